This design comes from an exercise in tuning for small area, a short achievable clock period and few clock cycles per item on the open sky130 flow, not from production work.
In this exercise RTL edits were held to simulation tests only and were not proved equivalent to the original.
The runs stand in the order in which they began. Some may have run side by side, so a run need not build on the results above it, and the first need not be the original design.
The series may have gaps, and a smaller design here may also do less where the tests do not look.
Power figures rest on the tool's default switching activity, not on a simulated workload.

`flow/run.sh`:
```
#!/bin/bash
# synth_recipe.tcl (not shown) runs the flow's synth.tcl, then flattens the netlist and writes it again
# the make line also repeats each setting of config.mk as NAME=value (left out here)
make -C /OpenROAD-flow-scripts/flow DESIGN_CONFIG=/design/flow/config.mk WORK_HOME=/design/flow/orfs CLKGATE_MAP_FILE= SYNTH_SCRIPT=/design/flow/synth_recipe.tcl finish
```
`flow/config.mk`:
```
export PLATFORM = sky130hd
export DESIGN_NAME = SHA256_core
export DESIGN_NICKNAME = SHA256_core
export VERILOG_FILES = /design/flow/design.v
export SDC_FILE = /design/flow/constraint.sdc
export NUM_CORES = 4
export LEC_CHECK = 0
export CAP_MARGIN = 20
export CORE_MARGIN = 2
export CORE_UTILIZATION = 40
export SLEW_MARGIN = 20
```
`flow/constraint.sdc`:
```
create_clock -name core_clock -period 15.0 [get_ports {CLK}]
set_input_delay 3.0000 -clock core_clock [delete_from_list [all_inputs] [get_ports {CLK}]]
set_output_delay 3.0000 -clock core_clock [all_outputs]
set_load 0.01 [all_outputs]
```
`flow/design.v`:
```
`timescale 1ns / 1ps
module SHA256_FSM(
    input clk,
    input rst,
    input next,
    input [5:0] t,
    output logic digest_we,
    output logic ah_update,
    output logic cnt_en,
    output logic cntr_reset,
    output logic w_reset,
    output logic core_ready
    );
    typedef enum {IDLE, ROUNDS, LAST_ROUND, BDONE} state;
    state PS, NS;
    always_ff @(posedge clk) begin
        if (rst) begin
            PS <= IDLE;
        end
        else begin
            PS <= NS;
        end
    end
    always_comb begin
        digest_we = 0;
        cntr_reset = 0;
        w_reset = 0;
        ah_update = 0;
        cnt_en = 0;
        core_ready = 0;
        case (PS)
            IDLE: begin
                core_ready = 1;
                if (next) begin
                    cnt_en = 1;
                    w_reset = 1;
                    NS = ROUNDS;  
                end
                else begin
                    cntr_reset = 1;  
                    w_reset = 1;
                    NS = IDLE;
                end
            end
            ROUNDS: begin
                cnt_en = 1;
                ah_update = 1;
                if (t == 63) NS = LAST_ROUND;
                else NS = ROUNDS;
            end
            LAST_ROUND: begin
                cnt_en = 1;
                ah_update = 1;
                NS = BDONE;
            end
            BDONE: begin
                digest_we = 1;
                cntr_reset = 1;  
                NS = IDLE;
            end
            default: begin
                NS = IDLE;
            end
        endcase
    end
endmodule
`timescale 1ns / 1ps
module CNTR(
    input clk,
    input reset,
    input cnt_en,
    output logic [5:0] cnt
    );
    always_ff @(posedge clk) begin
        if (reset) begin
            cnt <= 0;
        end
        else if (cnt_en) begin
            cnt <= cnt + 1;
        end
    end
endmodule
`timescale 1ns / 1ps
module DIGEST_REG(
    input clk,
    input WE,
    input RST,
    input [31:0] a,
    input [31:0] b,
    input [31:0] c,
    input [31:0] d,
    input [31:0] e,
    input [31:0] f,
    input [31:0] g,
    input [31:0] h,
    output [255:0] digest
    );
    localparam SHA256_H0_0 = 32'h6a09e667;
    localparam SHA256_H0_1 = 32'hbb67ae85;
    localparam SHA256_H0_2 = 32'h3c6ef372;
    localparam SHA256_H0_3 = 32'ha54ff53a;
    localparam SHA256_H0_4 = 32'h510e527f;
    localparam SHA256_H0_5 = 32'h9b05688c;
    localparam SHA256_H0_6 = 32'h1f83d9ab;
    localparam SHA256_H0_7 = 32'h5be0cd19;
    logic [255:0] digest_reg;
    always_ff @(posedge clk) begin
        if (RST) begin
            digest_reg <= {SHA256_H0_0, SHA256_H0_1, SHA256_H0_2, SHA256_H0_3, SHA256_H0_4, SHA256_H0_5, SHA256_H0_6, SHA256_H0_7};
        end
        else if (WE) begin
            digest_reg <= {(digest[255:224] + a), (digest[223:192] + b), (digest[191:160] + c), (digest[159:128] + d), (digest[127:96] + e), (digest[95:64] + f), (digest[63:32] + g), (digest[31:0] + h)};
        end
    end
    assign digest = digest_reg;
endmodule
`timescale 1ns / 1ps
module T1(
    input [31:0] e,
    input [31:0] f,
    input [31:0] g,
    input [31:0] h,
    input [31:0] k_t,
    input [31:0] w_t,
    output [31:0] T1
    );
    logic [31:0] sum1;
    logic [31:0] ch;
    assign sum1 = ({e[5:0], e[31:6]} ^ {e[10:0], e[31:11]} ^ {e[24:0], e[31:25]});
    assign ch = (e & f) ^ (~e & g);
    assign T1 = h + sum1 + ch + k_t + w_t;
endmodule
`timescale 1ns / 1ps
module T2(
    input [31:0] a,
    input [31:0] b,
    input [31:0] c,
    output [31:0] T2
    );
    logic [31:0] sum0;
    logic [31:0] maj;
    assign sum0 = ({a[1:0], a[31:2]} ^ {a[12:0], a[31:13]} ^ {a[21:0], a[31:22]});
    assign maj = (a & b) ^ (a & c) ^ (b & c);
    assign T2 = sum0 + maj;
endmodule
`timescale 1ns / 1ps
module ah_reg(
    input reset,
    input clk,
    input ah_update,
    input [255:0] digest,
    input [31:0] t1,
    input [31:0] t2,
    output logic [31:0] a,
    output logic [31:0] b,
    output logic [31:0] c,
    output logic [31:0] d,
    output logic [31:0] e,
    output logic [31:0] f,
    output logic [31:0] g,
    output logic [31:0] h
);
    localparam SHA256_H0_0 = 32'h6a09e667;
    localparam SHA256_H0_1 = 32'hbb67ae85;
    localparam SHA256_H0_2 = 32'h3c6ef372;
    localparam SHA256_H0_3 = 32'ha54ff53a;
    localparam SHA256_H0_4 = 32'h510e527f;
    localparam SHA256_H0_5 = 32'h9b05688c;
    localparam SHA256_H0_6 = 32'h1f83d9ab;
    localparam SHA256_H0_7 = 32'h5be0cd19;
    always_ff @(posedge clk) begin
        if (reset) begin
            a <= digest[255:224];
            b <= digest[223:192];
            c <= digest[191:160];
            d <= digest[159:128];
            e <= digest[127:96];
            f <= digest[95:64];
            g <= digest[63:32];
            h <= digest[31:0];
        end
        else if (ah_update) begin
            a <= t1 + t2;
            b <= a;
            c <= b;
            d <= c;
            e <= d + t1;
            f <= e;
            g <= f;
            h <= g;
        end
    end
endmodule
`timescale 1ns / 1ps
module k_constant_rom(
    input clk,
    input [5:0] t,
    output logic [31:0] k_out
    );
    logic [31:0] k_rom;
    always_comb begin
        case (t)
            6'd0: k_rom = 32'h428a2f98;
            6'd1: k_rom = 32'h71374491;
            6'd2: k_rom = 32'hb5c0fbcf;
            6'd3: k_rom = 32'he9b5dba5;
            6'd4: k_rom = 32'h3956c25b;
            6'd5: k_rom = 32'h59f111f1;
            6'd6: k_rom = 32'h923f82a4;
            6'd7: k_rom = 32'hab1c5ed5;
            6'd8: k_rom = 32'hd807aa98;
            6'd9: k_rom = 32'h12835b01;
            6'd10: k_rom = 32'h243185be;
            6'd11: k_rom = 32'h550c7dc3;
            6'd12: k_rom = 32'h72be5d74;
            6'd13: k_rom = 32'h80deb1fe;
            6'd14: k_rom = 32'h9bdc06a7;
            6'd15: k_rom = 32'hc19bf174;
            6'd16: k_rom = 32'he49b69c1;
            6'd17: k_rom = 32'hefbe4786;
            6'd18: k_rom = 32'h0fc19dc6;
            6'd19: k_rom = 32'h240ca1cc;
            6'd20: k_rom = 32'h2de92c6f;
            6'd21: k_rom = 32'h4a7484aa;
            6'd22: k_rom = 32'h5cb0a9dc;
            6'd23: k_rom = 32'h76f988da;
            6'd24: k_rom = 32'h983e5152;
            6'd25: k_rom = 32'ha831c66d;
            6'd26: k_rom = 32'hb00327c8;
            6'd27: k_rom = 32'hbf597fc7;
            6'd28: k_rom = 32'hc6e00bf3;
            6'd29: k_rom = 32'hd5a79147;
            6'd30: k_rom = 32'h06ca6351;
            6'd31: k_rom = 32'h14292967;
            6'd32: k_rom = 32'h27b70a85;
            6'd33: k_rom = 32'h2e1b2138;
            6'd34: k_rom = 32'h4d2c6dfc;
            6'd35: k_rom = 32'h53380d13;
            6'd36: k_rom = 32'h650a7354;
            6'd37: k_rom = 32'h766a0abb;
            6'd38: k_rom = 32'h81c2c92e;
            6'd39: k_rom = 32'h92722c85;
            6'd40: k_rom = 32'ha2bfe8a1;
            6'd41: k_rom = 32'ha81a664b;
            6'd42: k_rom = 32'hc24b8b70;
            6'd43: k_rom = 32'hc76c51a3;
            6'd44: k_rom = 32'hd192e819;
            6'd45: k_rom = 32'hd6990624;
            6'd46: k_rom = 32'hf40e3585;
            6'd47: k_rom = 32'h106aa070;
            6'd48: k_rom = 32'h19a4c116;
            6'd49: k_rom = 32'h1e376c08;
            6'd50: k_rom = 32'h2748774c;
            6'd51: k_rom = 32'h34b0bcb5;
            6'd52: k_rom = 32'h391c0cb3;
            6'd53: k_rom = 32'h4ed8aa4a;
            6'd54: k_rom = 32'h5b9cca4f;
            6'd55: k_rom = 32'h682e6ff3;
            6'd56: k_rom = 32'h748f82ee;
            6'd57: k_rom = 32'h78a5636f;
            6'd58: k_rom = 32'h84c87814;
            6'd59: k_rom = 32'h8cc70208;
            6'd60: k_rom = 32'h90befffa;
            6'd61: k_rom = 32'ha4506ceb;
            6'd62: k_rom = 32'hbef9a3f7;
            6'd63: k_rom = 32'hc67178f2;
            default: k_rom = 32'h0;
        endcase
    end
    always_ff @(posedge clk) begin
        k_out <= k_rom;
    end
endmodule
`timescale 1ns / 1ps
module w_reg(
    input clk,
    input reset,
    input [511:0] block,
    output [31:0] w_t
    );
    logic [31:0] w_reg [0:15];
    always_ff @(posedge clk) begin
        if (reset) begin
            w_reg[0] <= block[511 : 480];
            w_reg[1] <= block[479 : 448];
            w_reg[2] <= block[447 : 416];
            w_reg[3] <= block[415 : 384];
            w_reg[4] <= block[383 : 352];
            w_reg[5] <= block[351 : 320];
            w_reg[6] <= block[319 : 288];
            w_reg[7] <= block[287 : 256];
            w_reg[8] <= block[255 : 224];
            w_reg[9] <= block[223 : 192];
            w_reg[10] <= block[191 : 160];
            w_reg[11] <= block[159 : 128];
            w_reg[12] <= block[127 : 96];
            w_reg[13] <= block[95 : 64];
            w_reg[14] <= block[63 : 32];
            w_reg[15] <= block[31 : 0];     
        end
        else begin
            w_reg[0] <= w_reg[1];
            w_reg[1] <= w_reg[2];
            w_reg[2] <= w_reg[3];
            w_reg[3] <= w_reg[4];
            w_reg[4] <= w_reg[5];
            w_reg[5] <= w_reg[6];
            w_reg[6] <= w_reg[7];
            w_reg[7] <= w_reg[8];
            w_reg[8] <= w_reg[9];
            w_reg[9] <= w_reg[10];
            w_reg[10] <= w_reg[11];
            w_reg[11] <= w_reg[12];
            w_reg[12] <= w_reg[13];
            w_reg[13] <= w_reg[14];
            w_reg[14] <= w_reg[15];
            w_reg[15] <= ({w_reg[14][16:0], w_reg[14][31:17]} ^ {w_reg[14][18:0], w_reg[14][31:19]} ^ {10'b0, w_reg[14][31:10]}) + w_reg[9] + ({w_reg[1][6:0], w_reg[1][31:7]} ^ {w_reg[1][17:0], w_reg[1][31:18]} ^ {3'b0, w_reg[1][31:3]}) + w_reg[0];
        end
    end
    assign w_t = w_reg[0];
endmodule
`timescale 1ns / 1ps
module SHA256_core(
    input RST,
    input CLK,
    input next_b,
    input [511:0] block,
    output [255:0] digest,
    output core_ready
    );
    logic [31:0] a_bus;
    logic [31:0] b_bus;
    logic [31:0] c_bus;
    logic [31:0] d_bus;
    logic [31:0] e_bus;
    logic [31:0] f_bus;
    logic [31:0] g_bus;
    logic [31:0] h_bus;
    logic [255:0] digest_bus;
    logic [31:0] w_t;
    logic [31:0] k_t;
    logic [31:0] t1;
    logic [31:0] t2;
    logic digest_we;
    logic ah_update;
    logic cntr_reset;
    logic w_reset;
    logic cnt_en;
    logic [5:0] rounds_cntr;
    ah_reg AH0 (.clk(CLK), .reset(w_reset), .ah_update(ah_update), .digest(digest_bus), .t1(t1), .t2(t2), .a(a_bus), .b(b_bus), .c(c_bus), .d(d_bus), .e(e_bus), .f(f_bus), .g(g_bus), .h(h_bus));
    w_reg W0 (.clk(CLK), .reset(w_reset), .block(block), .w_t(w_t));
    SHA256_FSM CORE_FSM (.clk(CLK), .rst(RST), .next(next_b), .t(rounds_cntr), .digest_we(digest_we), .ah_update(ah_update), .cntr_reset(cntr_reset), .w_reset(w_reset), .cnt_en(cnt_en), .core_ready(core_ready));
    DIGEST_REG D_REG (.clk(CLK), .WE(digest_we), .RST(RST), .a(a_bus), .b(b_bus), .c(c_bus), .d(d_bus), .e(e_bus), .f(f_bus), .g(g_bus), .h(h_bus), .digest(digest_bus));
    k_constant_rom K_ROM (.clk(CLK), .t(rounds_cntr), .k_out(k_t));
    CNTR R_CNTR (.clk(CLK), .cnt_en(cnt_en), .reset(cntr_reset | RST), .cnt(rounds_cntr));
    T1 T1_L (.e(e_bus), .f(f_bus), .g(g_bus), .h(h_bus), .k_t(k_t), .w_t(w_t), .T1(t1));
    T2 T2_L (.a(a_bus), .b(b_bus), .c(c_bus), .T2(t2)); 
    assign digest = digest_bus;
endmodule  
```
==> results of run 1 <==
[stage by stage]
stage                     instance area, um^2  hold slack [ps]    util
after floorplan                         64300            434.0       -
after global placement                  73940            437.2  0.4621
final                                   78280            438.2  0.4892
after global routing                    78260            450.5  0.4891
after CTS                               78240            439.9  0.4889
after detailed placement                73940            439.8  0.4621
[kinds of logic after synthesis]
logic type	count (synthesis)
XOR/XNOR	549
AND/OR/NAND/NOR	1215
buffers and inverters	670
flip-flops	1064
adder cells (fa/ha/maj)	592
multiplexers	793
AO/OA/AOI/OAI	1551
[worst register-to-register path: cells and delay by family, from the launching register on]
family                   cells  cell delay (ps)
adder cells (fa/ha/maj)      6             2490
XOR/XNOR                     2              230
AND/OR/NAND/NOR              6              790
AO/OA/AOI/OAI               13             3400
buffers and inverters        2              180
flip-flops                   1              390
[Yosys cell counts (13+ instances only)]
cell                        count  area, um^2
sky130_fd_sc_hd__nor2_1       381        1430
sky130_fd_sc_hd__a2111oi_0     13       113.9
sky130_fd_sc_hd__nand2b_1      51       319.1
sky130_fd_sc_hd__inv_1        362        1359
sky130_fd_sc_hd__a21o_1       189        1419
sky130_fd_sc_hd__a211oi_1      78       585.6
sky130_fd_sc_hd__o21ai_1       27       135.1
sky130_fd_sc_hd__nand3_1       86       430.4
sky130_fd_sc_hd__fa_1         195        3904
sky130_fd_sc_hd__xnor2_1      386        3381
sky130_fd_sc_hd__o21a_1        58       435.4
sky130_fd_sc_hd__o211ai_1      27       202.7
sky130_fd_sc_hd__edfxtp_1     256        7687
sky130_fd_sc_hd__a311oi_1      14       122.6
sky130_fd_sc_hd__and2_1        17       106.4
sky130_fd_sc_hd__dfxtp_1      808       16180
sky130_fd_sc_hd__buf_1         23       86.33
sky130_fd_sc_hd__o31ai_1       46       345.3
sky130_fd_sc_hd__and3_1        42       262.8
sky130_fd_sc_hd__xor2_1       163        1428
sky130_fd_sc_hd__o22ai_1       13       81.33
sky130_fd_sc_hd__mux2i_1       82       820.8
sky130_fd_sc_hd__ha_1         394        4930
sky130_fd_sc_hd__a211o_1       31       271.5
sky130_fd_sc_hd__mux2_2       703        7916
sky130_fd_sc_hd__a31oi_1       46       287.8
sky130_fd_sc_hd__nor2b_1       52       325.3
sky130_fd_sc_hd__a21oi_1      403        2017
sky130_fd_sc_hd__o21bai_1      45       337.8
sky130_fd_sc_hd__a31o_2        13       113.9
sky130_fd_sc_hd__o21ai_0      405        2027
sky130_fd_sc_hd__clkbuf_1     279        1047
sky130_fd_sc_hd__nand4_1       19       118.9
sky130_fd_sc_hd__or3_1         22       137.6
sky130_fd_sc_hd__nand2_1      420        1577
sky130_fd_sc_hd__nor3_1        82       410.4
[routing by layer]
metal,track usage,share of wire,vias up
met5,0,0.00063,-
met1,0.4258,0.45,25546
met2,0.4365,0.43,2111
met4,0.06036,0.019,24
met3,0.08720,0.097,258
li1,-,-,24198
[layout make-up]
type | instances | area, um^2
fill | 14857 | 81730
multi-input combinational | 4700 | 37960
sequential | 1064 | 23870
timing repair buffer | 823 | 8134
clock buffer | 196 | 3752
tap | 2086 | 2610
inverter | 365 | 1383
clock inverter | 41 | 548.0
antenna | 10 | 25.02
[worst paths after layout]
path,end,slack [ps],depth (start not counted)
setup / recovery,AH0.e[30],7210,29
hold / removal,W0.w_reg[11][9],440,1
setup reg to reg,AH0.e[30],7210,29
hold reg to reg,W0.w_reg[11][9],440,1
==> reports/summary.log, run 1 <==
qor: run_status.run_status finished clean
qor: setup_path.worst-path-max-fanout 6
qor: clock_network.clk_path_buf_depth 3
qor: worst_hold_path.timing.hold.worst.start W0.w_reg[12][9]
qor: setup_path.path_delay_family compound AO/OA/AOI/OAI gates
qor: clock_network.cts-htree-levels 4
qor: yosys.post_synth_and_or_nand_nor_area_fraction 0.08451
qor: clock_network.clk-insertion-delay-late 810 ps
qor: grt.grt_remaining_overflow 0
qor: sta.final.setup_skew 54.13 ps
qor: place.buffers_on_ports 771
qor: clock_network.ctsResizeCount 0
qor: setup_path.worst_ep_arrival 8270 ps
qor: sta.rsz0062_at_grt no
qor: cells_and_area.area_growth_syn_to_layout 21.75%
qor: sta.final.min_clock_period 7785 ps
qor: setup_path.critical_path.endpoint_type flip-flop
qor: clock_network.worst_setup_hold_path_clk_slew 60 ps
qor: yosys.synth_enable_flop_cells 256
qor: cells_and_area.largest_reg_flops 512
qor: setup_path.type_of_the_worst_setup_path reg2reg
qor: yosys.asyncSetResetFlopFracSynth 0
qor: route.wl_per_cell 27.09 um
qor: route.first_iter_violations 5,244
qor: die.design.core.area 0.1600 mm^2
qor: yosys.ys.flop_type sky130_fd_sc_hd__dfxtp_1
qor: grt.number_of_global_route_vias_before_repair 48.94k
qor: sta.max_slew_margin 0.1556
qor: sta.slew_violations 0
qor: yosys.synth.avg_cell_area 9.994 um^2
qor: clock_network.cts_tree yes
qor: yosys.ys.warnings.count 7
qor: yosys.synthCells 6,434
qor: grt.track_usage 0.2960
qor: place.place_ws 7448 ps
qor: yosys.yosys.area_share.xor_xnor 0.07478
qor: place.placed_cells_incl_taps 9,037
qor: die.rows 147
qor: flow_run.timing.max_cap.violations 0
qor: clock_network.clock_sinks 1,064
qor: clock_network.clk_root_buffer_cell sky130_fd_sc_hd__clkbuf_16
qor: clock_network.cts-hold-fix-buffers 0
qor: setup_path.cpMaxStageDelayCell sky130_fd_sc_hd__a2111oi_0
qor: route.ant_nets 0
qor: route.route.vias.total 52.14k
qor: sta.finalHoldViolations 0
qor: die.fp.dieH 404.9 um
qor: yosys.synth_cell_types 91
qor: yosys.synthesized_area_fraction_occupied_by_adder_cells 0.1378
qor: clock_network.cts_buffers 130
qor: route.first_pass_iters 6
qor: place.hpwl 199,700 um
qor: cells_and_area.drive_above_1_share 0.1409
qor: clock_network.cts_setup_buffers 0
qor: setup_path.timing.critical_path.from_type flip-flop
qor: setup_path.critical-path-max-stage-delay 960 ps
qor: setup_path.buffering_stage_count_on_the_worst_path_with_inverters_included 2
qor: sta.postLayoutSetupSlackWorst 7215 ps
qor: sta.setup-tns-final 0 ps
qor: cells_and_area.num-nets-final 8,188
qor: setup_path.setup.worst_path.start AH0.h[1]
qor: yosys.muxShareOfSynthArea 0.1387
qor: sta.finalSetupViolCount 0
qor: setup_path.data_required_time_at_the_worst_endpoint 15,490 ps
qor: die.area_enclosed_by_the_die_boundary 0.1640 mm^2
qor: sta.tightest_slew 1262 ps
qor: yosys.synth.net_count 7,538
qor: worst_hold_path.hold_path.class reg2reg
qor: sta.max_freq 0.1284 GHz
qor: setup_path.crit-reg2reg-launch AH0.h[1]
qor: grt.wire_length_of_the_first_global_routing_pass 352,700 um
qor: sta.layout_worst_path_cycle_share 0.5190
qor: route.detailed_route_wl 251,500 um
qor: grt.grt_max_degree 163
qor: route.route.detailed.drc 0
qor: cells_and_area.most_frequent_standard_cell_in_the_layout_excluding_fill_and_tap_cells sky130_fd_sc_hd__dfxtp_1
qor: yosys.main_combinational_cell_family_by_area_after_synthesis compound AO/OA/AOI/OAI gates
qor: die.io-pin-count 772
qor: yosys.synth_compound_area_frac 0.1539
qor: yosys.yosysSeqAreaShare 0.3711
qor: die.initial_utilization 0.4018
qor: route.vias_per_cell 5.615
qor: yosys.post_synth_instance_area 0.06430 mm^2
qor: die.die_w 404.9 um
qor: cells_and_area.layout_common_cells 805 x sky130_fd_sc_hd__dfxtp_1, 770 x sky130_fd_sc_hd__clkdlybuf4s50_1, 703 x sky130_fd_sc_hd__mux2_2
qor: place.routability_congestion 0.9487
qor: cells_and_area.final-instance-count-excl-fill 9,285
qor: yosys.yosys_register_bits 1,064
qor: grt.grt_antenna_before_repair 34
Testbench counts, summed over its fixed seeds: cycles 8,456, blocks 128.
Power of run 1 is left out: the tool's default activity adds up to more than one toggle a clock period on the data nets, which glitch-free logic cannot reach.
==> inputs of run 2 (changes only) <==
==> flow/design.v (replaced) <==
module k_constant_rom(
    input [5:0] t,
    output [31:0] k
    );
    localparam logic [2047:0] KTAB = {
        32'hc67178f2, 32'hbef9a3f7, 32'ha4506ceb, 32'h90befffa, 32'h8cc70208, 32'h84c87814, 32'h78a5636f, 32'h748f82ee,
        32'h682e6ff3, 32'h5b9cca4f, 32'h4ed8aa4a, 32'h391c0cb3, 32'h34b0bcb5, 32'h2748774c, 32'h1e376c08, 32'h19a4c116,
        32'h106aa070, 32'hf40e3585, 32'hd6990624, 32'hd192e819, 32'hc76c51a3, 32'hc24b8b70, 32'ha81a664b, 32'ha2bfe8a1,
        32'h92722c85, 32'h81c2c92e, 32'h766a0abb, 32'h650a7354, 32'h53380d13, 32'h4d2c6dfc, 32'h2e1b2138, 32'h27b70a85,
        32'h14292967, 32'h06ca6351, 32'hd5a79147, 32'hc6e00bf3, 32'hbf597fc7, 32'hb00327c8, 32'ha831c66d, 32'h983e5152,
        32'h76f988da, 32'h5cb0a9dc, 32'h4a7484aa, 32'h2de92c6f, 32'h240ca1cc, 32'h0fc19dc6, 32'hefbe4786, 32'he49b69c1,
        32'hc19bf174, 32'h9bdc06a7, 32'h80deb1fe, 32'h72be5d74, 32'h550c7dc3, 32'h243185be, 32'h12835b01, 32'hd807aa98,
        32'hab1c5ed5, 32'h923f82a4, 32'h59f111f1, 32'h3956c25b, 32'he9b5dba5, 32'hb5c0fbcf, 32'h71374491, 32'h428a2f98
    };
    assign k = KTAB[{t, 5'd0} +: 32];
endmodule
module SHA256_core(
    input RST,
    input CLK,
    input next_b,
    input [511:0] block,
    output [255:0] digest,
    output core_ready
    );
    localparam logic [255:0] H_INIT = {32'h6a09e667, 32'hbb67ae85, 32'h3c6ef372, 32'ha54ff53a,
                                       32'h510e527f, 32'h9b05688c, 32'h1f83d9ab, 32'h5be0cd19};
    function automatic logic [31:0] ror(input logic [31:0] x, input int n);
        ror = (x >> n) | (x << (32 - n));
    endfunction
    logic rst_q;            
    logic rdy;              
    logic busy;             
    logic [6:0] cnt;        
    logic fin;              
    logic [31:0] ha [0:3];  
    logic [31:0] he [0:3];  
    logic [31:0] a, b, c, d, e, f, g, h;
    logic [31:0] w [0:15];
    logic [31:0] hk;        
    logic [31:0] k_t, kq;   
    k_constant_rom K_ROM (.t(cnt[5:0] + 6'd1), .k(k_t));
    logic [31:0] s1, ch, s0, mj;
    assign s1 = ror(e, 6) ^ ror(e, 11) ^ ror(e, 25);
    assign ch = (e & f) ^ (~e & g);
    assign s0 = ror(a, 2) ^ ror(a, 13) ^ ror(a, 22);
    assign mj = (a & b) ^ (a & c) ^ (b & c);
    logic [31:0] p1s, p1c, p2s, p2c, p3s, p3c, p4s, p4c, q2s, q2c, q3s, q3c;
    always_comb begin
        p1s = s1 ^ ch ^ hk;
        p1c = {((s1 & ch) | (s1 & hk) | (ch & hk)), 1'b0};
        p2s = s0 ^ mj ^ w[0];
        p2c = {((s0 & mj) | (s0 & w[0]) | (mj & w[0])), 1'b0};
        p3s = p1s ^ p1c ^ p2s;
        p3c = {((p1s & p1c) | (p1s & p2s) | (p1c & p2s)), 1'b0};
        p4s = p3s ^ p3c ^ p2c;
        p4c = {((p3s & p3c) | (p3s & p2c) | (p3c & p2c)), 1'b0};
        q2s = p1s ^ p1c ^ d;
        q2c = {((p1s & p1c) | (p1s & d) | (p1c & d)), 1'b0};
        q3s = q2s ^ q2c ^ w[0];
        q3c = {((q2s & q2c) | (q2s & w[0]) | (q2c & w[0])), 1'b0};
    end
    logic [31:0] a_new, e_new;
    assign a_new = p4s + p4c;
    assign e_new = q3s + q3c;
    logic [31:0] sg0, sg1, w_new;
    assign sg0 = ror(w[1], 7) ^ ror(w[1], 18) ^ (w[1] >> 3);
    assign sg1 = ror(w[14], 17) ^ ror(w[14], 19) ^ (w[14] >> 10);
    assign w_new = sg1 + w[9] + sg0 + w[0];
    logic [31:0] sum_a, sum_e;
    assign sum_a = ha[3] + a;
    assign sum_e = he[3] + e;
    always_ff @(posedge CLK) begin
        rst_q <= RST;
        if (RST) begin
            rdy <= 1'b0;
            busy <= 1'b0;
            cnt <= 7'd0;
            fin <= 1'b0;
        end else if (rst_q) begin
            rdy <= 1'b1;
            busy <= 1'b0;
            cnt <= 7'd0;
            fin <= 1'b0;
        end else if (busy) begin
            if (cnt == 7'd65) begin
                busy <= 1'b0;
                rdy <= 1'b1;
                cnt <= 7'd0;
            end else begin
                cnt <= cnt + 7'd1;
            end
            fin <= (cnt >= 7'd61) && (cnt != 7'd65);
        end else if (rdy) begin
            if (next_b) begin
                rdy <= 1'b0;
                busy <= 1'b1;
                cnt <= 7'd1;
            end
            fin <= 1'b0;
        end else begin
            rdy <= 1'b1;
            cnt <= 7'd0;
            fin <= 1'b0;
        end
    end
    always_ff @(posedge CLK) begin
        if (rst_q) begin
            {ha[0], ha[1], ha[2], ha[3], he[0], he[1], he[2], he[3]} <= H_INIT;
        end else if (fin) begin
            ha[0] <= sum_a;
            ha[1] <= ha[0];
            ha[2] <= ha[1];
            ha[3] <= ha[2];
            he[0] <= sum_e;
            he[1] <= he[0];
            he[2] <= he[1];
            he[3] <= he[2];
        end
    end
    always_ff @(posedge CLK) begin
        if (busy) begin
            a <= a_new;
            b <= a;
            c <= b;
            d <= c;
            e <= e_new;
            f <= e;
            g <= f;
            h <= g;
            for (int i = 0; i < 15; i++) w[i] <= w[i + 1];
            w[15] <= w_new;
        end else begin
            a <= ha[0];
            b <= ha[1];
            c <= ha[2];
            d <= ha[3];
            e <= he[0];
            f <= he[1];
            g <= he[2];
            h <= he[3];
            for (int i = 0; i < 16; i++) w[i] <= block[511 - 32*i -: 32];
        end
        kq <= k_t;
        hk <= (busy ? g : he[3]) + (busy ? kq : 32'h428a2f98);
    end
    assign digest = {ha[0], ha[1], ha[2], ha[3], he[0], he[1], he[2], he[3]};
    assign core_ready = rdy;
endmodule
==> run 2 against run 1 <==
Against the previous run:
- final cell count shrank 15%
- worst hold slack got worse by 6.6 ps
- clock skew up 12 ps
- routed wire length decreased by 16%
- highest routed layer unchanged
- non-clock buffer count decreased by 4
- largest cell class unchanged
- still clean
- via count is 19% lower
- first-iteration DRC count is 36% lower
- register-to-register slack improved by 1800 ps
==> reports/summary.log, run 2 <==
qor: run_status.run_status finished clean
qor: setup_path.path_delay_family compound AO/OA/AOI/OAI gates
qor: worst_hold_path.hold_path.class reg2reg
qor: clock_network.cts_tree yes
qor: setup_path.timing.critical_path.from_type flip-flop
qor: pwr.ir_worst_vdd 346.7 uV
qor: clock_network.cts-hold-fix-buffers 0 [unchanged]
qor: pwr.report.power.total 17.21 mW
qor: sta.max_slew_margin 0.2721 [+0.1165]
qor: die.die_w 375.2 um [-7.3%]
qor: clock_network.worst_setup_hold_path_clk_slew 60 ps [about the same]
qor: yosys.yosysSeqAreaShare 0.3875 [+0.01637]
qor: clock_network.cts-htree-levels 3 [-1]
qor: grt.wire_length_of_the_first_global_routing_pass 300,500 um [-15%]
qor: grt.grt_remaining_overflow 0 [unchanged]
qor: cells_and_area.multi_input_comb_area 0.03178 mm^2 [-16%]
qor: setup_path.buffering_stage_count_on_the_worst_path_with_inverters_included 0 [-2]
qor: yosys.ys.warnings.count 4 [-3]
qor: pwr.pwr-share-seq 0.189
qor: setup_path.critical-path-max-stage-delay 590 ps [-370 ps]
qor: setup_path.rrSetupSlack 8980 ps [+1760 ps]
qor: grt.grt_antenna_before_repair 46 [+35%]
qor: setup_path.worst_r2r_path_depth 18 [-38%]
qor: sta.layout_worst_path_cycle_share 0.4015 [-0.1175]
qor: setup_path.critical_path.endpoint_type flip-flop
qor: clock_network.cts_buffers 117 [-10%]
qor: yosys.synth_enable_flop_cells 0 [-100%]
qor: cells_and_area.num-nets-final 6,887 [-16%]
qor: cells_and_area.fillers 12.54k [-16%]
qor: die.fp.dieH 375.2 um [-7.3%]
qor: sta.finalSetupViolCount 0 [unchanged]
qor: pwr.swShare 0.4558
qor: setup_path.type_of_the_worst_setup_path reg2reg
qor: worst_hold_path.worstHoldPathCells 1 [unchanged]
qor: cells_and_area.most_frequent_standard_cell_in_the_layout_excluding_fill_and_tap_cells sky130_fd_sc_hd__dfxtp_1
qor: yosys.asyncSetResetFlopFracSynth 0 [unchanged]
qor: clock_network.clock_sinks 1,067 [+0.28%]
qor: place.place_ws 9120 ps [+1673 ps]
qor: setup_path.worst_ep_arrival 6670 ps [-1600 ps]
qor: yosys.synth_top_area_cell sky130_fd_sc_hd__dfxtp_1
qor: grt.track_usage 0.2930 [-0.003006]
qor: setup_path.data_required_time_at_the_worst_endpoint 15,640 ps [+150 ps]
qor: sta.rsz0062_at_grt no
qor: yosys.synth_cell_types 85 [-6.6%]
qor: yosys.ys.flop_type sky130_fd_sc_hd__dfxtp_1
qor: die.area_enclosed_by_the_die_boundary 0.1408 mm^2 [-14%]
qor: yosys.synth.cells.most_frequent 1,067 x sky130_fd_sc_hd__dfxtp_1, 750 x sky130_fd_sc_hd__mux2_2, 332 x sky130_fd_sc_hd__nand2_1
qor: pwr.internal_power 9.368 mW
qor: flow_run.timing.max_cap.violations 0 [unchanged]
qor: setup_path.crit-reg2reg-launch e[27]
qor: die.io-pin-count 772 [unchanged]
qor: route.vias_per_cell 5.379 [-4.2%]
qor: place.buffers_on_ports 771 [unchanged]
qor: worst_hold_path.timing.hold.worst.start w[15][7]
qor: pwr.power_frac_comb 0.626
qor: yosys.synth.avg_cell_area 10.42 um^2 [+4.3%]
qor: setup_path.rr_endpoint a[30]
qor: route.first_pass_iters 6 [unchanged]
qor: setup_path.cp_cell_sequence xor2_1 > xnor2_1 > fa_1 > xnor2_1 > xor2_1 > fa_1 > ha_1 > fa_1 > a21oi_1 > o21ai_1 > a31oi_1 > o211ai_1 > a221oi_2 > a211oi_1 > o31ai_1 > o21ai_1 > xor2_1 > mux2_2
qor: cells_and_area.layout_common_cells 1,064 x sky130_fd_sc_hd__dfxtp_1, 771 x sky130_fd_sc_hd__clkdlybuf4s50_1, 750 x sky130_fd_sc_hd__mux2_2
qor: place.hpwl 170,300 um [-15%]
qor: pwr.leakagePower 26.69 nW
qor: cells_and_area.seqCellArea 0.02137 mm^2 [-10%]
qor: cells_and_area.postLayoutCoreUtil 0.5017 [+0.01243]
qor: worst_hold_path.whs_endpoint w[14][7]
qor: yosys.yosysMostFrequentCell sky130_fd_sc_hd__dfxtp_1
qor: die.design.core.area 0.1372 mm^2 [-14%]
qor: yosys.synth.net_count 6,231 [-17%]
qor: place.routability_congestion 0.9667 [+1.9%]
qor: route.wl_per_cell 26.92 um [-0.62%]
qor: route.route.detailed.drc 0 [unchanged]
qor: sta.max_freq 0.1660 GHz [+29%]
qor: sta.setup-tns-final 0 ps [unchanged]
qor: sta.tightest_slew 1092 ps [-170.5 ps]
qor: grt.grt_max_degree 112 [-31%]
qor: clock_network.clk_root_buffer_cell sky130_fd_sc_hd__clkbuf_16
qor: route.route.vias.total 42.28k [-19%]
qor: route.detailed_route_wl 211,600 um [-16%]
qor: die.initial_utilization 0.4019 [about the same]
qor: setup_path.worst-path-max-fanout 6 [unchanged]
qor: yosys.yosys_register_bits 1,067 [+0.28%]
qor: yosys.post_synth_instance_area 0.05513 mm^2 [-14%]
qor: clock_network.cts_setup_buffers 0 [unchanged]
qor: sta.final.min_clock_period 6023 ps [-1763 ps]
qor: sta.slew_violations 0 [unchanged]
qor: route.first_iter_violations 3,374 [-36%]
qor: cells_and_area.area_growth_syn_to_layout 24.81%
qor: sta.final.setup_skew 66.45 ps [+12.32 ps]
qor: cells_and_area.drive_above_1_share 0.1721 [+0.03118]
qor: setup_path.cpMaxStageDelayCell sky130_fd_sc_hd__dfxtp_1
qor: sta.finalHoldViolations 0 [unchanged]
qor: pwr.p_sw 7.844 mW
qor: sta.postLayoutSetupSlackWorst 8977 ps [+1763 ps]
qor: pwr.power_density 250.2 mW/mm^2
qor: yosys.synthTopCellsByArea sky130_fd_sc_hd__dfxtp_1 39%, sky130_fd_sc_hd__mux2_2 15%, sky130_fd_sc_hd__fa_1 8.0%
qor: pwr.clkPwrFrac 0.185
qor: grt.number_of_global_route_vias_before_repair 41.88k [-14%]
qor: cells_and_area.largest_reg_flops 512 [unchanged]
qor: die.rows 136 [-7.5%]
qor: clock_network.clk_path_buf_depth 3 [unchanged]
qor: sta.whs 431.7 ps [-6.590 ps]
qor: yosys.synthCells 5,291 [-18%]
qor: yosys.netlist.area_leader.share 0.3875 [+0.1359]
qor: clock_network.ctsResizeCount 0 [unchanged]
qor: route.ant_nets 0 [unchanged]
qor: clock_network.clk-insertion-delay-late 790 ps [-20 ps]
==> run 2: changes by cell type in the layout (fill, tap and decap cells not counted), sizes merged, moves of 40 or more <==
cell,previous run,this run
dfxtp,808,1067
edfxtp,256,0
o21ai,432,207
ha,394,204
a21oi,403,238
mux2i,82,234
inv,375,263
a21o,190,102
nand2,420,332
xnor2,386,325
nor2,381,322
mux2,703,750
nand3,86,46
==> run 2: how the worst max path moves through the flow <==
stage          startpoint    end  slack [ps]  cells after the start
2_1_floorplan       e[13]  a[26]       10040                     19
3_3_place_gp        e[27]  a[26]        9080                     18
3_5_place_dp        e[27]  a[30]        9120                     18
4_1_cts             e[27]  a[30]        9060                     18
5_1_grt             e[27]  a[28]        8710                     18
6_report            e[27]  a[30]        8980                     18
==> run 2: power by group through the flow <==
stage / Clock, mW / Sequential, mW / Combinational [mW]
4_1_cts: 3.23 / 3.25 / 10.7
5_1_grt: 3.34 / 3.27 / 11.6
6_report: 3.19 / 3.25 / 10.8
3_3_place_gp: 0 / 3.31 / 10.6
3_5_place_dp: 0 / 3.31 / 10.6
2_1_floorplan: 0 / 3.15 / 7.56
==> run 2: stage by stage <==
step           cells  instance area, um^2
3_3_place_gp    7622                64470
2_1_floorplan   5291                55130
3_5_place_dp    7622                64470
6_report        7860                68800
4_1_cts         7843                68760
5_1_grt         7853                68790
==> run 2: per-layer routing <==
metal / GRT usage / wire length (um) / up-vias
met4: 0.08305 / 6060 / 28
met5: 0 / 184 / -
li1: - / - / 19619
met1: 0.3877 / 92440 / 20838
met2: 0.4811 / 98780 / 1500
met3: 0.06217 / 14120 / 293
==> run 2: worst reg2reg max path, stage by stage (launching register included) <==
cell and delay, ps:
sky130_fd_sc_hd__dfxtp_1 590, sky130_fd_sc_hd__xor2_1 270, sky130_fd_sc_hd__xnor2_1 190, sky130_fd_sc_hd__fa_1 530, sky130_fd_sc_hd__xnor2_1 300, sky130_fd_sc_hd__xor2_1 220, sky130_fd_sc_hd__fa_1 440, sky130_fd_sc_hd__ha_1 250
sky130_fd_sc_hd__fa_1 460, sky130_fd_sc_hd__a21oi_1 250, sky130_fd_sc_hd__o21ai_1 150, sky130_fd_sc_hd__a31oi_1 330, sky130_fd_sc_hd__o211ai_1 150, sky130_fd_sc_hd__a221oi_2 550, sky130_fd_sc_hd__a211oi_1 270, sky130_fd_sc_hd__o31ai_1 390
sky130_fd_sc_hd__o21ai_1 130, sky130_fd_sc_hd__xor2_1 150, sky130_fd_sc_hd__mux2_2 260
==> run 2: area by class of cell <==
type | instances | area share
multi-input combinational | 3680 | 0.4619
timing repair buffer | 819 | 0.1176
tap | 1794 | 0.03262
antenna | 17 | 0.0006183
clock inverter | 61 | 0.01406
inverter | 262 | 0.01433
clock buffer | 160 | 0.04826
sequential | 1067 | 0.3106
==> run 2: logic make-up after synthesis <==
family | synth area share
AO/OA/AOI/OAI | 0.1033
XOR/XNOR | 0.07134
adder cells (fa/ha/maj) | 0.1315
buffers and inverters | 0.03706
flip-flops | 0.3875
multiplexers | 0.1961
AND/OR/NAND/NOR | 0.07320
Testbench counts for the RTL of run 2, summed over its fixed seeds: cycles 8,456, blocks 128.
==> inputs of run 3 (changes only) <==
--- a/flow/design.v
+++ b/flow/design.v
@@ -65,7 +65,14 @@
     logic [31:0] sg0, sg1, w_new;
     assign sg0 = ror(w[1], 7) ^ ror(w[1], 18) ^ (w[1] >> 3);
     assign sg1 = ror(w[14], 17) ^ ror(w[14], 19) ^ (w[14] >> 10);
-    assign w_new = sg1 + w[9] + sg0 + w[0];
+    logic [31:0] ws1s, ws1c, ws2s, ws2c;
+    always_comb begin
+        ws1s = sg1 ^ w[9] ^ w[0];
+        ws1c = {((sg1 & w[9]) | (sg1 & w[0]) | (w[9] & w[0])), 1'b0};
+        ws2s = ws1s ^ ws1c ^ sg0;
+        ws2c = {((ws1s & ws1c) | (ws1s & sg0) | (ws1c & sg0)), 1'b0};
+    end
+    assign w_new = ws2s + ws2c;
     logic [31:0] sum_a, sum_e;
     assign sum_a = ha[3] + a;
     assign sum_e = he[3] + e;
==> flow/flow/run.sh (new file) <==
#!/bin/bash
# Layout flow: the standard synthesis and layout (standard.sh), with
#  - port buffers of the smallest buffer cell (buf_1) instead of the default choice,
#  - timing repair run with an extra setup margin so that the achieved period is pushed
#    well below the (loose) 15 ns clock; the SDC itself is unchanged.
# Each make step's output goes to its own log file here; ORFS keeps per-tool logs under orfs/logs.
set -eo pipefail
MARGIN=$(cat flow/margin.txt)
bash standard.sh synth > log_synth.txt 2>&1
bash standard.sh BUFFER_PORTS_ARGS="-buffer_cell sky130_fd_sc_hd__buf_1" \
    SETUP_SLACK_MARGIN=$MARGIN finish > log_layout.txt 2>&1
==> flow/flow/margin.txt (new file) <==
11.2
==> flow/standard.sh (new file) <==
#!/bin/bash
# synth_recipe.tcl (not shown) runs the flow's synth.tcl, then flattens the netlist and writes it again
# the make line also repeats each setting of config.mk as NAME=value (left out here)
make -C /OpenROAD-flow-scripts/flow DESIGN_CONFIG=/design/flow/config.mk WORK_HOME=/design/flow/orfs CLKGATE_MAP_FILE= SYNTH_SCRIPT=/design/flow/synth_recipe.tcl "${@:-finish}"
--- a/flow/config.mk
+++ b/flow/config.mk
@@ -5,7 +5,9 @@
 export SDC_FILE = /design/flow/constraint.sdc
 export NUM_CORES = 4
 export LEC_CHECK = 0
+export ABC_AREA = 1
 export CAP_MARGIN = 20
 export CORE_MARGIN = 2
-export CORE_UTILIZATION = 40
+export CORE_UTILIZATION = 55
+export PLACE_DENSITY = 0.65
 export SLEW_MARGIN = 20
removed: flow/run.sh
==> run 3 against run 2 <==
Against the previous run:
- the flow now stops in global routing
- synthesized cell count grew 56%
- area after synthesis grew 5.8%
==> reports/summary.log, run 3 <==
qor: clock_network.cts_buffers 107 [-8.5%]
qor: place.buffers_on_ports 771 [unchanged]
qor: die.initial_utilization 0.5541 [+0.1522]
qor: yosys.synth.net_count 9,184 [+47%]
qor: grt.grt_remaining_overflow 5
qor: place.placement.cell_area 0.06178 mm^2 [-4.2%]
qor: yosys.synth.avg_cell_area 7.077 um^2 [-32%]
qor: die.die_w 329.7 um [-12%]
qor: clock_network.clk_root_buffer_cell sky130_fd_sc_hd__clkbuf_16
qor: place.hpwl 196,100 um [+15%]
qor: yosys.synth.cells.most_frequent 3,249 x sky130_fd_sc_hd__nand2_1, 1,067 x sky130_fd_sc_hd__dfxtp_1, 745 x sky130_fd_sc_hd__inv_1
qor: place.placed_cells_incl_taps 10.08k [+32%]
qor: yosys.ys.flop_type sky130_fd_sc_hd__dfxtp_1
qor: yosys.ys.warnings.count 4 [unchanged]
qor: yosys.yosysSeqAreaShare 0.3662 [-0.02127]
qor: die.rows 119 [-13%]
qor: run_status.stop_stage global routing
qor: clock_network.cts-htree-levels 3 [unchanged]
qor: yosys.synth_enable_flop_cells 0 [unchanged]
qor: yosys.synthTopCellsByArea sky130_fd_sc_hd__dfxtp_1 37%, sky130_fd_sc_hd__nand2_1 21%, sky130_fd_sc_hd__fa_1 7.6%
qor: sta.worst-endpoint-pin-kind top-level output
qor: place.routability_congestion 1.047 [+8.3%]
qor: yosys.yosysMostFrequentCell sky130_fd_sc_hd__nand2_1
qor: yosys.netlist.area_leader.share 0.3662 [-0.02127]
qor: sta.grt_repair_worst_endpoint digest[216]
qor: yosys.asyncSetResetFlopFracSynth 0 [unchanged]
qor: clock_network.clk_path_buf_depth 3 [unchanged]
qor: grt.grt_max_degree 195
qor: yosys.yosys_register_bits 1,067 [unchanged]
qor: run_status.flow.first_error [ERROR GRT-0232] Routing congestion too high. Check the congestion heatmap in the GUI.
qor: die.io-pin-count 772 [unchanged]
qor: yosys.synth_cell_types 53 [-38%]
qor: run_status.run_status did not finish
qor: yosys.synth_top_area_cell sky130_fd_sc_hd__dfxtp_1
qor: grt.track_usage 0.5780
qor: clock_network.clock_sinks 1,067 [unchanged]
qor: yosys.post_synth_instance_area 0.05833 mm^2 [+5.8%]
qor: clock_network.cts-hold-fix-buffers 0 [unchanged]
qor: yosys.synthCells 8,242 [+56%]
qor: die.fp.dieH 329.7 um [-12%]
run 3: timing repair:
item	4_1_cts
setup endpoints to repair	597
pin swaps	216
buffers inserted	381
resized for setup	1762
run 3: worst min-delay path by stage:
stage / end / slack, ps / cells after the start
2_1_floorplan: w[10][0] / 400 / 2
3_3_place_gp: w[11][3] / 410 / 2
4_1_cts: w[14][10] / 400 / 2
3_5_place_dp: w[6][3] / 410 / 2
run 3: routing by layer:
metal | GRT overflow | global-route usage
met3 | 1 | 0.3108
met2 | 1 | 0.7637
met5 | 0 | 0.1135
met1 | 0 | 0.6731
met4 | 3 | 0.4773
run 3: stage by stage:
| stage | setup WS (ps) | hold slack [ps] |
|---|---|---|
| after floorplan | 11220 | 403.0 |
| after global placement | 9779 | 406.2 |
| after detailed placement | 9825 | 407.3 |
| after CTS | 10750 | 398.4 |
run 3: kinds of logic after synthesis:
group | count (synthesis) | share of synthesized area
AOI/OAI and AO/OA | 961 | 0.09029
xor gates and xnor gates | 347 | 0.05243
adders and majority gates | 438 | 0.1219
buffers and inverters | 1110 | 0.07332
DFF | 1067 | 0.3662
muxes | 17 | 0.002917
and+or+nand+nor | 4302 | 0.2929
Testbench counts for the RTL of run 3, summed over its fixed seeds: cycles 8,456, blocks 128.
==> inputs of run 4 (changes only) <==
==> flow/flow/margin.txt (replaced) <==
10.5
==> run 4 against run 3 <==
Against the previous run:
- the run now finishes clean
- area after synthesis did not move
- synthesized cell count unchanged
==> reports/summary.log, run 4 <==
qor: yosys.yosys_register_bits 1,067 [unchanged]
qor: pwr.power_density 246.2 mW/mm^2
qor: die.fp.dieH 329.7 um [unchanged]
qor: yosys.synthTopCellsByArea sky130_fd_sc_hd__dfxtp_1 37%, sky130_fd_sc_hd__nand2_1 21%, sky130_fd_sc_hd__fa_1 7.6%
qor: route.detailed_route_wl 246,000 um
qor: cells_and_area.fin_area 0.06641 mm^2
qor: cells_and_area.drive_above_1_share 0.05304
qor: route.route.detailed.drc 0
qor: die.initial_utilization 0.5541 [unchanged]
qor: die.design.core.area 0.1053 mm^2
qor: die.die_w 329.7 um [unchanged]
qor: yosys.post_synth_instance_area 0.05833 mm^2 [unchanged]
qor: yosys.asyncSetResetFlopFracSynth 0 [unchanged]
qor: yosys.yosysSeqAreaShare 0.3662 [unchanged]
qor: yosys.yosysMostFrequentCell sky130_fd_sc_hd__nand2_1
qor: die.area_enclosed_by_the_die_boundary 0.1087 mm^2
qor: place.buffers_on_ports 771 [unchanged]
qor: route.route.vias.total 58.65k
qor: clock_network.cts-htree-levels 3 [unchanged]
qor: yosys.netlist.area_leader.share 0.3662 [unchanged]
qor: sta.finalSetupViolCount 0
qor: sta.final.setup_skew 75.42 ps
qor: yosys.synth.cells.most_frequent 3,249 x sky130_fd_sc_hd__nand2_1, 1,067 x sky130_fd_sc_hd__dfxtp_1, 745 x sky130_fd_sc_hd__inv_1
qor: grt.grt_max_degree 261
qor: grt.number_of_global_route_vias_before_repair 54.31k
qor: yosys.synth.net_count 9,184 [unchanged]
qor: grt.grt_remaining_overflow 0
qor: cells_and_area.postLayoutCoreUtil 0.6308
qor: setup_path.timing.critical_path.from_type flip-flop
qor: setup_path.worst-path-max-fanout 4
qor: yosys.ys.flop_type sky130_fd_sc_hd__dfxtp_1
qor: run_status.run_status finished clean
qor: yosys.ys.warnings.count 4 [unchanged]
qor: setup_path.type_of_the_worst_setup_path reg2out
qor: clock_network.clock_sinks 1,067 [unchanged]
qor: cells_and_area.area_growth_syn_to_layout 13.85%
qor: sta.rsz0062_at_grt yes
qor: setup_path.cpMaxStageDelayCell sky130_fd_sc_hd__dfxtp_1
qor: sta.slew_violations 0
qor: route.first_iter_violations 7,647
qor: sta.setup-tns-final 0 ps
qor: cells_and_area.layout_common_cells 3,237 x sky130_fd_sc_hd__nand2_1, 993 x sky130_fd_sc_hd__dfxtp_1, 769 x sky130_fd_sc_hd__buf_1
qor: clock_network.worst_setup_hold_path_clk_slew 60 ps
qor: setup_path.critical-path-max-stage-delay 530 ps
qor: sta.whs 362.9 ps
qor: setup_path.data_required_time_at_the_worst_endpoint 12,000 ps
qor: clock_network.clk_path_buf_depth 3 [unchanged]
qor: yosys.synth_top_area_cell sky130_fd_sc_hd__dfxtp_1
qor: route.wl_per_cell 23.85 um
qor: setup_path.worst_ep_arrival 1490 ps
qor: clock_network.cts_tree yes
qor: setup_path.path_delay_family flip-flops
qor: place.hpwl 194,600 um [-0.77%]
qor: route.ant_nets 0
qor: setup_path.rrSetupSlack 10,510 ps
qor: clock_network.cts_buffers 110 [+2.8%]
qor: route.first_pass_iters 8
qor: pwr.report.power.total 16.35 mW
qor: yosys.synth.avg_cell_area 7.077 um^2 [unchanged]
qor: setup_path.cp_cell_sequence buf_1
qor: pwr.leakagePower 32.47 nW
qor: clock_network.clk-insertion-delay-late 760 ps
qor: place.routability_congestion 1.061 [+1.3%]
qor: grt.wire_length_of_the_first_global_routing_pass 349,900 um
qor: place.placement.cell_area 0.06179 mm^2 [about the same]
qor: pwr.ir_worst_vdd 245.1 uV
qor: sta.layout_worst_path_cycle_share 0.2997
qor: die.io-pin-count 772 [unchanged]
qor: sta.max_slew_margin 0.2331
qor: setup_path.critical_path.endpoint_type primary output
qor: clock_network.cts-hold-fix-buffers 0 [unchanged]
qor: yosys.synth_cell_types 53 [unchanged]
qor: yosys.synthCells 8,242 [unchanged]
qor: sta.final.min_clock_period 4495 ps
qor: sta.max_freq 0.2225 GHz
qor: sta.finalHoldViolations 0
qor: sta.tightest_slew 1150 ps
qor: cells_and_area.largest_reg_flops 512
qor: grt.grt_antenna_before_repair 31
qor: clock_network.clk_root_buffer_cell sky130_fd_sc_hd__clkbuf_16
qor: cells_and_area.num-nets-final 9,746
qor: grt.track_usage 0.4374
qor: yosys.synth_enable_flop_cells 0 [unchanged]
qor: setup_path.buffering_stage_count_on_the_worst_path_with_inverters_included 1
qor: die.rows 119 [unchanged]
qor: worst_hold_path.hold_path.class reg2reg
qor: route.vias_per_cell 5.686
qor: flow_run.timing.max_cap.violations 0
qor: cells_and_area.most_frequent_standard_cell_in_the_layout_excluding_fill_and_tap_cells sky130_fd_sc_hd__nand2_1
run 4: cell counts after synthesis:
Identical to the previous run, type by type.
run 4: path summary, 6_finish.rpt:
path / from / to / depth (start not counted)
setup / recovery: he[0][12] / digest[108] / 1
hold reg to reg: w[13][25] / w[12][25] / 2
setup reg to reg: e[19] / e[28] / 14
hold / removal: w[13][25] / w[12][25] / 2
run 4: logic make-up after synthesis:
group           count (synthesis)  share of synthesized area
fa+ha+maj                     438                     0.1219
simple gates                 4302                     0.2929
compound gates                961                    0.09029
flops                        1067                     0.3662
buf+inv                      1110                    0.07332
mux                            17                   0.002917
xor+xnor                      347                    0.05243
run 4: area by class of cell:
class / instances / area [um^2]
Inverter: 752 / 2840
Multi-Input combinational cell: 6065 / 33150
Timing Repair Buffer: 808 / 3268
Tap cell: 1391 / 1740
Sequential cell: 1067 / 21510
Clock inverter: 51 / 619.3
Antenna cell: 25 / 62.56
Clock buffer: 156 / 3216
Fill cell: 9514 / 38860
run 4: metrics by stage:
stage,cells,setup WS [ps]
after global routing,10310,10400
after detailed placement,10074,9824
final,10315,10510
after global placement,10074,9952
after floorplan,8242,11050
after CTS,10281,10450
run 4: per-layer routing:
metal	share of wire	global-route usage	vias to the layer above	wire (um)
met3	0.11	0.08714	719	26910
met5	0.00060	0	-	147
met1	0.39	0.5745	27375	95740
met4	0.068	0.2595	20	16770
li1	-	-	26916	-
met2	0.43	0.6688	3618	106400
run 4: report_power, final:
part	switching (mW)	internal (mW)	total, mW
clock network	1.24	1.62	2.86
logic	6.79	3.47	10.3
registers	0.213	3.01	3.22
total	8.25	8.10	16.3
run 4: timing repair:
action	CTS	global route
setup endpoints to repair	70	131
setup buffers	0	8
pin swaps	0	5
resized for setup	87	138
cloned	0	0
==> inputs of run 5 (changes only) <==
--- a/flow/design.v
+++ b/flow/design.v
@@ -22,12 +22,11 @@
     output [255:0] digest,
     output core_ready
     );
-    localparam logic [255:0] H_INIT = {32'h6a09e667, 32'hbb67ae85, 32'h3c6ef372, 32'ha54ff53a,
-                                       32'h510e527f, 32'h9b05688c, 32'h1f83d9ab, 32'h5be0cd19};
     function automatic logic [31:0] ror(input logic [31:0] x, input int n);
         ror = (x >> n) | (x << (32 - n));
     endfunction
-    logic rst_q;            
+    logic rsh;              
+    logic [1:0] rk;         
     logic rdy;              
     logic busy;             
     logic [6:0] cnt;        
@@ -37,8 +36,8 @@
     logic [31:0] a, b, c, d, e, f, g, h;
     logic [31:0] w [0:15];
     logic [31:0] hk;        
-    logic [31:0] k_t, kq;   
-    k_constant_rom K_ROM (.t(cnt[5:0] + 6'd1), .k(k_t));
+    logic [31:0] k_t;
+    k_constant_rom K_ROM (.t(cnt[5:0]), .k(k_t));
     logic [31:0] s1, ch, s0, mj;
     assign s1 = ror(e, 6) ^ ror(e, 11) ^ ror(e, 25);
     assign ch = (e & f) ^ (~e & g);
@@ -72,22 +71,33 @@
         ws2s = ws1s ^ ws1c ^ sg0;
         ws2c = {((ws1s & ws1c) | (ws1s & sg0) | (ws1c & sg0)), 1'b0};
     end
-    assign w_new = ws2s + ws2c;
+    add32_bk W_ADD (.x(ws2s), .y(ws2c), .s(w_new));
     logic [31:0] sum_a, sum_e;
-    assign sum_a = ha[3] + a;
-    assign sum_e = he[3] + e;
+    add32_bk A_ADD (.x(ha[3]), .y(a), .s(sum_a));
+    add32_bk E_ADD (.x(he[3]), .y(e), .s(sum_e));
+    logic [31:0] h0a, h0e;
+    always_comb begin
+        case (rk)
+            2'd0: begin h0a = 32'ha54ff53a; h0e = 32'h5be0cd19; end
+            2'd1: begin h0a = 32'h3c6ef372; h0e = 32'h1f83d9ab; end
+            2'd2: begin h0a = 32'hbb67ae85; h0e = 32'h9b05688c; end
+            default: begin h0a = 32'h6a09e667; h0e = 32'h510e527f; end
+        endcase
+    end
     always_ff @(posedge CLK) begin
-        rst_q <= RST;
         if (RST) begin
             rdy <= 1'b0;
             busy <= 1'b0;
             cnt <= 7'd0;
             fin <= 1'b0;
-        end else if (rst_q) begin
-            rdy <= 1'b1;
-            busy <= 1'b0;
-            cnt <= 7'd0;
-            fin <= 1'b0;
+            rsh <= 1'b1;
+            rk <= 2'd0;
+        end else if (rsh) begin
+            rk <= rk + 2'd1;
+            if (rk == 2'd3) begin
+                rsh <= 1'b0;
+                rdy <= 1'b1;
+            end
         end else if (busy) begin
             if (cnt == 7'd65) begin
                 busy <= 1'b0;
@@ -103,27 +113,25 @@
                 busy <= 1'b1;
                 cnt <= 7'd1;
             end
-            fin <= 1'b0;
         end else begin
-            rdy <= 1'b1;
-            cnt <= 7'd0;
-            fin <= 1'b0;
+            rsh <= 1'b1;
+            rk <= 2'd0;
         end
     end
     always_ff @(posedge CLK) begin
-        if (rst_q) begin
-            {ha[0], ha[1], ha[2], ha[3], he[0], he[1], he[2], he[3]} <= H_INIT;
-        end else if (fin) begin
-            ha[0] <= sum_a;
+        if (fin || rsh) begin
+            ha[0] <= rsh ? h0a : sum_a;
             ha[1] <= ha[0];
             ha[2] <= ha[1];
             ha[3] <= ha[2];
-            he[0] <= sum_e;
+            he[0] <= rsh ? h0e : sum_e;
             he[1] <= he[0];
             he[2] <= he[1];
             he[3] <= he[2];
         end
     end
+    logic [31:0] hk_new;
+    add32_bk H_ADD (.x(busy ? g : he[3]), .y(k_t), .s(hk_new));
     always_ff @(posedge CLK) begin
         if (busy) begin
             a <= a_new;
@@ -147,9 +155,43 @@
             h <= he[3];
             for (int i = 0; i < 16; i++) w[i] <= block[511 - 32*i -: 32];
         end
-        kq <= k_t;
-        hk <= (busy ? g : he[3]) + (busy ? kq : 32'h428a2f98);
+        hk <= hk_new;
     end
     assign digest = {ha[0], ha[1], ha[2], ha[3], he[0], he[1], he[2], he[3]};
     assign core_ready = rdy;
 endmodule
+module add32_bk(
+    input [31:0] x,
+    input [31:0] y,
+    output [31:0] s
+    );
+    logic [31:0] g [0:9];
+    logic [31:0] p [0:9];
+    assign g[0] = x & y;
+    assign p[0] = x ^ y;
+    genvar l, i;
+    for (l = 1; l <= 5; l++) begin : up
+        for (i = 0; i < 32; i++) begin : b
+            if ((i % (1 << l)) == ((1 << l) - 1)) begin : n
+                assign g[l][i] = g[l-1][i] | (p[l-1][i] & g[l-1][i - (1 << (l-1))]);
+                assign p[l][i] = p[l-1][i] & p[l-1][i - (1 << (l-1))];
+            end else begin : t
+                assign g[l][i] = g[l-1][i];
+                assign p[l][i] = p[l-1][i];
+            end
+        end
+    end
+    for (l = 6; l <= 9; l++) begin : dn
+        localparam int D = 1 << (9 - l);
+        for (i = 0; i < 32; i++) begin : b
+            if (i >= 3*D - 1 && ((i - (3*D - 1)) % (2*D)) == 0) begin : n
+                assign g[l][i] = g[l-1][i] | (p[l-1][i] & g[l-1][i - D]);
+                assign p[l][i] = p[l-1][i] & p[l-1][i - D];
+            end else begin : t
+                assign g[l][i] = g[l-1][i];
+                assign p[l][i] = p[l-1][i];
+            end
+        end
+    end
+    assign s = p[0] ^ {g[9][30:0], 1'b0};
+endmodule
==> run 5 against run 4 <==
Against the previous run:
- clock-buffer cell count is 8 lower
- sequential share of layout area rose by 5.2 points
- routed wire length down 10%
- register-to-register slack got worse by 20 ps
- worst setup slack got worse by 29 ps
- clock skew fell by 41 ps
- maximum frequency shrank 0.65%
- flip-flop and latch count decreased by 30
- non-clock buffer count grew 45
==> reports/summary.log, run 5 <==
qor: yosys.synthTopCellsByArea sky130_fd_sc_hd__dfxtp_1 29%, sky130_fd_sc_hd__nand2_1 18%, sky130_fd_sc_hd__edfxtp_1 14%
qor: cells_and_area.area_growth_syn_to_layout 16.24%
qor: cells_and_area.num-nets-final 8,089 [-17%]
qor: setup_path.cp_cell_sequence buf_1
qor: yosys.ys.flop_type sky130_fd_sc_hd__dfxtp_1
qor: flow_run.timing.max_cap.violations 0 [unchanged]
qor: cells_and_area.layout_common_cells 2,585 x sky130_fd_sc_hd__nand2_1, 770 x sky130_fd_sc_hd__buf_1, 690 x sky130_fd_sc_hd__dfxtp_1
qor: sta.final.setup_skew 34.69 ps [-40.73 ps]
qor: sta.max_freq 0.2210 GHz [-0.65%]
qor: cells_and_area.drive_above_1_share 0.07739 [+0.02435]
qor: yosys.synthCells 6,365 [-23%]
qor: yosys.synth_enable_flop_cells 256 [+256]
qor: clock_network.cts-htree-levels 3 [unchanged]
qor: route.vias_per_cell 5.718 [+0.56%]
qor: yosys.yosysMostFrequentCell sky130_fd_sc_hd__nand2_1
qor: setup_path.type_of_the_worst_setup_path reg2out
qor: cells_and_area.fillers 7,971 [-16%]
qor: die.io-pin-count 772 [unchanged]
qor: clock_network.cts_buffers 103 [-6.4%]
qor: setup_path.critical-path-max-stage-delay 600 ps [+70 ps]
qor: sta.rsz0062_at_grt yes
qor: die.initial_utilization 0.5556 [+0.001529]
qor: place.place_ws 9641 ps [-182.7 ps]
qor: worst_hold_path.hold_path.class reg2reg
qor: grt.grt_remaining_overflow 0 [unchanged]
qor: setup_path.cpMaxStageDelayCell sky130_fd_sc_hd__edfxtp_1
qor: setup_path.critical_path_depth 1 [unchanged]
qor: yosys.post_synth_instance_area 0.05381 mm^2 [-7.7%]
qor: sta.tightest_slew 1173 ps [+22.37 ps]
qor: sta.max_slew_margin 0.2129 [-0.02016]
qor: setup_path.rrSetupSlack 10,490 ps [-20 ps]
qor: place.routability_congestion 1.108 [+4.4%]
qor: yosys.asyncSetResetFlopFracSynth 0 [unchanged]
qor: clock_network.clk-insertion-delay-late 730 ps [-30 ps]
qor: clock_network.cts_tree yes
qor: setup_path.buffering_stage_count_on_the_worst_path_with_inverters_included 1 [unchanged]
qor: yosys.ys.warnings.count 10 [+6]
qor: setup_path.data_required_time_at_the_worst_endpoint 12,000 ps [about the same]
qor: setup_path.timing.critical_path.from_type flip-flop
qor: setup_path.worst-path-max-fanout 3 [-1]
qor: route.wl_per_cell 26.23 um [+10%]
qor: yosys.synth.net_count 7,396 [-19%]
qor: die.rows 114 [-4.2%]
qor: setup_path.worst_r2r_path_depth 16 [+2]
qor: clock_network.clk_path_buf_depth 3 [unchanged]
qor: clock_network.worst_setup_hold_path_clk_slew 70 ps [about the same]
qor: clock_network.clk_root_buffer_cell sky130_fd_sc_hd__clkbuf_16
qor: die.design.core.area 0.09685 mm^2 [-8.0%]
qor: clock_network.cts-hold-fix-buffers 0 [unchanged]
qor: cells_and_area.most_frequent_standard_cell_in_the_layout_excluding_fill_and_tap_cells sky130_fd_sc_hd__nand2_1
qor: yosys.synth.avg_cell_area 8.454 um^2 [+19%]
qor: sta.layout_worst_path_cycle_share 0.3016 [+0.001953]
qor: yosys.synth_cell_types 65 [+23%]
qor: die.area_enclosed_by_the_die_boundary 0.1004 mm^2 [-7.6%]
qor: die.die_w 316.8 um [-3.9%]
qor: place.hpwl 174,900 um [-10%]
qor: place.buffers_on_ports 771 [unchanged]
qor: sta.setup-tns-final 0 ps [unchanged]
qor: yosys.synth.cells.most_frequent 2,611 x sky130_fd_sc_hd__nand2_1, 781 x sky130_fd_sc_hd__dfxtp_1, 523 x sky130_fd_sc_hd__inv_1
qor: clock_network.clock_sinks 1,037 [-2.8%]
qor: sta.finalHoldViolations 0 [unchanged]
qor: setup_path.worst_ep_arrival 1520 ps [+30 ps]
qor: grt.grt_antenna_before_repair 18 [-42%]
qor: sta.finalSetupViolCount 0 [unchanged]
qor: grt.number_of_global_route_vias_before_repair 44.75k [-18%]
qor: route.route.vias.total 48.23k [-18%]
qor: route.detailed_route_wl 221,200 um [-10%]
qor: route.first_pass_iters 6 [-2]
qor: route.first_iter_violations 6,594 [-14%]
qor: yosys.yosys_register_bits 1,037 [-2.8%]
qor: sta.slew_violations 0 [unchanged]
qor: setup_path.path_delay_family flip-flops
qor: yosys.yosysSeqAreaShare 0.4334 [+0.06719]
qor: yosys.netlist.area_leader.share 0.2906 [-0.07567]
qor: setup_path.critical_path.endpoint_type primary output
qor: yosys.synth_top_area_cell sky130_fd_sc_hd__dfxtp_1
qor: worst_hold_path.worstHoldPathCells 2 [unchanged]
qor: grt.grt_max_degree 218 [-16%]
qor: route.route.detailed.drc 0 [unchanged]
qor: run_status.run_status finished clean
qor: grt.track_usage 0.4261 [-0.01133]
qor: route.ant_nets 0 [unchanged]
qor: sta.final.min_clock_period 4524 ps [+29.30 ps]
qor: grt.wire_length_of_the_first_global_routing_pass 305,400 um [-13%]
qor: die.fp.dieH 316.8 um [-3.9%]
qor: sta.postLayoutSetupSlackWorst 10,480 ps [-29.30 ps]
qor: cells_and_area.largest_reg_flops 512 [unchanged]
## run 5: changes by cell type in the layout (fill, tap and decap cells not counted), moves of 87 or more
cell                       delta
sky130_fd_sc_hd__o21ai_0    -194
sky130_fd_sc_hd__nand2_1    -652
sky130_fd_sc_hd__a21oi_1    -169
sky130_fd_sc_hd__inv_1      -227
sky130_fd_sc_hd__edfxtp_1   +256
sky130_fd_sc_hd__fa_1        +87
sky130_fd_sc_hd__dfxtp_1    -303
sky130_fd_sc_hd__nand3_1    -232
sky130_fd_sc_hd__nor2_1     -290
## run 5: metrics by stage
step / instance area, um^2 / instances / hold slack [ps] / utilization
2_1_floorplan: 53810 / 6365 / 403.0 / -
3_3_place_gp: 57370 / 8175 / 405.0 / 0.5923
3_5_place_dp: 57370 / 8175 / 407.9 / 0.5923
4_1_cts: 61380 / 8381 / 422.0 / 0.6338
5_1_grt: 62550 / 8433 / 434.6 / 0.6458
6_report: 62550 / 8435 / 419.3 / 0.6459
## run 5: repair_timing
item,4_1_cts,5_1_grt
setup endpoints to repair,176,69
pin swaps,7,44
buffers inserted,12,39
cloned,1,2
resized for setup,107,228
## run 5: per-layer routing
metal  GRT usage  vias up  share of wire
met2      0.6092     3376           0.42
met4      0.2213        8          0.061
li1            -    21327              -
met1      0.5879    22852           0.39
met3      0.1214      665           0.13
met5           0        -        0.00041
## run 5: worst register-to-register path: stages, from the launching register on
cell	delay [ps]
sky130_fd_sc_hd__dfxtp_4	460
sky130_fd_sc_hd__mux2i_1	590
sky130_fd_sc_hd__fa_1	450
sky130_fd_sc_hd__inv_1	100
sky130_fd_sc_hd__fa_1	500
sky130_fd_sc_hd__inv_1	50
sky130_fd_sc_hd__fa_1	470
sky130_fd_sc_hd__inv_1	40
sky130_fd_sc_hd__ha_1	450
sky130_fd_sc_hd__a21oi_1	450
sky130_fd_sc_hd__nand2_1	180
sky130_fd_sc_hd__a21oi_1	230
sky130_fd_sc_hd__nand2_1	80
sky130_fd_sc_hd__a21oi_1	130
sky130_fd_sc_hd__nand2_1	60
sky130_fd_sc_hd__nand3_1	70
sky130_fd_sc_hd__nand2_1	60
## run 5: path summary, 6_finish.rpt
kind,endpoint,from
setup / recovery,digest[100],he[0][4]
hold / removal,w[5][4],w[6][4]
setup reg to reg,e[31],e[29]
hold reg to reg,w[5][4],w[6][4]
## run 5: cells by family (layout without fill, tap and decap cells)
logic type | after synthesis | in the layout | synth area share
flops | 1037 | 1037 | 0.4334
mux | 19 | 19 | 0.003581
other cells | 0 | 13 | 0
fa+ha+maj | 533 | 533 | 0.1661
simple gates | 3071 | 3071 | 0.2234
xor+xnor | 324 | 324 | 0.05273
compound gates | 569 | 569 | 0.06083
buf+inv | 812 | 1593 | 0.05999
## run 5: layout make-up
cell class / instances / area (um^2) / share of cell area
multi-input combinational: 4516 / 27980 / 0.4474
sequential: 1037 / 23520 / 0.3760
timing repair buffer: 853 / 3690 / 0.05899
clock buffer: 148 / 3020 / 0.04829
inverter: 547 / 2100 / 0.03356
tap: 1276 / 1597 / 0.02552
clock inverter: 45 / 610.6 / 0.009761
antenna: 13 / 32.53 / 0.0005201
Testbench counts for the RTL of run 5, summed over its fixed seeds: cycles 8,456, blocks 128.
Power of run 5 is not shown: the default activity estimate is doubtful for this run.
==> inputs of run 6 (changes only) <==
--- a/flow/design.v
+++ b/flow/design.v
@@ -36,8 +36,8 @@
     logic [31:0] a, b, c, d, e, f, g, h;
     logic [31:0] w [0:15];
     logic [31:0] hk;        
-    logic [31:0] k_t;
-    k_constant_rom K_ROM (.t(cnt[5:0]), .k(k_t));
+    logic [31:0] k_t, kq;   
+    k_constant_rom K_ROM (.t(cnt[5:0] + 6'd1), .k(k_t));
     logic [31:0] s1, ch, s0, mj;
     assign s1 = ror(e, 6) ^ ror(e, 11) ^ ror(e, 25);
     assign ch = (e & f) ^ (~e & g);
@@ -131,7 +131,7 @@
         end
     end
     logic [31:0] hk_new;
-    add32_bk H_ADD (.x(busy ? g : he[3]), .y(k_t), .s(hk_new));
+    add32_bk H_ADD (.x(busy ? g : he[3]), .y(busy ? kq : 32'h428a2f98), .s(hk_new));
     always_ff @(posedge CLK) begin
         if (busy) begin
             a <= a_new;
@@ -155,6 +155,7 @@
             h <= he[3];
             for (int i = 0; i < 16; i++) w[i] <= block[511 - 32*i -: 32];
         end
+        kq <= k_t;
         hk <= hk_new;
     end
     assign digest = {ha[0], ha[1], ha[2], ha[3], he[0], he[1], he[2], he[3]};
==> flow/flow/margin.txt (replaced) <==
10.6
==> run 6 against run 5 <==
Against the previous run:
- final cell count up 2.5%
- sequential share of layout area up 0.19 points
- clock skew up 24 ps
- global-route usage down 2.6 points
- via count down 1.4%
- synthesized cell count up 2.0%
- register-to-register slack better by 130 ps
- area after synthesis up 1.4%
- die area up 1.4%
- critical path depth unchanged
- flip-flop and latch count up 32
- critical path type unchanged
- critical endpoint is now digest[97]
==> reports/summary.log, run 6 <==
qor: run_status.run_status finished clean
qor: route.route.vias.total 47.57k [-1.4%]
qor: yosys.post_synth_instance_area 0.05455 mm^2 [+1.4%]
qor: place.buffers_on_ports 771 [unchanged]
qor: clock_network.clk-insertion-delay-late 740 ps [about the same]
qor: clock_network.cts-hold-fix-buffers 0 [unchanged]
qor: setup_path.type_of_the_worst_setup_path reg2out
qor: clock_network.clock_sinks 1,069 [+3.1%]
qor: route.ant_nets 0 [unchanged]
qor: route.first_pass_iters 8 [+2]
qor: setup_path.cpMaxStageDelayCell sky130_fd_sc_hd__edfxtp_1
qor: setup_path.worst_ep_arrival 1460 ps [-60 ps]
qor: sta.setup-tns-final 0 ps [unchanged]
qor: route.first_iter_violations 5,854 [-11%]
qor: yosys.synth.net_count 7,519 [+1.7%]
qor: sta.final.min_clock_period 4457 ps [-66.90 ps]
qor: setup_path.critical_path.endpoint_type primary output
qor: place.routability_congestion 1.046 [-5.6%]
qor: sta.max_freq 0.2243 GHz [+1.5%]
qor: sta.finalHoldViolations 0 [unchanged]
qor: cells_and_area.drive_above_1_share 0.08337 [+0.005981]
qor: flow_run.timing.max_cap.violations 0 [unchanged]
qor: yosys.yosysSeqAreaShare 0.4393 [+0.005858]
qor: route.route.detailed.drc 0 [unchanged]
qor: yosys.synthTopCellsByArea sky130_fd_sc_hd__dfxtp_1 30%, sky130_fd_sc_hd__nand2_1 18%, sky130_fd_sc_hd__edfxtp_1 14%
qor: yosys.synth_top_area_cell sky130_fd_sc_hd__dfxtp_1
qor: clock_network.cts_buffers 106 [+2.9%]
qor: die.initial_utilization 0.5543 [-0.001332]
qor: grt.grt_antenna_before_repair 25 [+7]
qor: cells_and_area.layout_common_cells 2,619 x sky130_fd_sc_hd__nand2_1, 753 x sky130_fd_sc_hd__buf_1, 721 x sky130_fd_sc_hd__dfxtp_1
qor: die.io-pin-count 772 [unchanged]
qor: yosys.netlist.area_leader.share 0.2983 [+0.007798]
qor: sta.finalSetupViolCount 0 [unchanged]
qor: grt.wire_length_of_the_first_global_routing_pass 297,600 um [-2.6%]
qor: die.area_enclosed_by_the_die_boundary 0.1017 mm^2 [+1.4%]
qor: setup_path.path_delay_family flip-flops
qor: setup_path.timing.critical_path.from_type flip-flop
qor: cells_and_area.largest_reg_flops 512 [unchanged]
qor: yosys.yosys_register_bits 1,069 [+3.1%]
qor: die.rows 115 [+0.88%]
qor: clock_network.worst_setup_hold_path_clk_slew 60 ps [about the same]
qor: clock_network.cts_tree yes
qor: setup_path.critical-path-max-stage-delay 540 ps [-60 ps]
qor: route.detailed_route_wl 208,400 um [-5.8%]
qor: setup_path.worst-path-max-fanout 2 [-1]
qor: yosys.synth.avg_cell_area 8.403 um^2 [-0.61%]
qor: yosys.asyncSetResetFlopFracSynth 0 [unchanged]
qor: yosys.ys.warnings.count 10 [unchanged]
qor: worst_hold_path.hold_path.class reg2reg
qor: grt.grt_remaining_overflow 0 [unchanged]
qor: grt.track_usage 0.3999 [-0.02617]
qor: die.design.core.area 0.09842 mm^2 [+1.6%]
qor: clock_network.cts-htree-levels 3 [unchanged]
qor: sta.final.setup_skew 59.18 ps [+24.49 ps]
qor: route.wl_per_cell 24.11 um [-8.1%]
qor: die.fp.dieH 318.9 um [+0.68%]
qor: setup_path.cp_cell_sequence clkbuf_2
qor: setup_path.data_required_time_at_the_worst_endpoint 12,000 ps [about the same]
qor: cells_and_area.area_growth_syn_to_layout 17.35%
qor: yosys.ys.flop_type sky130_fd_sc_hd__dfxtp_1
qor: grt.grt_max_degree 260 [+19%]
qor: clock_network.clk_root_buffer_cell sky130_fd_sc_hd__clkbuf_16
qor: cells_and_area.num-nets-final 8,275 [+2.3%]
qor: yosys.synth_enable_flop_cells 256 [unchanged]
qor: setup_path.buffering_stage_count_on_the_worst_path_with_inverters_included 1 [unchanged]
qor: grt.number_of_global_route_vias_before_repair 45.06k [+0.68%]
qor: yosys.synth.cells.most_frequent 2,641 x sky130_fd_sc_hd__nand2_1, 813 x sky130_fd_sc_hd__dfxtp_1, 548 x sky130_fd_sc_hd__inv_1
qor: yosys.yosysMostFrequentCell sky130_fd_sc_hd__nand2_1
qor: cells_and_area.most_frequent_standard_cell_in_the_layout_excluding_fill_and_tap_cells sky130_fd_sc_hd__nand2_1
qor: yosys.synth_cell_types 48 [-26%]
qor: clock_network.clk_path_buf_depth 3 [unchanged]
qor: route.vias_per_cell 5.503 [-3.8%]
qor: die.die_w 318.9 um [+0.68%]
qor: sta.tightest_slew 1168 ps [-5.201 ps]
qor: yosys.synthCells 6,492 [+2.0%]
qor: sta.max_slew_margin 0.2216 [+0.008713]
qor: sta.layout_worst_path_cycle_share 0.2972 [-0.004460]
qor: sta.slew_violations 0 [unchanged]
qor: place.hpwl 160,900 um [-8.0%]
qor: sta.rsz0062_at_grt yes
## run 6: area by class of cell
class	count	area, um^2
diodes	16	40.04
clock buffers	148	2985
clock inverters	53	531.8
fillers	8550	34400
inverters	552	2102
multi-input cells	4594	28360
flip-flops and latches	1069	24190
well taps	1287	1610
repair buffers	924	4179
repair inverters	1	11.26
## run 6: worst paths after layout
check,from,slack [ps],to,cells past startpoint
setup reg to reg,e[16],10620,a[31],15
setup / recovery,he[0][1],10540,digest[97],1
hold / removal,w[13][26],420,w[12][26],2
hold reg to reg,w[13][26],420,w[12][26],2
## run 6: worst min-delay path, delay by kind of cell (launching register included)
family | cells | cell delay (ps)
AND/OR/NAND/NOR | 2 | 100
flip-flops | 1 | 310
## run 6: metrics by stage
| stage | setup WS, ps | util | cell area, um^2 | hold WS (ps) | instances |
|---|---|---|---|---|---|
| finish | 10540 | 0.6505 | 64020 | 422.3 | 8644 |
| global route | 10450 | 0.6504 | 64010 | 438.1 | 8640 |
| CTS | 10560 | 0.6390 | 62890 | 421.3 | 8592 |
| detailed placement | 9777 | 0.5920 | 58270 | 407.4 | 8299 |
| global placement | 9846 | 0.5920 | 58270 | 406.9 | 8299 |
| floorplan | 10610 | - | 54550 | 403.0 | 6492 |
## run 6: logic make-up after synthesis
family                     synth area share
muxes                              0.002936
DFF                                  0.4393
buffers and inverters               0.05752
adders and majority gates            0.1629
and+or+nand+nor                      0.2238
AOI/OAI and AO/OA                   0.06034
xor gates and xnor gates            0.05323
## run 6: per-layer routing
layer / global-route usage / vias up / wire length (um)
li1: - / 21828 / -
met1: 0.5645 / 22613 / 86840
met2: 0.5961 / 2695 / 88920
met3: 0.09494 / 418 / 23480
met4: 0.1538 / 12 / 9086
met5: 0 / - / 69
## run 6: repair_timing
| action | CTS | global route |
|---|---|---|
| hold endpoints to repair | 0 | 0 |
| buffers inserted | 91 | 35 |
| pin swaps | 25 | 64 |
| gates cloned | 1 | 1 |
| resized for setup | 128 | 207 |
| endpoints found under the setup margin | 136 | 67 |
Testbench counts for the RTL of run 6, summed over its fixed seeds: cycles 8,456, blocks 128.
Power of run 6 is not shown: the default activity estimate is doubtful for this run.
==> inputs of run 7 (changes only) <==
--- a/flow/config.mk
+++ b/flow/config.mk
@@ -8,6 +8,8 @@
 export ABC_AREA = 1
 export CAP_MARGIN = 20
 export CORE_MARGIN = 2
-export CORE_UTILIZATION = 55
-export PLACE_DENSITY = 0.65
+export CORE_UTILIZATION = 62
+export CTS_CLUSTER_DIAMETER = 80
+export CTS_CLUSTER_SIZE = 30
+export PLACE_DENSITY = 0.7
 export SLEW_MARGIN = 20
==> run 7 against run 6 <==
Against the previous run:
- critical endpoint unchanged
- flip-flop and latch count unchanged
- still clean on timing, DRC and antenna
- global-route usage up 4.7 points
- register-to-register slack about the same
==> reports/summary.log, run 7 <==
qor: cells_and_area.postLayoutCoreUtil 0.7086 [+0.05812]
qor: yosys.post_synth_instance_area 0.05455 mm^2 [unchanged]
qor: grt.met2_usage 0.6484 [+0.05227]
qor: die.area_enclosed_by_the_die_boundary 0.09038 mm^2 [-11%]
qor: route.route.detailed.drc 0 [unchanged]
qor: sta.slew_violations 0 [unchanged]
qor: setup_path.critical-path-max-stage-delay 570 ps [+30 ps]
qor: cells_and_area.seqCellArea 0.02416 mm^2 [-0.14%]
qor: cells_and_area.largest_reg_flops 512 [unchanged]
qor: die.io-pin-count 772 [unchanged]
qor: die.initial_utilization 0.6269 [+0.07258]
qor: sta.postLayoutSetupSlackWorst 10,540 ps [+0.7000 ps]
qor: clock_network.clock_sinks 1,069 [unchanged]
qor: yosys.synthCells 6,492 [unchanged]
qor: yosys.netlist.area_leader.share 0.2983 [unchanged]
qor: cells_and_area.drive_above_1_share 0.06530 [-0.01807]
qor: yosys.yosys_register_bits 1,069 [unchanged]
qor: grt.track_usage 0.4472 [+0.04732]
qor: sta.layout_worst_path_cycle_share 0.2971 [about the same]
qor: run_status.run_status finished clean
qor: sta.finalSetupViolCount 0 [unchanged]
qor: setup_path.type_of_the_worst_setup_path reg2out
qor: setup_path.cp_cell_sequence buf_6
qor: grt.grt.busiest_layer met2
qor: sta.final.min_clock_period 4457 ps [-0.7000 ps]
qor: route.first_pass_iters 8 [unchanged]
qor: grt.wire_length_of_the_first_global_routing_pass 294,900 um [-0.92%]
qor: place.place_ws 9708 ps [-68.77 ps]
qor: cells_and_area.fillers 6,893 [-19%]
qor: setup_path.critical_path.endpoint_type primary output
qor: cells_and_area.num-nets-final 8,178 [-1.2%]
qor: place.hpwl 160,300 um [-0.37%]
qor: grt.grt_antenna_before_repair 25 [unchanged]
qor: yosys.ys.flop_type sky130_fd_sc_hd__dfxtp_1
qor: sta.tightest_slew 1271 ps [+103.3 ps]
qor: clock_network.cts_buffers 49 [-54%]
qor: yosys.synth.avg_cell_area 8.403 um^2 [unchanged]
qor: yosys.ys.warnings.count 10 [unchanged]
qor: sta.setup-tns-final 0 ps [unchanged]
qor: setup_path.timing.critical_path.from_type flip-flop
qor: place.buffers_on_ports 771 [unchanged]
qor: sta.finalHoldViolations 0 [unchanged]
qor: grt.grt_use_met3 0.1234 [+0.02851]
qor: worst_hold_path.hold_path.class reg2reg
qor: clock_network.cts-htree-levels 2 [-1]
qor: yosys.yosysSeqAreaShare 0.4393 [unchanged]
qor: route.route.vias.total 48.19k [+1.3%]
qor: grt.number_of_global_route_vias_before_repair 46.16k [+2.5%]
qor: sta.max_slew_margin 0.1528 [-0.06884]
qor: clock_network.clk-insertion-delay-late 680 ps [-60 ps]
qor: yosys.synth_cell_types 48 [unchanged]
qor: setup_path.path_delay_family flip-flops
qor: cells_and_area.multi_input_comb_area 0.02835 mm^2 [about the same]
qor: clock_network.clk_path_buf_depth 3 [unchanged]
qor: setup_path.data_required_time_at_the_worst_endpoint 12,000 ps [about the same]
qor: cells_and_area.layout_common_cells 2,621 x sky130_fd_sc_hd__nand2_1, 749 x sky130_fd_sc_hd__buf_1, 731 x sky130_fd_sc_hd__dfxtp_1
qor: grt.grt_use_met1 0.6007 [+0.03621]
qor: route.wl_per_cell 24.69 um [+2.4%]
qor: yosys.synth.cells.most_frequent 2,641 x sky130_fd_sc_hd__nand2_1, 813 x sky130_fd_sc_hd__dfxtp_1, 548 x sky130_fd_sc_hd__inv_1
qor: cells_and_area.most_frequent_standard_cell_in_the_layout_excluding_fill_and_tap_cells sky130_fd_sc_hd__nand2_1
qor: route.vias_per_cell 5.765 [+4.8%]
qor: sta.max_freq 0.2244 GHz [about the same]
qor: yosys.synth.net_count 7,519 [unchanged]
qor: clock_network.worst_setup_hold_path_clk_slew 120 ps [+60 ps]
qor: die.rows 108 [-6.1%]
qor: clock_network.cts_tree yes
qor: die.die_w 300.6 um [-5.7%]
qor: sta.rsz0062_at_grt yes
qor: yosys.asyncSetResetFlopFracSynth 0 [unchanged]
qor: clock_network.clk_root_buffer_cell sky130_fd_sc_hd__clkbuf_16
qor: flow_run.timing.max_cap.violations 0 [unchanged]
qor: die.design.core.area 0.08702 mm^2 [-12%]
qor: sta.final.setup_skew 49.67 ps [-9.509 ps]
qor: yosys.synth_top_area_cell sky130_fd_sc_hd__dfxtp_1
qor: die.fp.dieH 300.6 um [-5.7%]
qor: route.ant_nets 0 [unchanged]
qor: place.routability_congestion 1.075 [+2.7%]
qor: yosys.yosysMostFrequentCell sky130_fd_sc_hd__nand2_1
qor: cells_and_area.area_growth_syn_to_layout 13.03%
qor: setup_path.worst_ep_arrival 1460 ps [about the same]
qor: setup_path.cpMaxStageDelayCell sky130_fd_sc_hd__edfxtp_1
qor: grt.grt_max_degree 252 [-3.1%]
qor: route.first_iter_violations 6,557 [+12%]
qor: setup_path.buffering_stage_count_on_the_worst_path_with_inverters_included 1 [unchanged]
qor: yosys.synth_enable_flop_cells 256 [unchanged]
qor: route.detailed_route_wl 206,300 um [-0.98%]
qor: yosys.synthTopCellsByArea sky130_fd_sc_hd__dfxtp_1 30%, sky130_fd_sc_hd__nand2_1 18%, sky130_fd_sc_hd__edfxtp_1 14%
qor: grt.grt_remaining_overflow 0 [unchanged]
qor: setup_path.worst-path-max-fanout 2 [unchanged]
-- run 7: cell counts after synthesis --
No cell type changed its count.
-- run 7: per-stage QoR --
| stage | hold WS, ps | instance area (um^2) | cells |
|---|---|---|---|
| 2_1_floorplan | 403.0 | 54550 | 6492 |
| 3_3_place_gp | 406.5 | 58130 | 8169 |
| 3_5_place_dp | 408.0 | 58130 | 8169 |
| 4_1_cts | 423.6 | 60550 | 8294 |
| 5_1_grt | 446.4 | 61640 | 8350 |
| 6_report | 421.4 | 61660 | 8359 |
-- run 7: final cells by class --
type,instances,share of cell area
Sequential cell,1069,0.3918
Antenna cell,22,0.0008928
Multi-Input combinational cell,4594,0.4597
Tap cell,1155,0.02344
Clock buffer,60,0.02090
Timing Repair Buffer,885,0.06306
Inverter,552,0.03387
Clock inverter,22,0.006351
-- run 7: final timing paths --
path	startpoint	to	slack, ps	cells after the start
max reg2reg	w[14][17]	w[15][31]	10630	23
max	he[0][1]	digest[97]	10540	1
min	w[3][1]	w[2][1]	420	2
min reg2reg	w[3][1]	w[2][1]	420	2
-- run 7: cell families (layout without fill, tap and decap cells) --
| family | after synthesis | after routing | synth area share |
|---|---|---|---|
| other cells | 0 | 22 | 0 |
| xor+xnor | 329 | 329 | 0.05323 |
| mux | 16 | 16 | 0.002936 |
| fa+ha+maj | 529 | 529 | 0.1629 |
| simple gates | 3130 | 3130 | 0.2238 |
| compound gates | 590 | 590 | 0.06034 |
| flops | 1069 | 1069 | 0.4393 |
| buf+inv | 829 | 1519 | 0.05752 |
-- run 7: metal layers --
metal  wire [um]  up-vias
met1       77710    22598
met5          69        -
met4       14460       10
li1            -    21551
met2       86530     3388
met3       27580      646
-- run 7: worst reg2reg max path, stage by stage (launching register included) --
cell and delay, ps:
sky130_fd_sc_hd__dfxtp_1 470, sky130_fd_sc_hd__xnor2_1 190, sky130_fd_sc_hd__xor2_1 240, sky130_fd_sc_hd__fa_1 460, sky130_fd_sc_hd__fa_1 490, sky130_fd_sc_hd__inv_1 40, sky130_fd_sc_hd__ha_1 320, sky130_fd_sc_hd__a21oi_1 140
sky130_fd_sc_hd__o21a_1 140, sky130_fd_sc_hd__nand2_2 70, sky130_fd_sc_hd__nand2_2 80, sky130_fd_sc_hd__nand2_4 60, sky130_fd_sc_hd__nand2_2 60, sky130_fd_sc_hd__nand2_2 60, sky130_fd_sc_hd__nand2_2 60, sky130_fd_sc_hd__nand2_2 60
sky130_fd_sc_hd__nand2_2 70, sky130_fd_sc_hd__nand2_2 50, sky130_fd_sc_hd__fa_2 370, sky130_fd_sc_hd__xnor2_2 150, sky130_fd_sc_hd__xnor2_1 170, sky130_fd_sc_hd__xor2_1 200, sky130_fd_sc_hd__xor2_1 170, sky130_fd_sc_hd__o21ai_1 70
-- run 7: what timing repair did --
item,4_1_cts,5_1_grt
gates cloned,0,1
hold buffers,0,0
setup buffers,43,42
pin swaps,31,47
setup endpoints to repair,83,86
resized for setup,143,189
Power of run 7 is not shown: the default activity estimate is doubtful for this run.
==> inputs of run 8 (changes only) <==
==> flow/flow/margin.txt (replaced) <==
10.75
--- a/flow/config.mk
+++ b/flow/config.mk
@@ -9,7 +9,7 @@
 export CAP_MARGIN = 20
 export CORE_MARGIN = 2
 export CORE_UTILIZATION = 62
-export CTS_CLUSTER_DIAMETER = 80
+export CTS_CLUSTER_DIAMETER = 70
 export CTS_CLUSTER_SIZE = 30
 export PLACE_DENSITY = 0.7
 export SLEW_MARGIN = 20
==> run 8 against run 7 <==
Against the previous run:
- still clean on timing, DRC and antenna
- utilization increased by 4.1 points
- sequential share of layout area fell by 2.1 points
- worst setup slack got worse by 200 ps
==> reports/summary.log, run 8 <==
qor: run_status.run_status finished clean
qor: yosys.synthTopCellsByArea sky130_fd_sc_hd__dfxtp_1 30%, sky130_fd_sc_hd__nand2_1 18%, sky130_fd_sc_hd__edfxtp_1 14%
qor: sta.max_freq 0.2148 GHz [-4.3%]
qor: setup_path.worst_ep_arrival 1650 ps [+190 ps]
qor: sta.finalSetupViolCount 0 [unchanged]
qor: setup_path.type_of_the_worst_setup_path reg2out
qor: sta.layout_worst_path_cycle_share 0.3103 [+0.01319]
qor: die.design.core.area 0.08702 mm^2 [unchanged]
qor: flow_run.timing.max_cap.violations 0 [unchanged]
qor: place.buffers_on_ports 771 [unchanged]
qor: cells_and_area.fillers 6,231 [-9.6%]
qor: cells_and_area.multi_input_comb_area 0.02898 mm^2 [+2.2%]
qor: clock_network.clock_sinks 1,069 [unchanged]
qor: sta.slew_violations 0 [unchanged]
qor: cells_and_area.area_growth_syn_to_layout 19.62%
qor: cells_and_area.seqCellArea 0.02422 mm^2 [+0.25%]
qor: yosys.asyncSetResetFlopFracSynth 0 [unchanged]
qor: place.place_ws 10,060 ps [+348.6 ps]
qor: route.ant_nets 0 [unchanged]
qor: clock_network.clk_path_buf_depth 3 [unchanged]
qor: sta.setup-tns-final 0 ps [unchanged]
qor: grt.wire_length_of_the_first_global_routing_pass 297,400 um [+0.85%]
qor: route.wl_per_cell 25.10 um [+1.7%]
qor: route.first_iter_violations 7,600 [+16%]
qor: grt.grt_antenna_before_repair 28 [+12%]
qor: grt.track_usage 0.4510 [+0.003766]
qor: yosys.netlist.area_leader.share 0.2983 [unchanged]
qor: route.vias_per_cell 5.836 [+1.2%]
qor: die.fp.dieH 300.6 um [unchanged]
qor: die.rows 108 [unchanged]
qor: yosys.synth_enable_flop_cells 256 [unchanged]
qor: sta.tightest_slew 1342 ps [+71.03 ps]
qor: yosys.synthCells 6,492 [unchanged]
qor: sta.max_slew_margin 0.1054 [-0.04735]
qor: yosys.synth.avg_cell_area 8.403 um^2 [unchanged]
qor: yosys.synth_cell_types 48 [unchanged]
qor: place.routability_congestion 1.067 [-0.66%]
qor: route.route.vias.total 50.49k [+4.8%]
qor: clock_network.worst_setup_hold_path_clk_slew 120 ps [about the same]
qor: yosys.synth_top_area_cell sky130_fd_sc_hd__dfxtp_1
qor: setup_path.cp_cell_sequence buf_1
qor: clock_network.cts-hold-fix-buffers 0 [unchanged]
qor: route.route.detailed.drc 0 [unchanged]
qor: place.hpwl 155,800 um [-2.8%]
qor: sta.final.setup_skew 44.17 ps [-5.496 ps]
qor: grt.grt_max_degree 275 [+9.1%]
qor: route.first_pass_iters 9 [+1]
qor: grt.met2_usage 0.6556 [+0.007187]
qor: grt.grt_use_met3 0.1209 [-0.002525]
qor: sta.postLayoutSetupSlackWorst 10,350 ps [-197.9 ps]
qor: die.die_w 300.6 um [unchanged]
qor: setup_path.cpMaxStageDelayCell sky130_fd_sc_hd__edfxtp_1
qor: setup_path.data_required_time_at_the_worst_endpoint 12,000 ps [about the same]
qor: cells_and_area.largest_reg_flops 512 [unchanged]
qor: grt.number_of_global_route_vias_before_repair 46.62k [+0.99%]
qor: grt.grt_use_met1 0.6124 [+0.01170]
qor: setup_path.path_delay_family flip-flops
qor: die.initial_utilization 0.6269 [unchanged]
qor: die.area_enclosed_by_the_die_boundary 0.09038 mm^2 [unchanged]
qor: grt.grt_remaining_overflow 0 [unchanged]
qor: yosys.synth.cells.most_frequent 2,641 x sky130_fd_sc_hd__nand2_1, 813 x sky130_fd_sc_hd__dfxtp_1, 548 x sky130_fd_sc_hd__inv_1
qor: cells_and_area.num-nets-final 8,459 [+3.4%]
qor: route.detailed_route_wl 217,100 um [+5.2%]
qor: worst_hold_path.hold_path.class reg2reg
qor: cells_and_area.drive_above_1_share 0.1401 [+0.07478]
qor: yosys.yosys_register_bits 1,069 [unchanged]
qor: yosys.post_synth_instance_area 0.05455 mm^2 [unchanged]
qor: grt.grt.busiest_layer met2
qor: yosys.synth.net_count 7,519 [unchanged]
qor: setup_path.critical_path.endpoint_type primary output
qor: clock_network.cts_buffers 54 [+10%]
qor: setup_path.buffering_stage_count_on_the_worst_path_with_inverters_included 1 [unchanged]
qor: clock_network.cts-htree-levels 2 [unchanged]
qor: setup_path.worst-path-max-fanout 2 [unchanged]
qor: sta.final.min_clock_period 4655 ps [+197.9 ps]
qor: yosys.yosysMostFrequentCell sky130_fd_sc_hd__nand2_1
qor: yosys.ys.flop_type sky130_fd_sc_hd__dfxtp_1
qor: yosys.ys.warnings.count 10 [unchanged]
qor: yosys.yosysSeqAreaShare 0.4393 [unchanged]
qor: clock_network.clk_root_buffer_cell sky130_fd_sc_hd__clkbuf_16
qor: cells_and_area.layout_common_cells 2,609 x sky130_fd_sc_hd__nand2_1, 718 x sky130_fd_sc_hd__dfxtp_1, 574 x sky130_fd_sc_hd__buf_1
qor: clock_network.cts_tree yes
qor: sta.rsz0062_at_grt yes
qor: setup_path.timing.critical_path.from_type flip-flop
qor: setup_path.critical-path-max-stage-delay 740 ps [+170 ps]
qor: die.io-pin-count 772 [unchanged]
qor: cells_and_area.most_frequent_standard_cell_in_the_layout_excluding_fill_and_tap_cells sky130_fd_sc_hd__nand2_1
qor: clock_network.clk-insertion-delay-late 710 ps [+30 ps]
qor: sta.finalHoldViolations 0 [unchanged]
## run 8: final cells by class
class / instances / area share
Antenna cell: 22 / 0.0008436
Clock buffer: 68 / 0.02247
Clock inverter: 30 / 0.008628
Inverter: 552 / 0.03198
Multi-Input combinational cell: 4594 / 0.4441
Sequential cell: 1069 / 0.3711
Tap cell: 1155 / 0.02215
Timing Repair Buffer: 1161 / 0.09865
## run 8: logic make-up (layout without fill, tap and decap cells)
group                    after synthesis  in the layout  synth area share
adder cells (fa/ha/maj)              529            529            0.1629
multiplexers                          16             16          0.002936
buffers and inverters                829           1811           0.05752
other                                  0             22                 0
AND/OR/NAND/NOR                     3130           3130            0.2238
AO/OA/AOI/OAI                        590            590           0.06034
XOR/XNOR                             329            329           0.05323
flip-flops                          1069           1069            0.4393
## run 8: final timing paths
check / startpoint / endpoint / slack (ps) / cells after the start
hold / removal: w[11][27] / w[10][27] / 420 / 2
setup / recovery: ha[3][31] / digest[159] / 10350 / 1
hold reg to reg: w[11][27] / w[10][27] / 420 / 2
setup reg to reg: w[1][14] / w[15][31] / 10620 / 22
## run 8: repair_timing
action | CTS | global route
pin swaps | 49 | 61
endpoints found under the setup margin | 400 | 332
gates resized for setup | 305 | 425
buffers inserted | 270 | 91
cloned | 1 | 1
## run 8: worst reg2reg max path: cells and delay by family (launching register included)
family / cells / cell delay, ps
adders and majority gates: 3 / 1170
DFF: 1 / 500
AOI/OAI and AO/OA: 3 / 420
xor gates and xnor gates: 6 / 1500
and+or+nand+nor: 9 / 570
buffers and inverters: 1 / 80
## run 8: routing by layer
layer,wire length [um],up-vias
met5,175,-
met4,16330,20
met3,31250,898
met2,90620,3973
met1,78770,23445
li1,-,22155
## run 8: stage by stage
stage	instances	utilization	hold WS [ps]	instance area, um^2
after floorplan	6492	-	402.9	54570
after global placement	8168	0.6678	407.1	58110
after detailed placement	8168	0.6678	408.1	58110
after CTS	8537	0.7261	421.5	63190
after global routing	8642	0.7496	420.7	65240
final	8651	0.7499	417.2	65260
Power of run 8 is not shown: the default activity estimate is doubtful for this run.
==> inputs of run 9 (changes only) <==
==> flow/flow/margin.txt (replaced) <==
10.6
--- a/flow/config.mk
+++ b/flow/config.mk
@@ -8,8 +8,8 @@
 export ABC_AREA = 1
 export CAP_MARGIN = 20
 export CORE_MARGIN = 2
-export CORE_UTILIZATION = 62
+export CORE_UTILIZATION = 70
 export CTS_CLUSTER_DIAMETER = 70
 export CTS_CLUSTER_SIZE = 30
-export PLACE_DENSITY = 0.7
+export PLACE_DENSITY = 0.78
 export SLEW_MARGIN = 20
==> run 9 against run 8 <==
Against the previous run:
- area after synthesis did not move
- register-to-register slack lost 250 ps
- utilization grew 5.3 points
- non-clock buffer count is 247 lower
- critical endpoint is now e[21]
==> reports/summary.log, run 9 <==
qor: run_status.run_status finished clean
qor: worst_hold_path.hold_path.class reg2reg
qor: clock_network.cts-hold-fix-buffers 0 [unchanged]
qor: route.ant_nets 0 [unchanged]
qor: grt.grt_remaining_overflow 0 [unchanged]
qor: place.hpwl 161,400 um [+3.6%]
qor: clock_network.cts_tree yes
qor: yosys.yosysSeqAreaShare 0.4393 [unchanged]
qor: clock_network.clock_sinks 1,069 [unchanged]
qor: yosys.synth_cell_types 48 [unchanged]
qor: cells_and_area.most_frequent_standard_cell_in_the_layout_excluding_fill_and_tap_cells sky130_fd_sc_hd__nand2_1
qor: clock_network.clk_path_buf_depth 3 [unchanged]
qor: setup_path.type_of_the_worst_setup_path reg2reg
qor: place.routability_congestion 1.123 [+5.2%]
qor: cells_and_area.num-nets-final 8,209 [-3.0%]
qor: clock_network.cts_buffers 50 [-7.4%]
qor: setup_path.cpMaxStageDelayCell sky130_fd_sc_hd__fa_2
qor: yosys.synthCells 6,492 [unchanged]
qor: cells_and_area.fillers 4,695 [-25%]
qor: sta.final.min_clock_period 4629 ps [-26.10 ps]
qor: sta.tightest_slew 1168 ps [-173.4 ps]
qor: clock_network.worst_setup_hold_path_clk_slew 120 ps [about the same]
qor: route.route.vias.total 52.59k [+4.1%]
qor: yosys.synth_enable_flop_cells 256 [unchanged]
qor: route.vias_per_cell 6.342 [+8.7%]
qor: yosys.yosys_register_bits 1,069 [unchanged]
qor: place.buffers_on_ports 771 [unchanged]
qor: route.first_pass_iters 13 [+4]
qor: yosys.ys.warnings.count 10 [unchanged]
qor: setup_path.worst-path-max-fanout 3 [+1]
qor: yosys.synth.avg_cell_area 8.403 um^2 [unchanged]
qor: setup_path.worst_ep_arrival 5210 ps [+3560 ps]
qor: setup_path.critical-path-max-stage-delay 600 ps [-140 ps]
qor: grt.grt_max_degree 167 [-39%]
qor: clock_network.clk-insertion-delay-late 720 ps [about the same]
qor: sta.layout_worst_path_cycle_share 0.3086 [-0.001740]
qor: die.design.core.area 0.07734 mm^2 [-11%]
qor: sta.final.setup_skew 38.27 ps [-5.907 ps]
qor: yosys.synth.cells.most_frequent 2,641 x sky130_fd_sc_hd__nand2_1, 813 x sky130_fd_sc_hd__dfxtp_1, 548 x sky130_fd_sc_hd__inv_1
qor: yosys.netlist.area_leader.share 0.2983 [unchanged]
qor: clock_network.cts-htree-levels 2 [unchanged]
qor: sta.max_slew_margin 0.2210 [+0.1156]
qor: route.wl_per_cell 26.98 um [+7.5%]
qor: cells_and_area.area_growth_syn_to_layout 13.80%
qor: sta.finalHoldViolations 0 [unchanged]
qor: setup_path.timing.critical_path.from_type flip-flop
qor: cells_and_area.seqCellArea 0.02416 mm^2 [-0.25%]
qor: grt.track_usage 0.5231 [+0.07210]
qor: yosys.asyncSetResetFlopFracSynth 0 [unchanged]
qor: flow_run.timing.max_cap.violations 0 [unchanged]
qor: yosys.synth.net_count 7,519 [unchanged]
qor: cells_and_area.multi_input_comb_area 0.02853 mm^2 [-1.6%]
qor: yosys.synth_top_area_cell sky130_fd_sc_hd__dfxtp_1
qor: sta.max_freq 0.2161 GHz [+0.57%]
qor: grt.wire_length_of_the_first_global_routing_pass 309,200 um [+4.0%]
qor: die.initial_utilization 0.7054 [+0.07850]
qor: clock_network.clk_root_buffer_cell sky130_fd_sc_hd__clkbuf_16
qor: route.first_iter_violations 9,722 [+28%]
qor: cells_and_area.largest_reg_flops 512 [unchanged]
qor: grt.number_of_global_route_vias_before_repair 48.90k [+4.9%]
qor: setup_path.data_required_time_at_the_worst_endpoint 15,580 ps [+3580 ps]
qor: route.route.detailed.drc 0 [unchanged]
qor: setup_path.cp_cell_sequence xnor2_2 > xor2_1 > inv_1 > fa_2 > buf_4 > fa_1 > fa_1 > inv_1 > fa_2 > inv_2 > nand2_2 > o21ai_4 > buf_4 > buf_4 > nand3_1 > nand3_1 > nand2_1 > nand3_1 > nand2_1
qor: place.placement.cell_area 0.05797 mm^2 [-0.24%]
qor: cells_and_area.drive_above_1_share 0.07346 [-0.06663]
qor: die.area_enclosed_by_the_die_boundary 0.08018 mm^2 [-11%]
qor: sta.finalSetupViolCount 0 [unchanged]
qor: sta.setup-tns-final 0 ps [unchanged]
qor: cells_and_area.layout_common_cells 2,620 x sky130_fd_sc_hd__nand2_1, 745 x sky130_fd_sc_hd__buf_1, 725 x sky130_fd_sc_hd__dfxtp_1
qor: yosys.post_synth_instance_area 0.05455 mm^2 [unchanged]
qor: sta.slew_violations 0 [unchanged]
qor: sta.rsz0062_at_grt yes
qor: die.io-pin-count 772 [unchanged]
qor: die.rows 102 [-5.6%]
qor: die.die_w 283.2 um [-5.8%]
qor: cells_and_area.fin_area 0.06208 mm^2 [-4.9%]
qor: route.detailed_route_wl 223,700 um [+3.0%]
qor: yosys.ys.flop_type sky130_fd_sc_hd__dfxtp_1
qor: die.fp.dieH 283.2 um [-5.8%]
qor: yosys.yosysMostFrequentCell sky130_fd_sc_hd__nand2_1
qor: yosys.synthTopCellsByArea sky130_fd_sc_hd__dfxtp_1 30%, sky130_fd_sc_hd__nand2_1 18%, sky130_fd_sc_hd__edfxtp_1 14%
qor: setup_path.critical_path.endpoint_type flip-flop
qor: grt.grt_antenna_before_repair 34 [+21%]
run 9: cell counts after synthesis:
No cell type changed its count.
run 9: per-stage QoR:
step	cells	utilization	setup WS [ps]	hold WS, ps
after floorplan	6492	-	10610	403.0
after global placement	8054	0.7496	9904	405.3
after detailed placement	8054	0.7496	9757	408.6
after CTS	8183	0.7835	10560	425.3
after global routing	8269	0.8019	10300	447.1
final	8292	0.8027	10370	428.3
run 9: cell families (layout without fill, tap and decap cells):
group	count (synthesis)	in the layout	share of synthesized area
buffers and inverters	829	1552	0.05752
muxes	16	16	0.002936
AOI/OAI and AO/OA	590	590	0.06034
adders and majority gates	529	529	0.1629
and+or+nand+nor	3130	3130	0.2238
DFF	1069	1069	0.4393
other	0	37	0
xor gates and xnor gates	329	329	0.05323
run 9: final cells by class:
class                      instances  area share
antenna                           37    0.001491
clock buffer                      61     0.02132
clock inverter                    24    0.006853
inverter                         552     0.03380
multi-input combinational       4594      0.4596
sequential                      1069      0.3892
tap                             1040     0.02096
timing repair buffer             914     0.06663
timing repair inverter             1   0.0001814
run 9: worst paths after layout:
check / depth (start not counted) / startpoint / end / slack, ps
worst max-delay path: 19 / e[27] / e[21] / 10370
worst min-delay path: 2 / w[12][12] / w[11][12] / 430
worst max register to register: 19 / e[27] / e[21] / 10370
worst min register to register: 2 / w[12][12] / w[11][12] / 430
run 9: critical path: cells and delay by family, from the launching register on:
kind,cells,cell delay [ps]
buf+inv,6,630
xor+xnor,2,430
fa+ha+maj,4,1990
flops,1,410
compound gates,1,200
simple gates,6,850
run 9: timing repair:
| item | in CTS | in global routing |
|---|---|---|
| endpoints found under the setup margin | 90 | 120 |
| resized for setup | 155 | 215 |
| pin swaps | 36 | 52 |
| setup buffers | 43 | 70 |
| cloned | 1 | 2 |
run 9: layer usage:
metal	share of wire	wire length, um	track usage
met5	0.00091	204	0
met4	0.10	22760	0.3782
met3	0.17	38460	0.2060
met2	0.40	89840	0.7407
met1	0.32	72420	0.6513
Power of run 9 is not shown: the default activity estimate is doubtful for this run.
==> inputs of run 10 (changes only) <==
--- a/flow/design.v
+++ b/flow/design.v
@@ -35,28 +35,29 @@
     logic [31:0] he [0:3];  
     logic [31:0] a, b, c, d, e, f, g, h;
     logic [31:0] w [0:15];
-    logic [31:0] hk;        
     logic [31:0] k_t, kq;   
-    k_constant_rom K_ROM (.t(cnt[5:0] + 6'd1), .k(k_t));
+    k_constant_rom K_ROM (.t(cnt[5:0]), .k(k_t));
     logic [31:0] s1, ch, s0, mj;
     assign s1 = ror(e, 6) ^ ror(e, 11) ^ ror(e, 25);
     assign ch = (e & f) ^ (~e & g);
     assign s0 = ror(a, 2) ^ ror(a, 13) ^ ror(a, 22);
     assign mj = (a & b) ^ (a & c) ^ (b & c);
-    logic [31:0] p1s, p1c, p2s, p2c, p3s, p3c, p4s, p4c, q2s, q2c, q3s, q3c;
+    logic [31:0] ks, kc, p1s, p1c, p2s, p2c, p3s, p3c, p4s, p4c, q2s, q2c, q3s, q3c;
     always_comb begin
-        p1s = s1 ^ ch ^ hk;
-        p1c = {((s1 & ch) | (s1 & hk) | (ch & hk)), 1'b0};
-        p2s = s0 ^ mj ^ w[0];
-        p2c = {((s0 & mj) | (s0 & w[0]) | (mj & w[0])), 1'b0};
+        ks = h ^ kq ^ w[0];
+        kc = {((h & kq) | (h & w[0]) | (kq & w[0])), 1'b0};
+        p1s = s1 ^ ch ^ ks;
+        p1c = {((s1 & ch) | (s1 & ks) | (ch & ks)), 1'b0};
+        p2s = s0 ^ mj ^ kc;
+        p2c = {((s0 & mj) | (s0 & kc) | (mj & kc)), 1'b0};
         p3s = p1s ^ p1c ^ p2s;
         p3c = {((p1s & p1c) | (p1s & p2s) | (p1c & p2s)), 1'b0};
         p4s = p3s ^ p3c ^ p2c;
         p4c = {((p3s & p3c) | (p3s & p2c) | (p3c & p2c)), 1'b0};
-        q2s = p1s ^ p1c ^ d;
-        q2c = {((p1s & p1c) | (p1s & d) | (p1c & d)), 1'b0};
-        q3s = q2s ^ q2c ^ w[0];
-        q3c = {((q2s & q2c) | (q2s & w[0]) | (q2c & w[0])), 1'b0};
+        q2s = p1s ^ p1c ^ kc;
+        q2c = {((p1s & p1c) | (p1s & kc) | (p1c & kc)), 1'b0};
+        q3s = q2s ^ q2c ^ d;
+        q3c = {((q2s & q2c) | (q2s & d) | (q2c & d)), 1'b0};
     end
     logic [31:0] a_new, e_new;
     assign a_new = p4s + p4c;
@@ -130,8 +131,6 @@
             he[3] <= he[2];
         end
     end
-    logic [31:0] hk_new;
-    add32_bk H_ADD (.x(busy ? g : he[3]), .y(busy ? kq : 32'h428a2f98), .s(hk_new));
     always_ff @(posedge CLK) begin
         if (busy) begin
             a <= a_new;
@@ -156,7 +155,6 @@
             for (int i = 0; i < 16; i++) w[i] <= block[511 - 32*i -: 32];
         end
         kq <= k_t;
-        hk <= hk_new;
     end
     assign digest = {ha[0], ha[1], ha[2], ha[3], he[0], he[1], he[2], he[3]};
     assign core_ready = rdy;
--- a/flow/config.mk
+++ b/flow/config.mk
@@ -8,8 +8,8 @@
 export ABC_AREA = 1
 export CAP_MARGIN = 20
 export CORE_MARGIN = 2
-export CORE_UTILIZATION = 70
-export CTS_CLUSTER_DIAMETER = 70
+export CORE_UTILIZATION = 62
+export CTS_CLUSTER_DIAMETER = 80
 export CTS_CLUSTER_SIZE = 30
-export PLACE_DENSITY = 0.78
+export PLACE_DENSITY = 0.7
 export SLEW_MARGIN = 20
==> run 10 against run 9 <==
Against the previous run:
- cell area fell by 1.1%
- critical path depth fell by 5
- clock-buffer cell count rose by 4
- clock skew rose by 7.7 ps
- maximum frequency rose by 1.6%
- final cell count fell by 0.90%
- via count fell by 8.4%
- die area rose by 12%
- sequential share of layout area rose by 0.51 points
==> reports/summary.log, run 10 <==
qor: run_status.run_status finished clean
qor: clock_network.cts-hold-fix-buffers 0 [unchanged]
qor: place.hpwl 167,200 um [+3.6%]
qor: place.buffers_on_ports 771 [unchanged]
qor: cells_and_area.layout_common_cells 2,558 x sky130_fd_sc_hd__nand2_1, 766 x sky130_fd_sc_hd__buf_1, 692 x sky130_fd_sc_hd__dfxtp_1
qor: yosys.synth_enable_flop_cells 256 [unchanged]
qor: sta.tightest_slew 1122 ps [-46.11 ps]
qor: die.die_w 299.3 um [+5.7%]
qor: sta.rsz0062_at_grt yes
qor: sta.final.setup_skew 45.92 ps [+7.657 ps]
qor: sta.finalHoldViolations 0 [unchanged]
qor: yosys.synth.cells.most_frequent 2,578 x sky130_fd_sc_hd__nand2_1, 813 x sky130_fd_sc_hd__dfxtp_1, 587 x sky130_fd_sc_hd__inv_1
qor: sta.finalSetupViolCount 0 [unchanged]
qor: setup_path.critical_path.endpoint_type flip-flop
qor: cells_and_area.multi_input_comb_area 0.02812 mm^2 [-1.4%]
qor: clock_network.cts_tree yes
qor: worst_hold_path.hold_path.class reg2reg
qor: sta.setup-tns-final 0 ps [unchanged]
qor: yosys.synthCells 6,365 [-2.0%]
qor: yosys.synth.avg_cell_area 8.494 um^2 [+1.1%]
qor: cells_and_area.most_frequent_standard_cell_in_the_layout_excluding_fill_and_tap_cells sky130_fd_sc_hd__nand2_1
qor: clock_network.clk-insertion-delay-late 690 ps [-30 ps]
qor: route.route.vias.total 48.19k [-8.4%]
qor: grt.track_usage 0.4556 [-0.06749]
qor: die.initial_utilization 0.6242 [-0.08118]
qor: setup_path.worst_ep_arrival 5180 ps [-30 ps]
qor: route.route.detailed.drc 0 [unchanged]
qor: yosys.yosys_register_bits 1,069 [unchanged]
qor: route.first_pass_iters 10 [-3]
qor: yosys.yosysSeqAreaShare 0.4432 [+0.003954]
qor: cells_and_area.largest_reg_flops 512 [unchanged]
qor: route.wl_per_cell 25.84 um [-4.2%]
qor: sta.layout_worst_path_cycle_share 0.3037 [-0.004907]
qor: clock_network.cts-htree-levels 2 [unchanged]
qor: yosys.synth_cell_types 60 [+25%]
qor: clock_network.cts_buffers 50 [unchanged]
qor: die.area_enclosed_by_the_die_boundary 0.08958 mm^2 [+12%]
qor: sta.final.min_clock_period 4555 ps [-73.60 ps]
qor: die.fp.dieH 299.3 um [+5.7%]
qor: setup_path.cp_cell_sequence a21oi_1 > o21bai_1 > fa_1 > inv_1 > fa_1 > fa_1 > ha_1 > a21oi_1 > o21ai_0 > a211oi_1 > nand3_1 > nand2_1 > nand3_1 > nand2_1
qor: flow_run.timing.max_cap.violations 0 [unchanged]
qor: route.detailed_route_wl 212,300 um [-5.1%]
qor: grt.grt_antenna_before_repair 17 [-50%]
qor: yosys.synth_top_area_cell sky130_fd_sc_hd__dfxtp_1
qor: clock_network.clk_path_buf_depth 3 [unchanged]
qor: yosys.netlist.area_leader.share 0.3010 [+0.002686]
qor: setup_path.buffering_stage_count_on_the_worst_path_with_inverters_included 1 [-5]
qor: setup_path.critical-path-max-stage-delay 650 ps [+50 ps]
qor: yosys.synthTopCellsByArea sky130_fd_sc_hd__dfxtp_1 30%, sky130_fd_sc_hd__nand2_1 18%, sky130_fd_sc_hd__edfxtp_1 14%
qor: yosys.ys.warnings.count 10 [unchanged]
qor: setup_path.data_required_time_at_the_worst_endpoint 15,630 ps [+50 ps]
qor: setup_path.timing.critical_path.from_type flip-flop
qor: yosys.yosysMostFrequentCell sky130_fd_sc_hd__nand2_1
qor: cells_and_area.seqCellArea 0.02421 mm^2 [+0.23%]
qor: yosys.post_synth_instance_area 0.05407 mm^2 [-0.89%]
qor: sta.max_slew_margin 0.2518 [+0.03074]
qor: grt.grt_remaining_overflow 0 [unchanged]
qor: route.vias_per_cell 5.865 [-7.5%]
qor: sta.slew_violations 0 [unchanged]
qor: grt.grt_max_degree 249 [+49%]
qor: die.design.core.area 0.08662 mm^2 [+12%]
qor: cells_and_area.fillers 6,534 [+39%]
qor: grt.wire_length_of_the_first_global_routing_pass 294,900 um [-4.6%]
qor: clock_network.worst_setup_hold_path_clk_slew 110 ps [about the same]
qor: cells_and_area.drive_above_1_share 0.07734 [+0.003880]
qor: yosys.ys.flop_type sky130_fd_sc_hd__dfxtp_1
qor: setup_path.cpMaxStageDelayCell sky130_fd_sc_hd__dfxtp_1
qor: setup_path.cp_common_cell sky130_fd_sc_hd__fa_1
qor: clock_network.clock_sinks 1,069 [unchanged]
qor: cells_and_area.num-nets-final 8,032 [-2.2%]
qor: place.routability_congestion 1.112 [-1.0%]
qor: clock_network.clk_root_buffer_cell sky130_fd_sc_hd__clkbuf_16
qor: setup_path.worst-path-max-fanout 7 [+4]
qor: cells_and_area.area_growth_syn_to_layout 13.61%
qor: grt.number_of_global_route_vias_before_repair 43.86k [-10%]
qor: die.io-pin-count 772 [unchanged]
qor: setup_path.path_delay_family adder cells
qor: route.ant_nets 0 [unchanged]
qor: sta.max_freq 0.2195 GHz [+1.6%]
qor: yosys.asyncSetResetFlopFracSynth 0 [unchanged]
qor: die.rows 108 [+5.9%]
qor: route.first_iter_violations 7,619 [-22%]
qor: setup_path.type_of_the_worst_setup_path reg2reg
qor: yosys.synth.net_count 7,381 [-1.8%]
run 10: cell families (layout without fill, tap and decap cells):
kind of cell / count (synthesis) / count (layout) / synth area share
xor+xnor: 315 / 315 / 0.05103
fa+ha+maj: 502 / 502 / 0.1607
mux: 8 / 8 / 0.001481
flops: 1069 / 1069 / 0.4432
compound gates: 618 / 618 / 0.06528
simple gates: 3001 / 3001 / 0.2163
other cells: 0 / 15 / 0
buf+inv: 852 / 1534 / 0.06202
run 10: metrics by stage:
stage / cell area [um^2] / hold slack [ps] / utilization / setup WS (ps) / std cells
finish: 61430 / 430.3 / 0.7091 / 10450 / 8217
global route: 61410 / 444.0 / 0.7089 / 10300 / 8209
CTS: 60110 / 432.2 / 0.6939 / 10450 / 8172
detailed placement: 57530 / 408.6 / 0.6641 / 9826 / 8059
global placement: 57530 / 405.2 / 0.6641 / 9879 / 8059
floorplan: 54070 / 403.0 / - / 10750 / 6365
run 10: worst reg2reg max path, delay by kind of cell (launching register included):
family                     cells  cell delay (ps)
and+or+nand+nor                4              370
buffers and inverters          1               60
DFF                            1              650
AOI/OAI and AO/OA              5             1410
adders and majority gates      4             2020
run 10: final cells by class:
type                            instances  share of cell area
Sequential cell                      1069              0.3942
Timing Repair Buffer                  859             0.05942
Inverter                              592             0.03640
Antenna cell                           15           0.0006111
Multi-Input combinational cell       4444              0.4578
Tap cell                             1155             0.02353
Clock inverter                         18            0.006070
Clock buffer                           65             0.02196
run 10: routing by layer:
metal | share of wire | global-route usage
met5 | 0.00017 | 0
met4 | 0.052 | 0.1765
met3 | 0.15 | 0.1534
met2 | 0.41 | 0.6418
met1 | 0.38 | 0.6494
run 10: final timing paths:
path | from | end | slack [ps] | cells after the start
setup / recovery | a[23] | a[28] | 10450 | 14
hold / removal | w[3][4] | w[2][4] | 430 | 2
setup reg to reg | a[23] | a[28] | 10450 | 14
hold reg to reg | w[3][4] | w[2][4] | 430 | 2
run 10: what timing repair did:
action | CTS | global route
gates resized for setup | 200 | 248
pin swaps | 36 | 53
setup endpoints to repair | 70 | 61
endpoints found under the hold margin | 0 | 0
cloned | 0 | 0
buffers inserted | 30 | 29
Testbench counts for the RTL of run 10, summed over its fixed seeds: cycles 8,456, blocks 128.
Power of run 10 is not shown: the default activity estimate is doubtful for this run.
==> inputs of run 11 (changes only) <==
--- a/flow/design.v
+++ b/flow/design.v
@@ -72,7 +72,7 @@
         ws2s = ws1s ^ ws1c ^ sg0;
         ws2c = {((ws1s & ws1c) | (ws1s & sg0) | (ws1c & sg0)), 1'b0};
     end
-    add32_bk W_ADD (.x(ws2s), .y(ws2c), .s(w_new));
+    assign w_new = ws2s + ws2c;
     logic [31:0] sum_a, sum_e;
     add32_bk A_ADD (.x(ha[3]), .y(a), .s(sum_a));
     add32_bk E_ADD (.x(he[3]), .y(e), .s(sum_e));
==> run 11 against run 10 <==
Against the previous run:
- area after synthesis grew 2.1%
- worst hold slack lost 4.6 ps
- register-to-register slack gained 140 ps
- cell area grew 0.35%
- first-iteration DRC count shrank 3.0%
- worst setup slack gained 110 ps
- via count grew 4.0%
- die area grew 2.1%
- maximum frequency grew 2.5%
- critical path type is now reg2out
- largest cell class unchanged
==> reports/summary.log, run 11 <==
qor: die.design.core.area 0.08837 mm^2 [+2.0%]
qor: clock_network.clk_path_buf_depth 3 [unchanged]
qor: die.io-pin-count 772 [unchanged]
qor: setup_path.data_required_time_at_the_worst_endpoint 12,000 ps [-3630 ps]
qor: clock_network.clk_root_buffer_cell sky130_fd_sc_hd__clkbuf_16
qor: clock_network.worst_setup_hold_path_clk_slew 120 ps [about the same]
qor: grt.grt_antenna_before_repair 17 [unchanged]
qor: grt.grt_max_degree 277 [+11%]
qor: yosys.asyncSetResetFlopFracSynth 0 [unchanged]
qor: grt.grt_remaining_overflow 0 [unchanged]
qor: grt.wire_length_of_the_first_global_routing_pass 296,900 um [+0.67%]
qor: die.fp.dieH 302.5 um [+1.1%]
qor: route.ant_nets 0 [unchanged]
qor: setup_path.cp_cell_sequence clkbuf_2
qor: sta.final.min_clock_period 4444 ps [-111.1 ps]
qor: yosys.post_synth_instance_area 0.05523 mm^2 [+2.1%]
qor: grt.number_of_global_route_vias_before_repair 45.93k [+4.7%]
qor: route.first_iter_violations 7,393 [-3.0%]
qor: setup_path.cpMaxStageDelayCell sky130_fd_sc_hd__edfxtp_1
qor: sta.max_slew_margin 0.2161 [-0.03567]
qor: route.first_pass_iters 18 [+8]
qor: yosys.ys.warnings.count 10 [unchanged]
qor: place.routability_congestion 1.093 [-1.6%]
qor: flow_run.timing.max_cap.violations 0 [unchanged]
qor: yosys.synth_cell_types 63 [+5.0%]
qor: yosys.synthTopCellsByArea sky130_fd_sc_hd__dfxtp_1 29%, sky130_fd_sc_hd__nand2_1 19%, sky130_fd_sc_hd__edfxtp_1 14%
qor: setup_path.critical_path.endpoint_type primary output
qor: die.die_w 302.5 um [+1.1%]
qor: place.place_ws 10,140 ps [+318.2 ps]
qor: sta.layout_worst_path_cycle_share 0.2963 [-0.007407]
qor: cells_and_area.largest_reg_flops 512 [unchanged]
qor: clock_network.cts_buffers 50 [unchanged]
qor: yosys.synthCells 6,764 [+6.3%]
qor: sta.postLayoutSetupSlackWorst 10,560 ps [+111.1 ps]
qor: sta.slew_violations 0 [unchanged]
qor: clock_network.cts_tree yes
qor: die.area_enclosed_by_the_die_boundary 0.09148 mm^2 [+2.1%]
qor: clock_network.cts-htree-levels 2 [unchanged]
qor: sta.final.setup_skew 79.64 ps [+33.72 ps]
qor: yosys.ys.flop_type sky130_fd_sc_hd__dfxtp_1
qor: route.vias_per_cell 5.802 [-1.1%]
qor: route.detailed_route_wl 213,500 um [+0.57%]
qor: cells_and_area.layout_common_cells 2,724 x sky130_fd_sc_hd__nand2_1, 766 x sky130_fd_sc_hd__buf_1, 738 x sky130_fd_sc_hd__dfxtp_1
qor: clock_network.clock_sinks 1,069 [unchanged]
qor: yosys.synth.net_count 7,737 [+4.8%]
qor: sta.tightest_slew 1176 ps [+53.50 ps]
qor: setup_path.critical-path-max-stage-delay 520 ps [-130 ps]
qor: grt.track_usage 0.4474 [-0.008197]
qor: sta.finalHoldViolations 0 [unchanged]
qor: die.rows 109 [+0.93%]
qor: place.hpwl 166,100 um [-0.69%]
qor: worst_hold_path.hold_path.class reg2reg
qor: yosys.synth.avg_cell_area 8.165 um^2 [-3.9%]
qor: setup_path.worst-path-max-fanout 2 [-5]
qor: route.route.vias.total 50.10k [+4.0%]
qor: yosys.yosysSeqAreaShare 0.4339 [-0.009309]
qor: sta.max_freq 0.2250 GHz [+2.5%]
qor: setup_path.path_delay_family flip-flops
qor: yosys.synth_top_area_cell sky130_fd_sc_hd__dfxtp_1
qor: yosys.yosysMostFrequentCell sky130_fd_sc_hd__nand2_1
qor: yosys.yosys_register_bits 1,069 [unchanged]
qor: route.route.detailed.drc 0 [unchanged]
qor: cells_and_area.postLayoutCoreUtil 0.6975 [-0.01166]
qor: sta.setup-tns-final 0 ps [unchanged]
qor: setup_path.buffering_stage_count_on_the_worst_path_with_inverters_included 1 [unchanged]
qor: cells_and_area.num-nets-final 8,400 [+4.6%]
qor: yosys.synth_enable_flop_cells 256 [unchanged]
qor: route.wl_per_cell 24.73 um [-4.3%]
qor: place.buffers_on_ports 771 [unchanged]
qor: setup_path.timing.critical_path.from_type flip-flop
qor: clock_network.cts-hold-fix-buffers 0 [unchanged]
qor: run_status.run_status finished clean
qor: sta.finalSetupViolCount 0 [unchanged]
qor: cells_and_area.area_growth_syn_to_layout 11.62%
qor: setup_path.worst_ep_arrival 1440 ps [-3740 ps]
qor: die.initial_utilization 0.6249 [+0.0007171]
qor: yosys.synth.cells.most_frequent 2,734 x sky130_fd_sc_hd__nand2_1, 813 x sky130_fd_sc_hd__dfxtp_1, 667 x sky130_fd_sc_hd__inv_1
qor: sta.rsz0062_at_grt yes
qor: clock_network.clk-insertion-delay-late 750 ps [+60 ps]
qor: yosys.netlist.area_leader.share 0.2947 [-0.006322]
qor: cells_and_area.drive_above_1_share 0.06102 [-0.01632]
qor: cells_and_area.most_frequent_standard_cell_in_the_layout_excluding_fill_and_tap_cells sky130_fd_sc_hd__nand2_1
qor: setup_path.type_of_the_worst_setup_path reg2out
## run 11: cell count changes in the layout (fill, tap and decap cells not counted), sizes merged, moves of 7 or more
cell / previous run / this run
o21ai: 295 / 254
a21oi: 168 / 217
nand3: 135 / 187
xor2: 137 / 152
nand4: 33 / 43
fa: 321 / 277
mux2i: 8 / 22
a21boi: 15 / 8
inv: 600 / 693
nor2: 181 / 262
buf: 859 / 877
nand2: 2581 / 2751
nor3: 31 / 24
## run 11: what timing repair did
| action | CTS | global route |
|---|---|---|
| gates cloned | 0 | 0 |
| endpoints found under the setup margin | 95 | 84 |
| buffers inserted | 54 | 21 |
| pin swaps | 2 | 16 |
| gates resized for setup | 41 | 183 |
## run 11: layout make-up
type / count / area (um^2)
Multi-Input combinational cell: 4744 / 28080
Fill cell: 6881 / 26730
Sequential cell: 1069 / 24070
Timing Repair Buffer: 878 / 3732
Inverter: 684 / 2582
Tap cell: 1165 / 1458
Clock buffer: 63 / 1310
Clock inverter: 19 / 377.9
Antenna cell: 12 / 30.03
## run 11: kinds of logic (layout without fill, tap and decap cells)
family,after synthesis,after routing,synth area share
AND/OR/NAND/NOR,3309,3309,0.2356
flip-flops,1069,1069,0.4339
buffers and inverters,951,1644,0.06747
AO/OA/AOI/OAI,623,623,0.06491
adder cells (fa/ha/maj),459,459,0.1416
XOR/XNOR,331,331,0.05249
multiplexers,22,22,0.003987
other,0,12,0
## run 11: metrics by stage
step	area, um^2	hold slack [ps]	std cells
6_report	61640	425.7	8634
4_1_cts	60900	430.7	8601
3_5_place_dp	58710	407.3	8465
3_3_place_gp	58710	405.2	8465
2_1_floorplan	55230	403.0	6764
5_1_grt	61620	445.8	8627
## run 11: per-layer routing
layer / GRT usage / up-vias / share of wire / wire length, um
li1: - / 22306 / - / -
met3: 0.1500 / 662 / 0.15 / 31880
met5: 0 / - / 0.00040 / 86
met4: 0.2046 / 12 / 0.055 / 11700
met2: 0.6351 / 3697 / 0.42 / 88920
met1: 0.6199 / 23418 / 0.38 / 80940
## run 11: worst paths after layout
path	from	endpoint	slack (ps)	cells after the start
setup / recovery	he[0][21]	digest[117]	10560	1
hold / removal	w[7][13]	w[6][13]	430	2
setup reg to reg	w[0][12]	e[31]	10590	23
hold reg to reg	w[7][13]	w[6][13]	430	2
Testbench counts for the RTL of run 11, summed over its fixed seeds: cycles 8,456, blocks 128.
Power of run 11 is not shown: the default activity estimate is doubtful for this run.
==> inputs of run 12 (changes only) <==
--- a/flow/config.mk
+++ b/flow/config.mk
@@ -9,7 +9,7 @@
 export CAP_MARGIN = 20
 export CORE_MARGIN = 2
 export CORE_UTILIZATION = 62
-export CTS_CLUSTER_DIAMETER = 80
+export CTS_CLUSTER_DIAMETER = 60
 export CTS_CLUSTER_SIZE = 30
 export PLACE_DENSITY = 0.7
 export SLEW_MARGIN = 20
==> run 12 against run 11 <==
Against the previous run:
- non-clock buffer count decreased by 17
- die area unchanged
- utilization increased by 1.3 points
- critical path type is now reg2reg
- critical endpoint is now e[31]
- highest routed layer unchanged
==> reports/summary.log, run 12 <==
qor: run_status.run_status finished clean
qor: die.io-pin-count 772 [unchanged]
qor: setup_path.timing.critical_path.from_type flip-flop
qor: die.fp.dieH 302.5 um [unchanged]
qor: route.vias_per_cell 5.838 [+0.62%]
qor: grt.grt.busiest_layer met2
qor: setup_path.data_required_time_at_the_worst_endpoint 15,580 ps [+3580 ps]
qor: yosys.yosys_register_bits 1,069 [unchanged]
qor: sta.final.min_clock_period 4427 ps [-17.00 ps]
qor: route.wl_per_cell 24.86 um [+0.54%]
qor: setup_path.buffering_stage_count_on_the_worst_path_with_inverters_included 4 [+3]
qor: route.first_pass_iters 12 [-6]
qor: setup_path.cp_cell_sequence xnor2_1 > xor2_1 > fa_1 > nor2_1 > inv_1 > nand2_1 > xor2_1 > inv_1 > fa_1 > ha_4 > nand2_2 > nor2_4 > inv_2 > nor3_4 > nand2_2 > nand2_4 > nand2_2 > nand2_2 > inv_1 > nand2_1 > nand2_1 > nand2_1 > nand2_1
qor: setup_path.critical-path-max-stage-delay 540 ps [+20 ps]
qor: yosys.synth.net_count 7,737 [unchanged]
qor: yosys.yosysMostFrequentCell sky130_fd_sc_hd__nand2_1
qor: setup_path.worst-path-max-fanout 6 [+4]
qor: setup_path.cp_common_cell sky130_fd_sc_hd__nand2_1
qor: yosys.synth_cell_types 63 [unchanged]
qor: setup_path.path_delay_family adder cells
qor: sta.final.setup_skew 66.32 ps [-13.33 ps]
qor: worst_hold_path.hold_path.class reg2reg
qor: grt.number_of_global_route_vias_before_repair 46.34k [+0.90%]
qor: yosys.synth_top_area_cell sky130_fd_sc_hd__dfxtp_1
qor: yosys.ys.warnings.count 10 [unchanged]
qor: route.first_iter_violations 7,918 [+7.1%]
qor: die.initial_utilization 0.6249 [unchanged]
qor: setup_path.cpMaxStageDelayCell sky130_fd_sc_hd__fa_1
qor: place.buffers_on_ports 771 [unchanged]
qor: sta.slew_violations 0 [unchanged]
qor: grt.grt_antenna_before_repair 23 [+6]
qor: sta.rsz0062_at_grt yes
qor: flow_run.timing.max_cap.violations 0 [unchanged]
qor: yosys.ys.flop_type sky130_fd_sc_hd__dfxtp_1
qor: place.routability_congestion 1.093 [unchanged]
qor: sta.setup-tns-final 0 ps [unchanged]
qor: cells_and_area.most_frequent_standard_cell_in_the_layout_excluding_fill_and_tap_cells sky130_fd_sc_hd__nand2_1
qor: yosys.synthCells 6,764 [unchanged]
qor: sta.tightest_slew 1194 ps [+18.55 ps]
qor: grt.met2_usage 0.6331 [-0.001961]
qor: cells_and_area.fillers 6,666 [-3.1%]
qor: cells_and_area.layout_common_cells 2,723 x sky130_fd_sc_hd__nand2_1, 765 x sky130_fd_sc_hd__buf_1, 735 x sky130_fd_sc_hd__dfxtp_1
qor: clock_network.cts_tree yes
qor: grt.grt_use_met3 0.1606 [+0.01060]
qor: clock_network.worst_setup_hold_path_clk_slew 110 ps [about the same]
qor: clock_network.cts-htree-levels 3 [+1]
qor: setup_path.worst_ep_arrival 5010 ps [+3570 ps]
qor: cells_and_area.area_growth_syn_to_layout 13.66%
qor: cells_and_area.largest_reg_flops 512 [unchanged]
qor: sta.max_slew_margin 0.2038 [-0.01236]
qor: yosys.asyncSetResetFlopFracSynth 0 [unchanged]
qor: yosys.netlist.area_leader.share 0.2947 [unchanged]
qor: sta.layout_worst_path_cycle_share 0.2951 [-0.001133]
qor: yosys.yosysSeqAreaShare 0.4339 [unchanged]
qor: clock_network.cts_buffers 73 [+46%]
qor: die.rows 109 [unchanged]
qor: place.hpwl 166,100 um [unchanged]
qor: grt.track_usage 0.4514 [+0.003972]
qor: cells_and_area.drive_above_1_share 0.07036 [+0.009344]
qor: grt.grt_max_degree 277 [unchanged]
qor: die.design.core.area 0.08837 mm^2 [unchanged]
qor: route.route.vias.total 50.64k [+1.1%]
qor: route.route.detailed.drc 0 [unchanged]
qor: place.placed_cells_incl_taps 8,465 [unchanged]
qor: setup_path.critical_path.endpoint_type flip-flop
qor: cells_and_area.num-nets-final 8,406 [+0.071%]
qor: clock_network.clock_sinks 1,069 [unchanged]
qor: sta.finalSetupViolCount 0 [unchanged]
qor: yosys.post_synth_instance_area 0.05523 mm^2 [unchanged]
qor: route.ant_nets 0 [unchanged]
qor: clock_network.clk_path_buf_depth 3 [unchanged]
qor: setup_path.type_of_the_worst_setup_path reg2reg
qor: grt.grt_remaining_overflow 0 [unchanged]
qor: clock_network.clk_root_buffer_cell sky130_fd_sc_hd__clkbuf_16
qor: sta.finalHoldViolations 0 [unchanged]
qor: yosys.synth.cells.most_frequent 2,734 x sky130_fd_sc_hd__nand2_1, 813 x sky130_fd_sc_hd__dfxtp_1, 667 x sky130_fd_sc_hd__inv_1
qor: yosys.synthTopCellsByArea sky130_fd_sc_hd__dfxtp_1 29%, sky130_fd_sc_hd__nand2_1 19%, sky130_fd_sc_hd__edfxtp_1 14%
qor: yosys.synth_enable_flop_cells 256 [unchanged]
qor: clock_network.clk-insertion-delay-late 730 ps [-20 ps]
qor: grt.grt_use_met1 0.6233 [+0.003433]
qor: die.die_w 302.5 um [unchanged]
qor: die.area_enclosed_by_the_die_boundary 0.09148 mm^2 [unchanged]
qor: cells_and_area.final-instance-count-excl-fill 8,674 [+0.46%]
qor: yosys.synth.avg_cell_area 8.165 um^2 [unchanged]
qor: sta.max_freq 0.2259 GHz [+0.38%]
qor: route.detailed_route_wl 215,700 um [+1.0%]
qor: grt.wire_length_of_the_first_global_routing_pass 299,000 um [+0.72%]
## run 12: final timing paths
kind / startpoint / end / slack [ps] / cells past startpoint
max: e[19] / e[31] / 10570 / 23
min: w[7][23] / w[6][23] / 410 / 2
max reg2reg: e[19] / e[31] / 10570 / 23
min reg2reg: w[7][23] / w[6][23] / 410 / 2
## run 12: repair_timing
item / 4_1_cts / 5_1_grt
buffers inserted: 34 / 24
endpoints found under the setup margin: 71 / 91
resized for setup: 39 / 227
pin swaps: 2 / 25
hold buffers: 0 / 0
## run 12: layout make-up
type | instances | area (um^2) | area share
tap | 1165 | 1458 | 0.02322
clock buffer | 78 | 1908 | 0.03040
clock inverter | 54 | 829.5 | 0.01322
sequential | 1069 | 24070 | 0.3835
antenna | 19 | 47.55 | 0.0007575
inverter | 684 | 2582 | 0.04114
timing repair buffer | 861 | 3606 | 0.05745
multi-input combinational | 4744 | 28270 | 0.4503
## run 12: worst min-delay path, stage by stage (launching register included)
cell	delay [ps]
sky130_fd_sc_hd__dfxtp_1	310
sky130_fd_sc_hd__nand2_1	40
sky130_fd_sc_hd__nand2_1	50
## run 12: metal layers
metal | vias to the layer above | wire length, um | part of all wire
met4 | 14 | 11870 | 0.055
met2 | 3866 | 89450 | 0.41
met1 | 23699 | 82040 | 0.38
met3 | 676 | 32200 | 0.15
met5 | - | 95 | 0.00044
li1 | 22383 | - | -
## run 12: per-stage QoR
| stage | hold slack, ps | utilization | worst slack, ps | cell area (um^2) |
|---|---|---|---|---|
| floorplan | 403.0 | - | 10660 | 55230 |
| global placement | 405.2 | 0.6643 | 10170 | 58710 |
| detailed placement | 407.3 | 0.6643 | 10140 | 58710 |
| CTS | 413.5 | 0.6993 | 10600 | 61800 |
| global route | 428.1 | 0.7099 | 10500 | 62740 |
| finish | 405.6 | 0.7103 | 10570 | 62770 |
## run 12: cell families after synthesis
logic type	after synthesis	share of synthesized area
AO/OA/AOI/OAI	623	0.06491
XOR/XNOR	331	0.05249
adder cells (fa/ha/maj)	459	0.1416
buffers and inverters	951	0.06747
flip-flops	1069	0.4339
multiplexers	22	0.003987
AND/OR/NAND/NOR	3309	0.2356
Power of run 12 is not shown: the default activity estimate is doubtful for this run.
==> inputs of run 13 (changes only) <==
==> flow/design.v: back to that of run 6 <==
==> run 13 against run 12 <==
Against the previous run:
- utilization increased by 1.1 points
- non-clock buffer count increased by 22
- worst setup slack got worse by 5.8 ps
- flip-flop and latch count unchanged
- global-route usage decreased by 0.070 points
- synthesized cell count decreased by 4.0%
- critical path type is now reg2out
- largest cell class unchanged
- highest routed layer unchanged
==> reports/summary.log, run 13 <==
qor: run_status.run_status finished clean
qor: grt.grt_antenna_before_repair 22 [-4.3%]
qor: setup_path.cpMaxStageDelayCell sky130_fd_sc_hd__edfxtp_1
qor: clock_network.clock_sinks 1,069 [unchanged]
qor: sta.tightest_slew 1185 ps [-9.206 ps]
qor: route.wl_per_cell 24.70 um [-0.64%]
qor: cells_and_area.largest_reg_flops 512 [unchanged]
qor: yosys.synth_top_area_cell sky130_fd_sc_hd__dfxtp_1
qor: clock_network.clk_path_buf_depth 3 [unchanged]
qor: yosys.yosysMostFrequentCell sky130_fd_sc_hd__nand2_1
qor: route.detailed_route_wl 207,800 um [-3.6%]
qor: die.initial_utilization 0.6269 [+0.001968]
qor: setup_path.worst_ep_arrival 1430 ps [-3580 ps]
qor: route.route.detailed.drc 0 [unchanged]
qor: grt.track_usage 0.4507 [-0.0006968]
qor: setup_path.path_delay_family flip-flops
qor: setup_path.timing.critical_path.from_type flip-flop
qor: route.ant_nets 0 [unchanged]
qor: yosys.netlist.area_leader.share 0.2983 [+0.003637]
qor: clock_network.worst_setup_hold_path_clk_slew 110 ps [about the same]
qor: clock_network.clk_root_buffer_cell sky130_fd_sc_hd__clkbuf_16
qor: setup_path.buffering_stage_count_on_the_worst_path_with_inverters_included 1 [-3]
qor: setup_path.data_required_time_at_the_worst_endpoint 12,000 ps [-3580 ps]
qor: route.vias_per_cell 5.793 [-0.77%]
qor: place.routability_congestion 1.075 [-1.7%]
qor: yosys.yosys_register_bits 1,069 [unchanged]
qor: cells_and_area.postLayoutCoreUtil 0.7212 [+0.01091]
qor: flow_run.timing.max_cap.violations 0 [unchanged]
qor: yosys.synth_cell_types 48 [-24%]
qor: sta.max_slew_margin 0.2046 [+0.0008360]
qor: clock_network.cts_tree yes
qor: route.route.vias.total 48.72k [-3.8%]
qor: sta.rsz0062_at_grt yes
qor: cells_and_area.fillers 6,708 [+0.63%]
qor: setup_path.critical-path-max-stage-delay 560 ps [+20 ps]
qor: die.area_enclosed_by_the_die_boundary 0.09038 mm^2 [-1.2%]
qor: route.first_iter_violations 6,632 [-16%]
qor: clock_network.cts_buffers 75 [+2.7%]
qor: yosys.ys.flop_type sky130_fd_sc_hd__dfxtp_1
qor: yosys.synth.avg_cell_area 8.403 um^2 [+2.9%]
qor: grt.grt_remaining_overflow 0 [unchanged]
qor: yosys.ys.warnings.count 10 [unchanged]
qor: cells_and_area.area_growth_syn_to_layout 15.05%
qor: clock_network.cts-hold-fix-buffers 0 [unchanged]
qor: die.rows 108 [-0.92%]
qor: sta.final.setup_skew 47.24 ps [-19.08 ps]
qor: setup_path.type_of_the_worst_setup_path reg2out
qor: grt.number_of_global_route_vias_before_repair 46.66k [+0.70%]
qor: sta.max_freq 0.2256 GHz [-0.13%]
qor: cells_and_area.layout_common_cells 2,619 x sky130_fd_sc_hd__nand2_1, 747 x sky130_fd_sc_hd__buf_1, 732 x sky130_fd_sc_hd__dfxtp_1
qor: die.die_w 300.6 um [-0.60%]
qor: die.io-pin-count 772 [unchanged]
qor: place.hpwl 160,300 um [-3.5%]
qor: sta.whs 411.5 ps [+5.887 ps]
qor: yosys.yosysSeqAreaShare 0.4393 [+0.005354]
qor: sta.finalHoldViolations 0 [unchanged]
qor: cells_and_area.drive_above_1_share 0.07170 [+0.001344]
qor: die.fp.dieH 300.6 um [-0.60%]
qor: worst_hold_path.hold_path.class reg2reg
qor: grt.wire_length_of_the_first_global_routing_pass 296,300 um [-0.92%]
qor: grt.grt_max_degree 252 [-9.0%]
qor: yosys.synthCells 6,492 [-4.0%]
qor: place.buffers_on_ports 771 [unchanged]
qor: yosys.synthTopCellsByArea sky130_fd_sc_hd__dfxtp_1 30%, sky130_fd_sc_hd__nand2_1 18%, sky130_fd_sc_hd__edfxtp_1 14%
qor: clock_network.cts-htree-levels 3 [unchanged]
qor: clock_network.clk-insertion-delay-late 680 ps [-50 ps]
qor: setup_path.cp_cell_sequence buf_6
qor: yosys.synth.net_count 7,519 [-2.8%]
qor: sta.finalSetupViolCount 0 [unchanged]
qor: route.first_pass_iters 7 [-5]
qor: cells_and_area.multi_input_comb_area 0.02830 mm^2 [+0.13%]
qor: die.design.core.area 0.08702 mm^2 [-1.5%]
qor: yosys.synth_enable_flop_cells 256 [unchanged]
qor: cells_and_area.seqCellArea 0.02413 mm^2 [+0.24%]
qor: sta.layout_worst_path_cycle_share 0.2955 [+0.0003867]
qor: sta.final.min_clock_period 4433 ps [+5.800 ps]
qor: sta.slew_violations 0 [unchanged]
qor: cells_and_area.most_frequent_standard_cell_in_the_layout_excluding_fill_and_tap_cells sky130_fd_sc_hd__nand2_1
qor: setup_path.critical_path.endpoint_type primary output
qor: yosys.post_synth_instance_area 0.05455 mm^2 [-1.2%]
qor: cells_and_area.num-nets-final 8,202 [-2.4%]
qor: yosys.synth.cells.most_frequent 2,641 x sky130_fd_sc_hd__nand2_1, 813 x sky130_fd_sc_hd__dfxtp_1, 548 x sky130_fd_sc_hd__inv_1
qor: yosys.asyncSetResetFlopFracSynth 0 [unchanged]
qor: sta.setup-tns-final 0 ps [unchanged]
qor: setup_path.worst-path-max-fanout 2 [-4]
run 13: changes by cell type after synthesis, moves of 39 or more:
cell,change
sky130_fd_sc_hd__buf_2,-79
sky130_fd_sc_hd__o21ai_0,+39
sky130_fd_sc_hd__nand2_1,-93
sky130_fd_sc_hd__a21oi_1,-40
sky130_fd_sc_hd__inv_1,-119
sky130_fd_sc_hd__clkbuf_1,+102
run 13: through the flow:
| step | setup slack (ps) | cells | instance area, um^2 |
|---|---|---|---|
| 3_5_place_dp | 9708 | 8169 | 58130 |
| 3_3_place_gp | 9783 | 8169 | 58130 |
| 2_1_floorplan | 10610 | 6492 | 54550 |
| 5_1_grt | 10340 | 8401 | 62740 |
| 4_1_cts | 10520 | 8347 | 61680 |
| 6_report | 10570 | 8411 | 62760 |
run 13: metal layers:
| metal | share of wire | wire length, um | global-route usage |
|---|---|---|---|
| met2 | 0.42 | 87920 | 0.6628 |
| met5 | 0.00038 | 79 | 0 |
| met3 | 0.14 | 28390 | 0.1291 |
| met4 | 0.068 | 14130 | 0.2570 |
| met1 | 0.37 | 77270 | 0.5985 |
run 13: kinds of logic (layout without fill, tap and decap cells):
group,after synthesis,in the layout,share of synthesized area
compound gates,590,590,0.06034
xor+xnor,329,329,0.05323
fa+ha+maj,529,529,0.1629
buf+inv,829,1575,0.05752
flops,1069,1069,0.4393
mux,16,16,0.002936
other cells,0,18,0
simple gates,3130,3130,0.2238
run 13: area by class of cell:
cell class	instances	share of cell area
repair buffers	883	0.06182
flip-flops and latches	1069	0.3845
clock buffers	84	0.03246
diodes	18	0.0007177
well taps	1155	0.02303
inverters	552	0.03327
multi-input cells	4594	0.4510
clock inverters	56	0.01324
run 13: timing repair:
item,4_1_cts,5_1_grt
pin swaps,33,46
gates cloned,0,1
gates resized for setup,139,172
setup buffers,38,45
setup endpoints to repair,84,83
hold endpoints to repair,0,0
run 13: worst paths after layout:
kind	startpoint	endpoint	slack [ps]	cells after the start
worst max register to register	e[27]	a[22]	10600	17
worst min-delay path	w[6][21]	w[5][21]	410	2
worst max-delay path	he[0][1]	digest[97]	10570	1
worst min register to register	w[6][21]	w[5][21]	410	2
Testbench counts for the RTL of run 13, summed over its fixed seeds: cycles 8,456, blocks 128.
Power of run 13 is not shown: the default activity estimate is doubtful for this run.

re-timing with driven ports:
The results above use ideal ports. As a check the final layouts listed here were re-extracted and re-timed, cells and wires unchanged. Step 1 assumes that a clkbuf_16 drives the clock port and a buf_2 every other input. Step 2 times the ports against the registers' clock, not the clock port: input delays grow and output delays shrink by t, the midpoint of the rising clock arrivals with the driver on. a / b / c = ideal ports / drivers / drivers and shift; a / b = the first two.
| run | t, ns | setup WS [ns] | worst setup path at the end | latest minus earliest clock arrival (ns) |
|---|---|---|---|---|
| run 1 | 0.867 | 7.215 / 7.215 / 7.215 | register to register | 0.054 / 0.054 |
| run 2 | 0.834 | 8.977 / 8.977 / 8.977 | register to register | 0.068 / 0.067 |
| run 4 | 0.801 | 10.505 / 10.423 / 10.513 | register to register | 0.076 / 0.076 |
| run 5 | 0.790 | 10.476 / 10.395 / 10.487 | register to register | 0.037 / 0.037 |
| run 6 | 0.783 | 10.543 / 10.472 / 10.621 | register to register | 0.060 / 0.060 |
| run 7 | 0.730 | 10.543 / 10.470 / 10.628 | register to register | 0.059 / 0.059 |
| run 8 | 0.756 | 10.345 / 10.273 / 10.593 | input to register | 0.047 / 0.047 |
| run 9 | 0.773 | 10.372 / 10.372 / 10.372 | register to register | 0.042 / 0.042 |
| run 10 | 0.724 | 10.445 / 10.445 / 10.445 | register to register | 0.047 / 0.047 |
| run 11 | 0.780 | 10.556 / 10.481 / 10.591 | register to register | 0.080 / 0.081 |
| run 12 | 0.776 | 10.573 / 10.499 / 10.573 | register to register | 0.069 / 0.069 |
| run 13 | 0.730 | 10.567 / 10.499 / 10.599 | register to register | 0.058 / 0.057 |
After both steps setup and hold are still met in every run listed.
